Background: an optimization exercise with open tools, aiming at small area. Do not read the settings as production practice. In this exercise RTL edits were held to simulation tests only and were not proved equivalent to the original. Runs are listed by start time; runs that overlapped did not see each other's results, and the first one shown may already differ from the original design. Some runs may be left out. An edit can pass the tests and still lose a function that they never use. Power is estimated from default activity; no workload was simulated.

<file path="flow/run.sh">
#!/bin/bash
# synth_recipe.tcl (not shown) runs the flow's synth.tcl, then flattens the netlist and writes it again
# the make line also repeats each setting of config.mk as NAME=value (left out here)
make -C /OpenROAD-flow-scripts/flow DESIGN_CONFIG=/design/flow/config.mk WORK_HOME=/design/flow/orfs CLKGATE_MAP_FILE= SYNTH_SCRIPT=/design/flow/synth_recipe.tcl finish
</file>
<file path="flow/config.mk">
export PLATFORM = sky130hd
export DESIGN_NAME = tomasulim
export DESIGN_NICKNAME = tomasulim
export VERILOG_FILES = /design/flow/design.v
export SDC_FILE = /design/flow/constraint.sdc
export NUM_CORES = 4
export LEC_CHECK = 0
export CAP_MARGIN = 20
export CORE_MARGIN = 2
export CORE_UTILIZATION = 40
export PLACE_DENSITY = 0.6
export SLEW_MARGIN = 20
</file>
<file path="flow/design.v">
module programCounter(CLK, CLR, incr, addrOut, addrNext);
	input CLK, CLR, incr;
	output reg [4:0] addrOut;
	output [4:0] addrNext;
	assign addrNext = addrOut + {4'b0, incr & ~CLR};
	always @(posedge CLK, posedge CLR) begin
		if (CLR) begin
			addrOut <= 5'b0;
		end else if (incr) begin
			addrOut <= addrOut + 1'b1;
		end
	end
endmodule
module instrRegister(CLK, CLR, IRin, instrIn, instrOut);
	input CLK, CLR, IRin;
	input [15:0] instrIn;
	output [15:0] instrOut;
	reg [15:0] ir;
	assign instrOut = IRin ? instrIn : ir;
	always @(posedge CLK, posedge CLR) begin
		if (CLR) begin
			ir <= 16'b0;
		end else if (IRin) begin
			ir <= instrIn;
		end
	end
endmodule
module instrQueue(CLK, CLR, cheio, vazio, adc, rtr, instrIn, instrOut);	 
	input CLK, CLR, adc, rtr;
	input [15:0] instrIn;
	output cheio, vazio;
	output reg [15:0] instrOut;
	reg [2:0] frente, tras;	 
	reg [7:0] iValid;			 
	reg [15:0] instrs[7:0];	 
	reg [7:0] iValid_v;
	assign cheio = &iValid;
	assign vazio = ~|iValid;
	always @(posedge CLK, posedge CLR) begin
		if (CLR) begin	 
			iValid <= 8'b0;
			frente <= 3'b0;
			tras <= 3'b0;
			instrOut <= 16'b0;
		end else begin
			iValid_v = iValid;
			if (adc && ~cheio) begin	 
				iValid_v[tras] = 1'b1;
				tras <= tras + 1'b1;
			end
			if (rtr && ~vazio) begin	 
				instrOut <= instrs[frente];
				iValid_v[frente] = 1'b0;
				frente <= frente + 1'b1;
			end
			iValid <= iValid_v;
		end
	end
	always @(posedge CLK) begin
		if (adc && ~cheio)
			instrs[tras] <= instrIn;
	end
endmodule
module decoder(CLK, CLR, load, ID, confirma);
	parameter [3:0] FIRST = 4'd1;
	input CLK, CLR, load;
	input [3:0] ID;
	output reg [1:0] confirma;
	always @(posedge CLK, posedge CLR) begin
		if (CLR) begin
			confirma <= 2'b00;
		end else if (load) begin
			if (ID == FIRST)
				confirma <= 2'b01;
			else if (ID == FIRST + 4'd1)
				confirma <= 2'b10;
		end
	end
endmodule
module UA(CLK, CLR, start, ID_RS_in, Dado1, Dado2, OP_Rd, Resultado, confirmacao, busy, confSet, ID_RS);
	input CLK, CLR, start;
	input [15:0]Dado1, Dado2;
	input [5:0]OP_Rd;
	input [3:0]ID_RS_in;
	output reg confirmacao;	 
	output reg busy;			 
	output reg [22:0] Resultado;		 
	output confSet;
	output reg [3:0]ID_RS;
	reg [2:0]Rd;
	reg [1:0]cont;
	assign confSet = (cont == 2'b01);
	always @(posedge CLK, posedge CLR)begin
		if(CLR)begin
			cont <= 2'b00;
			Resultado <= 23'b0;
			confirmacao <= 1'b0;
			busy <= 1'b0;
			ID_RS <= 4'b0000;
			Rd <= 3'b000;
		end else begin
			confirmacao <= 1'b0;
			case (cont)
				2'b00: begin  
					if (start) begin
						busy <= 1'b1;
						cont <= 2'b01;
						ID_RS <= ID_RS_in;
						Rd <= OP_Rd[5:3];
					end
				end
				2'b01: begin  
					cont <= 2'b10;
					Resultado[19:16] <= ID_RS;
					confirmacao <= 1'b1;
				end
				2'b10: begin  
					case(OP_Rd[2:0])
						3'b001 :	Resultado[15:0] <= Dado1 + Dado2;		 
						3'b010 :	Resultado[15:0] <= Dado1 - Dado2;		 
						3'b011 : Resultado[15:0] <= Dado1 + Dado2;		 
						3'b100 : Resultado[15:0] <= Dado1 + Dado2;
						default: ;
					endcase
					busy <= 1'b0;
					cont <= 2'b00;
					Resultado[22:20] <= Rd;
				end
				default: ;
			endcase
		end
	end
endmodule
module UA_Address(CLK, CLR, sclr, start, finalizado, ID_RS_in, Dado1, Dado2, OP_Rd, Resultado, confirmacao, busy, confSet, rawResultado, rawConfirmacao);
	input CLK, CLR, sclr, start, finalizado;
	input [15:0]Dado1, Dado2;
	input [5:0]OP_Rd;
	input [3:0]ID_RS_in;
	output confirmacao;	 
	output busy;			 
	output [22:0] Resultado;		 
	output confSet;
	output [22:0] rawResultado;
	output rawConfirmacao;
	reg conf_r, busy_r;
	reg [22:0] res_r;
	reg [1:0]cont;
	assign confirmacao = conf_r & ~sclr;
	assign busy = busy_r & ~sclr;
	assign Resultado = sclr ? 23'b0 : res_r;
	assign rawResultado = res_r;
	assign rawConfirmacao = conf_r;
	assign confSet = ~sclr & (cont == 2'b00) & start;
	always @(posedge CLK, posedge CLR)begin
		if(CLR)begin
			cont <= 2'b00;
			res_r <= 23'b0;
			conf_r <= 1'b0;
			busy_r <= 1'b0;
		end else if (sclr) begin
			cont <= 2'b00;
			res_r <= 23'b0;
			conf_r <= 1'b0;
			busy_r <= 1'b0;
		end else begin
			case (cont)
				2'b00: begin  
					if (start) begin
						busy_r <= 1'b1;
						cont <= 2'b01;
						res_r[19:16] <= ID_RS_in;
						res_r[22:20] <= OP_Rd[5:3];
						res_r[15:0] <= Dado1 + Dado2;
						conf_r <= 1'b1;
					end
				end
				2'b01: begin
					if(finalizado) begin
						busy_r <= 1'b0;
						cont <= 2'b00;
						conf_r <= 1'b0;
					end
				end
				default: ;
			endcase
		end
	end
endmodule
module ASRS(ID_in, CLK, CLR, start, busy, clockInstr, Valor1, Valor2, OP_Rd, despacho, ID_out, confirma, CDB, CLK_instr, IRout, depR0, dataR0, depR1, dataR1 );
	input CLK, CLR, start;
	input confirma;
	input [3:0]ID_in;
	input [19:0] CDB;
	input [15:0]IRout;		 
	input	 [2:0] depR0, depR1;
	input [15:0] dataR0, dataR1;
	input [9:0] CLK_instr;
	output reg [3:0]ID_out;
	output reg busy;
	output reg despacho;
	output reg [5:0]OP_Rd;
	output reg [15:0] Valor1,Valor2;
	output reg [9:0] clockInstr;
	reg [1:0] cont;
	reg [15:0] Vj, Vk;	 
	reg [3:0] Qj, Qk;		 
	reg [5:0] OPcode;
	always @(posedge CLK, posedge CLR)begin
		if(CLR)begin
				busy <= 1'b0;
				Vj <= 16'b0;
				Vk <= 16'b0;
				Qj <= 4'b0000;
				Qk <= 4'b0000;
				OPcode <= 6'b0;
				cont <= 2'b0;
				clockInstr <= 10'b0;
				despacho <= 1'b0;
				Valor1 <= 16'b0;
				Valor2 <= 16'b0;
				OP_Rd <= 6'b0;
				ID_out <= 4'b0;
		end else begin
			case(cont)
				2'b00: begin
						if(start)begin	 
							busy <= 1'b1;
							Vj <= dataR0;
							Vk <= dataR1;
							Qj <= {1'b0, depR0};
							Qk <= {1'b0, depR1};
							OPcode <= IRout[5:0];
							cont <= 2'b01;
							clockInstr <= CLK_instr;
						end
				end
				2'b01: begin
						if(Qj != 4'b0000 || Qk != 4'b0000)begin	 
							if(CDB[19:16] == Qj)begin
								Vj <= CDB[15:0];
								Qj <= 4'b0000;
							end
							if(CDB[19:16] == Qk)begin
								Vk <= CDB[15:0];
								Qk <= 4'b0000;
							end
						end else begin		 
							despacho <= 1'b1;
							Valor1 <= Vj;
							Valor2 <= Vk;
							OP_Rd <= OPcode;
							ID_out <= ID_in;
							cont <= 2'b10;
						end
				end
				2'b10: begin
						if(confirma)begin		 
								busy <= 1'b0;	 
								Vj <= 16'b0;
								Vk <= 16'b0;
								Qj <= 4'b0000;
								Qk <= 4'b0000;
								OPcode <= 6'b0;
								cont <= 2'b0;
								despacho <= 1'b0;
						end
				end
				default: ;
			endcase
		end
	end
endmodule
module LSRS(ID_in, CLK, CLR, start, busy, clockInstr, Valor1, Valor2, Valor3, OP_Rd, despacho, ID_out, confirma, CDB, CLK_instr, IRout, depR0, dataR0, depR1, dataR1 );
	input CLK, CLR, start;
	input confirma;
	input [3:0]ID_in;
	input [19:0] CDB;
	input [15:0]IRout;		 
	input [2:0] depR0, depR1;
	input [15:0] dataR0, dataR1;
	input [9:0] CLK_instr;
	output reg [3:0]ID_out;
	output reg busy;
	output reg despacho;
	output reg [5:0]OP_Rd;
	output reg [15:0] Valor1, Valor2, Valor3;
	output reg [9:0] clockInstr;
	reg [1:0] cont;
	reg [6:0]Offset;
	reg [15:0] Vj, Vk;	 
	reg [3:0] Qj, Qk;		 
	reg [5:0] OPcode;
	always @(posedge CLK, posedge CLR)begin
		if(CLR)begin
				busy <= 1'b0;
				Vj <= 16'b0;
				Vk <= 16'b0;
				Qj <= 4'b0000;
				Qk <= 4'b0000;
				OPcode <= 6'b0;
				cont <= 2'b0;
				clockInstr <= 10'b0;
				Offset <= 7'b0;
				Valor3 <= 16'b0;
				despacho <= 1'b0;
				Valor1 <= 16'b0;
				Valor2 <= 16'b0;
				OP_Rd <= 6'b0;
				ID_out <= 4'b0;
		end else begin
			case(cont)
				2'b00: begin
						if(start)begin
							busy <= 1'b1;
							Vj <= dataR0;
							Vk <= dataR1;
							Qj <= {1'b0, depR0};
							Qk <= {1'b0, depR1};
							OPcode <= IRout[5:0];
							Offset <= IRout[15:9];
							cont <= 2'b01;
							clockInstr <= CLK_instr;
						end
				end
				2'b01: begin
						if(OPcode[2:0] == 3'b011) begin  
							if(Qk != 4'b0000)begin	 
								if(CDB[19:16] == Qk)begin
									Vk <= CDB[15:0];
									Qk <= 4'b0000;
								end
							end else begin
								despacho <= 1'b1;
								Valor1 <= {9'b0, Offset};	 
								Valor2 <= Vk;		 
								OP_Rd <= OPcode;	 
								ID_out <= ID_in;	 
								cont <= 2'b10;
							end
						end
						if(OPcode[2:0] == 3'b100) begin	 
							if(Qj != 4'b0000 || Qk != 4'b0000)begin	 
								if(CDB[19:16] == Qj)begin
									Vj <= CDB[15:0];
									Qj <= 4'b0000;
								end
								if(CDB[19:16] == Qk)begin
									Vk <= CDB[15:0];
									Qk <= 4'b0000;
								end
							end else begin
								despacho <= 1'b1;
								Valor1 <= {9'b0, Offset};
								Valor2 <= Vk;
								OP_Rd <= OPcode;
								ID_out <= ID_in;
								cont <= 2'b10;
								Valor3 <= Vj;
							end
						end
				end
				2'b10: begin
						if(confirma)begin		 
								busy <= 1'b0;	 
								Vj <= 16'b0;
								Vk <= 16'b0;
								Qj <= 4'b0000;
								Qk <= 4'b0000;
								OPcode <= 6'b0;
								cont <= 2'b0;
								despacho <= 1'b0;
								Offset <= 7'b0;
						end
				end
				default: ;
			endcase
		end
	end
endmodule
module registerFile(CLK, CLR, wren, numW, depW, wdep, depID, dadoDep, dataW, numR0, depR0, dataR0, numR1, depR1, dataR1);
	input CLK, CLR, wren, wdep;
	input [2:0] numW, numR0, numR1, depID; 	 
	input [3:0] depW, dadoDep;
	input [15:0] dataW; 	 
	output reg [3:0] depR0, depR1;		 
	output reg [15:0] dataR0, dataR1;	 
	reg [127:0] regs;	 
	reg [31:0] depRegs;	 
	reg [127:0] regs_n;
	reg [31:0] depRegs_n;
	always @* begin
		regs_n = regs;
		depRegs_n = depRegs;
		if (wren) begin				 
			if (depW == 4'b0000) begin
				depRegs_n[numW*4 +: 4] = 4'b0000;		 
				regs_n[numW*16 +: 16] = dataW;			 
			end
		end
		if (wdep) begin	 
			depRegs_n[depID*4 +: 4] = dadoDep;  
		end
	end
	always @(posedge CLK, posedge CLR) begin
		if (CLR) begin	 
			regs <= {16'd24, 16'd7, 16'd6, 16'd5, 16'd4, 16'd3, 16'd2, 16'd1};
			depRegs <= 32'b0;
			depR0 <= 4'b0;
			depR1 <= 4'b0;
			dataR0 <= 16'b0;
			dataR1 <= 16'b0;
		end else begin
			regs <= regs_n;
			depRegs <= depRegs_n;
			depR0 <= depRegs_n[numR0*4 +: 4];
			if (depRegs_n[numR0*4 +: 4] == 4'b0000)
				dataR0 <= regs_n[numR0*16 +: 16];  
			depR1 <= depRegs_n[numR1*4 +: 4];
			if (depRegs_n[numR1*4 +: 4] == 4'b0000)
				dataR1 <= regs_n[numR1*16 +: 16];	 
		end
	end
endmodule
module CDBArbt(CLK, CLR, combo, controle, resultadoAddSub, resultadoLoadStore, CDB, wren_banco, RD);
	input CLK, CLR, combo;
	input controle;
	input [22:0]  resultadoAddSub;
	input [22:0]  resultadoLoadStore;
	output reg [19:0]CDB;
	output reg wren_banco;
	output reg [2:0] RD;
	reg combo_q;
	always @(posedge CLK, posedge CLR)begin
		if(CLR)begin
			wren_banco <= 1'b0;
			combo_q <= 1'b0;
			CDB <= 20'b0;
			RD <= 3'b0;
		end else begin
			combo_q <= combo;
			wren_banco <= 1'b0;
			if (combo_q & ~combo) begin
				wren_banco <= 1'b1;
				if(~controle) begin
					CDB <= resultadoAddSub[19:0];
					RD <= resultadoAddSub[22:20];
				end	else	begin
					CDB <= resultadoLoadStore[19:0];
					RD <= resultadoLoadStore[22:20];
				end
			end
		end
	end
endmodule
module tomasulim(CLK, CLR, mem_addr, mem_wdata, mem_we, mem_rdata, cdb_we, cdb_rd, cdb_tag, cdb_data);
	input CLK, CLR;
	output [4:0] mem_addr;
	output [15:0] mem_wdata;
	output mem_we;
	input [15:0] mem_rdata;
	output cdb_we;
	output [2:0] cdb_rd;
	output [3:0] cdb_tag;
	output [15:0] cdb_data;
	reg [9:0] counter;
	reg quemSai;
	reg quemSai2;
	wire [4:0] addrOut, addrNext;
	wire [3:0] depR0, depR1;
	wire [15:0] q, instrOut, IRout, dataR0, dataR1;
	wire cheio, vazio;
	reg [2:0]step;
	wire adiciona;
	reg adc, rtr;											 
	wire [3:0]busy;	 
	reg [3:0] start;	 
	reg IRin; 					 
	reg [2:0] numR0,numR1;	 
	reg wren;					 
	wire wren_cdb;				 
	reg [3:0] depW, numW;	 
	wire [2:0] RD;				 
	wire [9:0] clockInstr[1:0];
	wire [15:0] Valor1[1:0];
	wire [15:0] Valor2[1:0];
	wire [5:0] OP_Rd[1:0];
	wire [1:0] despacho;
	wire [1:0] confirma;
	wire [3:0] ID_out[1:0];
	wire [19:0] CDB;
	wire [9:0] clk_instLS[1:0];
	wire [15:0] Valor3[1:0];
	wire [15:0] Valor4[1:0];
	wire [15:0] Valor5[1:0];
	wire [5:0] OP_Rd2[1:0];  
	wire [1:0] despacho2;
	wire [1:0] confirma2;
	wire [3:0] ID_out2[1:0];
	reg strAddSub;
	reg [3:0] IDaddSub;
	reg [15:0] Dado1, Dado2;
	reg [5:0] OP_RdAddSub;
	wire [22:0] resultAddSub;
	wire confAddSub, busyAddSub;
	wire confSetAS;
	wire [3:0] idAS;
	reg strLoadStore;
	reg [3:0] IDloadStore;
	reg [15:0] Dado3, Dado4;
	reg [5:0] OP_RdLoadStore;
	wire [22:0] resultLoadStore, rawResultLoadStore;
	wire confAddress, busyLoadStore, rawConfAddress;
	wire confSetLS;
	reg confLoadStore, confLoad;
	reg [15:0]Dadolido;
	reg latencia;
	reg WMen;	 
	reg [9:0] maisAntiga;
	reg [2:0] step_v;
	reg adc_v, rtr_v, IRin_v, wren_v, strAddSub_v, strLoadStore_v, latencia_v, WMen_v;
	reg confLoadStore_v, confLoad_v;
	reg [2:0] numR0_v, numR1_v;
	reg [3:0] start_v;
	reg [15:0] Dadolido_v, Dado1_v, Dado2_v, Dado3_v, Dado4_v;
	reg [9:0] counter_v;
	reg [3:0] depW_v, numW_v, IDaddSub_v, IDloadStore_v;
	reg quemSai_v, quemSai2_v;
	reg [5:0] OP_RdAddSub_v, OP_RdLoadStore_v;
	assign q = mem_rdata;
	always @(posedge CLK, posedge CLR) begin
		if(CLR)begin
			adc <= 1'b0;
			rtr <= 1'b0;
			step <= 3'b0;
			IRin <= 1'b0;
			numR0 <= 3'b0;
			numR1 <= 3'b0;
			start <= 4'b0;
			Dadolido <= 16'b0;
			wren <= 1'b0;
			counter <= 10'b0;
			strAddSub <= 1'b0;
			strLoadStore <= 1'b0;
			latencia <= 1'b0;
			WMen <= 1'b0;
			confLoadStore <= 1'b0;
			confLoad <= 1'b0;
			depW <= 4'b0;
			numW <= 4'b0;
			quemSai <= 1'b0;
			quemSai2 <= 1'b0;
			Dado1 <= 16'b0;
			Dado2 <= 16'b0;
			Dado3 <= 16'b0;
			Dado4 <= 16'b0;
			IDaddSub <= 4'b0;
			IDloadStore <= 4'b0;
			OP_RdAddSub <= 6'b0;
			OP_RdLoadStore <= 6'b0;
		end else begin
			step_v = step; adc_v = adc; rtr_v = rtr; IRin_v = IRin; wren_v = wren;
			numR0_v = numR0; numR1_v = numR1; start_v = start; Dadolido_v = Dadolido;
			counter_v = counter; latencia_v = latencia; confLoadStore_v = confLoadStore;
			confLoad_v = confLoad; depW_v = depW; numW_v = numW;
			quemSai_v = quemSai; quemSai2_v = quemSai2;
			Dado1_v = Dado1; Dado2_v = Dado2; Dado3_v = Dado3; Dado4_v = Dado4;
			IDaddSub_v = IDaddSub; IDloadStore_v = IDloadStore;
			OP_RdAddSub_v = OP_RdAddSub; OP_RdLoadStore_v = OP_RdLoadStore;
			strAddSub_v = 1'b0;
			strLoadStore_v = 1'b0;
			maisAntiga = 10'b1111111111;
			WMen_v = 1'b0;
			if(~latencia_v) begin
				confLoadStore_v = 1'b0;
			end
			case(step_v)
				3'b000:	begin
					step_v = 3'b001;
				end
				3'b001:	begin
					step_v = 3'b010;
					adc_v = 1'b1;
				end
				3'b010:	begin
					step_v = 3'b011;
					rtr_v = 1'b1;
				end
				3'b011:	begin
					wren_v = 1'b0;
					step_v = 3'b100;
					rtr_v = 1'b0;
					IRin_v = 1'b1;
				end
				3'b100: begin
					IRin_v = 1'b0;
					counter_v = counter_v + 1'b1;
					numR0_v = IRout[5:3];
					numR1_v = IRout[8:6];
					step_v = 3'b101;
				end
				3'b101: begin
					if(IRout[2:0] == 3'b001 || IRout[2:0] == 3'b010)begin
						if(~busy[0])begin
							start_v[0] = 1'b1;
							depW_v = 4'b0001;
							numW_v = {1'b0, numR0_v};
							step_v = 3'b110;
						end else if(~busy[1]) begin
							start_v[1] = 1'b1;
							depW_v = 4'b0010;
							numW_v = {1'b0, numR0_v};
							step_v = 3'b110;
						end
					end else if(IRout[2:0] == 3'b011 || IRout[2:0] == 3'b100 )begin	 
						if(~busy[2])begin
							start_v[2] = 1'b1;
							depW_v = 4'b0101;
							numW_v = {1'b0, numR0_v};
							step_v = 3'b110;
						end else if(~busy[3]) begin
							start_v[3] = 1'b1;
							depW_v = 4'b0110;
							numW_v = {1'b0, numR0_v};
							step_v = 3'b110;
						end
					end else begin
						step_v = 3'b010;
					end
				end
				3'b110 : begin
					if(~confAddSub & ~confLoadStore_v)begin
						if(IRout[2:0] != 3'b100)
							wren_v = 1'b1;  
						step_v = 3'b010;  
						start_v = 4'b0000;
					end
				end
				default: ;
			endcase
			if ((despacho[0] || despacho[1]) && ~busyAddSub) begin
				if (despacho[0] && clockInstr[0] < maisAntiga) begin
					maisAntiga = clockInstr[0];
					quemSai_v = 1'b0;
				end
				if (despacho[1] && clockInstr[1] < maisAntiga) begin
					maisAntiga = clockInstr[1];
					quemSai_v = 1'b1;
				end
				strAddSub_v = 1'b1;
				Dado1_v = Valor1[quemSai_v];
				Dado2_v = Valor2[quemSai_v];
				IDaddSub_v = ID_out[quemSai_v];
				OP_RdAddSub_v = OP_Rd[quemSai_v];
			end
			if(~confAddress) begin
				if ((despacho2[0] || despacho2[1]) && ~busyLoadStore) begin
					if (despacho2[0] && clk_instLS[0] < maisAntiga) begin
						maisAntiga = clk_instLS[0];
						quemSai2_v = 1'b0;
					end
					if (despacho2[1] && clk_instLS[1] < maisAntiga) begin
						maisAntiga = clk_instLS[1];
						quemSai2_v = 1'b1;
					end
					strLoadStore_v = 1'b1;
					Dado3_v = Valor3[quemSai2_v];
					Dado4_v = Valor4[quemSai2_v];
					IDloadStore_v = ID_out2[quemSai2_v];
					OP_RdLoadStore_v = OP_Rd2[quemSai2_v];
				end
			end
			if(confAddress) begin
				if(OP_RdLoadStore_v[2:0] == 3'b011) begin 
					if(latencia_v == 1'b0)begin
						latencia_v = 1'b1;
						confLoad_v = 1'b1;
					end	else begin
						confLoadStore_v = 1'b1;
						Dadolido_v = q;
						latencia_v = 1'b0;
						confLoad_v = 1'b0;
					end
				end
				if(OP_RdLoadStore_v[2:0] == 3'b100) begin 
					WMen_v = 1'b1;
				end
			end
			step <= step_v; adc <= adc_v; rtr <= rtr_v; IRin <= IRin_v; wren <= wren_v;
			numR0 <= numR0_v; numR1 <= numR1_v; start <= start_v; Dadolido <= Dadolido_v;
			counter <= counter_v; latencia <= latencia_v; confLoadStore <= confLoadStore_v;
			confLoad <= confLoad_v; depW <= depW_v; numW <= numW_v;
			quemSai <= quemSai_v; quemSai2 <= quemSai2_v;
			Dado1 <= Dado1_v; Dado2 <= Dado2_v; Dado3 <= Dado3_v; Dado4 <= Dado4_v;
			IDaddSub <= IDaddSub_v; IDloadStore <= IDloadStore_v;
			OP_RdAddSub <= OP_RdAddSub_v; OP_RdLoadStore <= OP_RdLoadStore_v;
			strAddSub <= strAddSub_v; strLoadStore <= strLoadStore_v; WMen <= WMen_v;
		end
	end
	assign adiciona = (adc & (~WMen));
	assign mem_addr = confAddress ? resultLoadStore[4:0] : addrNext;
	assign mem_wdata = Valor5[quemSai2];
	assign mem_we = WMen;
	programCounter pc(CLK, CLR, ~cheio & ~confAddress, addrOut, addrNext);	 
	instrQueue iq(CLK, CLR, cheio, vazio, adiciona, rtr, q, instrOut);	 
	instrRegister IR(CLK, CLR, IRin, instrOut, IRout);					 
	registerFile RF(CLK, CLR, wren_cdb, RD, wren_cdb ? 4'b0000 : depW, wren, numW[2:0], depW, CDB[15:0], numR0, depR0, dataR0, numR1, depR1, dataR1);
	ASRS Est1(4'b0001, CLK, CLR, start[0], busy[0], clockInstr[0], Valor1[0], Valor2[0], OP_Rd[0], despacho[0], ID_out[0], confirma[0], CDB[19:0], counter, IRout, depR0[2:0], dataR0, depR1[2:0], dataR1 );
	ASRS Est2(4'b0010, CLK, CLR, start[1], busy[1], clockInstr[1], Valor1[1], Valor2[1], OP_Rd[1], despacho[1], ID_out[1], confirma[1], CDB[19:0], counter, IRout, depR0[2:0], dataR0, depR1[2:0], dataR1 );
	UA addSub(CLK, CLR, strAddSub, IDaddSub, Dado1, Dado2, OP_RdAddSub, resultAddSub, confAddSub, busyAddSub, confSetAS, idAS);
	decoder #(4'd1) decConfAddSub(CLK, CLR, confSetAS, idAS, confirma);
	LSRS Est5(4'b0101, CLK, CLR, start[2], busy[2], clk_instLS[0], Valor3[0], Valor4[0], Valor5[0], OP_Rd2[0], despacho2[0], ID_out2[0], confirma2[0], CDB[19:0], counter, IRout, depR0[2:0], dataR0, depR1[2:0], dataR1 );
	LSRS Est6(4'b0110, CLK, CLR, start[3], busy[3], clk_instLS[1], Valor3[1], Valor4[1], Valor5[1], OP_Rd2[1], despacho2[1], ID_out2[1], confirma2[1], CDB[19:0], counter, IRout, depR0[2:0], dataR0, depR1[2:0], dataR1 );
	UA_Address loadStore(CLK, CLR, confLoadStore, strLoadStore, confLoadStore|WMen, IDloadStore, Dado3, Dado4, OP_RdLoadStore, resultLoadStore, confAddress, busyLoadStore, confSetLS, rawResultLoadStore, rawConfAddress);
	decoder #(4'd5) decConfLoadStore(CLK, CLR, confSetLS, IDloadStore, confirma2);
	CDBArbt Arb(CLK, CLR, confAddSub | confLoad, rawConfAddress, resultAddSub, {rawResultLoadStore[22:16], Dadolido}, CDB, wren_cdb, RD);
	assign cdb_we = wren_cdb;
	assign cdb_rd = RD;
	assign cdb_tag = CDB[19:16];
	assign cdb_data = CDB[15:0];
endmodule
</file>
<file path="flow/constraint.sdc">
create_clock -name core_clock -period 10.0 [get_ports {CLK}]
set_input_delay 2.0000 -clock core_clock [delete_from_list [all_inputs] [get_ports {CLK}]]
set_output_delay 2.0000 -clock core_clock [all_outputs]
set_load 0.01 [all_outputs]
</file>
==> impl_metrics.py, run 1 <==
metrics = {
    "detailed_routing": {
        "drt_iter0_drc": 2043,
        "wl_per_cell_um": 22.9,
        "wirelength_um": 114000,
        "vias": 28000,
        "first_pass_iters": 18,
        "drc": 0,
        "viasPerCell": 5.60,
        "final_antenna_net_count": 0,
    },
    "final_layout": {
        "nFillCells": 9613,
        "layout-drive-gt1-share_pct": 19.2,
        "num-nets-final": 3637,
        "design_area_um2": 48000,
        "fin_util_pct": 45.5,
        "area_growth_syn_to_layout_pct": 12.8,
        "final_cells": 5005,
    },
    "cts": {
        "numCtsBuffers": 98,
        "clock-sinks": 917,
        "cts_max_level": 3,
        "hold_buffers": 0,
        "cts_tree": "built",
        "clk_pin_slew_ns": 0.06,
        "root_buffer": "clkbuf_16",
        "clock_latency_ns": 0.69,
        "post_cts_buffers": 0,
        "cts-resized-gates": 0,
        "clockBufferDepth": 3,
    },
    "die": {
        "die_h_um": 330,
        "row_count": 119,
        "die_area_um2": 109000,
        "die_x_um": 330,
        "core_area_um2": 105000,
        "io_pins": 64,
        "initial_core_util_pct": 40.3,
    },
    "sta": {
        "skew_ns": 0.0349,
        "setup_viol_count_final": 0,
        "finalCritPeriodShare_pct": 76.7,
        "slew_headroom_pct": 26.2,
        "whs_ns": 0.474,
        "rsz0062_at_grt": "false",
        "max_freq_ghz": 0.130,
        "finalHoldViolations": 0,
        "slew_violations": 0,
        "max_slew.worst_pin.slew_ns": 1.11,
        "fin_crit_ns": 7.67,
        "tns_ns": 0,
    },
    "worst_setup_path": {
        "cp-end-kind": "flop",
        "critPathSlowestCell": "nand4b_1",
        "critPathArrivalTime_ns": 8.20,
        "max_stage_delay_ns": 0.81,
        "worstPathRequired_ns": 10.52,
        "critPathKind": "flop to flop",
        "critPathTopFamily": "simple AND/OR/NAND/NOR gates",
        "worst_setup_path_start_kind": "flop",
        "cpMostUsedCell": "o21ai_0",
        "cp.buffers_inverters": 1,
        "path_max_fanout": 21,
    },
    "grt": {
        "grt.overflow.total": 0,
        "antenna_found_initial": 3,
        "grt_max_degree": 165,
        "grt.total_usage_pct": 21.2,
        "grt_pass1_wl_um": 177000,
        "grt_pass1_vias": 28100,
    },
    "synthesis": {
        "synth_nets": 3630,
        "synth_top_area_share_pct": 46.5,
        "synth.most_common_cell": "dfrtp_1",
        "synth_area_per_cell_um2": 12.1,
        "synth_warnings": 12,
        "netlist_area_um2": 42500,
        "synth_edf_count": 112,
        "synth.area.top_cells": "dfrtp_1 47%, mux2_2 8.1%, edfxtp_1 7.9%",
        "synth-seq-cells": 917,
        "synth_cells": 3522,
        "synth-async-reset-ratio_pct": 87.8,
        "ys_seq_area_share_pct": 55.3,
        "synth_area_leader_cell": "dfrtp_1",
        "ys.flop_type": "dfrtp_1",
        "synthTopCellsByCount": "791 x dfrtp_1, 344 x nand2_1, 307 x mux2_2",
        "synth_cell_types": 85,
    },
    "run": {
        "drv_cap": 0,
    },
    "power_and_ir_drop": {
        "p_leak_nw": 21.6,
        "ir_worst_vdd_mv": 0.343,
        "powerDensity_nw_per_um2": 374,
    },
    "placement": {
        "portBuffers": 63,
        "dp_hpwl_um": 74800,
        "gp_congestion": 0.880,
        "dp_cells": 4820,
        "dpl_cell_area_um2": 44600,
    },
    "worst_hold_path": {
        "min_path_type": "flop to flop",
    },
    "status": {
        "status": "complete, no violations",
    },
}
==> metrics by stage <==
stage	power (W)	setup WS, ns
6_report	0.0179	2.33
5_1_grt	0.0191	1.58
4_1_cts	0.0180	2.46
3_5_place_dp	0.0142	2.52
3_3_place_gp	0.0141	2.39
2_1_floorplan	0.0117	-3.04
==> cells by family (layout without fill, tap and decap cells) <==
family	after synthesis	count (layout)	synth area share, %
flops	917	917	55.3
other cells	0	2	0
simple gates	796	796	8.77
compound gates	731	731	11.2
mux	567	567	17.2
xor+xnor	76	76	1.57
buf+inv	345	435	3.23
fa+ha+maj	90	90	2.68
==> cell usage in the layout, fill, tap and decap left out, types with 9 or more instances in the layout <==
cell             instances
nor3_1                  34
xnor2_1                 53
dfstp_2                 14
o21a_1                  11
o21ai_0                296
nor2_1                 141
mux4_2                 101
mux2_2                 307
o2bb2ai_1               10
nand2_1                341
clkdlybuf4s50_1         63
a21o_1                  14
nor2b_1                 18
nand4_1                 42
ha_1                    88
edfxtp_1               112
a211oi_1                13
clkbuf_8                23
a22oi_1                 24
a22o_1                 144
and2_1                  14
buf_4                   57
dfrtp_1                785
nand2b_1                38
and3_1                  29
nor4_1                   9
o31ai_1                 29
xor2_1                  23
a21oi_1                 87
a31oi_1                 36
clkbuf_1                26
a2bb2oi_1               10
clkinv_2                14
or2_2                   11
inv_1                  124
mux2i_1                157
clkbuf_16              103
nand3_1                 61
==> flip-flops by register name, summed over array words and instances, names as in the netlist, 20 cells and up <==
register	count
RF.depRegs	32
iq.instrs	112
addSub.Resultado	21
Arb.CDB	20
RF.regs	128
==> layout make-up <==
cell class / instances / area, um^2 / area share, %
sequential: 917 / 23500 / 49.0
multi-input combinational: 2260 / 17700 / 36.9
clock buffer: 153 / 3000 / 6.25
tap: 1391 / 1740 / 3.63
timing repair buffer: 125 / 1150 / 2.40
inverter: 127 / 483 / 1.01
clock inverter: 30 / 360 / 0.751
antenna: 2 / 5.00 / 0.0104
==> worst paths after layout <==
kind                                    start                end  slack (ns)  cells past startpoint
hold reg to reg                OP_RdAddSub[3]     OP_RdAddSub[3]        0.47                      2
setup / recovery           Est1.clockInstr[7]  OP_RdLoadStore[4]        2.33                     26
min in group asynchronous                 CLR      pc.addrOut[1]        1.93                      2
max in group asynchronous                 CLR     Est1.Valor1[7]        5.96                      4
setup reg to reg           Est1.clockInstr[7]  OP_RdLoadStore[4]        2.33                     26
hold / removal                 OP_RdAddSub[3]     OP_RdAddSub[3]        0.47                      2
==> where the power goes <==
group          switching, W  internal [W]
clock network       0.00154       0.00222
logic               0.00465       0.00337
registers           0.00102       0.00514
==> worst register-to-register path, stage by stage (launching register included) <==
cell and delay, ns:
dfrtp_1 0.38, nand4_1 0.13, o31ai_1 0.46, nor2_1 0.12
ha_1 0.33, a2111oi_0 0.45, nand2_1 0.12, o21ai_0 0.34
nand2_1 0.32, o21ai_0 0.24, nand2_1 0.13, inv_1 0.09
ha_1 0.23, a211oi_1 0.28, o21ai_0 0.16, a211oi_1 0.28
nor2b_1 0.29, a21boi_2 0.24, mux2i_1 0.19, ha_1 0.36
nand4_1 0.10, or3_1 0.44, o21ai_0 0.27, or3b_2 0.18
nand4b_1 0.81, nand4_1 0.43, a31oi_1 0.13
==> routing by layer <==
metal	global-route usage, %	up-vias	routed length, um
met5	0	-	16
met3	3.25	167	5930
met4	6.37	2	2800
met1	30.4	14300	52900
met2	33.4	712	52800
li1	-	12800	-
==> run 2: changes to the inputs <==
==> flow/design.v (replaced) <==
module ASRS(CLK, CLR, start, cont, clockInstr, R, ORd_rd, valid, confirma, cdb_tag, cdb_data, CLK_instr, instr, depR0, dataR0, depR1, dataR1);
	input CLK, CLR, start, confirma;
	input [2:0] cdb_tag;
	input [15:0] cdb_data;
	input [9:0] CLK_instr;
	input [13:0] instr;
	input [2:0] depR0, depR1;
	input [15:0] dataR0, dataR1;
	output reg [1:0] cont;
	output reg [9:0] clockInstr;
	output reg [15:0] R;
	output reg [2:0] ORd_rd;
	output reg valid;
	reg [15:0] Vj, Vk;
	reg [2:0] Qj, Qk;
	reg [2:0] rd;
	reg sub;
	always @(posedge CLK, posedge CLR) begin
		if (CLR) begin
			cont <= 2'b00;
			ORd_rd <= 3'b0;
			valid <= 1'b0;
		end else begin
			case (cont)
				2'b00: if (start) cont <= 2'b01;
				2'b01: if (Qj == 3'b0 && Qk == 3'b0) begin
					cont <= 2'b10;
					ORd_rd <= rd;
					valid <= 1'b1;
				end
				2'b10: if (confirma) cont <= 2'b00;
				default: ;
			endcase
		end
	end
	always @(posedge CLK) begin
		case (cont)
			2'b00: if (start) begin
				Vj <= dataR0;
				Vk <= dataR1;
				Qj <= depR0;
				Qk <= depR1;
				sub <= instr[1];
				rd <= instr[5:3];
				clockInstr <= CLK_instr;
			end
			2'b01: begin
				if (Qj != 3'b0 || Qk != 3'b0) begin
					if (cdb_tag == Qj) begin
						Vj <= cdb_data;
						Qj <= 3'b0;
					end
					if (cdb_tag == Qk) begin
						Vk <= cdb_data;
						Qk <= 3'b0;
					end
				end else begin
					R <= sub ? Vj - Vk : Vj + Vk;
				end
			end
			default: ;
		endcase
	end
endmodule
module LSRS(CLK, CLR, start, cont, clockInstr, A, V3, ORd_rd, ORd_st, valid, confirma, cdb_tag, cdb_data, CLK_instr, instr, depR0, dataR0, depR1, dataR1);
	input CLK, CLR, start, confirma;
	input [2:0] cdb_tag;
	input [15:0] cdb_data;
	input [9:0] CLK_instr;
	input [13:0] instr;
	input [2:0] depR0, depR1;
	input [15:0] dataR0, dataR1;
	output reg [1:0] cont;
	output reg [9:0] clockInstr;
	output reg [4:0] A;
	output reg [15:0] V3;
	output reg [2:0] ORd_rd;
	output reg ORd_st;
	output reg valid;
	reg [15:0] Vj;
	reg [4:0] Vk;
	reg [2:0] Qj, Qk;
	reg [2:0] rd;
	reg [4:0] off;
	reg st;
	wire ready = st ? (Qj == 3'b0 && Qk == 3'b0) : (Qk == 3'b0);
	always @(posedge CLK, posedge CLR) begin
		if (CLR) begin
			cont <= 2'b00;
			A <= 5'b0;
			V3 <= 16'b0;
			ORd_rd <= 3'b0;
			ORd_st <= 1'b0;
			valid <= 1'b0;
		end else begin
			case (cont)
				2'b00: if (start) cont <= 2'b01;
				2'b01: if (ready) begin
					cont <= 2'b10;
					A <= off + Vk;
					if (st) V3 <= Vj;
					ORd_rd <= rd;
					ORd_st <= st;
					valid <= 1'b1;
				end
				2'b10: if (confirma) cont <= 2'b00;
				default: ;
			endcase
		end
	end
	always @(posedge CLK) begin
		case (cont)
			2'b00: if (start) begin
				Vj <= dataR0;
				Vk <= dataR1[4:0];
				Qj <= depR0;
				Qk <= depR1;
				st <= instr[2];
				rd <= instr[5:3];
				off <= instr[13:9];
				clockInstr <= CLK_instr;
			end
			2'b01: begin
				if (st) begin
					if (Qj != 3'b0 || Qk != 3'b0) begin
						if (cdb_tag == Qj) begin
							Vj <= cdb_data;
							Qj <= 3'b0;
						end
						if (cdb_tag == Qk) begin
							Vk <= cdb_data[4:0];
							Qk <= 3'b0;
						end
					end
				end else begin
					if (Qk != 3'b0 && cdb_tag == Qk) begin
						Vk <= cdb_data[4:0];
						Qk <= 3'b0;
					end
				end
			end
			default: ;
		endcase
	end
endmodule
module tomasulim(CLK, CLR, mem_addr, mem_wdata, mem_we, mem_rdata, cdb_we, cdb_rd, cdb_tag, cdb_data);
	input CLK, CLR;
	output [4:0] mem_addr;
	output [15:0] mem_wdata;
	output mem_we;
	input [15:0] mem_rdata;
	output reg cdb_we;
	output reg [2:0] cdb_rd;
	output [3:0] cdb_tag;
	output reg [15:0] cdb_data;
	reg [2:0] step;
	reg [9:0] counter;
	reg quemSai, quemSai2;
	reg wren;				 
	reg sel;				 
	reg [15:0] Dadolido;
	reg strAddSub, strLoadStore, latencia, WMen, confLoadStore, confLoad;
	reg [15:0] DadoR;
	reg [1:0] IDas;
	reg [2:0] OPas_rd;
	reg OPas_v;
	reg [4:0] DadoA;
	reg [1:0] IDls;
	reg [2:0] OPls_rd;
	reg OPls_ld, OPls_st;
	reg [1:0] ua_cont;
	reg [1:0] ua_id;
	reg [2:0] ua_rd;
	reg [15:0] res_data;
	reg [1:0] res_id;
	reg [2:0] res_rd;
	reg ls_busy;
	reg [4:0] ls_addr;
	reg [1:0] ls_id;
	reg [2:0] ls_rd;
	reg [1:0] confA, confL;
	reg combo_q;
	reg [2:0] tag;
	reg [4:0] pc;
	reg [2:0] frente, tras;
	reg full;
	reg [13:0] instrs [0:7];
	reg [13:0] instr;		 
	reg [15:0] regs [0:7];
	reg [2:0] tags [0:7];
	wire [2:0] op = instr[2:0];
	wire isAS = (op == 3'b001) || (op == 3'b010);
	wire isLS = (op == 3'b011) || (op == 3'b100);
	wire adc = (step != 3'b000) && (step != 3'b001);
	wire rtr = (step == 3'b011);
	wire empty = (frente == tras) && !full;
	wire push = adc && !WMen && !full;
	wire pop = rtr && !empty;
	wire ua_busy = (ua_cont != 2'b00);
	wire confAddSub = (ua_cont == 2'b10);
	wire confAddress = ls_busy && !confLoadStore;
	wire incr = !full && !confAddress;
	wire st110 = (step == 3'b110);
	wire startA0 = st110 && isAS && !sel;
	wire startA1 = st110 && isAS && sel;
	wire startL0 = st110 && isLS && !sel;
	wire startL1 = st110 && isLS && sel;
	wire [2:0] depR0 = tags[instr[5:3]];
	wire [2:0] depR1 = tags[instr[8:6]];
	wire [15:0] dataR0 = regs[instr[5:3]];
	wire [15:0] dataR1 = regs[instr[8:6]];
	wire [1:0] contA0, contA1, contL0, contL1;
	wire [9:0] cA0, cA1, cL0, cL1;
	wire [15:0] RA0, RA1, V3L0, V3L1;
	wire [4:0] AL0, AL1;
	wire [2:0] rdA0, rdA1, rdL0, rdL1;
	wire vA0, vA1, vL0, vL1, stL0, stL1;
	ASRS Est1(CLK, CLR, startA0, contA0, cA0, RA0, rdA0, vA0, confA[0], tag, cdb_data, counter, instr, depR0, dataR0, depR1, dataR1);
	ASRS Est2(CLK, CLR, startA1, contA1, cA1, RA1, rdA1, vA1, confA[1], tag, cdb_data, counter, instr, depR0, dataR0, depR1, dataR1);
	LSRS Est5(CLK, CLR, startL0, contL0, cL0, AL0, V3L0, rdL0, stL0, vL0, confL[0], tag, cdb_data, counter, instr, depR0, dataR0, depR1, dataR1);
	LSRS Est6(CLK, CLR, startL1, contL1, cL1, AL1, V3L1, rdL1, stL1, vL1, confL[1], tag, cdb_data, counter, instr, depR0, dataR0, depR1, dataR1);
	wire busyA0 = (contA0 != 2'b00), busyA1 = (contA1 != 2'b00);
	wire busyL0 = (contL0 != 2'b00), busyL1 = (contL1 != 2'b00);
	wire despA0 = (contA0 == 2'b10), despA1 = (contA1 == 2'b10);
	wire despL0 = (contL0 == 2'b10), despL1 = (contL1 == 2'b10);
	wire as_go = (despA0 || despA1) && !ua_busy;
	wire ls_go = (despL0 || despL1) && !confAddress;
	reg [9:0] M;
	reg q_v, q2_v;
	always @* begin
		M = 10'h3ff;
		q_v = quemSai;
		q2_v = quemSai2;
		if (as_go) begin
			if (despA0 && cA0 < M) begin M = cA0; q_v = 1'b0; end
			if (despA1 && cA1 < M) begin M = cA1; q_v = 1'b1; end
		end
		if (ls_go) begin
			if (despL0 && cL0 < M) begin M = cL0; q2_v = 1'b0; end
			if (despL1 && cL1 < M) begin q2_v = 1'b1; end
		end
	end
	assign mem_addr = confAddress ? ls_addr : (pc + {4'b0, incr});
	assign mem_wdata = quemSai2 ? V3L1 : V3L0;
	assign mem_we = WMen;
	assign cdb_tag = {1'b0, tag};
	always @(posedge CLK, posedge CLR) begin
		if (CLR) begin
			step <= 3'b0;
			counter <= 10'b0;
			quemSai <= 1'b0;
			quemSai2 <= 1'b0;
			wren <= 1'b0;
			Dadolido <= 16'b0;
			strAddSub <= 1'b0;
			strLoadStore <= 1'b0;
			latencia <= 1'b0;
			WMen <= 1'b0;
			confLoadStore <= 1'b0;
			confLoad <= 1'b0;
		end else begin
			case (step)
				3'b000: step <= 3'b001;
				3'b001: step <= 3'b010;
				3'b010: step <= 3'b011;
				3'b011: begin
					wren <= 1'b0;
					step <= 3'b100;
				end
				3'b100: begin
					counter <= counter + 1'b1;
					step <= 3'b101;
				end
				3'b101: begin
					if (isAS) begin
						if (!busyA0) begin sel <= 1'b0; step <= 3'b110; end
						else if (!busyA1) begin sel <= 1'b1; step <= 3'b110; end
					end else if (isLS) begin
						if (!busyL0) begin sel <= 1'b0; step <= 3'b110; end
						else if (!busyL1) begin sel <= 1'b1; step <= 3'b110; end
					end else begin
						step <= 3'b010;
					end
				end
				3'b110: begin
					if (!confAddSub) begin
						if (op != 3'b100) wren <= 1'b1;
						step <= 3'b010;
					end
				end
				default: ;
			endcase
			strAddSub <= as_go;
			if (as_go) quemSai <= q_v;
			strLoadStore <= ls_go;
			if (ls_go) quemSai2 <= q2_v;
			WMen <= confAddress && OPls_st;
			confLoadStore <= confAddress && OPls_ld && latencia;
			if (confAddress && OPls_ld) begin
				if (!latencia) begin
					latencia <= 1'b1;
					confLoad <= 1'b1;
				end else begin
					Dadolido <= mem_rdata;
					latencia <= 1'b0;
					confLoad <= 1'b0;
				end
			end
		end
	end
	always @(posedge CLK) begin
		if (as_go) begin
			DadoR <= q_v ? RA1 : RA0;
			IDas <= q_v ? {vA1, 1'b0} : {1'b0, vA0};
			OPas_rd <= q_v ? rdA1 : rdA0;
			OPas_v <= q_v ? vA1 : vA0;
		end
		if (ls_go) begin
			DadoA <= q2_v ? AL1 : AL0;
			IDls <= q2_v ? {vL1, 1'b0} : {1'b0, vL0};
			OPls_rd <= q2_v ? rdL1 : rdL0;
			OPls_ld <= q2_v ? (vL1 && !stL1) : (vL0 && !stL0);
			OPls_st <= q2_v ? (vL1 && stL1) : (vL0 && stL0);
		end
	end
	always @(posedge CLK, posedge CLR) begin
		if (CLR) begin
			ua_cont <= 2'b00;
			res_data <= 16'b0;
			res_id <= 2'b0;
			res_rd <= 3'b0;
			ls_busy <= 1'b0;
			confA <= 2'b0;
			confL <= 2'b0;
			combo_q <= 1'b0;
			cdb_we <= 1'b0;
			tag <= 3'b0;
			cdb_data <= 16'b0;
			cdb_rd <= 3'b0;
		end else begin
			case (ua_cont)
				2'b00: if (strAddSub) ua_cont <= 2'b01;
				2'b01: begin
					ua_cont <= 2'b10;
					res_id <= ua_id;
					if (ua_id != 2'b00) confA <= ua_id;
				end
				2'b10: begin
					ua_cont <= 2'b00;
					if (OPas_v) res_data <= DadoR;
					res_rd <= ua_rd;
				end
				default: ;
			endcase
			if (confLoadStore)
				ls_busy <= 1'b0;
			else if (!ls_busy) begin
				if (strLoadStore) begin
					ls_busy <= 1'b1;
					if (IDls != 2'b00) confL <= IDls;
				end
			end else if (WMen)
				ls_busy <= 1'b0;
			combo_q <= confAddSub | confLoad;
			cdb_we <= 1'b0;
			if (combo_q && !(confAddSub | confLoad)) begin
				cdb_we <= 1'b1;
				if (!ls_busy) begin
					tag <= {1'b0, res_id};
					cdb_data <= res_data;
					cdb_rd <= res_rd;
				end else begin
					tag <= {|ls_id, ls_id};
					cdb_data <= Dadolido;
					cdb_rd <= ls_rd;
				end
			end
		end
	end
	always @(posedge CLK) begin
		if (ua_cont == 2'b00 && strAddSub) begin
			ua_id <= IDas;
			ua_rd <= OPas_rd;
		end
		if (!confLoadStore && !ls_busy && strLoadStore) begin
			ls_addr <= DadoA;
			ls_id <= IDls;
			ls_rd <= OPls_rd;
		end
	end
	always @(posedge CLK, posedge CLR) begin
		if (CLR) begin
			pc <= 5'b0;
			frente <= 3'b0;
			tras <= 3'b0;
			full <= 1'b0;
			instr <= 14'b0;
		end else begin
			if (incr) pc <= pc + 1'b1;
			if (push) tras <= tras + 1'b1;
			if (pop) begin
				frente <= frente + 1'b1;
				instr <= instrs[frente];
			end
			if (push && !pop)
				full <= (tras + 3'd1 == frente);
			else if (pop && !push)
				full <= 1'b0;
		end
	end
	always @(posedge CLK) begin
		if (push) instrs[tras] <= mem_rdata[13:0];
	end
	wire [2:0] depW = {isLS, sel, !sel};
	integer i;
	always @(posedge CLK, posedge CLR) begin
		if (CLR) begin
			for (i = 0; i < 8; i = i + 1) begin
				regs[i] <= (i == 7) ? 16'd24 : i + 1;
				tags[i] <= 3'b0;
			end
		end else begin
			if (cdb_we) begin
				regs[cdb_rd] <= cdb_data;
				tags[cdb_rd] <= 3'b0;
			end
			if (wren) tags[instr[5:3]] <= depW;
		end
	end
endmodule
==> run 2 against run 1 <==
Compared with the run above: non-clock buffer count down 16; register-to-register slack gained 0.51 ns; critical path type unchanged; hold slack got worse by 0.056 ns; global-route usage fell by 0.35 points.
==> impl_metrics.py, run 2 <==
metrics = {
    "worst_setup_path": {
        "cp-end-kind": "flop",
        "critPathSlowestCell": "a211oi_1",
        "max_stage_delay_ns": 0.52,
        "worstPathRequired_ns": 10.37,
        "worst_setup_path_start_kind": "flop",
        "path_max_fanout": 20,
        "critPathArrivalTime_ns": 7.53,
        "r2r_slack_ns": 2.84,
        "r2r_cells": 28,
        "rr_startpoint": "Est1.cont[0]",
        "endpoint": "OPls_rd[2]",
        "startpoint": "Est1.cont[0]",
        "cpMostUsedCell": "a21o_1",
        "critPathKind": "flop to flop",
        "r2r-end": "OPls_rd[2]",
    },
    "cts": {
        "hold_buffers": 0,
        "numCtsBuffers": 83,
        "post_cts_buffers": 0,
        "root_buffer": "clkbuf_16",
        "clock-sinks": 725,
        "clk_pin_slew_ns": 0.06,
        "cts-resized-gates": 0,
        "cts_tree": "built",
        "cts_max_level": 3,
        "clockBufferDepth": 3,
        "clock_latency_ns": 0.64,
    },
    "final_layout": {
        "area_growth_syn_to_layout_pct": 14.3,
        "nFillCells": 7395,
        "layout-drive-gt1-share_pct": 19.1,
        "largest_reg_flops": 128,
        "design_area_um2": 38600,
        "mostFrequentLayoutCell": "edfxtp_1",
        "regMostFlops": "regs",
        "layout_common_cells": "390 x edfxtp_1, 335 x nand2_1, 315 x dfrtp_1",
        "num-nets-final": 2865,
        "top_regs": "regs x128, instrs x112, tags x24",
    },
    "detailed_routing": {
        "drc": 0,
        "wl_per_cell_um": 23.1,
        "final_antenna_net_count": 0,
        "wirelength_um": 90100,
        "viasPerCell": 5.59,
        "vias": 21800,
        "first_pass_iters": 6,
        "drt_iter0_drc": 2040,
    },
    "synthesis": {
        "synth.area.top_cells": "edfxtp_1 35%, dfrtp_1 24%, mux2_2 8.0%",
        "synth_edf_count": 390,
        "ys_seq_area_share_pct": 59.6,
        "synth_cell_types": 74,
        "ys.flop_type": "edfxtp_1",
        "synth-seq-cells": 725,
        "synth_warnings": 5,
        "synth_cells": 2696,
        "synth_area_per_cell_um2": 12.5,
        "synth-async-reset-ratio_pct": 46.2,
        "synth_top_area_share_pct": 34.7,
        "synth_nets": 2812,
        "synth.most_common_cell": "edfxtp_1",
        "synthTopCellsByCount": "390 x edfxtp_1, 335 x nand2_1, 321 x dfrtp_1",
        "synth_area_leader_cell": "edfxtp_1",
        "netlist_area_um2": 33800,
    },
    "die": {
        "die_h_um": 295,
        "die_x_um": 295,
        "io_pins": 64,
        "initial_core_util_pct": 40.4,
        "die_area_um2": 86700,
        "row_count": 106,
        "core_area_um2": 83600,
    },
    "power_and_ir_drop": {
        "powerDensity_nw_per_um2": 385,
        "ir_worst_vdd_mv": 0.184,
        "p_leak_nw": 15.3,
    },
    "grt": {
        "grt_max_degree": 158,
        "grt.total_usage_pct": 20.9,
        "antenna_found_initial": 2,
        "grt.overflow.total": 0,
        "grt_pass1_vias": 21900,
        "grt_pass1_wl_um": 136000,
    },
    "sta": {
        "max_slew.worst_pin.slew_ns": 1.19,
        "finalCritPeriodShare_pct": 71.6,
        "slew_headroom_pct": 20.7,
        "skew_ns": 0.0294,
        "fin_crit_ns": 7.16,
        "tns_ns": 0,
        "slew_violations": 0,
        "finalHoldViolations": 0,
        "max_freq_ghz": 0.140,
        "rsz0062_at_grt": "false",
        "setup_viol_count_final": 0,
    },
    "status": {
        "status": "complete, no violations",
    },
    "placement": {
        "gp_congestion": 0.867,
        "dpl_cell_area_um2": 35700,
        "portBuffers": 62,
        "dp_hpwl_um": 61800,
    },
    "run": {
        "drv_cap": 0,
    },
    "worst_hold_path": {
        "min_path_type": "flop to flop",
        "min-delay-start": "DadoA[4]",
    },
}
run 2: cell types whose count changed after synthesis, sizes merged, moves of 54 or more:
cell    before  now
o21ai      297  230
dfrtp      791  321
edfxtp     112  390
mux4       101   47
mux2       309  241
a22o       144   30
mux2i      157   70
run 2: worst max-delay path: cells and delay by family, from the launching register on:
family | cells | cell delay, ns
AOI/OAI and AO/OA | 15 | 3.25
adders and majority gates | 4 | 1.34
buffers and inverters | 3 | 0.49
DFF | 1 | 0.41
muxes | 1 | 0.31
and+or+nand+nor | 5 | 1.09
run 2: routing by layer:
layer	GRT usage, %	vias up	part of all wire (%)
met5	0	-	0
met4	8.36	0	3.8
met3	3.46	197	5.1
met2	35.1	640	49
met1	26.9	11000	42
li1	-	9945	-
run 2: kinds of logic after synthesis:
family | Yosys count | share of synthesized area, %
simple gates | 687 | 9.04
xor+xnor | 111 | 2.88
mux | 358 | 13.3
fa+ha+maj | 98 | 3.72
other cells | 1 | 0.0111
buf+inv | 216 | 2.42
flops | 725 | 59.6
compound gates | 500 | 9.07
run 2: power breakdown:
part	internal [W]	total (W)	switching, W
sequential	0.00473	0.00565	0.000922
clock	0.00188	0.00312	0.00124
combinational	0.00247	0.00609	0.00362
run 2: worst min-delay path by stage:
stage	cells after the start	slack, ns	end
after floorplan	0	0.40	ls_addr[0]
after global placement	0	0.40	ua_rd[1]
after detailed placement	0	0.41	ua_id[1]
after CTS	0	0.42	ls_addr[0]
after global routing	0	0.43	ua_id[1]
final	0	0.42	ls_addr[4]
run 2: final cells by class:
class	count	area (um^2)	share of cell area (%)
clock inverters	32	375	0.973
flip-flops and latches	725	20100	52.1
multi-input cells	1755	13000	33.6
repair buffers	109	1010	2.62
well taps	1080	1350	3.50
clock buffers	122	2480	6.42
diodes	1	2.50	0.00648
inverters	75	285	0.739
run 2: per-stage QoR:
stage               total power (W)  hold WS, ns  cells  setup WS, ns  util, %
floorplan                   0.00944        0.400   2696          2.70        -
global placement             0.0115        0.401   3742          2.84     42.7
detailed placement           0.0117        0.405   3742          2.58     42.7
CTS                          0.0149        0.419   3896          2.57     46.1
global route                 0.0157        0.428   3898          2.21     46.2
finish                       0.0149        0.418   3899          2.84     46.2
==> run 3: changes to the inputs <==
--- a/flow/config.mk
+++ b/flow/config.mk
@@ -5,8 +5,11 @@
 export SDC_FILE = /design/flow/constraint.sdc
 export NUM_CORES = 4
 export LEC_CHECK = 0
+export ABC_AREA = 1
 export CAP_MARGIN = 20
 export CORE_MARGIN = 2
-export CORE_UTILIZATION = 40
-export PLACE_DENSITY = 0.6
+export CORE_UTILIZATION = 60
+export CTS_BUF_LIST = sky130_fd_sc_hd__clkbuf_4
+export CTS_CLUSTER_SIZE = 30
+export PLACE_DENSITY = 0.75
 export SLEW_MARGIN = 20
==> run 3 against run 2 <==
Compared with the run above: die area is 35% lower; worst setup slack better by 0.40 ns; clock power decreased by 17%; first-iteration DRC count up 40%; global-route usage increased by 11 points; largest cell class unchanged; combinational power down 12%; count of clock-buffer cells in the layout grew 152; design area is 4.3% lower; sequential share of layout area is 2.3 points higher.
==> impl_metrics.py, run 3 <==
metrics = {
    "run": {
        "drv_cap": 0,
    },
    "cts": {
        "clock-sinks": 725,
        "cts_max_level": 4,
        "clock_latency_ns": 1.07,
        "numCtsBuffers": 181,
        "cts-resized-gates": 0,
        "root_buffer": "clkbuf_4",
        "clockBufferDepth": 3,
        "cts_tree": "built",
        "hold_buffers": 0,
        "clk_pin_slew_ns": 0.08,
        "post_cts_buffers": 0,
    },
    "final_layout": {
        "top_regs": "regs x128, instrs x112, tags x24",
        "multi_input_area_um2": 11200,
        "num-nets-final": 3532,
        "fin_util_pct": 68.4,
        "nFillCells": 4099,
        "area_growth_syn_to_layout_pct": 12.4,
        "regMostFlops": "regs",
        "seqCellArea_um2": 20100,
        "layout-drive-gt1-share_pct": 12.4,
        "mostFrequentLayoutCell": "nand2_1",
        "layout_common_cells": "706 x nand2_1, 403 x o21ai_0, 390 x edfxtp_1",
        "largest_reg_flops": 128,
    },
    "detailed_routing": {
        "wirelength_um": 89200,
        "first_pass_iters": 6,
        "drt_iter0_drc": 2850,
        "drc": 0,
        "wl_per_cell_um": 20.9,
        "vias": 25400,
        "viasPerCell": 5.95,
        "final_antenna_net_count": 0,
    },
    "sta": {
        "skew_ns": 0.0503,
        "finalHoldViolations": 0,
        "slew_headroom_pct": 31.2,
        "rsz0062_at_grt": "false",
        "fin_crit_ns": 6.76,
        "tns_ns": 0,
        "slew_violations": 0,
        "max_freq_ghz": 0.148,
        "max_slew.worst_pin.slew_ns": 1.03,
        "finalCritPeriodShare_pct": 67.6,
        "setup_viol_count_final": 0,
    },
    "placement": {
        "dp_hpwl_um": 60500,
        "gp_congestion": 0.941,
        "portBuffers": 62,
    },
    "grt": {
        "grt_max_degree": 177,
        "grt_pass1_wl_um": 137000,
        "grt.total_usage_pct": 32.1,
        "antenna_found_initial": 5,
        "grt.overflow.total": 0,
        "grt_pass1_vias": 24300,
    },
    "synthesis": {
        "synth_cell_types": 53,
        "synth.most_common_cell": "nand2_1",
        "synth_area_per_cell_um2": 10.2,
        "ys.flop_type": "edfxtp_1",
        "synthTopCellsByCount": "707 x nand2_1, 403 x o21ai_0, 390 x edfxtp_1",
        "synth_cells": 3231,
        "synth-async-reset-ratio_pct": 46.2,
        "ys_seq_area_share_pct": 61.2,
        "synth_top_area_share_pct": 35.6,
        "synth_warnings": 5,
        "synth_edf_count": 390,
        "synth-seq-cells": 725,
        "synth.area.top_cells": "edfxtp_1 36%, dfrtp_1 24%, nand2_1 8.1%",
        "netlist_area_um2": 32900,
        "synth_nets": 3347,
        "synth_area_leader_cell": "edfxtp_1",
    },
    "die": {
        "row_count": 85,
        "die_x_um": 238,
        "io_pins": 64,
        "initial_core_util_pct": 60.8,
        "die_h_um": 238,
        "core_area_um2": 54000,
        "die_area_um2": 56700,
    },
    "worst_setup_path": {
        "critPathTopFamily": "simple AND/OR/NAND/NOR gates",
        "worstPathRequired_ns": 10.88,
        "max_stage_delay_ns": 0.60,
        "cp-end-kind": "flop",
        "cpMostUsedCell": "nand2_1",
        "path_max_fanout": 20,
        "cp.buffers_inverters": 2,
        "worst_setup_path_start_kind": "flop",
        "critPathSlowestCell": "a211oi_1",
        "critPathKind": "flop to flop",
        "critPathArrivalTime_ns": 7.64,
    },
    "status": {
        "status": "complete, no violations",
    },
    "power_and_ir_drop": {
        "p_leak_nw": 15.7,
        "ir_worst_vdd_mv": 0.166,
        "powerDensity_nw_per_um2": 363,
    },
    "worst_hold_path": {
        "min_path_type": "flop to flop",
    },
}
[run 3: cell count changes after synthesis, sizes merged, moves of 47 or more]
cell	before	now
inv	73	295
nand2	335	717
nor2	152	261
mux2	241	24
mux4	47	0
mux2i	70	0
o21ai	230	411
[run 3: through the flow]
| stage | hold WS, ns | setup slack (ns) | cell area [um^2] | instances | power (W) |
|---|---|---|---|---|---|
| final | 0.414 | 3.24 | 36900 | 4269 | 0.0134 |
| after CTS | 0.419 | 3.35 | 36900 | 4265 | 0.0133 |
| after global placement | 0.404 | 3.55 | 34400 | 3928 | 0.0104 |
| after global routing | 0.428 | 2.54 | 36900 | 4269 | 0.0142 |
| after floorplan | 0.400 | 2.70 | 32900 | 3231 | 0.00859 |
| after detailed placement | 0.406 | 3.39 | 34400 | 3928 | 0.0107 |
[run 3: per-layer routing]
metal  wire (um)  part of all wire [%]  global-route usage (%)  up-vias
met5          32                 0.036                       0        -
met4        3240                   3.6                    15.3        4
met3        9420                    11                    7.92      233
met2       40100                    45                    47.9     1342
met1       36400                    41                    44.7    12200
li1            -                     -                       -    11600
[run 3: worst paths after layout]
check | endpoint | startpoint | slack, ns | cells past startpoint
max reg2reg | OPls_rd[1] | Est1.cont[0] | 3.24 | 28
min in group asynchronous | Est5.ORd_rd[0] | CLR | 1.48 | 2
min | ls_rd[1] | OPls_rd[1] | 0.41 | 0
max in group asynchronous | instr[12] | CLR | 6.31 | 5
min reg2reg | ls_rd[1] | OPls_rd[1] | 0.41 | 0
max | OPls_rd[1] | Est1.cont[0] | 3.24 | 28
[run 3: cell families (layout without fill, tap and decap cells)]
kind of cell	count (synthesis)	count (layout)	synth area share, %
and+or+nand+nor	1099	1099	13.2
AOI/OAI and AO/OA	746	746	13.0
DFF	725	725	61.2
buffers and inverters	428	767	4.98
xor gates and xnor gates	110	110	2.93
adders and majority gates	98	98	3.82
muxes	24	24	0.822
other	1	4	0.0114
[run 3: power breakdown]
part	switching [W]	internal [W]	leakage (nW)	total, W
logic	0.00360	0.00175	6.40	0.00534
clock network	0.00122	0.00136	1.44	0.00258
registers	0.000826	0.00464	7.86	0.00547
[run 3: cell type report]
cell class | instances | share of cell area (%)
Clock inverter | 63 | 1.02
Inverter | 305 | 3.11
Timing Repair Buffer | 125 | 3.05
Tap cell | 696 | 2.36
Antenna cell | 3 | 0.0203
Clock buffer | 274 | 5.57
Sequential cell | 725 | 54.4
Multi-Input combinational cell | 2078 | 30.4
[run 3: worst reg2reg max path: cells and delay by family, from the launching register on]
| kind | cells | cell delay [ns] |
|---|---|---|
| buffers and inverters | 2 | 0.51 |
| adders and majority gates | 4 | 1.27 |
| and+or+nand+nor | 15 | 2.68 |
| DFF | 1 | 0.40 |
| AOI/OAI and AO/OA | 7 | 1.77 |
==> run 4: changes to the inputs <==
--- a/flow/design.v
+++ b/flow/design.v
@@ -327,8 +327,6 @@
 		if (CLR) begin
 			ua_cont <= 2'b00;
 			res_data <= 16'b0;
-			res_id <= 2'b0;
-			res_rd <= 3'b0;
 			ls_busy <= 1'b0;
 			confA <= 2'b0;
 			confL <= 2'b0;
@@ -342,13 +340,11 @@
 				2'b00: if (strAddSub) ua_cont <= 2'b01;
 				2'b01: begin
 					ua_cont <= 2'b10;
-					res_id <= ua_id;
 					if (ua_id != 2'b00) confA <= ua_id;
 				end
 				2'b10: begin
 					ua_cont <= 2'b00;
 					if (OPas_v) res_data <= DadoR;
-					res_rd <= ua_rd;
 				end
 				default: ;
 			endcase
@@ -378,6 +374,8 @@
 		end
 	end
 	always @(posedge CLK) begin
+		if (ua_cont == 2'b01) res_id <= ua_id;
+		if (ua_cont == 2'b10) res_rd <= ua_rd;
 		if (ua_cont == 2'b00 && strAddSub) begin
 			ua_id <= IDas;
 			ua_rd <= OPas_rd;
@@ -394,14 +392,10 @@
 			frente <= 3'b0;
 			tras <= 3'b0;
 			full <= 1'b0;
-			instr <= 14'b0;
 		end else begin
 			if (incr) pc <= pc + 1'b1;
 			if (push) tras <= tras + 1'b1;
-			if (pop) begin
-				frente <= frente + 1'b1;
-				instr <= instrs[frente];
-			end
+			if (pop) frente <= frente + 1'b1;
 			if (push && !pop)
 				full <= (tras + 3'd1 == frente);
 			else if (pop && !push)
@@ -410,6 +404,7 @@
 	end
 	always @(posedge CLK) begin
 		if (push) instrs[tras] <= mem_rdata[13:0];
+		if (pop) instr <= instrs[frente];
 	end
 	wire [2:0] depW = {isLS, sel, !sel};
 	integer i;
--- a/flow/config.mk
+++ b/flow/config.mk
@@ -8,8 +8,9 @@
 export ABC_AREA = 1
 export CAP_MARGIN = 20
 export CORE_MARGIN = 2
-export CORE_UTILIZATION = 60
-export CTS_BUF_LIST = sky130_fd_sc_hd__clkbuf_4
+export CORE_UTILIZATION = 40
+export CTS_BUF_LIST = sky130_fd_sc_hd__clkbuf_16
+export CTS_CLUSTER_DIAMETER = 60
 export CTS_CLUSTER_SIZE = 30
-export PLACE_DENSITY = 0.75
+export PLACE_DENSITY = 0.6
 export SLEW_MARGIN = 20
==> run 4 against run 3 <==
Compared with the run above: critical path depth is the same; synthesized cell count decreased by 0.77%; power decreased by 3.7%; clock skew increased by 0.0026 ns; combinational power is 3.7% lower; register-to-register slack gained 0.62 ns; wire length decreased by 0.18%; count of clock-buffer cells in the layout down 225; sequential power increased by 1%; first-iteration DRC count decreased by 13%; flip-flop and latch count stayed put; design area down 0.75%; largest power group unchanged.
==> impl_metrics.py, run 4 <==
metrics = {
    "detailed_routing": {
        "vias": 23200,
        "viasPerCell": 5.32,
        "drc": 0,
        "wl_per_cell_um": 20.4,
        "drt_iter0_drc": 2492,
        "wirelength_um": 89000,
        "final_antenna_net_count": 0,
        "first_pass_iters": 6,
    },
    "sta": {
        "skew_ns": 0.0529,
        "finalCritPeriodShare_pct": 61.4,
        "slew_violations": 0,
        "slew_headroom_pct": 25.0,
        "whs_ns": 0.422,
        "tns_ns": 0,
        "max_slew.worst_pin.slew_ns": 1.10,
        "fin_crit_ns": 6.14,
        "rsz0062_at_grt": "false",
        "fin_ws_ns": 3.86,
        "setup_viol_count_final": 0,
        "max_freq_ghz": 0.163,
        "finalHoldViolations": 0,
    },
    "synthesis": {
        "synth-seq-cells": 725,
        "synth.area.top_cells": "edfxtp_1 37%, dfrtp_1 23%, nand2_1 7.8%",
        "synth-async-reset-ratio_pct": 43.6,
        "netlist_area_um2": 32900,
        "synth_area_per_cell_um2": 10.3,
        "ys.flop_type": "edfxtp_1",
        "synth_edf_count": 409,
        "synthTopCellsByCount": "682 x nand2_1, 409 x edfxtp_1, 393 x o21ai_0",
        "synth_area_leader_cell": "edfxtp_1",
        "ys_seq_area_share_pct": 61.4,
        "synth.most_common_cell": "nand2_1",
        "synth_cell_types": 57,
        "synth_nets": 3321,
        "synth_top_area_share_pct": 37.3,
        "synth_cells": 3206,
        "synth_warnings": 5,
    },
    "cts": {
        "clockBufferDepth": 3,
        "numCtsBuffers": 48,
        "hold_buffers": 0,
        "clk_pin_slew_ns": 0.08,
        "clock-sinks": 725,
        "root_buffer": "clkbuf_16",
        "cts_tree": "built",
        "post_cts_buffers": 0,
        "clock_latency_ns": 0.66,
        "cts-resized-gates": 0,
        "cts_max_level": 2,
    },
    "worst_setup_path": {
        "worstPathRequired_ns": 10.39,
        "critPathArrivalTime_ns": 6.52,
        "r2r_slack_ns": 3.86,
        "cp-end-kind": "flop",
        "critPathSlowestCell": "a211oi_1",
        "cp.depth": 28,
        "worst_setup_path_start_kind": "flop",
        "cp.buffers_inverters": 4,
        "endpoint": "IDls[0]",
        "critPathTopFamily": "simple AND/OR/NAND/NOR gates",
        "path_max_fanout": 20,
        "rr_startpoint": "Est1.cont[0]",
        "r2r-end": "IDls[0]",
        "startpoint": "Est1.cont[0]",
        "max_stage_delay_ns": 0.53,
        "cpMostUsedCell": "nand2_1",
        "critPathKind": "flop to flop",
        "r2r_cells": 28,
    },
    "worst_hold_path": {
        "min_path_type": "flop to flop",
    },
    "die": {
        "die_area_um2": 84600,
        "die_x_um": 291,
        "io_pins": 64,
        "die_h_um": 291,
        "core_area_um2": 81700,
        "row_count": 105,
        "initial_core_util_pct": 40.3,
    },
    "final_layout": {
        "largest_reg_flops": 128,
        "regMostFlops": "regs",
        "layout-drive-gt1-share_pct": 8.08,
        "num-nets-final": 3369,
        "diodes": 0,
        "top_regs": "regs x128, instrs x112, tags x24",
        "layout_common_cells": "682 x nand2_1, 409 x edfxtp_1, 393 x o21ai_0",
        "mostFrequentLayoutCell": "nand2_1",
        "area_growth_syn_to_layout_pct": 11.4,
    },
    "grt": {
        "grt_pass1_vias": 22200,
        "grt.total_usage_pct": 21.0,
        "grt.overflow.total": 0,
        "antenna_found_initial": 1,
        "grt_max_degree": 71,
        "grt_pass1_wl_um": 136000,
    },
    "status": {
        "status": "complete, no violations",
    },
    "power_and_ir_drop": {
        "p_leak_nw": 15.0,
        "powerDensity_nw_per_um2": 352,
        "ir_worst_vdd_mv": 0.199,
    },
    "placement": {
        "dp_hpwl_um": 62200,
        "place_ws_ns": 3.89,
        "gp_congestion": 0.926,
        "portBuffers": 62,
    },
    "run": {
        "drv_cap": 0,
    },
}
-- run 4: layer usage --
| layer | part of all wire [%] | GRT usage (%) | wire (um) |
|---|---|---|---|
| met5 | 0.015 | 0 | 13 |
| met4 | 3.1 | 6.62 | 2770 |
| met3 | 7.3 | 3.46 | 6500 |
| met2 | 45 | 33.1 | 40500 |
| met1 | 44 | 29.7 | 39300 |
-- run 4: area by class of cell --
type / count / area (um^2)
inverters: 308 / 1160
flip-flops and latches: 725 / 20200
clock buffers: 49 / 1230
well taps: 1070 / 1340
clock inverters: 41 / 526
multi-input cells: 2052 / 11200
repair buffers: 119 / 1050
fillers: 7682 / 45000
-- run 4: stage by stage --
| stage | cell area (um^2) | std cells | power, W | utilization, % |
|---|---|---|---|---|
| floorplan | 32900 | 3206 | 0.00859 | - |
| global placement | 34900 | 4274 | 0.0106 | 42.7 |
| detailed placement | 34900 | 4274 | 0.0107 | 42.7 |
| CTS | 36700 | 4364 | 0.0129 | 44.9 |
| global route | 36700 | 4364 | 0.0138 | 44.9 |
| finish | 36700 | 4364 | 0.0129 | 44.9 |
-- run 4: how the worst min path moves through the flow --
stage / startpoint / end / slack (ns) / depth (start not counted)
6_report: OPas_rd[1] / ua_rd[1] / 0.42 / 0
4_1_cts: OPas_rd[1] / ua_rd[1] / 0.42 / 0
3_5_place_dp: DadoA[2] / ls_addr[2] / 0.41 / 0
2_1_floorplan: DadoA[0] / ls_addr[0] / 0.40 / 0
5_1_grt: OPas_rd[1] / ua_rd[1] / 0.43 / 0
3_3_place_gp: ua_rd[0] / res_rd[0] / 0.40 / 0
-- run 4: report_power, final --
group / internal, W / total [W] / leakage (nW) / switching [W]
combinational: 0.00170 / 0.00514 / 6.34 / 0.00344
sequential: 0.00469 / 0.00553 / 7.77 / 0.000841
clock: 0.00102 / 0.00223 / 0.849 / 0.00122
total: 0.00740 / 0.0129 / 15.0 / 0.00549
-- run 4: cell families (layout without fill, tap and decap cells) --
group,count (synthesis),count (layout),synth area share (%)
AND/OR/NAND/NOR,1101,1101,13.4
flip-flops,725,725,61.4
AO/OA/AOI/OAI,714,714,12.4
buffers and inverters,429,517,5.05
XOR/XNOR,107,107,2.85
adder cells (fa/ha/maj),97,97,3.78
multiplexers,32,32,1.10
other,1,1,0.0114
==> run 5: changes to the inputs <==
==> flow/config.mk (replaced) <==
export PLATFORM = sky130hd
export DESIGN_NAME = tomasulim
export DESIGN_NICKNAME = tomasulim
export VERILOG_FILES = /design/flow/design.v
export SDC_FILE = /design/flow/constraint.sdc
export NUM_CORES = 4
export LEC_CHECK = 0
export ABC_AREA = 1
export CAP_MARGIN = 20
export CORE_MARGIN = 2
export CORE_UTILIZATION = 50
export CTS_BUF_LIST = sky130_fd_sc_hd__clkbuf_8 sky130_fd_sc_hd__clkbuf_16
export CTS_CLUSTER_DIAMETER = 80
export CTS_CLUSTER_SIZE = 24
export PLACE_DENSITY = 0.65
export SLEW_MARGIN = 20
==> run 5 against run 4 <==
Compared with the run above: critical path depth up 2; cell count fell by 5.3%; worst setup slack worse by 0.11 ns; design area down 2.1%; fmax decreased by 1.8%; critical path type unchanged; hold slack got worse by 0.0016 ns; clock skew shrank 0.027 ns; synthesized cell count unchanged; count of clock-buffer cells in the layout shrank 4; first-iteration DRC count down 9.4%.
==> impl_metrics.py, run 5 <==
metrics = {
    "status": {
        "status": "complete, no violations",
    },
    "synthesis": {
        "synth-seq-cells": 725,
        "ys.flop_type": "edfxtp_1",
        "synth.area.top_cells": "edfxtp_1 37%, dfrtp_1 23%, nand2_1 7.8%",
        "ys_seq_area_share_pct": 61.4,
        "synth_cells": 3206,
        "synth_top_area_share_pct": 37.3,
        "synth_area_leader_cell": "edfxtp_1",
        "netlist_area_um2": 32900,
        "synthTopCellsByCount": "682 x nand2_1, 409 x edfxtp_1, 393 x o21ai_0",
        "synth_cell_types": 57,
        "synth.most_common_cell": "nand2_1",
        "synth_warnings": 5,
        "synth_area_per_cell_um2": 10.3,
        "synth_edf_count": 409,
        "synth-async-reset-ratio_pct": 43.6,
        "synth_nets": 3321,
    },
    "sta": {
        "tns_ns": 0,
        "finalCritPeriodShare_pct": 62.5,
        "slew_violations": 0,
        "max_slew.worst_pin.slew_ns": 1.29,
        "fin_crit_ns": 6.25,
        "max_freq_ghz": 0.160,
        "rsz0062_at_grt": "false",
        "slew_headroom_pct": 14.1,
        "finalHoldViolations": 0,
        "skew_ns": 0.0261,
        "setup_viol_count_final": 0,
    },
    "grt": {
        "grt_max_degree": 178,
        "grtUsageMet3_pct": 3.62,
        "grt_pass1_wl_um": 133000,
        "grt.total_usage_pct": 25.7,
        "top_usage_layer": "met2",
        "grt_util_met1_pct": 37.7,
        "antenna_found_initial": 0,
        "grt_use_met2_pct": 40.5,
        "grt_pass1_vias": 22400,
        "grt.overflow.total": 0,
    },
    "detailed_routing": {
        "drt_iter0_drc": 2257,
        "viasPerCell": 5.71,
        "drc": 0,
        "vias": 23600,
        "wirelength_um": 86800,
        "final_antenna_net_count": 0,
        "wl_per_cell_um": 21.0,
        "first_pass_iters": 6,
    },
    "power_and_ir_drop": {
        "cell_internal_pwr_w": 0.00719,
        "p_sw_share_pct": 42.3,
        "p_leak_nw": 14.8,
        "ir_worst_vdd_mv": 0.160,
        "seqPwrFrac_pct": 44.3,
        "clockPowerShare_pct": 14.1,
        "pwr-share-comb_pct": 41.6,
        "powerDensity_nw_per_um2": 347,
        "p_switching_w": 0.00527,
    },
    "final_layout": {
        "regMostFlops": "regs",
        "layout_common_cells": "681 x nand2_1, 409 x edfxtp_1, 393 x o21ai_0",
        "mostFrequentLayoutCell": "nand2_1",
        "top_regs": "regs x128, instrs x112, tags x24",
        "fin_util_pct": 54.8,
        "diodes": 0,
        "area_growth_syn_to_layout_pct": 9.05,
        "layout-drive-gt1-share_pct": 6.92,
        "largest_reg_flops": 128,
        "multi_input_area_um2": 11200,
        "nFillCells": 5583,
        "num-nets-final": 3355,
        "seqCellArea_um2": 20200,
    },
    "cts": {
        "cts_tree": "built",
        "clk_pin_slew_ns": 0.10,
        "cts_max_level": 2,
        "clock_latency_ns": 0.60,
        "root_buffer": "clkbuf_16",
        "numCtsBuffers": 38,
        "clock-sinks": 725,
        "post_cts_buffers": 0,
        "hold_buffers": 0,
        "cts-resized-gates": 0,
        "clockBufferDepth": 3,
    },
    "worst_setup_path": {
        "cpMostUsedCell": "nand2_1",
        "r2r-end": "IDls[0]",
        "r2r_slack_ns": 3.75,
        "r2r_cells": 30,
        "rr_startpoint": "Est1.clockInstr[5]",
        "critPathSlowestCell": "a211oi_1",
        "critPathKind": "flop to flop",
        "cp-end-kind": "flop",
        "critPathArrivalTime_ns": 6.61,
        "path_max_fanout": 20,
        "worstPathRequired_ns": 10.36,
        "worst_setup_path_start_kind": "flop",
        "max_stage_delay_ns": 0.64,
    },
    "die": {
        "io_pins": 64,
        "die_area_um2": 67900,
        "row_count": 94,
        "core_area_um2": 65500,
        "initial_core_util_pct": 50.2,
        "die_x_um": 261,
        "die_h_um": 261,
    },
    "worst_hold_path": {
        "min_path_type": "flop to flop",
        "min-delay-start": "DadoA[4]",
        "min_path_cells": 0,
        "hold_end": "ls_addr[4]",
    },
    "placement": {
        "dp_hpwl_um": 61700,
        "gp_congestion": 0.909,
        "portBuffers": 62,
    },
    "run": {
        "drv_cap": 0,
    },
}
-- run 5: cell type report --
cell class	instances	area share [%]
flip-flops and latches	725	56.3
multi-input cells	2052	31.1
inverters	308	3.23
clock buffers	45	3.01
well taps	864	3.01
repair buffers	115	2.98
clock inverters	23	0.345
-- run 5: cell families (layout without fill, tap and decap cells) --
family | count (synthesis) | after routing | share of synthesized area, %
AND/OR/NAND/NOR | 1101 | 1101 | 13.4
flip-flops | 725 | 725 | 61.4
AO/OA/AOI/OAI | 714 | 714 | 12.4
buffers and inverters | 429 | 491 | 5.05
XOR/XNOR | 107 | 107 | 2.85
adder cells (fa/ha/maj) | 97 | 97 | 3.78
multiplexers | 32 | 32 | 1.10
other | 1 | 1 | 0.0114
-- run 5: power by group through the flow --
stage | Sequential, W | Clock, W | Combinational, W
5_1_grt | 0.00562 | 0.00190 | 0.00575
3_3_place_gp | 0.00552 | 0 | 0.00494
3_5_place_dp | 0.00556 | 0 | 0.00509
4_1_cts | 0.00550 | 0.00179 | 0.00511
6_report | 0.00552 | 0.00176 | 0.00517
2_1_floorplan | 0.00522 | 0 | 0.00336
-- run 5: worst max-delay path by stage --
stage | startpoint | to | slack (ns) | cells after the start
floorplan | CLR | sel | 2.73 | 3
global placement | Est1.clockInstr[5] | IDls[0] | 3.82 | 30
detailed placement | Est1.clockInstr[5] | IDls[0] | 3.80 | 30
CTS | Est1.clockInstr[5] | IDls[0] | 3.76 | 30
global route | Est1.clockInstr[5] | OPls_st | 3.01 | 30
finish | Est1.clockInstr[5] | IDls[0] | 3.75 | 30
-- run 5: through the flow --
stage	total power (W)	setup slack [ns]	hold WS (ns)	std cells	instance area [um^2]
6_report	0.0125	3.75	0.421	4132	35900
5_1_grt	0.0133	3.01	0.433	4132	35900
4_1_cts	0.0124	3.76	0.419	4131	35800
3_5_place_dp	0.0107	3.80	0.405	4063	34600
3_3_place_gp	0.0105	3.82	0.400	4061	34600
2_1_floorplan	0.00859	2.73	0.400	3206	32900
-- run 5: routing by layer --
layer  share of wire, %  wire (um)  vias up
li1                   -          -    11000
met1                 44      38100    11500
met2                 46      39700      956
met3                7.7       6650      135
met4                2.6       2290        0
met5                  0          0        -
-- run 5: worst max-delay path: cells and delay by family, from the launching register on --
kind,cells,cell delay [ns]
and+or+nand+nor,19,2.79
AOI/OAI and AO/OA,5,1.37
DFF,1,0.37
adders and majority gates,3,0.99
buffers and inverters,3,0.49
==> run 6: changes to the inputs <==
==> flow/flow/run.sh (new file) <==
#!/bin/bash
set -euo pipefail
here=$(pwd)
rm -rf "$here/orfs_scripts"
cp -r "$FLOW_HOME/scripts" "$here/orfs_scripts"
cp "$here/flow/abc_area.script" "$here/orfs_scripts/abc_area.script"
bash standard.sh SCRIPTS_DIR="$here/orfs_scripts" ABC_AREA=1 finish > "$here/standard_flow.log" 2>&1
==> flow/flow/abc_area.script (new file) <==
strash
balance
rewrite
refactor
balance
rewrite
rewrite -z
balance
refactor -z
rewrite -z
balance
dch -f
amap
strash
dch -f
amap
topo
stime -c
buffer -c
upsize -c
dnsize -c
==> flow/standard.sh (new file) <==
#!/bin/bash
# synth_recipe.tcl (not shown) runs the flow's synth.tcl, then flattens the netlist and writes it again
# the make line also repeats each setting of config.mk as NAME=value (left out here)
make -C /OpenROAD-flow-scripts/flow DESIGN_CONFIG=/design/flow/config.mk WORK_HOME=/design/flow/orfs CLKGATE_MAP_FILE= SYNTH_SCRIPT=/design/flow/synth_recipe.tcl "${@:-finish}"
removed: flow/run.sh
==> run 6 against run 5 <==
Compared with the run above: still clean; fmax is 19% lower; area after synthesis is 3.5% lower; sequential power is about 10% lower; wire length is 3.6% higher; flip-flop and latch count stayed put; global-route usage is 1.4 points higher; sequential share of layout area is 1.6 points higher; via count is 1.4% lower; register-to-register slack worse by 1.5 ns; critical endpoint is now OPls_st; largest power group is now combinational cells.
==> impl_metrics.py, run 6 <==
metrics = {
    "final_layout": {
        "top_regs": "regs x128, instrs x112, tags x24",
        "seqCellArea_um2": 20200,
        "nFillCells": 5300,
        "multi_input_area_um2": 9850,
        "num-nets-final": 2927,
        "layout_common_cells": "481 x o22ai_1, 409 x edfxtp_1, 349 x inv_1",
        "area_growth_syn_to_layout_pct": 9.89,
        "largest_reg_flops": 128,
        "diodes": 0,
        "mostFrequentLayoutCell": "o22ai_1",
        "regMostFlops": "regs",
        "layout-drive-gt1-share_pct": 7.25,
    },
    "sta": {
        "slew_violations": 0,
        "fin_ws_ns": 2.28,
        "skew_ns": 0.0274,
        "fin_crit_ns": 7.72,
        "slew_headroom_pct": 22.0,
        "tns_ns": 0,
        "setup_viol_count_final": 0,
        "finalCritPeriodShare_pct": 77.2,
        "max_slew.worst_pin.slew_ns": 1.17,
        "max_freq_ghz": 0.130,
        "rsz0062_at_grt": "false",
        "finalHoldViolations": 0,
    },
    "placement": {
        "gp_congestion": 0.903,
        "place_ws_ns": 2.34,
        "dp_hpwl_um": 60400,
        "portBuffers": 62,
    },
    "die": {
        "die_x_um": 256,
        "initial_core_util_pct": 50.4,
        "io_pins": 64,
        "die_area_um2": 65500,
        "row_count": 92,
        "die_h_um": 256,
        "core_area_um2": 63000,
    },
    "cts": {
        "numCtsBuffers": 38,
        "clk_pin_slew_ns": 0.10,
        "cts_tree": "built",
        "cts-resized-gates": 0,
        "cts_max_level": 2,
        "hold_buffers": 0,
        "root_buffer": "clkbuf_16",
        "clock_latency_ns": 0.61,
        "clock-sinks": 725,
        "post_cts_buffers": 0,
        "clockBufferDepth": 3,
    },
    "worst_setup_path": {
        "cp.buffers_inverters": 1,
        "cp.depth": 29,
        "startpoint": "Est1.clockInstr[2]",
        "max_stage_delay_ns": 0.91,
        "path_max_fanout": 21,
        "critPathTopFamily": "compound AO/OA/AOI/OAI gates",
        "r2r_slack_ns": 2.28,
        "worst_setup_path_start_kind": "flop",
        "r2r-end": "OPls_st",
        "r2r_cells": 29,
        "worstPathRequired_ns": 10.34,
        "critPathKind": "flop to flop",
        "critPathArrivalTime_ns": 8.06,
        "rr_startpoint": "Est1.clockInstr[2]",
        "cp-end-kind": "flop",
        "critPathSlowestCell": "a2111oi_4",
    },
    "detailed_routing": {
        "wirelength_um": 89900,
        "wl_per_cell_um": 24.4,
        "viasPerCell": 6.30,
        "final_antenna_net_count": 0,
        "drc": 0,
        "first_pass_iters": 6,
        "vias": 23200,
        "drt_iter0_drc": 2778,
    },
    "power_and_ir_drop": {
        "power.total_w": 0.0117,
        "ir_worst_vdd_mv": 0.156,
        "pwr-share-comb_pct": 42.5,
        "cell_internal_pwr_w": 0.00689,
        "p_switching_w": 0.00481,
        "p_sw_share_pct": 41.1,
        "p_leak_nw": 13.6,
        "clockPowerShare_pct": 15.3,
        "powerDensity_nw_per_um2": 335,
        "seqPwrFrac_pct": 42.3,
    },
    "grt": {
        "grt_pass1_wl_um": 137000,
        "grt.overflow.total": 0,
        "grt_pass1_vias": 22600,
        "grt.total_usage_pct": 27.2,
        "grt_max_degree": 187,
        "antenna_found_initial": 2,
    },
    "synthesis": {
        "synthTopCellsByCount": "481 x o22ai_1, 409 x edfxtp_1, 333 x inv_1",
        "synth.most_common_cell": "o22ai_1",
        "netlist_area_um2": 31700,
        "synth_nets": 2900,
        "synth_cells": 2785,
        "synth_area_per_cell_um2": 11.4,
        "synth-seq-cells": 725,
        "ys_seq_area_share_pct": 63.7,
        "synth_top_area_share_pct": 38.7,
        "ys.flop_type": "edfxtp_1",
        "synth_cell_types": 54,
        "synth-async-reset-ratio_pct": 43.6,
        "synth_area_leader_cell": "edfxtp_1",
        "synth_warnings": 5,
        "synth.area.top_cells": "edfxtp_1 39%, dfrtp_1 24%, o22ai_1 9.5%",
        "synth_edf_count": 409,
    },
    "run": {
        "drv_cap": 0,
    },
    "worst_hold_path": {
        "min_path_type": "flop to flop",
        "hold_end": "ls_addr[3]",
        "min_path_cells": 0,
        "min-delay-start": "DadoA[3]",
    },
    "status": {
        "status": "complete, no violations",
    },
}
==> run 6: cell count changes after synthesis, sizes merged, moves of 36 or more <==
cell   delta
o21ai   -322
nand3    -36
xnor2    -50
inv      +39
xor2     -57
o22ai   +433
nand2   -588
a22o     +43
==> run 6: power groups by stage <==
| stage | clock network [W] | logic [W] | registers, W |
|---|---|---|---|
| final | 0.00179 | 0.00497 | 0.00495 |
| after global routing | 0.00192 | 0.00540 | 0.00504 |
| after CTS | 0.00182 | 0.00486 | 0.00494 |
| after detailed placement | 0 | 0.00484 | 0.00501 |
| after global placement | 0 | 0.00470 | 0.00498 |
| after floorplan | 0 | 0.00314 | 0.00483 |
==> run 6: worst max-delay path by stage <==
| stage | end | slack, ns |
|---|---|---|
| floorplan | OPls_ld | 3.42 |
| global placement | OPls_ld | 2.49 |
| detailed placement | OPls_st | 2.34 |
| CTS | OPls_st | 2.33 |
| global route | OPls_ld | 1.43 |
| finish | OPls_st | 2.28 |
==> run 6: area by class of cell <==
| class | instances | area share, % |
|---|---|---|
| Sequential cell | 725 | 57.9 |
| Multi-Input combinational cell | 1552 | 28.2 |
| Inverter | 359 | 3.88 |
| Timing Repair Buffer | 136 | 3.40 |
| Clock buffer | 43 | 3.05 |
| Tap cell | 846 | 3.03 |
| Clock inverter | 27 | 0.466 |
==> run 6: stage by stage <==
step	hold WS, ns	util (%)	area, um^2	std cells
3_5_place_dp	0.405	53.4	33600	3618
2_1_floorplan	0.400	-	31700	2785
5_1_grt	0.433	55.4	34900	3688
6_report	0.423	55.4	34900	3688
4_1_cts	0.421	55.4	34900	3688
3_3_place_gp	0.402	53.4	33600	3617
==> run 6: per-layer routing <==
layer	vias to the layer above	routed length (um)	part of all wire, %	global-route usage, %
met5	-	19	0.021	0
met3	262	8590	9.6	5.10
met4	4	3380	3.8	9.60
met1	11400	37700	42	38.9
met2	1198	40100	45	41.8
li1	10400	-	-	-
==> run 6: worst register-to-register path: cells and delay by family, from the launching register on <==
family / cells / cell delay (ns)
buf+inv: 1 / 0.11
compound gates: 14 / 4.61
fa+ha+maj: 3 / 1.06
simple gates: 11 / 1.30
flops: 1 / 0.37
==> run 6: cell families (layout without fill, tap and decap cells) <==
logic type | Yosys count | in the layout | synth area share, %
AO/OA/AOI/OAI | 927 | 927 | 19.2
adder cells (fa/ha/maj) | 97 | 97 | 3.92
buffers and inverters | 508 | 565 | 6.03
flip-flops | 725 | 725 | 63.7
other | 1 | 1 | 0.0118
AND/OR/NAND/NOR | 527 | 527 | 7.15
==> run 7: changes to the inputs <==
--- a/flow/design.v
+++ b/flow/design.v
@@ -159,21 +159,22 @@
 	reg wren;				 
 	reg sel;				 
 	reg [15:0] Dadolido;
-	reg strAddSub, strLoadStore, latencia, WMen, confLoadStore, confLoad;
+	reg strAddSub, strLoadStore, latencia, WMen, confLoadStore;
+	wire confLoad = latencia;	 
 	reg [15:0] DadoR;
 	reg [1:0] IDas;
 	reg [2:0] OPas_rd;
-	reg OPas_v;
+	wire OPas_v = |IDas;	 
 	reg [4:0] DadoA;
 	reg [1:0] IDls;
 	reg [2:0] OPls_rd;
-	reg OPls_ld, OPls_st;
+	reg OPls_isst;
+	wire OPls_ld = |IDls && !OPls_isst;
+	wire OPls_st = |IDls && OPls_isst;
 	reg [1:0] ua_cont;
 	reg [1:0] ua_id;
 	reg [2:0] ua_rd;
 	reg [15:0] res_data;
-	reg [1:0] res_id;
-	reg [2:0] res_rd;
 	reg ls_busy;
 	reg [4:0] ls_addr;
 	reg [1:0] ls_id;
@@ -257,7 +258,6 @@
 			latencia <= 1'b0;
 			WMen <= 1'b0;
 			confLoadStore <= 1'b0;
-			confLoad <= 1'b0;
 		end else begin
 			case (step)
 				3'b000: step <= 3'b001;
@@ -299,11 +299,9 @@
 			if (confAddress && OPls_ld) begin
 				if (!latencia) begin
 					latencia <= 1'b1;
-					confLoad <= 1'b1;
 				end else begin
 					Dadolido <= mem_rdata;
 					latencia <= 1'b0;
-					confLoad <= 1'b0;
 				end
 			end
 		end
@@ -313,14 +311,12 @@
 			DadoR <= q_v ? RA1 : RA0;
 			IDas <= q_v ? {vA1, 1'b0} : {1'b0, vA0};
 			OPas_rd <= q_v ? rdA1 : rdA0;
-			OPas_v <= q_v ? vA1 : vA0;
 		end
 		if (ls_go) begin
 			DadoA <= q2_v ? AL1 : AL0;
 			IDls <= q2_v ? {vL1, 1'b0} : {1'b0, vL0};
 			OPls_rd <= q2_v ? rdL1 : rdL0;
-			OPls_ld <= q2_v ? (vL1 && !stL1) : (vL0 && !stL0);
-			OPls_st <= q2_v ? (vL1 && stL1) : (vL0 && stL0);
+			OPls_isst <= q2_v ? stL1 : stL0;
 		end
 	end
 	always @(posedge CLK, posedge CLR) begin
@@ -362,9 +358,9 @@
 			if (combo_q && !(confAddSub | confLoad)) begin
 				cdb_we <= 1'b1;
 				if (!ls_busy) begin
-					tag <= {1'b0, res_id};
+					tag <= {1'b0, ua_id};
 					cdb_data <= res_data;
-					cdb_rd <= res_rd;
+					cdb_rd <= ua_rd;
 				end else begin
 					tag <= {|ls_id, ls_id};
 					cdb_data <= Dadolido;
@@ -374,8 +370,6 @@
 		end
 	end
 	always @(posedge CLK) begin
-		if (ua_cont == 2'b01) res_id <= ua_id;
-		if (ua_cont == 2'b10) res_rd <= ua_rd;
 		if (ua_cont == 2'b00 && strAddSub) begin
 			ua_id <= IDas;
 			ua_rd <= OPas_rd;
--- a/flow/config.mk
+++ b/flow/config.mk
@@ -9,8 +9,8 @@
 export CAP_MARGIN = 20
 export CORE_MARGIN = 2
 export CORE_UTILIZATION = 50
-export CTS_BUF_LIST = sky130_fd_sc_hd__clkbuf_8 sky130_fd_sc_hd__clkbuf_16
-export CTS_CLUSTER_DIAMETER = 80
-export CTS_CLUSTER_SIZE = 24
+export CTS_BUF_LIST = sky130_fd_sc_hd__clkbuf_8
+export CTS_CLUSTER_DIAMETER = 50
+export CTS_CLUSTER_SIZE = 13
 export PLACE_DENSITY = 0.65
 export SLEW_MARGIN = 20
==> run 7 against run 6 <==
Compared with the run above: still clean; worst setup slack gained 0.44 ns; fmax grew 6.1%; power grew 5.7%; global-route usage grew 1.0 points; combinational power grew 5.2%; critical path depth shrank 1; clock skew grew 0.022 ns; first-iteration DRC count shrank 5.8%; synthesized cell count grew 0.36%; cell count grew 2.5%; sequential share of layout area shrank 1.0 points; critical endpoint is now DadoA[4]; largest cell class unchanged.
==> impl_metrics.py, run 7 <==
metrics = {
    "sta": {
        "slew_violations": 0,
        "slew_headroom_pct": 18.7,
        "setup_viol_count_final": 0,
        "finalCritPeriodShare_pct": 72.8,
        "tns_ns": 0,
        "skew_ns": 0.0495,
        "finalHoldViolations": 0,
        "rsz0062_at_grt": "false",
        "max_freq_ghz": 0.137,
        "max_slew.worst_pin.slew_ns": 1.21,
        "fin_crit_ns": 7.28,
    },
    "die": {
        "core_area_um2": 62700,
        "initial_core_util_pct": 50.3,
        "die_h_um": 255,
        "die_x_um": 255,
        "die_area_um2": 65100,
        "row_count": 92,
        "io_pins": 64,
    },
    "power_and_ir_drop": {
        "cell_internal_pwr_w": 0.00723,
        "p_leak_nw": 13.8,
        "p_sw_share_pct": 41.5,
        "seqPwrFrac_pct": 41.0,
        "power.total_w": 0.0124,
        "p_switching_w": 0.00514,
        "ir_worst_vdd_mv": 0.192,
        "clockPowerShare_pct": 16.7,
        "pwr-share-comb_pct": 42.3,
        "powerDensity_nw_per_um2": 352,
    },
    "worst_setup_path": {
        "path_max_fanout": 21,
        "critPathTopFamily": "compound AO/OA/AOI/OAI gates",
        "max_stage_delay_ns": 0.84,
        "worstPathRequired_ns": 10.44,
        "critPathSlowestCell": "o31ai_1",
        "r2r-end": "DadoA[4]",
        "r2r_slack_ns": 2.72,
        "cp.depth": 28,
        "worst_setup_path_start_kind": "flop",
        "r2r_cells": 28,
        "critPathKind": "flop to flop",
        "cp.buffers_inverters": 1,
        "rr_startpoint": "Est1.clockInstr[2]",
        "cp-end-kind": "flop",
        "critPathArrivalTime_ns": 7.72,
    },
    "final_layout": {
        "layout-drive-gt1-share_pct": 8.70,
        "regMostFlops": "regs",
        "final_cells": 3780,
        "area_growth_syn_to_layout_pct": 11.4,
        "mostFrequentLayoutCell": "o22ai_1",
        "num-nets-final": 2984,
        "fin_util_pct": 56.0,
        "layout_common_cells": "428 x o22ai_1, 402 x edfxtp_1, 358 x inv_1",
        "nFillCells": 5258,
        "largest_reg_flops": 128,
        "top_regs": "regs x128, instrs x112, tags x24",
    },
    "cts": {
        "clock_latency_ns": 0.71,
        "hold_buffers": 0,
        "cts-resized-gates": 0,
        "numCtsBuffers": 76,
        "cts_tree": "built",
        "root_buffer": "clkbuf_8",
        "clock-sinks": 718,
        "clockBufferDepth": 3,
        "clk_pin_slew_ns": 0.08,
        "cts_max_level": 3,
        "post_cts_buffers": 0,
    },
    "synthesis": {
        "ys.flop_type": "edfxtp_1",
        "synth-seq-cells": 718,
        "synthTopCellsByCount": "428 x o22ai_1, 402 x edfxtp_1, 334 x inv_1",
        "synth_edf_count": 402,
        "synth_area_leader_cell": "edfxtp_1",
        "synth_area_per_cell_um2": 11.3,
        "synth.area.top_cells": "edfxtp_1 38%, dfrtp_1 24%, o22ai_1 8.5%",
        "synth_cell_types": 55,
        "ys_seq_area_share_pct": 63.4,
        "synth-async-reset-ratio_pct": 44.0,
        "synth_nets": 2911,
        "netlist_area_um2": 31600,
        "synth.most_common_cell": "o22ai_1",
        "synth_warnings": 5,
        "synth_cells": 2795,
        "synth_top_area_share_pct": 38.2,
    },
    "status": {
        "status": "complete, no violations",
    },
    "placement": {
        "portBuffers": 62,
        "dp_cells": 3634,
        "gp_congestion": 0.938,
        "dp_hpwl_um": 61100,
    },
    "grt": {
        "grt_pass1_vias": 22900,
        "grt.total_usage_pct": 28.2,
        "grt_pass1_wl_um": 137000,
        "antenna_found_initial": 2,
        "grt.overflow.total": 0,
        "grt_max_degree": 189,
    },
    "worst_hold_path": {
        "min_path_cells": 0,
        "min-delay-start": "OPls_rd[2]",
        "hold_end": "ls_rd[2]",
        "min_path_type": "flop to flop",
    },
    "detailed_routing": {
        "vias": 23500,
        "first_pass_iters": 6,
        "wl_per_cell_um": 24.1,
        "drt_iter0_drc": 2617,
        "viasPerCell": 6.21,
        "drc": 0,
        "wirelength_um": 91300,
        "final_antenna_net_count": 0,
    },
    "run": {
        "drv_cap": 0,
    },
}
[run 7: cell families (layout without fill, tap and decap cells)]
| group | after synthesis | after routing | synth area share [%] |
|---|---|---|---|
| flip-flops | 718 | 718 | 63.4 |
| adder cells (fa/ha/maj) | 98 | 98 | 3.98 |
| AO/OA/AOI/OAI | 925 | 925 | 19.2 |
| AND/OR/NAND/NOR | 545 | 545 | 7.36 |
| other | 1 | 3 | 0.0119 |
| buffers and inverters | 508 | 645 | 6.06 |
[run 7: worst max-delay path by stage]
stage	end	from	slack, ns
after global placement	DadoA[4]	Est1.clockInstr[1]	2.59
final	DadoA[4]	Est1.clockInstr[2]	2.72
after CTS	DadoA[4]	Est1.clockInstr[2]	2.44
after global routing	DadoA[4]	Est1.clockInstr[9]	2.05
after floorplan	DadoA[4]	Est1.clockInstr[1]	3.69
after detailed placement	DadoA[4]	Est1.clockInstr[2]	2.48
[run 7: per-stage QoR]
stage               hold WS (ns)  setup slack (ns)  cell area (um^2)
floorplan                  0.400              3.69             31600
global placement           0.401              2.59             33400
detailed placement         0.410              2.48             33400
CTS                        0.417              2.44             35100
global route               0.427              2.05             35200
finish                     0.417              2.72             35200
[run 7: layer usage]
metal | up-vias | global-route usage (%) | wire length (um)
li1 | 10500 | - | -
met1 | 11500 | 39.7 | 37400
met2 | 1214 | 42.5 | 40700
met3 | 222 | 6.42 | 9740
met4 | 0 | 11.3 | 3360
met5 | - | 0 | 0
[run 7: area by class of cell]
| class | count | area (um^2) | area share, % |
|---|---|---|---|
| sequential | 718 | 20000 | 56.9 |
| multi-input combinational | 1569 | 9840 | 28.0 |
| inverter | 362 | 1360 | 3.88 |
| timing repair buffer | 141 | 1260 | 3.58 |
| clock buffer | 83 | 1140 | 3.25 |
| tap | 846 | 1060 | 3.01 |
| clock inverter | 59 | 493 | 1.40 |
| antenna | 2 | 5.00 | 0.0142 |
[run 7: power groups by stage]
stage               Combinational [W]  Sequential (W)  Clock, W
floorplan                     0.00326         0.00492         0
global placement              0.00492         0.00509         0
detailed placement            0.00508         0.00512         0
CTS                           0.00511         0.00506   0.00210
global route                  0.00566         0.00517   0.00222
finish                        0.00523         0.00507   0.00206
==> run 8: changes to the inputs <==
--- a/flow/config.mk
+++ b/flow/config.mk
@@ -10,7 +10,7 @@
 export CORE_MARGIN = 2
 export CORE_UTILIZATION = 50
 export CTS_BUF_LIST = sky130_fd_sc_hd__clkbuf_8
-export CTS_CLUSTER_DIAMETER = 50
-export CTS_CLUSTER_SIZE = 13
+export CTS_CLUSTER_DIAMETER = 60
+export CTS_CLUSTER_SIZE = 16
 export PLACE_DENSITY = 0.65
 export SLEW_MARGIN = 20
==> run 8 against run 7 <==
Compared with the run above: sequential share of layout area grew 1.0 points; utilization shrank 0.99 points; design area shrank 1.8%; still clean; combinational power is essentially flat; synthesized cell count is the same; largest power group unchanged; critical path depth is the same; die area is the same; cell count shrank 1.1%; via count shrank 1.5%; fmax is essentially flat; worst setup slack gained 0.0014 ns.
==> impl_metrics.py, run 8 <==
metrics = {
    "status": {
        "status": "complete, no violations",
    },
    "synthesis": {
        "synth_cells": 2795,
        "synth_area_per_cell_um2": 11.3,
        "synth_top_area_share_pct": 38.2,
        "synth.most_common_cell": "o22ai_1",
        "synth_cell_types": 55,
        "synth.area.top_cells": "edfxtp_1 38%, dfrtp_1 24%, o22ai_1 8.5%",
        "ys.flop_type": "edfxtp_1",
        "synth-seq-cells": 718,
        "synth_nets": 2911,
        "synth-async-reset-ratio_pct": 44.0,
        "ys_seq_area_share_pct": 63.4,
        "synthTopCellsByCount": "428 x o22ai_1, 402 x edfxtp_1, 334 x inv_1",
        "synth_area_leader_cell": "edfxtp_1",
        "synth_warnings": 5,
        "netlist_area_um2": 31600,
        "synth_edf_count": 402,
    },
    "sta": {
        "fin_crit_ns": 7.27,
        "slew_headroom_pct": 19.3,
        "max_slew.worst_pin.slew_ns": 1.21,
        "slew_violations": 0,
        "tns_ns": 0,
        "setup_viol_count_final": 0,
        "skew_ns": 0.0564,
        "rsz0062_at_grt": "false",
        "max_freq_ghz": 0.137,
        "fin_ws_ns": 2.73,
        "finalHoldViolations": 0,
        "finalCritPeriodShare_pct": 72.7,
    },
    "worst_setup_path": {
        "critPathKind": "flop to flop",
        "rr_startpoint": "Est1.clockInstr[2]",
        "r2r_cells": 28,
        "path_max_fanout": 21,
        "max_stage_delay_ns": 0.86,
        "worstPathRequired_ns": 10.46,
        "cp.buffers_inverters": 1,
        "cp-end-kind": "flop",
        "r2r-end": "DadoA[4]",
        "critPathArrivalTime_ns": 7.73,
        "r2r_slack_ns": 2.73,
        "critPathTopFamily": "compound AO/OA/AOI/OAI gates",
        "startpoint": "Est1.clockInstr[2]",
        "critPathSlowestCell": "o31ai_1",
        "worst_setup_path_start_kind": "flop",
        "cp.depth": 28,
        "endpoint": "DadoA[4]",
    },
    "grt": {
        "antenna_found_initial": 2,
        "grt_max_degree": 189,
        "grt_pass1_wl_um": 136000,
        "grt.overflow.total": 0,
        "grt.total_usage_pct": 27.9,
        "grt_pass1_vias": 22700,
    },
    "detailed_routing": {
        "final_antenna_net_count": 0,
        "vias": 23100,
        "wirelength_um": 90400,
        "drt_iter0_drc": 2458,
        "viasPerCell": 6.19,
        "drc": 0,
        "first_pass_iters": 6,
        "wl_per_cell_um": 24.2,
    },
    "die": {
        "die_h_um": 255,
        "die_area_um2": 65100,
        "initial_core_util_pct": 50.3,
        "io_pins": 64,
        "core_area_um2": 62700,
        "die_x_um": 255,
        "row_count": 92,
    },
    "cts": {
        "post_cts_buffers": 0,
        "clk_pin_slew_ns": 0.10,
        "clock_latency_ns": 0.72,
        "root_buffer": "clkbuf_8",
        "cts-resized-gates": 0,
        "hold_buffers": 0,
        "cts_tree": "built",
        "numCtsBuffers": 54,
        "cts_max_level": 2,
        "clock-sinks": 718,
        "clockBufferDepth": 3,
    },
    "placement": {
        "gp_congestion": 0.938,
        "dp_hpwl_um": 61100,
        "place_ws_ns": 2.48,
        "dpl_cell_area_um2": 33400,
        "portBuffers": 62,
    },
    "power_and_ir_drop": {
        "p_leak_nw": 13.5,
        "ir_worst_vdd_mv": 0.189,
        "powerDensity_nw_per_um2": 342,
    },
    "final_layout": {
        "layout_common_cells": "428 x o22ai_1, 402 x edfxtp_1, 367 x inv_1",
        "top_regs": "regs x128, instrs x112, tags x24",
        "design_area_um2": 34500,
        "largest_reg_flops": 128,
        "layout-drive-gt1-share_pct": 7.26,
        "area_growth_syn_to_layout_pct": 9.43,
        "mostFrequentLayoutCell": "o22ai_1",
        "num-nets-final": 2962,
        "regMostFlops": "regs",
    },
    "worst_hold_path": {
        "min_path_type": "flop to flop",
        "min_path_cells": 0,
    },
    "run": {
        "drv_cap": 0,
    },
}
[run 8: layer usage]
layer	GRT usage [%]	wire [um]
met1	39.4	37800
met2	42.8	40400
met3	6.20	8840
met4	9.54	3360
met5	0	0
[run 8: cell type report]
cell class | instances | area [um^2]
Antenna cell | 1 | 2.50
Sequential cell | 718 | 20000
Multi-Input combinational cell | 1569 | 9840
Inverter | 362 | 1360
Fill cell | 5333 | 28200
Clock inverter | 47 | 274
Clock buffer | 54 | 743
Tap cell | 846 | 1060
Timing Repair Buffer | 141 | 1260
[run 8: report_power, final]
| group | switching (W) | internal [W] | total (W) |
|---|---|---|---|
| clock | 0.000970 | 0.000572 | 0.00154 |
| sequential | 0.000554 | 0.00451 | 0.00507 |
| combinational | 0.00347 | 0.00174 | 0.00521 |
| total | 0.00500 | 0.00683 | 0.0118 |
[run 8: per-stage QoR]
| step | power, W | std cells | hold WS [ns] | utilization, % |
|---|---|---|---|---|
| 6_report | 0.0118 | 3738 | 0.433 | 55.1 |
| 5_1_grt | 0.0125 | 3738 | 0.439 | 55.1 |
| 4_1_cts | 0.0117 | 3735 | 0.432 | 54.9 |
| 3_5_place_dp | 0.0102 | 3634 | 0.410 | 53.3 |
| 3_3_place_gp | 0.0100 | 3631 | 0.401 | 53.3 |
| 2_1_floorplan | 0.00819 | 2795 | 0.400 | - |
[run 8: worst min path at each step]
| stage | endpoint | slack, ns | start |
|---|---|---|---|
| after floorplan | ls_addr[0] | 0.40 | DadoA[0] |
| after global placement | ua_rd[2] | 0.40 | OPas_rd[2] |
| after detailed placement | ls_addr[4] | 0.41 | DadoA[4] |
| after CTS | ls_addr[2] | 0.43 | DadoA[2] |
| after global routing | ls_addr[2] | 0.44 | DadoA[2] |
| final | ls_addr[4] | 0.43 | DadoA[4] |
[run 8: cell families (layout without fill, tap and decap cells)]
kind of cell | after synthesis | count (layout) | synth area share (%)
other cells | 1 | 2 | 0.0119
simple gates | 545 | 545 | 7.36
compound gates | 925 | 925 | 19.2
fa+ha+maj | 98 | 98 | 3.98
flops | 718 | 718 | 63.4
buf+inv | 508 | 604 | 6.06
==> run 9: changes to the inputs <==
==> flow/flow/run.sh (replaced) <==
#!/bin/bash
set -euo pipefail
here=$(pwd)
rm -rf "$here/orfs_scripts"
cp -r "$FLOW_HOME/scripts" "$here/orfs_scripts"
cp "$here/flow/abc_area.script" "$here/orfs_scripts/abc_area.script"
sed -i 's/^  -sink_clustering_enable \\$/  -sink_clustering_enable -dont_use_dummy_load \\/' "$here/orfs_scripts/cts.tcl"
grep -q -- '-dont_use_dummy_load' "$here/orfs_scripts/cts.tcl"
bash standard.sh SCRIPTS_DIR="$here/orfs_scripts" ABC_AREA=1 finish > "$here/standard_flow.log" 2>&1
--- a/flow/config.mk
+++ b/flow/config.mk
@@ -11,6 +11,6 @@
 export CORE_UTILIZATION = 50
 export CTS_BUF_LIST = sky130_fd_sc_hd__clkbuf_8
 export CTS_CLUSTER_DIAMETER = 60
-export CTS_CLUSTER_SIZE = 16
+export CTS_CLUSTER_SIZE = 18
 export PLACE_DENSITY = 0.65
 export SLEW_MARGIN = 20
==> run 9 against run 8 <==
Compared with the run above: count of clock-buffer cells in the layout is 2 lower; via count is 0.20% higher; area after synthesis stayed put; die area stayed put; utilization is 0.48 points lower; combinational power hardly changed; wire length is 0.39% lower; critical path depth stayed put.
==> impl_metrics.py, run 9 <==
metrics = {
    "die": {
        "io_pins": 64,
        "row_count": 92,
        "die_area_um2": 65100,
        "die_h_um": 255,
        "die_x_um": 255,
        "core_area_um2": 62700,
        "initial_core_util_pct": 50.3,
    },
    "synthesis": {
        "synth_nets": 2911,
        "synth_area_leader_cell": "edfxtp_1",
        "synth_warnings": 5,
        "synth.area.top_cells": "edfxtp_1 38%, dfrtp_1 24%, o22ai_1 8.5%",
        "yosys.area_share.simple_pct": 7.36,
        "synth_cells": 2795,
        "ys.flop_type": "edfxtp_1",
        "synthXorXnorAreaFrac_pct": 0,
        "ys_seq_area_share_pct": 63.4,
        "synthTopCellsByCount": "428 x o22ai_1, 402 x edfxtp_1, 334 x inv_1",
        "synth_top_family_by_area": "compound AO/OA/AOI/OAI gates",
        "synth_mux_area_share_pct": 0,
        "synthAdderAreaFrac_pct": 3.98,
        "synth_cell_types": 55,
        "synth_edf_count": 402,
        "synth-seq-cells": 718,
        "synth.most_common_cell": "o22ai_1",
        "netlist_area_um2": 31600,
        "synth_area_per_cell_um2": 11.3,
        "synth_top_area_share_pct": 38.2,
        "synth-compound-area-share_pct": 19.2,
        "synth-async-reset-ratio_pct": 44.0,
    },
    "power_and_ir_drop": {
        "powerDensity_nw_per_um2": 340,
        "p_switching_w": 0.00493,
        "cell_internal_pwr_w": 0.00672,
        "clockPowerShare_pct": 11.7,
        "ir_worst_vdd_mv": 0.193,
        "p_sw_share_pct": 42.3,
        "seqPwrFrac_pct": 43.5,
        "p_leak_nw": 13.2,
        "pwr-share-comb_pct": 44.8,
    },
    "cts": {
        "hold_buffers": 0,
        "root_buffer": "clkbuf_8",
        "cts_max_level": 2,
        "cts-resized-gates": 0,
        "cts_tree": "built",
        "clock_latency_ns": 0.70,
        "clockBufferDepth": 3,
        "numCtsBuffers": 52,
        "post_cts_buffers": 0,
        "clock-sinks": 718,
        "clk_pin_slew_ns": 0.12,
    },
    "final_layout": {
        "design_area_um2": 34200,
        "top_regs": "regs x128, instrs x112, tags x24",
        "layout_common_cells": "428 x o22ai_1, 402 x edfxtp_1, 333 x inv_1",
        "regMostFlops": "regs",
        "seqCellArea_um2": 20000,
        "multi_input_area_um2": 9840,
        "area_growth_syn_to_layout_pct": 8.48,
        "num-nets-final": 2960,
        "layout-drive-gt1-share_pct": 6.86,
        "fin_util_pct": 54.6,
        "nFillCells": 5355,
        "largest_reg_flops": 128,
        "mostFrequentLayoutCell": "o22ai_1",
    },
    "sta": {
        "max_slew.worst_pin.slew_ns": 1.24,
        "whs_ns": 0.423,
        "slew_violations": 0,
        "rsz0062_at_grt": "false",
        "skew_ns": 0.0892,
        "slew_headroom_pct": 16.2,
        "max_freq_ghz": 0.137,
        "finalHoldViolations": 0,
        "tns_ns": 0,
        "fin_crit_ns": 7.29,
        "setup_viol_count_final": 0,
        "fin_ws_ns": 2.71,
        "finalCritPeriodShare_pct": 72.9,
    },
    "worst_setup_path": {
        "r2r-end": "DadoA[4]",
        "critPathTopFamily": "compound AO/OA/AOI/OAI gates",
        "worstPathRequired_ns": 10.45,
        "cp-end-kind": "flop",
        "rr_startpoint": "Est1.clockInstr[2]",
        "worst_setup_path_start_kind": "flop",
        "r2r_cells": 28,
        "cp.buffers_inverters": 1,
        "critPathArrivalTime_ns": 7.74,
        "path_max_fanout": 21,
        "critPathKind": "flop to flop",
        "max_stage_delay_ns": 0.85,
        "critPathSlowestCell": "o31ai_1",
        "r2r_slack_ns": 2.71,
    },
    "grt": {
        "antenna_found_initial": 2,
        "grt.total_usage_pct": 27.8,
        "grt_max_degree": 189,
        "grt_pass1_vias": 22600,
        "grt.overflow.total": 0,
        "grt_pass1_wl_um": 136000,
    },
    "detailed_routing": {
        "wirelength_um": 90000,
        "viasPerCell": 6.28,
        "wl_per_cell_um": 24.4,
        "final_antenna_net_count": 0,
        "first_pass_iters": 5,
        "vias": 23200,
        "drt_iter0_drc": 2525,
        "drc": 0,
    },
    "placement": {
        "place_ws_ns": 2.48,
        "portBuffers": 62,
        "dpl_cell_area_um2": 33400,
        "dp_hpwl_um": 61100,
        "gp_congestion": 0.938,
    },
    "worst_hold_path": {
        "hold_end": "ls_rd[2]",
        "min-delay-start": "OPls_rd[2]",
        "min_path_type": "flop to flop",
        "min_path_cells": 0,
    },
    "run": {
        "drv_cap": 0,
    },
    "status": {
        "status": "complete, no violations",
    },
}
[run 9: cell count changes in the layout (fill, tap and decap cells not counted), moves of 2 or more]
cell / previous run / this run
inv_1: 367 / 333
inv_6: 4 / 0
bufinv_16: 2 / 0
clkbuf_8: 54 / 52
clkinv_2: 2 / 0
clkinvlp_4: 3 / 1
[run 9: cell type report]
class | count | share of cell area (%)
clock buffer | 52 | 2.09
timing repair buffer | 141 | 3.67
inverter | 362 | 3.98
sequential | 718 | 58.4
antenna | 1 | 0.00731
multi-input combinational | 1569 | 28.8
tap | 846 | 3.09
[run 9: metrics by stage]
step / std cells / power, W
floorplan: 2795 / 0.00819
global route: 3689 / 0.0123
global placement: 3631 / 0.0100
detailed placement: 3634 / 0.0102
finish: 3689 / 0.0116
CTS: 3686 / 0.0116
[run 9: worst register-to-register path, delay by kind of cell, from the launching register on]
kind | cells | cell delay, ns
compound gates | 15 | 3.96
flops | 1 | 0.37
simple gates | 9 | 1.47
buf+inv | 1 | 0.21
fa+ha+maj | 3 | 1.05
[run 9: power groups by stage]
stage	registers, W	clock network (W)	logic, W
2_1_floorplan	0.00492	0	0.00326
3_3_place_gp	0.00509	0	0.00492
3_5_place_dp	0.00512	0	0.00508
4_1_cts	0.00506	0.00139	0.00510
5_1_grt	0.00517	0.00148	0.00565
6_report	0.00507	0.00136	0.00522
[run 9: logic make-up (layout without fill, tap and decap cells)]
group | Yosys count | after routing
buf+inv | 508 | 555
fa+ha+maj | 98 | 98
flops | 718 | 718
simple gates | 545 | 545
compound gates | 925 | 925
other cells | 1 | 2
[run 9: metal layers]
metal,routed length [um],track usage [%],vias up
met5,0,0,-
met4,2920,9.37,0
met3,8890,6.08,200
met2,40600,42.8,1139
met1,37700,39.4,11400
li1,-,-,10400
[run 9: how the worst max path moves through the flow]
stage	from	to	slack, ns	cells past startpoint
floorplan	Est1.clockInstr[1]	DadoA[4]	3.69	31
global placement	Est1.clockInstr[1]	DadoA[4]	2.59	28
detailed placement	Est1.clockInstr[2]	DadoA[4]	2.48	28
CTS	Est1.clockInstr[2]	DadoA[4]	2.42	28
global route	Est1.clockInstr[2]	DadoA[4]	2.03	28
finish	Est1.clockInstr[2]	DadoA[4]	2.71	28
==> run 10: changes to the inputs <==
--- a/flow/config.mk
+++ b/flow/config.mk
@@ -11,6 +11,6 @@
 export CORE_UTILIZATION = 50
 export CTS_BUF_LIST = sky130_fd_sc_hd__clkbuf_8
 export CTS_CLUSTER_DIAMETER = 60
-export CTS_CLUSTER_SIZE = 18
+export CTS_CLUSTER_SIZE = 16
 export PLACE_DENSITY = 0.65
 export SLEW_MARGIN = 20
==> run 10 against run 9 <==
Compared with the run above: still clean on timing, DRC and antenna; hold slack improved by 0.0078 ns; sequential power about the same; global-route usage barely moved; design area is essentially flat.
==> impl_metrics.py, run 10 <==
metrics = {
    "status": {
        "status": "complete, no violations",
    },
    "cts": {
        "numCtsBuffers": 54,
        "clock_latency_ns": 0.71,
        "cts_max_level": 2,
        "hold_buffers": 0,
        "clockBufferDepth": 3,
        "cts-resized-gates": 0,
        "cts_tree": "built",
        "clock-sinks": 718,
        "root_buffer": "clkbuf_8",
        "clk_pin_slew_ns": 0.10,
        "post_cts_buffers": 0,
    },
    "detailed_routing": {
        "final_antenna_net_count": 0,
        "wl_per_cell_um": 24.5,
        "drt_iter0_drc": 2563,
        "drc": 0,
        "vias": 23100,
        "wirelength_um": 90300,
        "viasPerCell": 6.27,
        "first_pass_iters": 6,
    },
    "final_layout": {
        "largest_reg_flops": 128,
        "multi_input_area_um2": 9840,
        "mostFrequentLayoutCell": "o22ai_1",
        "top_regs": "regs x128, instrs x112, tags x24",
        "layout-drive-gt1-share_pct": 6.93,
        "regMostFlops": "regs",
        "nFillCells": 5354,
        "seqCellArea_um2": 20000,
        "layout_common_cells": "428 x o22ai_1, 402 x edfxtp_1, 333 x inv_1",
        "area_growth_syn_to_layout_pct": 8.56,
        "num-nets-final": 2962,
    },
    "sta": {
        "fin_ws_ns": 2.74,
        "fin_crit_ns": 7.26,
        "slew_headroom_pct": 22.3,
        "skew_ns": 0.0777,
        "setup_viol_count_final": 0,
        "tns_ns": 0,
        "finalHoldViolations": 0,
        "slew_violations": 0,
        "max_freq_ghz": 0.138,
        "rsz0062_at_grt": "false",
        "finalCritPeriodShare_pct": 72.6,
        "max_slew.worst_pin.slew_ns": 1.16,
        "whs_ns": 0.431,
    },
    "worst_setup_path": {
        "critPathKind": "flop to flop",
        "critPathArrivalTime_ns": 7.69,
        "worst_setup_path_start_kind": "flop",
        "worstPathRequired_ns": 10.43,
        "cp-end-kind": "flop",
        "critPathSlowestCell": "o31ai_1",
        "path_max_fanout": 21,
        "max_stage_delay_ns": 0.85,
    },
    "die": {
        "row_count": 92,
        "io_pins": 64,
        "die_x_um": 255,
        "initial_core_util_pct": 50.3,
        "die_h_um": 255,
        "die_area_um2": 65100,
        "core_area_um2": 62700,
    },
    "synthesis": {
        "synth.area.top_cells": "edfxtp_1 38%, dfrtp_1 24%, o22ai_1 8.5%",
        "synth_warnings": 5,
        "synth_area_per_cell_um2": 11.3,
        "synth_nets": 2911,
        "synth-async-reset-ratio_pct": 44.0,
        "synth.most_common_cell": "o22ai_1",
        "synth_cell_types": 55,
        "synth_area_leader_cell": "edfxtp_1",
        "ys_seq_area_share_pct": 63.4,
        "ys.flop_type": "edfxtp_1",
        "synth-seq-cells": 718,
        "synth_cells": 2795,
        "synth_top_area_share_pct": 38.2,
        "synthTopCellsByCount": "428 x o22ai_1, 402 x edfxtp_1, 334 x inv_1",
        "synth_edf_count": 402,
        "netlist_area_um2": 31600,
    },
    "placement": {
        "portBuffers": 62,
        "place_ws_ns": 2.48,
        "gp_congestion": 0.938,
        "dp_hpwl_um": 61100,
    },
    "grt": {
        "antenna_found_initial": 2,
        "grt_pass1_wl_um": 136000,
        "grt_max_degree": 189,
        "grt.total_usage_pct": 27.8,
        "grt_pass1_vias": 22600,
        "grt.overflow.total": 0,
    },
    "power_and_ir_drop": {
        "clockPowerShare_pct": 11.8,
        "powerDensity_nw_per_um2": 340,
        "p_sw_share_pct": 42.2,
        "p_leak_nw": 13.2,
        "cell_internal_pwr_w": 0.00674,
        "seqPwrFrac_pct": 43.5,
        "ir_worst_vdd_mv": 0.189,
        "pwr-share-comb_pct": 44.7,
        "p_switching_w": 0.00492,
    },
    "worst_hold_path": {
        "min_path_type": "flop to flop",
    },
    "run": {
        "drv_cap": 0,
    },
}
-- run 10: cell counts after synthesis --
Identical to the previous run, type by type.
-- run 10: cell families (layout without fill, tap and decap cells) --
family                     Yosys count  in the layout  share of synthesized area [%]
AOI/OAI and AO/OA                  925            925                           19.2
adders and majority gates           98             98                           3.98
buffers and inverters              508            557                           6.06
DFF                                718            718                           63.4
other                                1              2                         0.0119
and+or+nand+nor                    545            545                           7.36
-- run 10: through the flow --
stage          area (um^2)  total power (W)  instances  util (%)
2_1_floorplan        31600          0.00819       2795         -
3_3_place_gp         33400           0.0100       3631      53.3
3_5_place_dp         33400           0.0102       3634      53.3
4_1_cts              34200           0.0116       3688      54.5
5_1_grt              34300           0.0123       3691      54.6
6_report             34300           0.0117       3691      54.6
-- run 10: layer usage --
layer	wire [um]	vias to the layer above	global-route usage (%)
met5	0	-	0
met4	3070	0	9.39
met3	9020	202	5.77
met2	40500	1160	42.8
met1	37700	11400	39.6
li1	-	10400	-
-- run 10: critical path: cells and delay by family, from the launching register on --
family          cells  cell delay [ns]
simple gates        9             1.46
fa+ha+maj           3             1.05
flops               1             0.36
compound gates     15             3.94
buf+inv             1             0.20
-- run 10: final cells by class --
cell class	count	share of cell area [%]
sequential	718	58.4
multi-input combinational	1569	28.7
inverter	362	3.98
timing repair buffer	141	3.67
tap	846	3.09
clock buffer	54	2.17
antenna	1	0.00730
-- run 10: path summary, 6_finish.rpt --
check | from | end | slack [ns] | depth (start not counted)
min in group asynchronous | CLR | confLoadStore | 1.88 | 2
max | Est1.clockInstr[2] | DadoA[4] | 2.74 | 28
min reg2reg | DadoA[4] | ls_addr[4] | 0.43 | 0
min | DadoA[4] | ls_addr[4] | 0.43 | 0
max reg2reg | Est1.clockInstr[2] | DadoA[4] | 2.74 | 28
max in group asynchronous | CLR | regs[7][4] | 6.24 | 5
-- run 10: power by group through the flow --
| stage | clock network [W] | logic [W] | registers (W) |
|---|---|---|---|
| 5_1_grt | 0.00150 | 0.00565 | 0.00517 |
| 2_1_floorplan | 0 | 0.00326 | 0.00492 |
| 3_5_place_dp | 0 | 0.00508 | 0.00512 |
| 4_1_cts | 0.00141 | 0.00510 | 0.00506 |
| 6_report | 0.00138 | 0.00521 | 0.00507 |
| 3_3_place_gp | 0 | 0.00492 | 0.00509 |
==> run 11: changes to the inputs <==
--- a/flow/config.mk
+++ b/flow/config.mk
@@ -8,9 +8,9 @@
 export ABC_AREA = 1
 export CAP_MARGIN = 20
 export CORE_MARGIN = 2
-export CORE_UTILIZATION = 50
+export CORE_UTILIZATION = 62
 export CTS_BUF_LIST = sky130_fd_sc_hd__clkbuf_8
 export CTS_CLUSTER_DIAMETER = 60
 export CTS_CLUSTER_SIZE = 16
-export PLACE_DENSITY = 0.65
+export PLACE_DENSITY = 0.74
 export SLEW_MARGIN = 20
==> run 11 against run 10 <==
Compared with the run above: count of clock-buffer cells in the layout is the same; flip-flop and latch count stayed put; clock power barely moved; design area decreased by 0.59%; first-iteration DRC count up 20%; still clean; global-route usage grew 6.1 points; power rose by 0.27%; via count rose by 2.5%; critical path depth stayed put; clock skew rose by 0.023 ns; sequential power up 0.8%; cell count decreased by 4.7%.
==> impl_metrics.py, run 11 <==
metrics = {
    "synthesis": {
        "synth_area_leader_cell": "edfxtp_1",
        "synth-compound-area-share_pct": 19.2,
        "yosys.area_share.simple_pct": 7.36,
        "synth.most_common_cell": "o22ai_1",
        "synth_cell_types": 55,
        "synth_area_per_cell_um2": 11.3,
        "synth_mux_area_share_pct": 0,
        "synthAdderAreaFrac_pct": 3.98,
        "synth_top_family_by_area": "compound AO/OA/AOI/OAI gates",
        "synth-seq-cells": 718,
        "synth_nets": 2911,
        "synth.area.top_cells": "edfxtp_1 38%, dfrtp_1 24%, o22ai_1 8.5%",
        "synth_top_area_share_pct": 38.2,
        "ys.flop_type": "edfxtp_1",
        "ys_seq_area_share_pct": 63.4,
        "synth-async-reset-ratio_pct": 44.0,
        "synth_warnings": 5,
        "synthTopCellsByCount": "428 x o22ai_1, 402 x edfxtp_1, 334 x inv_1",
        "synth_cells": 2795,
        "synth_edf_count": 402,
        "netlist_area_um2": 31600,
        "synthXorXnorAreaFrac_pct": 0,
    },
    "power_and_ir_drop": {
        "p_leak_nw": 13.2,
        "cell_internal_pwr_w": 0.00673,
        "clockPowerShare_pct": 11.8,
        "p_sw_share_pct": 42.4,
        "pwr-share-comb_pct": 44.5,
        "p_switching_w": 0.00496,
        "powerDensity_nw_per_um2": 343,
        "ir_worst_vdd_mv": 0.196,
        "seqPwrFrac_pct": 43.7,
    },
    "sta": {
        "max_slew.worst_pin.slew_ns": 1.28,
        "rsz0062_at_grt": "false",
        "finalHoldViolations": 0,
        "setup_viol_count_final": 0,
        "tns_ns": 0,
        "finalCritPeriodShare_pct": 72.3,
        "fin_ws_ns": 2.77,
        "skew_ns": 0.100,
        "slew_violations": 0,
        "slew_headroom_pct": 15.0,
        "fin_crit_ns": 7.23,
        "max_freq_ghz": 0.138,
        "whs_ns": 0.425,
    },
    "cts": {
        "cts_tree": "built",
        "clock-sinks": 718,
        "clockBufferDepth": 3,
        "root_buffer": "clkbuf_8",
        "post_cts_buffers": 0,
        "clock_latency_ns": 0.73,
        "cts-resized-gates": 0,
        "clk_pin_slew_ns": 0.09,
        "numCtsBuffers": 54,
        "cts_max_level": 2,
        "hold_buffers": 0,
    },
    "detailed_routing": {
        "drt_iter0_drc": 3079,
        "wirelength_um": 89500,
        "wl_per_cell_um": 25.5,
        "first_pass_iters": 8,
        "final_antenna_net_count": 0,
        "drc": 0,
        "viasPerCell": 6.74,
        "vias": 23700,
    },
    "worst_setup_path": {
        "max_stage_delay_ns": 0.80,
        "rr_startpoint": "Est1.clockInstr[2]",
        "r2r_slack_ns": 2.77,
        "critPathSlowestCell": "o31ai_1",
        "r2r_cells": 28,
        "worstPathRequired_ns": 10.42,
        "r2r-end": "DadoA[4]",
        "critPathArrivalTime_ns": 7.65,
        "path_max_fanout": 21,
        "critPathTopFamily": "compound AO/OA/AOI/OAI gates",
        "critPathKind": "flop to flop",
        "worst_setup_path_start_kind": "flop",
        "cp-end-kind": "flop",
        "cp.buffers_inverters": 1,
    },
    "grt": {
        "grt.overflow.total": 0,
        "grt_pass1_vias": 22800,
        "grt_max_degree": 189,
        "antenna_found_initial": 3,
        "grt.total_usage_pct": 34.0,
        "grt_pass1_wl_um": 135000,
    },
    "die": {
        "initial_core_util_pct": 62.9,
        "row_count": 82,
        "die_area_um2": 52700,
        "die_x_um": 230,
        "io_pins": 64,
        "die_h_um": 230,
        "core_area_um2": 50200,
    },
    "final_layout": {
        "multi_input_area_um2": 9870,
        "area_growth_syn_to_layout_pct": 7.92,
        "seqCellArea_um2": 20000,
        "regMostFlops": "regs",
        "layout_common_cells": "428 x o22ai_1, 402 x edfxtp_1, 333 x inv_1",
        "design_area_um2": 34100,
        "top_regs": "regs x128, instrs x112, tags x24",
        "layout-drive-gt1-share_pct": 7.07,
        "diodes": 0,
        "nFillCells": 3701,
        "num-nets-final": 2963,
        "mostFrequentLayoutCell": "o22ai_1",
        "largest_reg_flops": 128,
    },
    "worst_hold_path": {
        "min_path_type": "flop to flop",
        "min_path_cells": 0,
        "min-delay-start": "DadoA[0]",
        "hold_end": "ls_addr[0]",
    },
    "placement": {
        "gp_congestion": 0.913,
        "dp_hpwl_um": 59800,
        "dpl_cell_area_um2": 33300,
        "portBuffers": 62,
        "place_ws_ns": 2.76,
    },
    "status": {
        "status": "complete, no violations",
    },
    "run": {
        "drv_cap": 0,
    },
}
==> run 11: cell type report <==
class | instances | share of cell area, %
clock buffers | 54 | 2.18
well taps | 672 | 2.47
repair buffers | 142 | 3.68
flip-flops and latches | 718 | 58.7
multi-input cells | 1569 | 29.0
inverters | 362 | 4.00
==> run 11: per-stage QoR <==
step	power [W]	instances	utilization, %
global placement	0.00996	3462	66.3
CTS	0.0115	3516	67.8
detailed placement	0.0102	3462	66.3
floorplan	0.00819	2795	-
global route	0.0123	3517	67.9
finish	0.0117	3517	67.9
==> run 11: routing by layer <==
layer / vias to the layer above / track usage (%) / part of all wire (%)
li1: 10400 / - / -
met1: 11600 / 49.3 / 40
met2: 1487 / 50.7 / 44
met3: 261 / 7.71 / 12
met4: 4 / 12.3 / 3.8
met5: - / 0 / 0.020
==> run 11: cell families (layout without fill, tap and decap cells) <==
group | Yosys count | in the layout
AOI/OAI and AO/OA | 925 | 925
DFF | 718 | 718
and+or+nand+nor | 545 | 545
buffers and inverters | 508 | 558
adders and majority gates | 98 | 98
other | 1 | 1
==> run 11: worst max path at each step <==
stage,to,from,slack [ns],cells past startpoint
after floorplan,DadoA[4],Est1.clockInstr[1],3.69,31
after global placement,DadoA[4],Est1.clockInstr[2],2.87,28
after detailed placement,DadoA[4],Est1.clockInstr[2],2.76,28
after CTS,DadoA[4],Est1.clockInstr[2],2.74,28
after global routing,DadoA[4],Est1.clockInstr[0],2.02,28
final,DadoA[4],Est1.clockInstr[2],2.77,28
==> run 11: power by group through the flow <==
stage          clock network, W  registers (W)  logic (W)
2_1_floorplan                 0        0.00492    0.00326
3_3_place_gp                  0        0.00511    0.00485
3_5_place_dp                  0        0.00515    0.00502
4_1_cts                 0.00139        0.00509    0.00505
5_1_grt                 0.00149        0.00520    0.00559
6_report                0.00138        0.00511    0.00520
==> run 12: changes to the inputs <==
--- a/flow/design.v
+++ b/flow/design.v
@@ -164,7 +164,6 @@
 	reg [15:0] DadoR;
 	reg [1:0] IDas;
 	reg [2:0] OPas_rd;
-	wire OPas_v = |IDas;	 
 	reg [4:0] DadoA;
 	reg [1:0] IDls;
 	reg [2:0] OPls_rd;
@@ -174,7 +173,6 @@
 	reg [1:0] ua_cont;
 	reg [1:0] ua_id;
 	reg [2:0] ua_rd;
-	reg [15:0] res_data;
 	reg ls_busy;
 	reg [4:0] ls_addr;
 	reg [1:0] ls_id;
@@ -308,7 +306,6 @@
 	end
 	always @(posedge CLK) begin
 		if (as_go) begin
-			DadoR <= q_v ? RA1 : RA0;
 			IDas <= q_v ? {vA1, 1'b0} : {1'b0, vA0};
 			OPas_rd <= q_v ? rdA1 : rdA0;
 		end
@@ -322,7 +319,7 @@
 	always @(posedge CLK, posedge CLR) begin
 		if (CLR) begin
 			ua_cont <= 2'b00;
-			res_data <= 16'b0;
+			DadoR <= 16'b0;
 			ls_busy <= 1'b0;
 			confA <= 2'b0;
 			confL <= 2'b0;
@@ -332,6 +329,7 @@
 			cdb_data <= 16'b0;
 			cdb_rd <= 3'b0;
 		end else begin
+			if (as_go && (q_v ? vA1 : vA0)) DadoR <= q_v ? RA1 : RA0;
 			case (ua_cont)
 				2'b00: if (strAddSub) ua_cont <= 2'b01;
 				2'b01: begin
@@ -340,7 +338,6 @@
 				end
 				2'b10: begin
 					ua_cont <= 2'b00;
-					if (OPas_v) res_data <= DadoR;
 				end
 				default: ;
 			endcase
@@ -359,7 +356,7 @@
 				cdb_we <= 1'b1;
 				if (!ls_busy) begin
 					tag <= {1'b0, ua_id};
-					cdb_data <= res_data;
+					cdb_data <= DadoR;
 					cdb_rd <= ua_rd;
 				end else begin
 					tag <= {|ls_id, ls_id};
--- a/flow/config.mk
+++ b/flow/config.mk
@@ -8,9 +8,9 @@
 export ABC_AREA = 1
 export CAP_MARGIN = 20
 export CORE_MARGIN = 2
-export CORE_UTILIZATION = 62
+export CORE_UTILIZATION = 50
 export CTS_BUF_LIST = sky130_fd_sc_hd__clkbuf_8
 export CTS_CLUSTER_DIAMETER = 60
 export CTS_CLUSTER_SIZE = 16
-export PLACE_DENSITY = 0.74
+export PLACE_DENSITY = 0.65
 export SLEW_MARGIN = 20
==> run 12 against run 11 <==
Compared with the run above: combinational power grew 2%; fmax grew 6.1%; highest routed layer unchanged; wire length is essentially flat; count of clock-buffer cells in the layout shrank 1; critical path type unchanged; sequential share of layout area shrank 0.64 points; largest cell class unchanged; clock skew shrank 0.023 ns; register-to-register slack gained 0.41 ns; flip-flop and latch count shrank 16; via count shrank 3.4%; critical endpoint unchanged; still clean.
==> impl_metrics.py, run 12 <==
metrics = {
    "run": {
        "drv_cap": 0,
    },
    "cts": {
        "clock-sinks": 702,
        "numCtsBuffers": 53,
        "clock_latency_ns": 0.73,
        "root_buffer": "clkbuf_8",
        "cts_max_level": 2,
        "hold_buffers": 0,
        "cts-resized-gates": 0,
        "cts_tree": "built",
        "clk_pin_slew_ns": 0.10,
        "post_cts_buffers": 0,
        "clockBufferDepth": 3,
    },
    "power_and_ir_drop": {
        "p_switching_w": 0.00496,
        "ir_worst_vdd_mv": 0.161,
        "cell_internal_pwr_w": 0.00669,
        "pwr-share-comb_pct": 45.3,
        "seqPwrFrac_pct": 43.0,
        "clockPowerShare_pct": 11.7,
        "power.total_w": 0.0117,
        "p_sw_share_pct": 42.6,
        "powerDensity_nw_per_um2": 347,
        "p_leak_nw": 13.0,
    },
    "die": {
        "core_area_um2": 61500,
        "row_count": 91,
        "initial_core_util_pct": 50.5,
        "die_area_um2": 64100,
        "die_x_um": 253,
        "die_h_um": 253,
        "io_pins": 64,
    },
    "sta": {
        "max_freq_ghz": 0.147,
        "fin_crit_ns": 6.82,
        "finalCritPeriodShare_pct": 68.2,
        "rsz0062_at_grt": "false",
        "max_slew.worst_pin.slew_ns": 1.19,
        "tns_ns": 0,
        "finalHoldViolations": 0,
        "slew_violations": 0,
        "setup_viol_count_final": 0,
        "skew_ns": 0.0774,
        "slew_headroom_pct": 20.0,
    },
    "worst_setup_path": {
        "worstPathRequired_ns": 10.43,
        "worst_setup_path_start_kind": "flop",
        "r2r_cells": 27,
        "rr_startpoint": "Est1.clockInstr[0]",
        "critPathKind": "flop to flop",
        "critPathArrivalTime_ns": 7.25,
        "r2r-end": "DadoA[4]",
        "path_max_fanout": 21,
        "cp-end-kind": "flop",
        "startpoint": "Est1.clockInstr[0]",
        "r2r_slack_ns": 3.18,
    },
    "final_layout": {
        "fin_util_pct": 54.7,
        "area_growth_syn_to_layout_pct": 8.30,
        "regMostFlops": "regs",
        "top_regs": "regs x128, instrs x112, tags x24",
        "largest_reg_flops": 128,
        "num-nets-final": 2942,
        "nFillCells": 5303,
        "mostFrequentLayoutCell": "o22ai_1",
        "design_area_um2": 33600,
        "layout_common_cells": "464 x o22ai_1, 386 x edfxtp_1, 321 x inv_1",
        "layout-drive-gt1-share_pct": 7.15,
    },
    "synthesis": {
        "synth_area_per_cell_um2": 11.1,
        "synth_cell_types": 54,
        "synth_cells": 2787,
        "synthTopCellsByCount": "464 x o22ai_1, 386 x edfxtp_1, 322 x inv_1",
        "synth.area.top_cells": "edfxtp_1 37%, dfrtp_1 24%, o22ai_1 9.4%",
        "synth.most_common_cell": "o22ai_1",
        "synth_area_leader_cell": "edfxtp_1",
        "synth-async-reset-ratio_pct": 45.0,
        "netlist_area_um2": 31000,
        "synth_top_area_share_pct": 37.3,
        "synth_nets": 2903,
        "ys.flop_type": "edfxtp_1",
        "synth-seq-cells": 702,
        "synth_warnings": 5,
        "synth_edf_count": 386,
        "ys_seq_area_share_pct": 62.9,
    },
    "grt": {
        "grt_max_degree": 184,
        "grt_pass1_vias": 22300,
        "grt.total_usage_pct": 28.0,
        "grt.overflow.total": 0,
        "grt_pass1_wl_um": 135000,
        "antenna_found_initial": 1,
    },
    "status": {
        "status": "complete, no violations",
    },
    "detailed_routing": {
        "wirelength_um": 89400,
        "wl_per_cell_um": 24.7,
        "viasPerCell": 6.33,
        "final_antenna_net_count": 0,
        "drc": 0,
        "vias": 22900,
        "first_pass_iters": 6,
        "drt_iter0_drc": 2463,
    },
    "worst_hold_path": {
        "hold_end": "ua_rd[2]",
        "min-delay-start": "OPas_rd[2]",
        "min_path_type": "flop to flop",
        "min_path_cells": 0,
    },
    "placement": {
        "gp_congestion": 0.906,
        "dpl_cell_area_um2": 32800,
        "portBuffers": 62,
        "dp_hpwl_um": 60200,
    },
}
## run 12: changes by cell type after synthesis, sizes merged, moves of 5 or more
cell | previous run | this run
o22ai | 428 | 465
o21ai | 100 | 94
nor4 | 23 | 34
inv | 338 | 324
edfxtp | 402 | 386
a2111oi | 12 | 1
a22o | 35 | 19
a21oi | 135 | 145
o221ai | 18 | 13
nand3 | 19 | 24
or2 | 8 | 14
a221oi | 42 | 30
## run 12: per-stage QoR
| stage | hold WS, ns | setup slack [ns] | instances |
|---|---|---|---|
| 3_3_place_gp | 0.407 | 2.77 | 3558 |
| 3_5_place_dp | 0.414 | 2.58 | 3558 |
| 4_1_cts | 0.426 | 2.57 | 3611 |
| 6_report | 0.426 | 3.18 | 3615 |
| 5_1_grt | 0.436 | 2.49 | 3615 |
| 2_1_floorplan | 0.400 | 3.80 | 2787 |
## run 12: layer usage
metal / GRT usage (%) / vias up / wire [um]
met1: 39.9 / 11200 / 37300
met4: 10.6 / 2 / 3540
met2: 42.6 / 1179 / 40200
met3: 5.64 / 238 / 8360
met5: 0.541 / - / 44
li1: - / 10300 / -
## run 12: worst max path at each step
stage,end,cells after the start
after floorplan,DadoR[0],1
after global placement,DadoA[4],26
after detailed placement,DadoA[4],26
after CTS,DadoA[4],26
after global routing,DadoA[4],26
final,DadoA[4],27
## run 12: cell families after synthesis
kind of cell	Yosys count	synth area share, %
adders and majority gates	98	4.05
buffers and inverters	498	6.06
DFF	702	62.9
other	1	0.0121
and+or+nand+nor	568	7.92
AOI/OAI and AO/OA	920	19.1
## run 12: worst max-delay path, cell delays in order, from the launching register on
cell and delay (ns):
edfxtp_1 0.36, nand4_1 0.12, o31ai_2 0.62, nor2_1 0.14, ha_1 0.35, a21oi_1 0.14, nand3b_1 0.12, a31oi_1 0.10
nor4_2 0.62, nor2_1 0.11, a211oi_1 0.46, ha_1 0.35, a21oi_1 0.14, nand2_1 0.07, a211o_1 0.29, a31oi_1 0.17
o21ai_2 0.23, nand2_1 0.13, o21ai_0 0.10, ha_1 0.36, a21o_1 0.17, a21oi_1 0.15, o21ai_0 0.09, nor3_1 0.17
o21ai_0 0.23, o21ai_4 0.37, inv_2 0.18, a22o_1 0.26
## run 12: layout make-up
cell class / count / area, um^2 / share of cell area (%)
sequential: 702 / 19500 / 58.1
multi-input combinational: 1587 / 9880 / 29.4
inverter: 348 / 1310 / 3.90
timing repair buffer: 134 / 1190 / 3.53
tap: 790 / 988 / 2.94
clock buffer: 53 / 729 / 2.17
antenna: 1 / 2.50 / 0.00744
## run 12: power groups by stage
stage                     registers [W]  logic, W  clock network (W)
after global routing            0.00511   0.00573            0.00149
after floorplan                 0.00483   0.00337                  0
after detailed placement        0.00507   0.00513                  0
final                           0.00501   0.00528            0.00136
after CTS                       0.00501   0.00516            0.00139
after global placement          0.00504   0.00499                  0
==> run 13: changes to the inputs <==
--- a/flow/config.mk
+++ b/flow/config.mk
@@ -9,8 +9,8 @@
 export CAP_MARGIN = 20
 export CORE_MARGIN = 2
 export CORE_UTILIZATION = 50
-export CTS_BUF_LIST = sky130_fd_sc_hd__clkbuf_8
-export CTS_CLUSTER_DIAMETER = 60
-export CTS_CLUSTER_SIZE = 16
+export CTS_BUF_LIST = sky130_fd_sc_hd__clkbuf_4 sky130_fd_sc_hd__clkbuf_8
+export CTS_CLUSTER_DIAMETER = 50
+export CTS_CLUSTER_SIZE = 12
 export PLACE_DENSITY = 0.65
 export SLEW_MARGIN = 20
==> run 13 against run 12 <==
Compared with the run above: wire length is 0.78% higher; critical path depth stayed put; synthesized cell count stayed put; critical endpoint unchanged; clock skew hardly changed.
==> impl_metrics.py, run 13 <==
metrics = {
    "die": {
        "initial_core_util_pct": 50.5,
        "die_x_um": 253,
        "die_h_um": 253,
        "io_pins": 64,
        "core_area_um2": 61500,
        "die_area_um2": 64100,
        "row_count": 91,
    },
    "final_layout": {
        "num-nets-final": 2969,
        "mostFrequentLayoutCell": "o22ai_1",
        "largest_reg_flops": 128,
        "regMostFlops": "regs",
        "seqCellArea_um2": 19500,
        "layout_common_cells": "464 x o22ai_1, 386 x edfxtp_1, 321 x inv_1",
        "layout-drive-gt1-share_pct": 8.03,
        "area_growth_syn_to_layout_pct": 9.51,
        "multi_input_area_um2": 9880,
        "top_regs": "regs x128, instrs x112, tags x24",
        "final_cells": 3643,
        "nFillCells": 5285,
    },
    "power_and_ir_drop": {
        "pwr-share-comb_pct": 44.2,
        "p_switching_w": 0.00503,
        "powerDensity_nw_per_um2": 352,
        "cell_internal_pwr_w": 0.00693,
        "ir_worst_vdd_mv": 0.162,
        "clockPowerShare_pct": 13.8,
        "p_leak_nw": 13.2,
        "seqPwrFrac_pct": 42.0,
        "p_sw_share_pct": 42.0,
    },
    "worst_setup_path": {
        "r2r_cells": 27,
        "rr_startpoint": "Est1.clockInstr[0]",
        "r2r-end": "DadoA[4]",
        "worstPathRequired_ns": 10.41,
        "critPathArrivalTime_ns": 7.24,
        "critPathKind": "flop to flop",
        "r2r_slack_ns": 3.17,
        "worst_setup_path_start_kind": "flop",
        "cp-end-kind": "flop",
        "path_max_fanout": 21,
    },
    "synthesis": {
        "netlist_area_um2": 31000,
        "ys.flop_type": "edfxtp_1",
        "synthTopCellsByCount": "464 x o22ai_1, 386 x edfxtp_1, 322 x inv_1",
        "ys_seq_area_share_pct": 62.9,
        "synth_cell_types": 54,
        "synth_cells": 2787,
        "synth_top_area_share_pct": 37.3,
        "synth_warnings": 5,
        "synth_edf_count": 386,
        "synth.area.top_cells": "edfxtp_1 37%, dfrtp_1 24%, o22ai_1 9.4%",
        "synth_area_leader_cell": "edfxtp_1",
        "synth.most_common_cell": "o22ai_1",
        "synth_area_per_cell_um2": 11.1,
        "synth_nets": 2903,
        "synth-seq-cells": 702,
        "synth-async-reset-ratio_pct": 45.0,
    },
    "worst_hold_path": {
        "min_path_cells": 0,
        "min_path_type": "flop to flop",
        "min-delay-start": "OPas_rd[2]",
        "hold_end": "ua_rd[2]",
    },
    "grt": {
        "antenna_found_initial": 1,
        "grt.total_usage_pct": 28.3,
        "grt_max_degree": 184,
        "grt_pass1_vias": 22600,
        "grt_pass1_wl_um": 136000,
        "grt.overflow.total": 0,
    },
    "sta": {
        "max_slew.worst_pin.slew_ns": 1.19,
        "setup_viol_count_final": 0,
        "whs_ns": 0.418,
        "skew_ns": 0.0777,
        "slew_headroom_pct": 19.7,
        "slew_violations": 0,
        "max_freq_ghz": 0.146,
        "finalCritPeriodShare_pct": 68.3,
        "tns_ns": 0,
        "fin_crit_ns": 6.83,
        "fin_ws_ns": 3.17,
        "rsz0062_at_grt": "false",
        "finalHoldViolations": 0,
    },
    "placement": {
        "dp_cells": 3558,
        "place_ws_ns": 2.58,
        "dp_hpwl_um": 60200,
        "portBuffers": 62,
        "gp_congestion": 0.906,
    },
    "cts": {
        "numCtsBuffers": 80,
        "clock_latency_ns": 0.69,
        "clk_pin_slew_ns": 0.08,
        "cts_tree": "built",
        "post_cts_buffers": 0,
        "cts_max_level": 3,
        "cts-resized-gates": 0,
        "clock-sinks": 702,
        "root_buffer": "clkbuf_8",
        "clockBufferDepth": 3,
        "hold_buffers": 0,
    },
    "detailed_routing": {
        "final_antenna_net_count": 0,
        "wirelength_um": 90100,
        "viasPerCell": 6.35,
        "vias": 23100,
        "drt_iter0_drc": 2825,
        "wl_met3_um": 8440,
        "wl_per_cell_um": 24.7,
        "first_pass_iters": 7,
        "met2RoutedLength_um": 40100,
        "met1Wirelength_um": 37700,
        "top_layer_used": "met4",
        "drc": 0,
    },
    "status": {
        "status": "complete, no violations",
    },
    "run": {
        "drv_cap": 0,
    },
}
==> run 13: worst max path at each step <==
stage / startpoint / endpoint / slack [ns] / depth (start not counted)
after global routing: Est1.clockInstr[2] / DadoA[4] / 2.46 / 26
after CTS: Est1.clockInstr[1] / DadoA[4] / 2.55 / 26
final: Est1.clockInstr[0] / DadoA[4] / 3.17 / 27
after detailed placement: Est1.clockInstr[1] / DadoA[4] / 2.58 / 26
after global placement: Est1.clockInstr[1] / DadoA[4] / 2.77 / 26
after floorplan: CLR / DadoR[0] / 3.80 / 1
==> run 13: logic make-up (layout without fill, tap and decap cells) <==
logic type	count (synthesis)	after routing	synth area share [%]
AOI/OAI and AO/OA	920	920	19.1
adders and majority gates	98	98	4.05
buffers and inverters	498	562	6.06
DFF	702	702	62.9
other	1	3	0.0121
and+or+nand+nor	568	568	7.92
==> run 13: final cells by class <==
cell class,count,share of cell area (%)
diodes,2,0.0147
clock buffers,80,3.24
inverters,348,3.85
multi-input cells,1587,29.1
flip-flops and latches,702,57.4
well taps,790,2.91
repair buffers,134,3.50
==> run 13: routing by layer <==
metal  up-vias  track usage, %
met5         -           0.541
met4         0            12.5
met1     11300            40.0
li1      10400               -
met3       267            5.59
met2      1197            42.5
==> run 13: power groups by stage <==
stage	Clock [W]	Sequential [W]	Combinational, W
CTS	0.00169	0.00501	0.00516
global route	0.00180	0.00511	0.00574
detailed placement	0	0.00507	0.00513
floorplan	0	0.00483	0.00337
finish	0.00165	0.00502	0.00529
global placement	0	0.00504	0.00499
==> run 13: through the flow <==
stage / cell area (um^2) / total power [W] / utilization (%)
2_1_floorplan: 31000 / 0.00820 / -
3_3_place_gp: 32800 / 0.0100 / 53.3
3_5_place_dp: 32800 / 0.0102 / 53.4
4_1_cts: 33900 / 0.0119 / 55.1
5_1_grt: 34000 / 0.0127 / 55.3
6_report: 34000 / 0.0120 / 55.3
==> run 13: critical path, cell delays in order, from the launching register on <==
cell      delay [ns]
edfxtp_1        0.36
nand4_1         0.12
o31ai_2         0.62
nor2_1          0.14
ha_1            0.35
a21oi_1         0.14
nand3b_1        0.12
a31oi_1         0.10
nor4_2          0.62
nor2_1          0.11
a211oi_1        0.46
ha_1            0.35
a21oi_1         0.14
nand2_1         0.07
a211o_1         0.29
a31oi_1         0.17
o21ai_2         0.23
nand2_1         0.12
o21ai_0         0.10
ha_1            0.36
a21o_1          0.17
a21oi_1         0.15
o21ai_0         0.09
nor3_1          0.17
o21ai_0         0.22
o21ai_4         0.37
inv_2           0.18
a22o_1          0.26
==> run 14: changes to the inputs <==
==> flow/flow/run.sh (replaced) <==
#!/bin/bash
set -euo pipefail
here=$(pwd)
rm -rf "$here/orfs_scripts"
cp -r "$FLOW_HOME/scripts" "$here/orfs_scripts"
cp "$here/flow/abc_area.script" "$here/orfs_scripts/abc_area.script"
sed -i 's/^  -sink_clustering_enable \\$/  -sink_clustering_enable -dont_use_dummy_load \\/' "$here/orfs_scripts/cts.tcl"
grep -q -- '-dont_use_dummy_load' "$here/orfs_scripts/cts.tcl"
bash standard.sh SCRIPTS_DIR="$here/orfs_scripts" ABC_AREA=1 "BUFFER_PORTS_ARGS=-buffer_cell sky130_fd_sc_hd__buf_1" finish > "$here/standard_flow.log" 2>&1
--- a/flow/config.mk
+++ b/flow/config.mk
@@ -9,8 +9,8 @@
 export CAP_MARGIN = 20
 export CORE_MARGIN = 2
 export CORE_UTILIZATION = 50
-export CTS_BUF_LIST = sky130_fd_sc_hd__clkbuf_4 sky130_fd_sc_hd__clkbuf_8
-export CTS_CLUSTER_DIAMETER = 50
-export CTS_CLUSTER_SIZE = 12
+export CTS_BUF_LIST = sky130_fd_sc_hd__clkbuf_8
+export CTS_CLUSTER_DIAMETER = 60
+export CTS_CLUSTER_SIZE = 16
 export PLACE_DENSITY = 0.65
 export SLEW_MARGIN = 20
==> run 14 against run 13 <==
Compared with the run above: still clean; count of clock-buffer cells in the layout is 25 lower; synthesized cell count stayed put; critical path depth stayed put; via count is 0.16% lower; sequential share of layout area is 1.3 points higher; global-route usage is 0.21 points lower; design area is 2.2% lower; power is 3.4% lower; worst setup slack worse by 0.15 ns.
==> impl_metrics.py, run 14 <==
metrics = {
    "status": {
        "status": "complete, no violations",
    },
    "worst_setup_path": {
        "cp-end-kind": "flop",
        "critPathArrivalTime_ns": 7.43,
        "rr_startpoint": "Est1.clockInstr[1]",
        "r2r_slack_ns": 3.02,
        "r2r-end": "DadoA[4]",
        "cp.buffers_inverters": 2,
        "path_max_fanout": 21,
        "critPathKind": "flop to flop",
        "max_stage_delay_ns": 0.82,
        "critPathSlowestCell": "o31ai_1",
        "worst_setup_path_start_kind": "flop",
        "critPathTopFamily": "compound AO/OA/AOI/OAI gates",
        "worstPathRequired_ns": 10.45,
        "r2r_cells": 27,
    },
    "power_and_ir_drop": {
        "ir_worst_vdd_mv": 0.124,
        "cell_internal_pwr_w": 0.00657,
        "powerDensity_nw_per_um2": 348,
        "clockPowerShare_pct": 12.0,
        "p_switching_w": 0.00499,
        "p_leak_nw": 12.9,
        "seqPwrFrac_pct": 43.4,
        "p_sw_share_pct": 43.1,
        "pwr-share-comb_pct": 44.6,
    },
    "synthesis": {
        "synth_top_area_share_pct": 37.3,
        "netlist_area_um2": 31000,
        "ys_seq_area_share_pct": 62.9,
        "synth.area.top_cells": "edfxtp_1 37%, dfrtp_1 24%, o22ai_1 9.4%",
        "ys.flop_type": "edfxtp_1",
        "synth.most_common_cell": "o22ai_1",
        "synth_nets": 2903,
        "synth_cells": 2787,
        "synth_area_leader_cell": "edfxtp_1",
        "synth-seq-cells": 702,
        "synth_warnings": 5,
        "synth_cell_types": 54,
        "synth_area_per_cell_um2": 11.1,
        "synth-async-reset-ratio_pct": 45.0,
        "synth_edf_count": 386,
        "synthTopCellsByCount": "464 x o22ai_1, 386 x edfxtp_1, 322 x inv_1",
    },
    "cts": {
        "cts_tree": "built",
        "cts_max_level": 2,
        "numCtsBuffers": 55,
        "clock_latency_ns": 0.73,
        "root_buffer": "clkbuf_8",
        "clockBufferDepth": 3,
        "post_cts_buffers": 0,
        "clk_pin_slew_ns": 0.10,
        "cts-resized-gates": 0,
        "clock-sinks": 702,
        "hold_buffers": 0,
    },
    "final_layout": {
        "mostFrequentLayoutCell": "o22ai_1",
        "layout-drive-gt1-share_pct": 7.15,
        "fin_util_pct": 54.1,
        "layout_common_cells": "464 x o22ai_1, 386 x edfxtp_1, 321 x inv_1",
        "num-nets-final": 2943,
        "area_growth_syn_to_layout_pct": 7.12,
        "regMostFlops": "regs",
        "largest_reg_flops": 128,
        "top_regs": "regs x128, instrs x112, tags x24",
    },
    "detailed_routing": {
        "vias": 23100,
        "drc": 0,
        "viasPerCell": 6.39,
        "wirelength_um": 90100,
        "final_antenna_net_count": 0,
        "drt_iter0_drc": 2795,
        "wl_per_cell_um": 24.9,
        "first_pass_iters": 6,
    },
    "worst_hold_path": {
        "min-delay-start": "OPls_rd[0]",
        "min_path_type": "flop to flop",
        "min_path_cells": 0,
        "hold_end": "ls_rd[0]",
    },
    "grt": {
        "grt.overflow.total": 0,
        "grt.total_usage_pct": 28.1,
        "grtUsageMet3_pct": 5.98,
        "top_usage_layer": "met2",
        "grt_use_met2_pct": 42.6,
        "grt_pass1_vias": 22500,
        "antenna_found_initial": 2,
        "grt_util_met1_pct": 39.0,
        "grt_max_degree": 176,
        "grt_pass1_wl_um": 135000,
    },
    "sta": {
        "max_slew.worst_pin.slew_ns": 1.20,
        "slew_headroom_pct": 19.5,
        "fin_crit_ns": 6.98,
        "whs_ns": 0.424,
        "rsz0062_at_grt": "false",
        "finalCritPeriodShare_pct": 69.8,
        "slew_violations": 0,
        "skew_ns": 0.0888,
        "setup_viol_count_final": 0,
        "fin_ws_ns": 3.02,
        "tns_ns": 0,
        "max_freq_ghz": 0.143,
        "finalHoldViolations": 0,
    },
    "die": {
        "io_pins": 64,
        "row_count": 91,
        "die_h_um": 253,
        "die_area_um2": 64100,
        "core_area_um2": 61500,
        "die_x_um": 253,
        "initial_core_util_pct": 50.5,
    },
    "placement": {
        "gp_congestion": 0.942,
        "place_ws_ns": 2.93,
        "dp_hpwl_um": 60200,
        "portBuffers": 62,
    },
    "run": {
        "drv_cap": 0,
    },
}
## run 14: cell counts after synthesis
No cell type changed its count.
## run 14: how the worst max path moves through the flow
stage / startpoint / slack, ns / depth (start not counted) / to
2_1_floorplan: CLR / 3.80 / 1 / DadoR[0]
3_3_place_gp: Est1.clockInstr[1] / 3.06 / 27 / DadoA[4]
3_5_place_dp: Est1.clockInstr[1] / 2.93 / 27 / DadoA[4]
4_1_cts: Est1.clockInstr[1] / 2.87 / 27 / DadoA[4]
5_1_grt: Est1.clockInstr[1] / 2.51 / 27 / DadoA[4]
6_report: Est1.clockInstr[1] / 3.02 / 27 / DadoA[4]
## run 14: cell families after synthesis
| family | synth area share (%) |
|---|---|
| AOI/OAI and AO/OA | 19.1 |
| adders and majority gates | 4.05 |
| buffers and inverters | 6.06 |
| DFF | 62.9 |
| other | 0.0121 |
| and+or+nand+nor | 7.92 |
## run 14: layout make-up
class / instances / area (um^2)
multi-input combinational: 1587 / 9880
sequential: 702 / 19500
inverter: 348 / 1310
fill: 5299 / 28200
timing repair buffer: 133 / 796
tap: 790 / 988
clock buffer: 55 / 757
antenna: 1 / 2.50
## run 14: metrics by stage
step	instances	cell area, um^2	total power [W]
after global placement	3557	32400	0.00991
after floorplan	2787	31000	0.00820
after global routing	3616	33200	0.0122
final	3616	33200	0.0116
after detailed placement	3559	32400	0.0101
after CTS	3614	33200	0.0114
## run 14: power by group through the flow
| stage | Sequential (W) | Combinational, W | Clock (W) |
|---|---|---|---|
| after detailed placement | 0.00507 | 0.00501 | 0 |
| after global routing | 0.00511 | 0.00561 | 0.00151 |
| final | 0.00501 | 0.00516 | 0.00138 |
| after CTS | 0.00501 | 0.00503 | 0.00141 |
| after floorplan | 0.00483 | 0.00337 | 0 |
| after global placement | 0.00503 | 0.00487 | 0 |
## run 14: routing by layer
metal / routed length (um) / up-vias
met2: 40100 / 1143
met5: 13 / -
li1: - / 10300
met4: 4290 / 2
met1: 37100 / 11400
met3: 8570 / 259
==> run 15: changes to the inputs <==
==> flow/flow/abc_area.script (replaced) <==
strash
balance
rewrite
refactor
balance
rewrite
rewrite -z
balance
refactor -z
rewrite -z
balance
dch -f
amap -F 2 -A 8
strash
dch -f
amap -F 2 -A 8
topo
stime -c
buffer -c
upsize -c
dnsize -c
==> run 15 against run 14 <==
Compared with the run above: still clean on timing, DRC and antenna; hold slack worse by 0.0012 ns; register-to-register slack worse by 0.17 ns; fmax down 2.4%; area after synthesis about the same; clock power about the same; global-route usage about the same; die area about the same; clock skew down 0.021 ns; non-clock buffer count unchanged; first-iteration DRC count down 4.3%; cell count up 1.3%; sequential power up 1%; largest cell class unchanged; largest power group unchanged.
==> impl_metrics.py, run 15 <==
metrics = {
    "synthesis": {
        "synthTopCellsByCount": "437 x o22ai_1, 386 x edfxtp_1, 333 x inv_1",
        "ys_seq_area_share_pct": 62.8,
        "synth.area.top_cells": "edfxtp_1 37%, dfrtp_1 24%, o22ai_1 8.8%",
        "synth-seq-cells": 702,
        "synth_top_area_share_pct": 37.3,
        "netlist_area_um2": 31100,
        "synth_cell_types": 60,
        "synth-async-reset-ratio_pct": 45.0,
        "synth_warnings": 5,
        "synth_area_per_cell_um2": 11.2,
        "ys.flop_type": "edfxtp_1",
        "synth_cells": 2781,
        "synth_edf_count": 386,
        "synth_nets": 2897,
        "synth_area_leader_cell": "edfxtp_1",
        "synth.most_common_cell": "o22ai_1",
    },
    "worst_setup_path": {
        "critPathSlowestCell": "o31ai_1",
        "path_max_fanout": 21,
        "cp-end-kind": "flop",
        "critPathArrivalTime_ns": 7.61,
        "critPathKind": "flop to flop",
        "worst_setup_path_start_kind": "flop",
        "r2r_cells": 28,
        "worstPathRequired_ns": 10.45,
        "max_stage_delay_ns": 0.83,
    },
    "detailed_routing": {
        "viasPerCell": 6.29,
        "wirelength_um": 90100,
        "vias": 23000,
        "first_pass_iters": 5,
        "drc": 0,
        "final_antenna_net_count": 0,
        "wl_per_cell_um": 24.6,
        "drt_iter0_drc": 2676,
    },
    "grt": {
        "grt_max_degree": 142,
        "grtUsageMet3_pct": 5.62,
        "grt_pass1_wl_um": 136000,
        "antenna_found_initial": 2,
        "grt.total_usage_pct": 28.1,
        "grt.overflow.total": 0,
        "top_usage_layer": "met2",
        "grt_use_met2_pct": 42.7,
        "grt_pass1_vias": 22500,
        "grt_util_met1_pct": 39.2,
    },
    "sta": {
        "slew_violations": 0,
        "tns_ns": 0,
        "finalCritPeriodShare_pct": 71.6,
        "rsz0062_at_grt": "false",
        "finalHoldViolations": 0,
        "slew_headroom_pct": 19.3,
        "max_freq_ghz": 0.140,
        "max_slew.worst_pin.slew_ns": 1.20,
        "skew_ns": 0.0681,
        "setup_viol_count_final": 0,
        "fin_crit_ns": 7.16,
    },
    "cts": {
        "clock-sinks": 702,
        "root_buffer": "clkbuf_8",
        "cts_tree": "built",
        "cts-resized-gates": 0,
        "post_cts_buffers": 0,
        "clk_pin_slew_ns": 0.11,
        "hold_buffers": 0,
        "cts_max_level": 2,
        "clockBufferDepth": 3,
        "clock_latency_ns": 0.72,
        "numCtsBuffers": 55,
    },
    "die": {
        "die_x_um": 253,
        "row_count": 91,
        "io_pins": 64,
        "die_h_um": 253,
        "die_area_um2": 64100,
        "core_area_um2": 61600,
        "initial_core_util_pct": 50.4,
    },
    "final_layout": {
        "top_regs": "regs x128, instrs x112, tags x24",
        "mostFrequentLayoutCell": "o22ai_1",
        "layout_common_cells": "437 x o22ai_1, 386 x edfxtp_1, 332 x inv_1",
        "layout-drive-gt1-share_pct": 6.80,
        "largest_reg_flops": 128,
        "num-nets-final": 2942,
        "regMostFlops": "regs",
        "area_growth_syn_to_layout_pct": 7.07,
    },
    "power_and_ir_drop": {
        "ir_worst_vdd_mv": 0.182,
        "p_leak_nw": 12.9,
        "power.total_w": 0.0115,
        "powerDensity_nw_per_um2": 347,
    },
    "status": {
        "status": "complete, no violations",
    },
    "worst_hold_path": {
        "min_path_cells": 0,
        "min_path_type": "flop to flop",
    },
    "placement": {
        "dp_hpwl_um": 60600,
        "portBuffers": 62,
        "gp_congestion": 0.923,
    },
    "run": {
        "drv_cap": 0,
    },
}
[run 15: cell count changes in the layout (fill, tap and decap cells not counted), sizes merged, moves of 8 or more]
cell,before,now
a2111oi,1,10
a21oi,145,164
inv,323,336
nand2,120,94
nand2b,9,1
nor2,287,316
nor4,34,22
o21a,24,4
o221ai,13,24
o22ai,465,437
[run 15: cell families (layout without fill, tap and decap cells)]
group / after synthesis / in the layout / share of synthesized area (%)
adders and majority gates: 98 / 98 / 4.05
DFF: 702 / 702 / 62.8
buffers and inverters: 504 / 547 / 6.13
other: 1 / 2 / 0.0121
AOI/OAI and AO/OA: 932 / 932 / 19.5
and+or+nand+nor: 544 / 544 / 7.41
[run 15: final timing paths]
kind                                    to               start  slack [ns]
min in group asynchronous          combo_q                 CLR        1.58
max in group asynchronous       Est5.V3[0]                 CLR        6.30
worst max register to register    DadoA[4]  Est1.clockInstr[2]        2.84
worst min register to register    ua_id[0]             IDas[0]        0.42
worst min-delay path              ua_id[0]             IDas[0]        0.42
worst max-delay path              DadoA[4]  Est1.clockInstr[2]        2.84
[run 15: per-stage QoR]
step	hold WS, ns	setup WS [ns]	utilization [%]	instance area [um^2]	instances
after floorplan	0.400	3.80	-	31100	2781
after global placement	0.406	3.26	52.7	32400	3605
after detailed placement	0.415	2.93	52.7	32400	3605
after CTS	0.422	2.89	53.9	33200	3660
after global routing	0.429	2.36	54.0	33200	3662
final	0.423	2.84	54.0	33200	3662
[run 15: report_power, final]
part           internal, W  switching [W]  leakage (nW)
sequential         0.00444       0.000616          7.60
combinational      0.00162        0.00347          4.91
clock             0.000490       0.000891         0.395
[run 15: layer usage]
metal | wire, um | up-vias | share of wire (%)
met3 | 8100 | 246 | 9.0
li1 | - | 10300 | -
met2 | 40200 | 1140 | 45
met1 | 37600 | 11300 | 42
met4 | 4090 | 4 | 4.5
met5 | 75 | - | 0.083
[run 15: layout make-up]
| class | count | area, um^2 |
|---|---|---|
| Tap cell | 837 | 1050 |
| Multi-Input combinational cell | 1575 | 9780 |
| Fill cell | 5299 | 28300 |
| Timing Repair Buffer | 133 | 798 |
| Sequential cell | 702 | 19500 |
| Inverter | 359 | 1350 |
| Clock buffer | 55 | 757 |
| Antenna cell | 1 | 2.50 |
[run 15: worst max-delay path, delay by kind of cell, from the launching register on]
| family | cells | cell delay [ns] |
|---|---|---|
| adders and majority gates | 3 | 1.11 |
| AOI/OAI and AO/OA | 13 | 3.73 |
| buffers and inverters | 2 | 0.47 |
| and+or+nand+nor | 10 | 1.20 |
| DFF | 1 | 0.39 |
==> run 16: changes to the inputs <==
--- a/flow/config.mk
+++ b/flow/config.mk
@@ -6,11 +6,11 @@
 export NUM_CORES = 4
 export LEC_CHECK = 0
 export ABC_AREA = 1
-export CAP_MARGIN = 20
+export CAP_MARGIN = 0
 export CORE_MARGIN = 2
 export CORE_UTILIZATION = 50
 export CTS_BUF_LIST = sky130_fd_sc_hd__clkbuf_8
 export CTS_CLUSTER_DIAMETER = 60
 export CTS_CLUSTER_SIZE = 16
 export PLACE_DENSITY = 0.65
-export SLEW_MARGIN = 20
+export SLEW_MARGIN = 0
==> run 16 against run 15 <==
Compared with the run above: via count is 0.78% higher; global-route usage grew 0.26 points; register-to-register slack improved by 0.02 ns; sequential share of layout area up 0.095 points; power about the same; flip-flop and latch count did not move; critical path type unchanged; critical endpoint unchanged.
==> impl_metrics.py, run 16 <==
metrics = {
    "status": {
        "status": "complete, no violations",
    },
    "die": {
        "initial_core_util_pct": 50.4,
        "die_x_um": 253,
        "row_count": 91,
        "die_area_um2": 64100,
        "die_h_um": 253,
        "io_pins": 64,
        "core_area_um2": 61600,
    },
    "sta": {
        "fin_crit_ns": 7.14,
        "setup_viol_count_final": 0,
        "rsz0062_at_grt": "false",
        "slew_violations": 0,
        "tns_ns": 0,
        "slew_headroom_pct": 14.7,
        "max_freq_ghz": 0.140,
        "skew_ns": 0.0587,
        "finalHoldViolations": 0,
        "max_slew.worst_pin.slew_ns": 1.27,
        "finalCritPeriodShare_pct": 71.4,
    },
    "synthesis": {
        "synth_nets": 2897,
        "synth.area.top_cells": "edfxtp_1 37%, dfrtp_1 24%, o22ai_1 8.8%",
        "netlist_area_um2": 31100,
        "synth-async-reset-ratio_pct": 45.0,
        "synth_warnings": 5,
        "synth.most_common_cell": "o22ai_1",
        "synth-seq-cells": 702,
        "ys.flop_type": "edfxtp_1",
        "synth_area_per_cell_um2": 11.2,
        "synth_area_leader_cell": "edfxtp_1",
        "synthTopCellsByCount": "437 x o22ai_1, 386 x edfxtp_1, 333 x inv_1",
        "synth_top_area_share_pct": 37.3,
        "synth_cells": 2781,
        "ys_seq_area_share_pct": 62.8,
        "synth_cell_types": 60,
        "synth_edf_count": 386,
    },
    "grt": {
        "grt.total_usage_pct": 28.3,
        "grt.overflow.total": 0,
        "top_usage_layer": "met2",
        "grt_max_degree": 142,
        "antenna_found_initial": 3,
        "grtUsageMet3_pct": 4.88,
        "grt_util_met1_pct": 40.2,
        "grt_pass1_wl_um": 137000,
        "grt_pass1_vias": 22600,
        "grt_use_met2_pct": 43.6,
    },
    "detailed_routing": {
        "drt_iter0_drc": 2804,
        "wirelength_um": 90500,
        "first_pass_iters": 8,
        "wl_per_cell_um": 24.7,
        "final_antenna_net_count": 0,
        "drc": 0,
        "viasPerCell": 6.34,
        "vias": 23200,
    },
    "cts": {
        "cts-resized-gates": 0,
        "root_buffer": "clkbuf_8",
        "cts_max_level": 2,
        "clk_pin_slew_ns": 0.09,
        "clock_latency_ns": 0.71,
        "post_cts_buffers": 0,
        "clockBufferDepth": 3,
        "numCtsBuffers": 55,
        "cts_tree": "built",
        "clock-sinks": 702,
        "hold_buffers": 0,
    },
    "final_layout": {
        "layout_common_cells": "437 x o22ai_1, 386 x edfxtp_1, 332 x inv_1",
        "num-nets-final": 2941,
        "top_regs": "regs x128, instrs x112, tags x24",
        "layout-drive-gt1-share_pct": 6.62,
        "fin_util_pct": 53.9,
        "area_growth_syn_to_layout_pct": 6.90,
        "largest_reg_flops": 128,
        "mostFrequentLayoutCell": "o22ai_1",
        "regMostFlops": "regs",
    },
    "power_and_ir_drop": {
        "p_leak_nw": 12.9,
        "ir_worst_vdd_mv": 0.154,
        "powerDensity_nw_per_um2": 347,
    },
    "placement": {
        "portBuffers": 62,
        "dp_hpwl_um": 60700,
        "gp_congestion": 0.923,
    },
    "run": {
        "drv_cap": 0,
    },
    "worst_setup_path": {
        "path_max_fanout": 21,
        "critPathKind": "flop to flop",
        "cp-end-kind": "flop",
        "startpoint": "Est1.clockInstr[2]",
        "critPathArrivalTime_ns": 7.61,
        "worst_setup_path_start_kind": "flop",
        "max_stage_delay_ns": 0.84,
        "critPathSlowestCell": "o31ai_1",
        "worstPathRequired_ns": 10.46,
        "rr_startpoint": "Est1.clockInstr[2]",
    },
    "worst_hold_path": {
        "min-delay-start": "IDas[1]",
        "min_path_type": "flop to flop",
    },
}
-- run 16: cells by family after synthesis --
group	Yosys count	synth area share, %
AO/OA/AOI/OAI	932	19.5
flip-flops	702	62.8
AND/OR/NAND/NOR	544	7.41
buffers and inverters	504	6.13
adder cells (fa/ha/maj)	98	4.05
other	1	0.0121
-- run 16: final timing paths --
check	slack, ns	end	depth (start not counted)
worst max register to register	2.86	DadoA[4]	29
worst min-delay path	0.43	ua_id[1]	0
min in group asynchronous	1.58	Dadolido[15]	2
worst min register to register	0.43	ua_id[1]	0
worst max-delay path	2.86	DadoA[4]	29
max in group asynchronous	6.30	Est6.V3[8]	4
-- run 16: stage by stage --
stage,hold slack [ns],cells,instance area (um^2),worst slack (ns),power (W)
finish,0.428,3662,33200,2.86,0.0115
global route,0.439,3661,33200,2.38,0.0122
CTS,0.430,3660,33200,2.93,0.0114
detailed placement,0.411,3605,32400,2.95,0.0101
global placement,0.406,3605,32400,3.26,0.00989
floorplan,0.400,2781,31100,3.80,0.00820
-- run 16: area by class of cell --
| cell class | count | area (um^2) |
|---|---|---|
| diodes | 2 | 5.00 |
| clock buffers | 55 | 757 |
| fillers | 5288 | 28400 |
| inverters | 359 | 1350 |
| multi-input cells | 1575 | 9750 |
| flip-flops and latches | 702 | 19500 |
| well taps | 837 | 1050 |
| repair buffers | 132 | 771 |
-- run 16: where the power goes --
group          internal (W)  switching, W
combinational       0.00161       0.00348
clock              0.000490      0.000895
sequential          0.00444      0.000617
-- run 16: routing by layer --
layer	vias up	wire length, um
met1	11500	37800
met4	0	3460
met3	218	8330
li1	10300	-
met2	1224	40900
met5	-	0
-- run 16: critical path, delay by kind of cell, from the launching register on --
kind | cells | cell delay, ns
adder cells (fa/ha/maj) | 3 | 1.05
buffers and inverters | 2 | 0.47
flip-flops | 1 | 0.38
AO/OA/AOI/OAI | 14 | 3.75
AND/OR/NAND/NOR | 10 | 1.25

==> what the ideal ports hide <==
No port has a modelled driver above. Below, the same layouts with a new extraction and two added sets of constraints. Step 1 (the two cells are an assumption about what drives the block):
set clk [get_ports {CLK}]
set_driving_cell -lib_cell sky130_fd_sc_hd__clkbuf_16 $clk
set_driving_cell -lib_cell sky130_fd_sc_hd__buf_2 [delete_from_list [all_inputs] $clk]
Step 2 also shifts input and output timing later by t, the mid clock arrival at the registers, as if the neighbouring blocks saw the same clock. Slacks: ideal / step 1 / step 2; pairs: ideal / step 1.
| run | t (ns) | setup slack, ns | slew at the worst register clock pin (ns) | worst data-port slew with drivers (ns) | cell pins on the clock port's net |
|---|---|---|---|---|---|
| run 1 | 0.738 | 2.325 / 2.325 / 2.325 | 0.07 / 0.07 | 0.08 | 1 |
| run 2 | 0.688 | 2.839 / 2.839 / 2.839 | 0.06 / 0.06 | 0.04 | 1 |
| run 3 | 1.087 | 3.240 / 3.240 / 3.240 | 0.08 / 0.08 | 0.03 | 1 |
| run 4 | 0.692 | 3.862 / 3.833 / 3.862 | 0.12 / 0.12 | 0.06 | 1 |
| run 5 | 0.647 | 3.752 / 3.752 / 3.752 | 0.10 / 0.10 | 0.04 | 1 |
| run 6 | 0.657 | 2.282 / 2.282 / 2.282 | 0.10 / 0.10 | 0.06 | 1 |
| run 7 | 0.745 | 2.724 / 2.724 / 2.724 | 0.09 / 0.09 | 0.07 | 1 |
| run 8 | 0.752 | 2.726 / 2.726 / 2.726 | 0.11 / 0.11 | 0.07 | 1 |
| run 9 | 0.711 | 2.713 / 2.713 / 2.713 | 0.12 / 0.12 | 0.07 | 1 |
| run 10 | 0.732 | 2.741 / 2.741 / 2.741 | 0.11 / 0.11 | 0.07 | 1 |
| run 11 | 0.740 | 2.769 / 2.769 / 2.769 | 0.11 / 0.11 | 0.04 | 1 |
| run 12 | 0.729 | 3.182 / 3.182 / 3.182 | 0.11 / 0.11 | 0.07 | 1 |
| run 13 | 0.703 | 3.169 / 3.169 / 3.169 | 0.08 / 0.08 | 0.06 | 1 |
| run 14 | 0.747 | 3.016 / 3.016 / 3.016 | 0.11 / 0.11 | 0.10 | 1 |
| run 15 | 0.738 | 2.843 / 2.843 / 2.843 | 0.11 / 0.11 | 0.03 | 1 |
| run 16 | 0.736 | 2.859 / 2.859 / 2.859 | 0.11 / 0.11 | 0.03 | 1 |
After both steps every run listed still meets setup and hold.
